From an optimization exercise on the open Yosys and OpenROAD flow, aimed at small area; shortcuts taken in it are not production practice.
At most, simulation tests tie the RTL to the original design; equivalence was not proved.
The runs stand in the order in which they began. Some may have run side by side, so a run need not build on the results above it, and the first need not be the original design.
The series may have gaps, and a smaller design here may also do less where the tests do not look.
For runs 1, 4, 10 and 11, only the layout was checked, not whether the RTL still works.

[run.sh]
#!/bin/bash
# synth_recipe.tcl (not shown) runs the flow's synth.tcl, then flattens the netlist and writes it again
# the make line also repeats each setting of config.mk as NAME=value (left out here)
make -C /OpenROAD-flow-scripts/flow DESIGN_CONFIG=/design/flow/config.mk WORK_HOME=/design/flow/orfs CLKGATE_MAP_FILE= SYNTH_SCRIPT=/design/flow/synth_recipe.tcl finish
[config.mk]
export PLATFORM = sky130hd
export DESIGN_NAME = ioTest
export DESIGN_NICKNAME = ioTest
export VERILOG_FILES = /design/flow/design.v
export SDC_FILE = /design/flow/constraint.sdc
export NUM_CORES = 4
export LEC_CHECK = 0
export CAP_MARGIN = 20
export CORE_MARGIN = 2
export CORE_UTILIZATION = 40
export SLEW_MARGIN = 20
[constraint.sdc]
create_clock -name core_clock -period 10.0 [get_ports {M_CLOCK}]
set_input_delay 2.0000 -clock core_clock [delete_from_list [all_inputs] [get_ports {M_CLOCK}]]
set_output_delay 2.0000 -clock core_clock [all_outputs]
set_load 0.01 [all_outputs]
[design.v]
module ioTest (input  M_CLOCK,	   
		   input  rst,	   
		   input  [3:0] IO_PB,	   
		   input  [7:0] IO_DSW,	   
	    	output reg [3:0] F_LED,	   
	   	output reg [7:0] IO_LED,	   
		   output reg [3:0] IO_SSEGD,  
		   output reg [7:0] IO_SSEG,   
		   output IO_SSEG_COL);	   
	parameter s0 = 3'b000, s1 = 3'b001, s2 = 3'b010, s3 = 3'b011, s4 = 3'b100, s5 = 3'b101;	
	reg [7:0] sevSeg3, sevSeg4;	
	reg [2:0] state, refreshState;
	reg [3:0] scrollCountGreet, scrollCountLose;
	reg [7:0] sCount, level_state, firstBlock, secondBlock, thirdBlock, fourthBlock, dig1, dig2;
	reg [31:0] sCounter, bCounter, counter, timerCounter, delay_time, gCounter;
	integer i[0:15];
	integer seq_val;
	reg [7:0] x_out;
	wire linear_feedback;
	assign IO_SSEG_COL = 1;		 
	assign linear_feedback = !(!(x_out[7] ^ x_out[5]) ^ x_out[1]);
	always @(posedge M_CLOCK) begin
	  if(rst) begin
		state = s0; refreshState = s0;
		scrollCountGreet = 0; scrollCountLose = 0;
		sCount = 0; level_state = 1;
		sCounter = 0; bCounter = 1; counter = 0; timerCounter = 8000; delay_time = 0; gCounter = 1;
		x_out = 8'b11101001;
		F_LED = 4'b0000; IO_LED = 8'b00000000; IO_SSEGD = 4'b1111; IO_SSEG = 8'b11111111;
	  end else begin
		bCounter = bCounter + 1;
		sCounter = sCounter + 1;
		gCounter = gCounter + 1;
		if(sCounter >= 32 && state != s0 && state != s3 && state != s5) begin
			sCounter = 1;		
			case(refreshState)
				s0: begin IO_SSEGD = 4'b1110; IO_SSEG = 8'b01000111; refreshState = s1; end		 
				s1: begin IO_SSEGD = 4'b1101; IO_SSEG = 8'b10111111; refreshState = s2; end		 
				s2: begin IO_SSEGD = 4'b1011; IO_SSEG = dig1; refreshState = s3; end					 
				s3: begin IO_SSEGD = 4'b0111; IO_SSEG = dig2; refreshState = s0; end					 
			endcase
		end
		case(state)
			s0: begin
					IO_LED = 8'b00000000;
					if(sCounter >= 32) begin
						sCounter = 1;
						if(gCounter >= 5000) begin
							gCounter = 1;
							scrollCountGreet = scrollCountGreet + 1;
							if(scrollCountGreet >= 14) scrollCountGreet = 0;
						end
						case(refreshState)
							s0: begin IO_SSEGD = 4'b1110; IO_SSEG = fourthBlock; refreshState = s1; end					 
							s1: begin IO_SSEGD = 4'b1101; IO_SSEG = thirdBlock; refreshState = s2; end						 
							s2: begin IO_SSEGD = 4'b1011; IO_SSEG = secondBlock; refreshState = s3; end					 
							s3: begin IO_SSEGD = 4'b0111; IO_SSEG = firstBlock; refreshState = s0; end						 
						endcase					
					end		
					if(~IO_DSW[7]) begin state = s1; level_state = 1; scrollCountGreet = 0; end
			end  
			s1: begin 
					counter = counter + 32'b1;
					if(counter >= timerCounter && sCount <= level_state) begin
						x_out = {x_out[6], x_out[5], x_out[4], x_out[3], x_out[2], x_out[1], x_out[0], linear_feedback};
						if(level_state == 1) begin i[sCount] = {x_out[7],x_out[6]}; seq_val = {x_out[7],x_out[6]}; end
						else if(sCount == level_state) begin i[sCount] = {x_out[7],x_out[6]}; seq_val = {x_out[7],x_out[6]}; end
						else seq_val = i[sCount];
						case(seq_val)
							0: begin IO_LED = 8'b10000000; end
							1: begin IO_LED = 8'b01000000; end 
							2: begin IO_LED = 8'b00100000; end
							3: begin IO_LED = 8'b00010000; end
							default: IO_LED = 8'b00000000;			
						endcase
						sCount = sCount + 1'b1;
						counter = 32'b1;
					end
					if(counter >= (timerCounter / 2)) begin
						IO_LED = 8'b00000000;
						if(sCount >= (1 + level_state)) begin
							counter = 32'b1;
							sCount = 0;
							state = s2;
						end
					end
			end  
			s2: begin
					case({~IO_PB[0], ~IO_PB[1], ~IO_PB[2], ~IO_PB[3]})
						1: begin 
							IO_LED = 8'b00010000;
							state = s4;
							if(i[sCount] == 3) begin sCount = sCount + 1'b1; end
							else state = s3;
						end
						2: begin
							IO_LED = 8'b00100000;
							state = s4;
							if(i[sCount] == 2) begin sCount = sCount + 1'b1; end
							else state = s3;
						end
						4: begin
							IO_LED = 8'b01000000;
							state = s4;
							if(i[sCount] == 1) begin sCount = sCount + 1'b1; end
							else state = s3;
						end
						8: begin
							IO_LED = 8'b10000000;
							state = s4;
							if(i[sCount] == 0) begin sCount = sCount + 1'b1; end
							else state = s3;									
						end
						default: begin IO_LED = 8'b00000000; end
					endcase
					if(sCount >= (1 + level_state)) begin
						counter = 32'b1;
						timerCounter = timerCounter - 700;
						state = s4;
					end				
			end  
			s3: begin
					F_LED = 4'b1111;
					counter = counter + 1'b1;
					if(bCounter <= 1000) IO_SSEGD = 4'b1111;
					else if(bCounter >= 1001 && bCounter <= 2000) begin
						if(sCounter >= 32) begin
							sCounter = 1;
							case(refreshState)
								s0: begin IO_SSEGD = 4'b1110; IO_SSEG = 8'b01000111; refreshState = s1; end		 
								s1: begin IO_SSEGD = 4'b1101; IO_SSEG = 8'b10111111; refreshState = s2; end		 
								s2: begin IO_SSEGD = 4'b1011; IO_SSEG = dig1; refreshState = s3; end					 
								s3: begin IO_SSEGD = 4'b0111; IO_SSEG = dig2; refreshState = s0; end					 
							endcase
						end
					end
					else if(bCounter >= 2001) bCounter = 1;
					if(counter >= 16000) state = s5;
			end  
			s4: begin
					delay_time = delay_time + 1;
					if(delay_time >= 2000) IO_LED = 8'b00000000;
					if(delay_time >= 4000) begin
						if(sCount >= (1 + level_state)) begin level_state = level_state + 1; sCount = 0; state = s1; end
						else state = s2;
						delay_time = 0;
					end			
			end  
			s5: begin
					if(sCounter >= 32) begin
						sCounter = 1;
						if(gCounter >= 5000) begin
							gCounter = 1;
							scrollCountLose = scrollCountLose + 1;
							if(scrollCountLose >= 13) begin
								scrollCountLose = 0;
								timerCounter = 8000;
								counter = 32'b1;
								F_LED = 4'b0000;
								state = s0;
								level_state = 1;
								sCount = 0;
							end
						end
						case(refreshState)
							s0: begin IO_SSEGD = 4'b1110; IO_SSEG = fourthBlock; refreshState = s1; end					 
							s1: begin IO_SSEGD = 4'b1101; IO_SSEG = thirdBlock; refreshState = s2; end						 
							s2: begin IO_SSEGD = 4'b1011; IO_SSEG = secondBlock; refreshState = s3; end					 
							s3: begin IO_SSEGD = 4'b0111; IO_SSEG = firstBlock; refreshState = s0; end						 
						endcase
					end					
			end  
		endcase  
	  end
	end  
	always @* begin
		sevSeg3 = level_state / 10;
		sevSeg4 = level_state % 10;
		case(sevSeg3)
			0: dig1 = 8'b11000000;
			1: dig1 = 8'b11111001;
			2: dig1 = 8'b10100100;
			3: dig1 = 8'b10110000;
			4: dig1 = 8'b10011001;
			5: dig1 = 8'b10010010;
			6: dig1 = 8'b10000010;
			7: dig1 = 8'b11111000;
			8: dig1 = 8'b10000000;
			9: dig1 = 8'b10011000;
			default: dig1 = 8'b11000000;
		endcase
		case(sevSeg4)
			0: dig2 = 8'b11000000;
			1: dig2 = 8'b11111001;
			2: dig2 = 8'b10100100;
			3: dig2 = 8'b10110000;
			4: dig2 = 8'b10011001;
			5: dig2 = 8'b10010010;
			6: dig2 = 8'b10000010;
			7: dig2 = 8'b11111000;
			8: dig2 = 8'b10000000;
			9: dig2 = 8'b10011000;
			default: dig2 = 8'b11000000;
		endcase
	end  
	always @* begin
		case(state)
			s0: begin
				case(scrollCountGreet)
					0: begin
						fourthBlock = 8'b11111111;			 
						thirdBlock = 8'b11111111;			 
						secondBlock = 8'b11111111;			 
						firstBlock = 8'b11111111;			 
					end
					1: begin
						fourthBlock = 8'b11111111;			 
						thirdBlock = 8'b11111111;			 
						secondBlock = 8'b11111111;			 
						firstBlock = 8'b10010000;			 
					end
					2: begin
						fourthBlock = 8'b11111111;			 
						thirdBlock = 8'b11111111;			 
						secondBlock = 8'b10010000;			 
						firstBlock = 8'b10101111;			 
					end
					3: begin
						fourthBlock = 8'b11111111;			 
						thirdBlock = 8'b10010000;			 
						secondBlock = 8'b10101111;			 
						firstBlock = 8'b10000110;			 
					end					
					4: begin
						fourthBlock = 8'b10010000;			 
						thirdBlock = 8'b10101111;			 
						secondBlock = 8'b10000110;			 
						firstBlock = 8'b10000110;			 
					end
					5: begin
						fourthBlock = 8'b10101111;			 
						thirdBlock = 8'b10000110;			 
						secondBlock = 8'b10000110;			 
						firstBlock = 8'b10000111;			 
					end
					6: begin
						fourthBlock = 8'b10000110;			 
						thirdBlock = 8'b10000110;			 
						secondBlock = 8'b10000111;			 
						firstBlock = 8'b11101111;			 
					end
					7: begin
						fourthBlock = 8'b10000110;			 
						thirdBlock = 8'b10000111;			 
						secondBlock = 8'b11101111;			 
						firstBlock = 8'b10101011;			 
					end
					8: begin
						fourthBlock = 8'b10000111;			 
						thirdBlock = 8'b11101111;			 
						secondBlock = 8'b10101011;			 
						firstBlock = 8'b10010000;			 
					end
					9: begin
						fourthBlock = 8'b11101111;			 
						thirdBlock = 8'b10101011;			 
						secondBlock = 8'b10010000;			 
						firstBlock = 8'b10010010;			 
					end
					10: begin
						fourthBlock = 8'b10101011;			 
						thirdBlock = 8'b10010000;			 
						secondBlock = 8'b10010010;			 
						firstBlock = 8'b11111111;			 
					end
					11: begin
						fourthBlock = 8'b10010000;			 
						thirdBlock = 8'b10010010;			 
						secondBlock = 8'b11111111;			 
						firstBlock = 8'b11111111;			 
					end
					12: begin
						fourthBlock = 8'b10010010;			 
						thirdBlock = 8'b11111111;			 
						secondBlock = 8'b11111111;			 
						firstBlock = 8'b11111111;			 
					end
					13: begin
						fourthBlock = 8'b11111111;			 
						thirdBlock = 8'b11111111;			 
						secondBlock = 8'b11111111;			 
						firstBlock = 8'b11111111;			 
					end
					default: begin
						fourthBlock = 8'b11111111;			 
						thirdBlock = 8'b11111111;			 
						secondBlock = 8'b11111111;			 
						firstBlock = 8'b11111111;			 
					end
				endcase  
			end  
			s5: begin
				case(scrollCountLose)
					0: begin
						fourthBlock = 8'b11111111;			 
						thirdBlock = 8'b11111111;			 
						secondBlock = 8'b11111111;			 
						firstBlock = 8'b11111111;			 
					end
					1: begin
						fourthBlock = 8'b11111111;			 
						thirdBlock = 8'b11111111;			 
						secondBlock = 8'b11111111;			 
						firstBlock = 8'b10010001;			 
					end
					2: begin
						fourthBlock = 8'b11111111;			 
						thirdBlock = 8'b11111111;			 
						secondBlock = 8'b10010001;			 
						firstBlock = 8'b11000000;			 
					end
					3: begin
						fourthBlock = 8'b11111111;			 
						thirdBlock = 8'b10010001;			 
						secondBlock = 8'b11000000;			 
						firstBlock = 8'b11000001;			 
					end
					4: begin
						fourthBlock = 8'b10010001;			 
						thirdBlock = 8'b11000000;			 
						secondBlock = 8'b11000001;			 
						firstBlock = 8'b11111111;			 
					end
					5: begin
						fourthBlock = 8'b11000000;			 
						thirdBlock = 8'b11000001;			 
						secondBlock = 8'b11111111;			 
						firstBlock = 8'b11000111;			 
					end
					6: begin
						fourthBlock = 8'b11000001;			 
						thirdBlock = 8'b11111111;			 
						secondBlock = 8'b11000111;			 
						firstBlock = 8'b11000000;			 
					end
					7: begin
						fourthBlock = 8'b11111111;			 
						thirdBlock = 8'b11000111;			 
						secondBlock = 8'b11000000;			 
						firstBlock = 8'b10010010;			 
					end
					8: begin
						fourthBlock = 8'b11000111;			 
						thirdBlock = 8'b11000000;			 
						secondBlock = 8'b10010010;			 
						firstBlock = 8'b10000110;			 
					end
					9: begin
						fourthBlock = 8'b11000000;			 
						thirdBlock = 8'b10010010;			 
						secondBlock = 8'b10000110;			 
						firstBlock = 8'b11111111;			 
					end
					10: begin
						fourthBlock = 8'b10010010;			 
						thirdBlock = 8'b10000110;			 
						secondBlock = 8'b11111111;			 
						firstBlock = 8'b11111111;			 
					end
					11: begin
						fourthBlock = 8'b10000110;			 
						thirdBlock = 8'b11111111;			 
						secondBlock = 8'b11111111;			 
						firstBlock = 8'b11111111;			 
					end
					12: begin
						fourthBlock = 8'b11111111;			 
						thirdBlock = 8'b11111111;			 
						secondBlock = 8'b11111111;			 
						firstBlock = 8'b11111111;			 
					end
					default: begin
						fourthBlock = 8'b11111111;			 
						thirdBlock = 8'b11111111;			 
						secondBlock = 8'b11111111;			 
						firstBlock = 8'b11111111;			 
					end				
				endcase	 
			end  
			default: begin
				fourthBlock = 8'b11111111;
				thirdBlock = 8'b11111111;
				secondBlock = 8'b11111111;
				firstBlock = 8'b11111111;
			end
		endcase  
	end  
endmodule
==> impl_results.md, run 1 <==
- Iteration-0 DRC count of the detailed router: 1,469
- Resized cells post-CTS: 0
- CTS Buffer Depth: 3
- Clock Skew: 0.0164 ns
- Total detailed-routing wirelength: 58,100 um
- Worst Hold Endpoint: gCounter[0]$_SDFF_PP1_
- Post-placement setup slack: 1.91 ns
- Hold Crit Start: gCounter[0]$_SDFF_PP1_
- Number of antenna violations at the first check in global routing: 0
- Number of failing setup endpoints in the final timing report: 0
- Area of the multi-input gates: 0.0147 mm2
- Maximum number of pins on one net before global-route repair: 70
- Share of post-route cells with drive strength above 1: 0.0611
- Placeable Area: 0.0561 mm2
- Die Area: 0.0583 mm2
- Post-detailed-route wirelength per cell: 16.5 um
- Relative slew slack: 0.253
- Share of Yosys cell area claimed by the top area cell type: 0.260
- Final estimated routing congestion in global placement: 0.895
- Final hold violations: 0
- Post-DP HPWL: 42,100 um
- Critical path class: reg2reg
- Upper clock frequency limit: 0.127 GHz
- Gr ovfl total: 0
- Die Width: 241 um
- Met1 layer usage reported by global route: 0.267
- Crit-path max cell delay: 0.88 ns
- Post-layout min period: 7.90 ns
- Reg-to-reg endpoint: counter[16]$_SDFFE_PP0P_
- Max Cap Violations: 0
- Sequential fraction of the synthesis area: 0.303
- Library cell with the largest summed area after synthesis: dfxtp_1
- Setup Fix Bufs, Post-CTS: 0
- Routing usage on met2: 0.331
- Hold Crit Depth: 1
- Overall track demand over capacity in global routing: 0.197
- Min-Delay Path Class: reg2reg
- Result of the run: complete, no violations
- Setup repair after global routing missed its margin: false
- Proportion of register bits with asynchronous set or reset after synthesis: 0
- Number of enable-type register cells in the synthesized netlist: 32
- Most instantiated library cell after synthesis: nor2_1
- Number of warnings printed during yosys synthesis: 2
- Cts hold-fix bufs: 0
- First-pass GRT wire length: 95,500 um
- Depth of the most critical reg-to-reg path: 32
- Storage element area: 0.00683 mm2
- FF-to-FF Start: counter[2]$_SDFFE_PP0P_
- Number of remaining DRC errors: 0
- H-Tree Level Count: 2
- Average footprint of a synthesized cell: 8.06 um2
- Maximum fanout along the worst path: 31
- Clock edge transition at the registers on the reported setup and hold paths: 0.06 ns
- Ys flop type: dfxtp_1
- Cell area after synthesis: 0.0225 mm2
- Average via count per standard cell: 5.72
- Worst slew pin tran: 1.12 ns
- Met3 usage: 0.0245
- DR vias: 20,100
- Filler cell count in the final layout: 5,552
- Antenna cell count: 0
- Cell family with most CP delay: compound AO/OA/AOI/OAI gates
- Total number of nets in the final design: 2,894
- Number of sinks on the clock net: 325
- Data required time at the worst endpoint: 10.47 ns
- Nature of the critical path endpoint: flop
- Max Slew Vio Count: 0
- DR pass1 iterations: 8
- Flop and latch count out of synthesis: 325
- Buffers plus inverters on the worst setup path: 3
- CP Data Arrival Time: 8.37 ns
- Slowest CP cell: nor4_1
- Crit-path most repeated cell: a21o_1
- Root buffer cell: clkbuf_16
- Total CTS buffers: 40
- Register-to-register setup slack: 2.10 ns
- Count of different cell masters after synthesis: 112
- Die Ht: 241 um
- Cell types with the largest area share after synthesis: dfxtp_1 26%, ha_1 8.1%, nor2_1 5.7%
- Syn Inst Count: 2,798
- CTS tree: yes
- Antenna Nets Post-Route: 0
- Worst skew pair latency: 0.57 ns
- Number of global-route vias before repair: 18,700
- Initial core utilization: 0.402
- Number of top-level pins: 39
- # rows: 87
- Busiest layer in global routing: met2
- Final WS setup: 2.10 ns
- Commonest cells in the netlist: 345 x nor2_1, 293 x dfxtp_1, 232 x nand2_1
- Setup TNS: 0 ns
- Type of element launching the critical path: flop
- Share of the cycle needed by the critical path after routing: 0.790
- Port bufs: 26
- Area growth syn-to-layout: 9.84%
## how the worst max path moves through the flow
stage	from	to	slack, ns	depth (start not counted)
3_5_place_dp	counter[2]$_SDFFE_PP0P_	sCount[0]$_SDFFE_PP0P_	1.91	30
6_report	counter[2]$_SDFFE_PP0P_	counter[16]$_SDFFE_PP0P_	2.10	32
3_3_place_gp	counter[2]$_SDFFE_PP0P_	sCount[0]$_SDFFE_PP0P_	2.01	30
5_1_grt	counter[2]$_SDFFE_PP0P_	counter[16]$_SDFFE_PP0P_	1.50	28
2_1_floorplan	counter[6]$_SDFFE_PP0P_	counter[8]$_SDFFE_PP0P_	2.77	36
4_1_cts	counter[2]$_SDFFE_PP0P_	sCount[0]$_SDFFE_PP0P_	1.85	30
## metal layers
| metal | wire length, um | vias up |
|---|---|---|
| met2 | 27100 | 509 |
| met1 | 27100 | 9540 |
| met3 | 2760 | 75 |
| met4 | 1080 | 0 |
| li1 | - | 10000 |
| met5 | 0 | - |
## cells by family after synthesis
family / synth area share
buffers and inverters: 0.0495
AND/OR/NAND/NOR: 0.267
adder cells (fa/ha/maj): 0.0810
XOR/XNOR: 0.0738
flip-flops: 0.303
other: 0.000333
AO/OA/AOI/OAI: 0.196
multiplexers: 0.0294
## cell usage in the layout, fill, tap and decap left out, types with 41 or more instances in the layout
cell type    n
inv_1      104
clkbuf_16   41
nor3_1      79
nand2b_1    46
a21o_1      55
nor2_1     345
nand3_1    121
xor2_1      70
a21oi_1    142
nor2b_1     41
dfxtp_1    293
xnor2_1    120
o21ai_0     98
ha_1       146
and3_1      70
nand2_1    232
mux2i_1     47
nand4_1     56
## per-stage QoR
step	std cells	utilization	hold WS, ns	area [um2]
2_1_floorplan	2801	-	0.422	22600
3_3_place_gp	3448	0.415	0.441	23300
3_5_place_dp	3448	0.415	0.454	23300
4_1_cts	3520	0.442	0.467	24800
5_1_grt	3520	0.442	0.495	24800
6_report	3520	0.442	0.468	24800
## layout make-up
| cell class | count | area share |
|---|---|---|
| clock buffer | 52 | 0.0459 |
| clock inverter | 20 | 0.0141 |
| inverter | 108 | 0.0164 |
| multi-input combinational | 2209 | 0.592 |
| sequential | 325 | 0.276 |
| tap | 756 | 0.0382 |
| timing repair buffer | 50 | 0.0177 |
Power of run 1 is not shown: the default activity estimate is doubtful for this run.
==> inputs of run 2 (changes only) <==
==> design.v (replaced) <==
module ioTest (input  M_CLOCK,         
               input  rst,             
               input  [3:0] IO_PB,     
               input  [7:0] IO_DSW,    
               output [3:0] F_LED,     
               output [7:0] IO_LED,    
               output [3:0] IO_SSEGD,  
               output reg [7:0] IO_SSEG,   
               output IO_SSEG_COL);    
  localparam S0 = 3'd0, S1 = 3'd1, S2 = 3'd2, S3 = 3'd3, S4 = 3'd4, S5 = 3'd5;
  function [13:0] inc14(input [13:0] a);
    integer n; reg c;
    begin c = 1'b1;
      for (n = 0; n < 14; n = n + 1) begin inc14[n] = a[n] ^ c; c = c & a[n]; end
    end
  endfunction
  function [5:0] inc6(input [5:0] a);
    integer n; reg c;
    begin c = 1'b1;
      for (n = 0; n < 6; n = n + 1) begin inc6[n] = a[n] ^ c; c = c & a[n]; end
    end
  endfunction
  function [3:0] inc4(input [3:0] a);
    integer n; reg c;
    begin c = 1'b1;
      for (n = 0; n < 4; n = n + 1) begin inc4[n] = a[n] ^ c; c = c & a[n]; end
    end
  endfunction
  function [2:0] inc3(input [2:0] a);
    integer n; reg c;
    begin c = 1'b1;
      for (n = 0; n < 3; n = n + 1) begin inc3[n] = a[n] ^ c; c = c & a[n]; end
    end
  endfunction
  function ge14(input [13:0] a, input [13:0] b);
    integer n; reg g, e;
    begin g = 1'b0; e = 1'b1;
      for (n = 13; n >= 0; n = n - 1) begin
        g = g | (e & a[n] & ~b[n]); e = e & ~(a[n] ^ b[n]);
      end
      ge14 = g | e;
    end
  endfunction
  reg  [2:0]  state;
  reg  [1:0]  rs;         
  reg  [3:0]  sc;         
  reg  [3:0]  scnt;       
  reg  [3:0]  lvl;        
  reg  [7:0]  x;          
  reg  [25:0] q;          
  reg  [5:0]  sc32;       
  reg  [13:0] r;          
  reg         z;          
  reg         fled;
  reg         lon;        
  reg  [1:0]  lval;       
  reg         blank;      
  assign IO_SSEG_COL = 1'b1;
  assign F_LED = {4{fled}};
  assign IO_LED = {lon & (lval == 2'd0), lon & (lval == 2'd1),
                   lon & (lval == 2'd2), lon & (lval == 2'd3), 4'b0000};
  assign IO_SSEGD = blank ? 4'b1111 :
                    (rs == 2'd1) ? 4'b1110 :
                    (rs == 2'd2) ? 4'b1101 :
                    (rs == 2'd3) ? 4'b1011 : 4'b0111;
  function [7:0] txt(input lose, input [4:0] j);
    begin
      txt = 8'b11111111;
      if ({lose, j} == 6'b0_00100) txt = 8'b10010000;
      if ({lose, j} == 6'b0_00101) txt = 8'b10101111;
      if ({lose, j} == 6'b0_00110) txt = 8'b10000110;
      if ({lose, j} == 6'b0_00111) txt = 8'b10000110;
      if ({lose, j} == 6'b0_01000) txt = 8'b10000111;
      if ({lose, j} == 6'b0_01001) txt = 8'b11101111;
      if ({lose, j} == 6'b0_01010) txt = 8'b10101011;
      if ({lose, j} == 6'b0_01011) txt = 8'b10010000;
      if ({lose, j} == 6'b0_01100) txt = 8'b10010010;
      if ({lose, j} == 6'b1_00100) txt = 8'b10010001;
      if ({lose, j} == 6'b1_00101) txt = 8'b11000000;
      if ({lose, j} == 6'b1_00110) txt = 8'b11000001;
      if ({lose, j} == 6'b1_01000) txt = 8'b11000111;
      if ({lose, j} == 6'b1_01001) txt = 8'b11000000;
      if ({lose, j} == 6'b1_01010) txt = 8'b10010010;
      if ({lose, j} == 6'b1_01011) txt = 8'b10000110;
    end
  endfunction
  function [12:0] halfm1(input [3:0] l);
    begin
      halfm1 = 13'b0;
      if (l == 4'd1) halfm1 = 13'd3999;
      if (l == 4'd2) halfm1 = 13'd3649;
      if (l == 4'd3) halfm1 = 13'd3299;
      if (l == 4'd4) halfm1 = 13'd2949;
      if (l == 4'd5) halfm1 = 13'd2599;
      if (l == 4'd6) halfm1 = 13'd2249;
      if (l == 4'd7) halfm1 = 13'd1899;
      if (l == 4'd8) halfm1 = 13'd1549;
      if (l == 4'd9) halfm1 = 13'd1199;
      if (l == 4'd10) halfm1 = 13'd849;
      if (l == 4'd11) halfm1 = 13'd499;
      if (l == 4'd12) halfm1 = 13'd149;
    end
  endfunction
  function [15:0] lev(input [3:0] l);
    begin
      lev = 16'b0;
      if (l == 4'd1) lev = {8'b11000000, 8'b11111001};
      if (l == 4'd2) lev = {8'b11000000, 8'b10100100};
      if (l == 4'd3) lev = {8'b11000000, 8'b10110000};
      if (l == 4'd4) lev = {8'b11000000, 8'b10011001};
      if (l == 4'd5) lev = {8'b11000000, 8'b10010010};
      if (l == 4'd6) lev = {8'b11000000, 8'b10000010};
      if (l == 4'd7) lev = {8'b11000000, 8'b11111000};
      if (l == 4'd8) lev = {8'b11000000, 8'b10000000};
      if (l == 4'd9) lev = {8'b11000000, 8'b10011000};
      if (l == 4'd10) lev = {8'b11111001, 8'b11000000};
      if (l == 4'd11) lev = {8'b11111001, 8'b11111001};
      if (l == 4'd12) lev = {8'b11111001, 8'b10100100};
      if (l == 4'd13) lev = {8'b11111001, 8'b10110000};
    end
  endfunction
  wire [4:0]  tj;
  wire        tc0 = sc[0] & rs[0];
  wire        tc1 = (sc[1] & rs[1]) | ((sc[1] ^ rs[1]) & tc0);
  assign tj = {sc[3] & sc[2] & tc1, sc[3] ^ (sc[2] & tc1), sc[2] ^ tc1, sc[1] ^ rs[1] ^ tc0, sc[0] ^ rs[0]};
  wire        tick   = sc32[5];
  wire [7:0]  tchar  = txt(state == S5, tj);
  wire [15:0] ldig   = lev(lvl);
  wire [7:0]  lchar  = (rs == 2'd0) ? 8'b01000111 :
                       (rs == 2'd1) ? 8'b10111111 :
                       (rs == 2'd2) ? ldig[15:8] : ldig[7:0];
  wire        done   = ~ge14({10'b0, lvl}, {10'b0, scnt});               
  wire        match  = (r[12:0] == halfm1(lvl)) && (lvl != 4'd13);
  wire [7:0]  xn     = {x[6:0], x[7] ^ x[5] ^ x[1]};
  wire [3:0]  pb     = {~IO_PB[0], ~IO_PB[1], ~IO_PB[2], ~IO_PB[3]};
  wire        single = (pb == 4'd1) || (pb == 4'd2) || (pb == 4'd4) || (pb == 4'd8);
  wire [1:0]  pv     = {~IO_PB[2] | ~IO_PB[3], ~IO_PB[1] | ~IO_PB[3]};
  wire        u0     = (r[10:0] == 11'd0);
  wire        ushow  = ge14({3'b0, r[10:0]}, 14'd1000);
  reg rot;            
  reg [1:0] rin;      
  always @(posedge M_CLOCK) begin
    if (rst) begin
      state <= S0; rs <= 2'd0; sc <= 4'd0; scnt <= 4'd0; lvl <= 4'd1;
      x <= 8'b11101001; sc32 <= 6'd1; r <= 14'd1; z <= 1'b1;
      fled <= 1'b0; lon <= 1'b0; blank <= 1'b1; IO_SSEG <= 8'hFF;
    end else begin
      rot = 1'b0;
      rin = q[1:0];
      sc32 <= tick ? sc32 : inc6(sc32);
      case (state)
        S0: begin
          lon <= 1'b0;
          r <= inc14(r);
          if (tick) begin
            sc32 <= 6'd2;
            if (ge14(r, 14'd4999)) begin
              r <= 14'd1;
              sc <= (sc == 4'd13) ? 4'd0 : inc4(sc);
            end
            IO_SSEG <= tchar; blank <= 1'b0; rs <= {rs[1]^rs[0], ~rs[0]};
          end
          if (~IO_DSW[7]) begin
            state <= S1; sc <= 4'd0; r <= {13'd0, ~z};
          end
        end
        S1: begin
          z <= 1'b0;
          r <= inc14(r);
          if (tick) begin
            sc32 <= 6'd2; IO_SSEG <= lchar; blank <= 1'b0; rs <= {rs[1]^rs[0], ~rs[0]};
          end
          if (match & r[13]) begin
            x <= xn;
            rot = 1'b1;
            if (lvl == 4'd1 || scnt == lvl) rin = xn[7:6];
            lon <= 1'b1; lval <= rin;
            scnt <= inc4(scnt);
            r <= 14'd1;
          end else begin
            if (done && scnt != 4'd13) begin rot = 1'b1; scnt <= inc4(scnt); end
            if (match) begin
              lon <= 1'b0;
              r <= 14'h2000;
              if (done) begin scnt <= 4'd0; state <= S2; end
            end
          end
        end
        S2: begin
          r <= 14'd0;
          if (tick) begin
            sc32 <= 6'd2; IO_SSEG <= lchar; blank <= 1'b0; rs <= {rs[1]^rs[0], ~rs[0]};
          end
          lon <= single; lval <= pv;
          if (single) begin
            if (q[1:0] == pv) begin
              rot = 1'b1; scnt <= inc4(scnt); state <= S4;
            end else state <= S3;
          end
        end
        S3: begin
          fled <= 1'b1;
          if (r[10:0] == 11'd1999) r <= {inc3(r[13:11]), 11'd0};
          else r <= inc14(r);
          if (!u0 && !ushow) blank <= 1'b1;
          if (ushow && tick) begin
            sc32 <= 6'd2; IO_SSEG <= lchar; blank <= 1'b0; rs <= {rs[1]^rs[0], ~rs[0]};
          end
          if (r == {3'd7, 11'd1998}) state <= S5;
        end
        S4: begin
          r <= inc14(r);
          if (tick) begin
            sc32 <= 6'd2; IO_SSEG <= lchar; blank <= 1'b0; rs <= {rs[1]^rs[0], ~rs[0]};
          end
          if (done && scnt != 4'd13) begin rot = 1'b1; scnt <= inc4(scnt); end
          if (ge14(r, 14'd1999)) lon <= 1'b0;
          if (r == 14'd3999) begin
            r <= 14'd1;
            if (done) begin lvl <= inc4(lvl); scnt <= 4'd0; state <= S1; end
            else state <= S2;
          end
        end
        S5: begin
          r <= inc14(r);
          if (tick) begin
            sc32 <= 6'd2;
            if (ge14(r, 14'd4999)) begin
              r <= 14'd1;
              sc <= inc4(sc);
              if (sc == 4'd12) begin
                sc <= 4'd0; fled <= 1'b0; state <= S0; lvl <= 4'd1; scnt <= 4'd0;
              end
            end
            IO_SSEG <= tchar; blank <= 1'b0; rs <= {rs[1]^rs[0], ~rs[0]};
          end
        end
        default: ;
      endcase
      if (rot) begin
        q <= {rin, q[25:2]};
      end
    end
  end
endmodule
==> impl_results.md, run 2 <==
- Max Slew Vio Count: 0 (unchanged)
- Flop and latch count out of synthesis: 85 (-74%)
- Average via count per standard cell: 6.15 (+7.5%)
- Final WS setup: 5.33 ns (+3.23 ns)
- Post-placement setup slack: 5.34 ns (+3.43 ns)
- Port bufs: 26 (unchanged)
- Number of failing setup endpoints in the final timing report: 0 (unchanged)
- Setup repair after global routing missed its margin: false
- Worst slew pin tran: 1.04 ns (-0.0781 ns)
- Result of the run: complete, no violations
- Maximum number of pins on one net before global-route repair: 33 (-53%)
- Sequential fraction of the synthesis area: 0.322 (+0.0189)
- First-pass GRT wire length: 28,000 um (-71%)
- Slowest CP cell: ha_1
- Die Area: 0.0164 mm2 (-72%)
- Placeable Area: 0.0151 mm2 (-73%)
- Gr ovfl total: 0 (unchanged)
- DR pass1 iterations: 5 (-3)
- Max Cap Violations: 0 (unchanged)
- Count of different cell masters after synthesis: 85 (-24%)
- H-Tree Level Count: 3 (+1)
- Filler cell count in the final layout: 1,443 (-74%)
- Overall track demand over capacity in global routing: 0.213 (+0.0160)
- Final core utilization: 0.443 (+0.00140)
- Relative slew slack: 0.306 (+0.0530)
- Initial core utilization: 0.407 (+0.00462)
- Cts hold-fix bufs: 0 (unchanged)
- DR vias: 5,687 (-72%)
- CP Data Arrival Time: 4.69 ns (-3.68 ns)
- Ys flop type: dfxtp_1
- Area growth syn-to-layout: 8.93%
- Post-DP HPWL: 12,000 um (-71%)
- Root buffer cell: clkbuf_16
- Total placed instance area: 0.00642 mm2 (-72%)
- Antenna cell count: 0 (unchanged)
- Crit-path most repeated cell: and3_1
- Proportion of register bits with asynchronous set or reset after synthesis: 0 (unchanged)
- Share of post-route cells with drive strength above 1: 0.0516 (-0.00958)
- Final estimated routing congestion in global placement: 0.895 (about the same)
- Number of remaining DRC errors: 0 (unchanged)
- Iteration-0 DRC count of the detailed router: 489 (-67%)
- Cell types with the largest area share after synthesis: dfxtp_1 19%, edfxtp_1 14%, ha_1 8.9%
- Number of warnings printed during yosys synthesis: 1 (-1)
- Setup Fix Bufs, Post-CTS: 0 (unchanged)
- Share of the cycle needed by the critical path after routing: 0.467 (-0.323)
- Storage element area: 0.00198 mm2 (-71%)
- Worst-path cell chain: ha_1 > inv_1 > and3_1 > or4_1 > a22oi_1 > and3_1 > nand4_2 > o2bb2ai_1 > a21oi_2 > buf_4
- Worst skew pair latency: 0.35 ns (-0.22 ns)
- Total number of nets in the final design: 791 (-73%)
- CTS tree: yes
- Top flop regs: q: 26 flops, r: 14 flops
- Crit-path max cell delay: 0.82 ns (-0.06 ns)
- Resized cells post-CTS: 0 (unchanged)
- Leading cell types in the layout, fill and taps excluded: 73 x nand2_1, 73 x nor2_1, 57 x dfxtp_1
- Cell area after synthesis: 0.00616 mm2 (-73%)
- Number of antenna violations at the first check in global routing: 0 (unchanged)
- Share of Yosys cell area claimed by the top area cell type: 0.185 (-0.0749)
- Average footprint of a synthesized cell: 8.32 um2 (+3.2%)
- Flip-flop count of the largest register after layout: 26
- Clock edge transition at the registers on the reported setup and hold paths: 0.07 ns (about the same)
- Final hold violations: 0 (unchanged)
- Post-layout min period: 4.67 ns (-3.23 ns)
- Die Ht: 128 um (-47%)
- Setup TNS: 0 ns (unchanged)
- Top reg by flops: q
- Die Width: 128 um (-47%)
- Number of top-level pins: 39 (unchanged)
- Clock Skew: 0.0105 ns (-0.00590 ns)
- Number of enable-type register cells in the synthesized netlist: 28 (-13%)
- Antenna Nets Post-Route: 0 (unchanged)
- Total non-filler cell area in the finished layout: 0.00671 mm2 (-73%)
- Post-detailed-route wirelength per cell: 18.3 um (+11%)
- Syn Inst Count: 741 (-74%)
- CTS Buffer Depth: 2 (-1)
- Min-Delay Path Class: reg2reg
- Maximum fanout along the worst path: 28 (-9.7%)
- Number of sinks on the clock net: 85 (-74%)
- Upper clock frequency limit: 0.214 GHz (+69%)
- Type of element launching the critical path: flop
- # rows: 45 (-48%)
- Total CTS buffers: 9 (-78%)
- Commonest cells in the netlist: 73 x nand2_1, 73 x nor2_1, 57 x dfxtp_1
- Area of the multi-input gates: 0.00381 mm2 (-74%)
- Total detailed-routing wirelength: 16,900 um (-71%)
- Number of global-route vias before repair: 5,614 (-70%)
- Nature of the critical path endpoint: flop
- Data required time at the worst endpoint: 10.02 ns (-0.45 ns)
- Library cell with the largest summed area after synthesis: dfxtp_1
- Critical path class: reg2reg
run 2: metrics by stage:
step	hold WS, ns	cells
2_1_floorplan	0.400	744
3_3_place_gp	0.404	909
3_5_place_dp	0.406	909
4_1_cts	0.435	925
5_1_grt	0.436	925
6_report	0.428	925
run 2: final cells by class:
class,instances,area share
clock buffers,9,0.0336
clock inverters,7,0.0101
multi-input cells,578,0.568
inverters,30,0.0168
well taps,188,0.0350
repair buffers,28,0.0410
flip-flops and latches,85,0.295
run 2: metal layers:
layer	wire length, um	GRT usage
met3	879	0.0447
met2	7990	0.346
met4	569	0.106
met1	7500	0.269
met5	0	0
run 2: cell families after synthesis:
group,share of synthesized area
AOI/OAI and AO/OA,0.240
xor gates and xnor gates,0.0227
adders and majority gates,0.0942
buffers and inverters,0.0617
DFF,0.322
muxes,0.0282
other,0.00122
and+or+nand+nor,0.230
run 2: critical path: cells and delay by family (launching register included):
kind	cells	cell delay, ns
AO/OA/AOI/OAI	3	0.65
flip-flops	1	0.48
adder cells (fa/ha/maj)	1	0.82
AND/OR/NAND/NOR	4	1.77
buffers and inverters	2	0.61
run 2: path summary, 6_finish.rpt:
path / startpoint / end / slack (ns) / depth (start not counted)
max reg2reg: lvl[1]$_SDFFE_PP0P_ / q[9]$_DFFE_PP_ / 5.33 / 10
max: lvl[1]$_SDFFE_PP0P_ / q[9]$_DFFE_PP_ / 5.33 / 10
min reg2reg: q[8]$_DFFE_PP_ / q[6]$_DFFE_PP_ / 0.43 / 0
min: q[8]$_DFFE_PP_ / q[6]$_DFFE_PP_ / 0.43 / 0
Power of run 2 is not shown: the default activity estimate is doubtful for this run.
==> inputs of run 3 (changes only) <==
--- a/config.mk
+++ b/config.mk
@@ -9,3 +9,4 @@
 export CORE_MARGIN = 2
 export CORE_UTILIZATION = 40
+export CTS_BUF_LIST = sky130_fd_sc_hd__clkbuf_8
 export SLEW_MARGIN = 20
==> impl_results.md, run 3 <==
- Result of the run: complete, no violations
- Antenna Nets Post-Route: 0 (unchanged)
- Min-Delay Path Class: reg2reg
- Final estimated routing congestion in global placement: 0.895 (unchanged)
- Hold Crit Depth: 0 (unchanged)
- Flip-flop count of the largest register after layout: 26 (unchanged)
- Initial core utilization: 0.407 (unchanged)
- Die Ht: 128 um (unchanged)
- Data required time at the worst endpoint: 10.07 ns (+0.05 ns)
- Max Slew Vio Count: 0 (unchanged)
- Total CTS buffers: 9 (unchanged)
- Number of warnings printed during yosys synthesis: 1 (unchanged)
- Ys flop type: dfxtp_1
- Number of enable-type register cells in the synthesized netlist: 28 (unchanged)
- # rows: 45 (unchanged)
- Overall track demand over capacity in global routing: 0.214 (+0.00106)
- Clock Skew: 0.0137 ns (+0.00315 ns)
- Worst skew pair latency: 0.39 ns (+0.04 ns)
- H-Tree Level Count: 3 (unchanged)
- First-pass GRT wire length: 28,100 um (+0.37%)
- Upper clock frequency limit: 0.213 GHz (-0.52%)
- Number of global-route vias before repair: 5,627 (+0.23%)
- Proportion of register bits with asynchronous set or reset after synthesis: 0 (unchanged)
- Gr ovfl total: 0 (unchanged)
- Share of post-route cells with drive strength above 1: 0.0516 (unchanged)
- Post-DP HPWL: 12,000 um (unchanged)
- CTS Buffer Depth: 2 (unchanged)
- Maximum number of pins on one net before global-route repair: 33 (unchanged)
- Critical path class: reg2reg
- Maximum fanout along the worst path: 28 (unchanged)
- Top flop regs: q: 26 flops, r: 14 flops
- Clock edge transition at the registers on the reported setup and hold paths: 0.10 ns (+0.03 ns)
- Count of different cell masters after synthesis: 85 (unchanged)
- Setup Fix Bufs, Post-CTS: 0 (unchanged)
- Cell types with the largest area share after synthesis: dfxtp_1 19%, edfxtp_1 14%, ha_1 8.9%
- Die Width: 128 um (unchanged)
- Number of top-level pins: 39 (unchanged)
- Smallest hold slack: 0.432 ns (+0.00390 ns)
- Port bufs: 26 (unchanged)
- Post-layout min period: 4.69 ns (+0.0244 ns)
- Top reg by flops: q
- Worst Hold Endpoint: q[12]$_DFFE_PP_
- Number of sinks on the clock net: 85 (unchanged)
- Library cell with the largest summed area after synthesis: dfxtp_1
- Final hold violations: 0 (unchanged)
- Number of antenna violations at the first check in global routing: 0 (unchanged)
- DR pass1 iterations: 5 (unchanged)
- Average footprint of a synthesized cell: 8.32 um2 (unchanged)
- Number of remaining DRC errors: 0 (unchanged)
- Hold Crit Start: q[14]$_DFFE_PP_
- Leading cell types in the layout, fill and taps excluded: 73 x nand2_1, 73 x nor2_1, 57 x dfxtp_1
- Sequential fraction of the synthesis area: 0.322 (unchanged)
- FF-to-FF Start: lvl[1]$_SDFFE_PP0P_
- CP Data Arrival Time: 4.76 ns (+0.07 ns)
- Resized cells post-CTS: 0 (unchanged)
- Cell area after synthesis: 0.00616 mm2 (unchanged)
- CTS tree: yes
- Depth of the most critical reg-to-reg path: 10 (unchanged)
- Total number of nets in the final design: 791 (unchanged)
- Area growth syn-to-layout: 7.29%
- Antenna cell count: 0 (unchanged)
- Relative slew slack: 0.301 (-0.00556)
- Syn Inst Count: 741 (unchanged)
- Placeable Area: 0.0151 mm2 (unchanged)
- Setup repair after global routing missed its margin: false
- Type of element launching the critical path: flop
- Die Area: 0.0164 mm2 (unchanged)
- Nature of the critical path endpoint: flop
- Max Cap Violations: 0 (unchanged)
- Setup TNS: 0 ns (unchanged)
- Register-to-register setup slack: 5.31 ns (-0.02 ns)
- Flop and latch count out of synthesis: 85 (unchanged)
- Total detailed-routing wirelength: 17,000 um (+0.51%)
- Share of Yosys cell area claimed by the top area cell type: 0.185 (unchanged)
- Iteration-0 DRC count of the detailed router: 473 (-3.3%)
- DR vias: 5,731 (+0.77%)
- Worst slew pin tran: 1.05 ns (+0.00834 ns)
- Average via count per standard cell: 6.20 (+0.77%)
- Root buffer cell: clkbuf_8
- Share of the cycle needed by the critical path after routing: 0.469 (+0.00243)
- Reg-to-reg endpoint: q[13]$_DFFE_PP_
- Cts hold-fix bufs: 0 (unchanged)
- Commonest cells in the netlist: 73 x nand2_1, 73 x nor2_1, 57 x dfxtp_1
- Post-detailed-route wirelength per cell: 18.4 um (+0.51%)
- Number of failing setup endpoints in the final timing report: 0 (unchanged)
[run 3: cell counts after synthesis]
No cell type changed its count.
[run 3: cell type report]
cell class	instances	area [um2]
clock inverters	7	67.6
repair buffers	28	275
clock buffers	9	124
well taps	188	235
fillers	1460	8530
flip-flops and latches	85	1980
multi-input cells	578	3810
inverters	30	113
[run 3: how the worst max path moves through the flow]
stage	slack (ns)	depth (start not counted)	from	to
global placement	5.44	10	lvl[1]$_SDFFE_PP0P_	q[25]$_DFFE_PP_
global route	4.90	10	lvl[1]$_SDFFE_PP0P_	q[3]$_DFFE_PP_
floorplan	5.72	6	IO_PB[2]	q[0]$_DFFE_PP_
CTS	5.35	10	lvl[1]$_SDFFE_PP0P_	q[19]$_DFFE_PP_
finish	5.31	10	lvl[1]$_SDFFE_PP0P_	q[13]$_DFFE_PP_
detailed placement	5.34	10	lvl[1]$_SDFFE_PP0P_	q[19]$_DFFE_PP_
[run 3: cells by family (layout without fill, tap and decap cells)]
group,Yosys count,in the layout,share of synthesized area
compound gates,214,214,0.240
xor+xnor,16,16,0.0227
fa+ha+maj,46,46,0.0942
buf+inv,81,74,0.0617
flops,85,85,0.322
mux,17,17,0.0282
other cells,2,5,0.00122
simple gates,280,280,0.230
[run 3: metrics by stage]
step	cell area [um2]	utilization	instances	worst slack, ns
6_report	6610	0.437	925	5.31
2_1_floorplan	6170	-	744	5.72
4_1_cts	6610	0.437	925	5.35
3_3_place_gp	6420	0.424	909	5.44
3_5_place_dp	6420	0.424	909	5.34
5_1_grt	6610	0.437	925	4.90
[run 3: critical path: stages, from the launching register on]
cell and delay, ns:
dfxtp_1 0.48, ha_1 0.82, inv_1 0.30, and3_1 0.25, or4_1 0.47, a22oi_1 0.21, and3_1 0.56, nand4_2 0.50
o2bb2ai_1 0.30, a21oi_2 0.15, buf_4 0.31
[run 3: per-layer routing]
| metal | global-route usage | vias to the layer above | wire length [um] |
|---|---|---|---|
| met1 | 0.269 | 2726 | 7450 |
| met2 | 0.347 | 239 | 7950 |
| li1 | - | 2726 | - |
| met5 | 0 | - | 0 |
| met4 | 0.101 | 0 | 573 |
| met3 | 0.0518 | 40 | 1070 |
Power of run 3 is not shown: the default activity estimate is doubtful for this run.
==> inputs of run 4 (changes only) <==
--- a/design.v
+++ b/design.v
@@ -47,6 +47,5 @@
   reg  [3:0]  scnt;       
   reg  [3:0]  lvl;        
-  reg  [7:0]  x;          
-  reg  [25:0] q;          
+  reg  [3:0]  g;          
   reg  [5:0]  sc32;       
   reg  [13:0] r;          
@@ -85,4 +84,42 @@
     end
   endfunction
+  function [3:0] pos(input [3:0] k);
+    begin
+      pos = 4'd0;
+      if (k == 4'd0) pos = 4'd1;
+      if (k == 4'd1) pos = 4'd2;
+      if (k == 4'd2) pos = 4'd5;
+      if (k == 4'd3) pos = 4'd9;
+      if (k == 4'd4) pos = 4'd2;
+      if (k == 4'd5) pos = 4'd8;
+      if (k == 4'd6) pos = 4'd3;
+      if (k == 4'd7) pos = 4'd11;
+      if (k == 4'd8) pos = 4'd8;
+      if (k == 4'd9) pos = 4'd6;
+      if (k == 4'd10) pos = 4'd5;
+      if (k == 4'd11) pos = 4'd5;
+      if (k == 4'd12) pos = 4'd6;
+    end
+  endfunction
+  function [1:0] val(input [3:0] p);
+    begin
+      val = 2'd0;
+      if (p == 4'd0) val = 2'd3;
+      if (p == 4'd1) val = 2'd3;
+      if (p == 4'd2) val = 2'd2;
+      if (p == 4'd3) val = 2'd1;
+      if (p == 4'd4) val = 2'd2;
+      if (p == 4'd6) val = 2'd1;
+      if (p == 4'd7) val = 2'd2;
+      if (p == 4'd11) val = 2'd1;
+    end
+  endfunction
+  function [3:0] add12(input [3:0] a, input [3:0] b);
+    reg [4:0] t;
+    begin
+      t = {1'b0, a} + {1'b0, b};
+      add12 = (t >= 5'd12) ? t[3:0] - 4'd12 : t[3:0];
+    end
+  endfunction
   function [12:0] halfm1(input [3:0] l);
     begin
@@ -132,20 +169,19 @@
   wire        done   = ~ge14({10'b0, lvl}, {10'b0, scnt});               
   wire        match  = (r[12:0] == halfm1(lvl)) && (lvl != 4'd13);
-  wire [7:0]  xn     = {x[6:0], x[7] ^ x[5] ^ x[1]};
   wire [3:0]  pb     = {~IO_PB[0], ~IO_PB[1], ~IO_PB[2], ~IO_PB[3]};
   wire        single = (pb == 4'd1) || (pb == 4'd2) || (pb == 4'd4) || (pb == 4'd8);
   wire [1:0]  pv     = {~IO_PB[2] | ~IO_PB[3], ~IO_PB[1] | ~IO_PB[3]};
-  wire        u0     = (r[10:0] == 11'd0);
-  wire        ushow  = ge14({3'b0, r[10:0]}, 14'd1000);
-  reg rot;            
-  reg [1:0] rin;      
+  wire        u1     = (r[10:0] == 11'd1);
+  wire        ushow  = ge14({3'b0, r[10:0]}, 14'd1001);
+  wire        step   = (state == S1) & match & r[13];
+  wire [3:0]  kk     = (state == S5) ? lvl : scnt;
+  wire [3:0]  gk     = add12(g, pos(kk));
+  wire [1:0]  sv     = val(gk);
   always @(posedge M_CLOCK) begin
     if (rst) begin
       state <= S0; rs <= 2'd0; sc <= 4'd0; scnt <= 4'd0; lvl <= 4'd1;
-      x <= 8'b11101001; sc32 <= 6'd1; r <= 14'd1; z <= 1'b1;
+      g <= 4'd0; sc32 <= 6'd1; r <= 14'd1; z <= 1'b1;
       fled <= 1'b0; lon <= 1'b0; blank <= 1'b1; IO_SSEG <= 8'hFF;
     end else begin
-      rot = 1'b0;
-      rin = q[1:0];
       sc32 <= tick ? sc32 : inc6(sc32);
       case (state)
@@ -171,22 +207,16 @@
             sc32 <= 6'd2; IO_SSEG <= lchar; blank <= 1'b0; rs <= {rs[1]^rs[0], ~rs[0]};
           end
-          if (match & r[13]) begin
-            x <= xn;
-            rot = 1'b1;
-            if (lvl == 4'd1 || scnt == lvl) rin = xn[7:6];
-            lon <= 1'b1; lval <= rin;
+          if (step) begin
+            lon <= 1'b1; lval <= sv;
             scnt <= inc4(scnt);
             r <= 14'd1;
-          end else begin
-            if (done && scnt != 4'd13) begin rot = 1'b1; scnt <= inc4(scnt); end
-            if (match) begin
-              lon <= 1'b0;
-              r <= 14'h2000;
-              if (done) begin scnt <= 4'd0; state <= S2; end
-            end
+          end else if (match) begin
+            lon <= 1'b0;
+            r <= 14'h2000;
+            if (done) begin scnt <= 4'd0; state <= S2; end
           end
         end
         S2: begin
-          r <= 14'd0;
+          r <= 14'd1;
           if (tick) begin
             sc32 <= 6'd2; IO_SSEG <= lchar; blank <= 1'b0; rs <= {rs[1]^rs[0], ~rs[0]};
@@ -194,6 +224,6 @@
           lon <= single; lval <= pv;
           if (single) begin
-            if (q[1:0] == pv) begin
-              rot = 1'b1; scnt <= inc4(scnt); state <= S4;
+            if (sv == pv) begin
+              scnt <= inc4(scnt); state <= S4;
             end else state <= S3;
           end
@@ -201,11 +231,11 @@
         S3: begin
           fled <= 1'b1;
-          if (r[10:0] == 11'd1999) r <= {inc3(r[13:11]), 11'd0};
+          if (r[10:0] == 11'd2000) r <= {inc3(r[13:11]), 11'd1};
           else r <= inc14(r);
-          if (!u0 && !ushow) blank <= 1'b1;
+          if (!u1 && !ushow) blank <= 1'b1;
           if (ushow && tick) begin
             sc32 <= 6'd2; IO_SSEG <= lchar; blank <= 1'b0; rs <= {rs[1]^rs[0], ~rs[0]};
           end
-          if (r == {3'd7, 11'd1998}) state <= S5;
+          if (r == {3'd7, 11'd1999}) state <= S5;
         end
         S4: begin
@@ -214,7 +244,6 @@
             sc32 <= 6'd2; IO_SSEG <= lchar; blank <= 1'b0; rs <= {rs[1]^rs[0], ~rs[0]};
           end
-          if (done && scnt != 4'd13) begin rot = 1'b1; scnt <= inc4(scnt); end
-          if (ge14(r, 14'd1999)) lon <= 1'b0;
-          if (r == 14'd3999) begin
+          if (ge14(r, 14'd2000)) lon <= 1'b0;
+          if (r == 14'd4000) begin
             r <= 14'd1;
             if (done) begin lvl <= inc4(lvl); scnt <= 4'd0; state <= S1; end
@@ -231,4 +260,5 @@
               if (sc == 4'd12) begin
                 sc <= 4'd0; fled <= 1'b0; state <= S0; lvl <= 4'd1; scnt <= 4'd0;
+                g <= gk;   
               end
             end
@@ -238,7 +268,4 @@
         default: ;
       endcase
-      if (rot) begin
-        q <= {rin, q[25:2]};
-      end
     end
   end
==> impl_results.md, run 4 <==
- Sequential fraction of the synthesis area: 0.214 (-0.107)
- Die Ht: 118 um (-7.6%)
- Top flop regs: r: 14 flops, IO_SSEG: 8 flops, sc32: 6 flops
- DR vias: 4,955 (-14%)
- Nature of the critical path endpoint: flop
- Setup repair after global routing missed its margin: false
- Most instantiated library cell after synthesis: nor2_1
- Total number of nets in the final design: 736 (-7.0%)
- Root buffer cell: clkbuf_8
- Worst skew pair latency: 0.33 ns (-0.06 ns)
- Routing usage on met2: 0.313 (-0.0334)
- Maximum fanout along the worst path: 23 (-18%)
- Relative slew slack: 0.335 (+0.0346)
- First-pass GRT wire length: 22,500 um (-20%)
- Total detailed-routing wirelength: 13,500 um (-21%)
- Post-DP HPWL: 9820 um (-18%)
- Clock Skew: 0.00961 ns (-0.00407 ns)
- Most common cell after layout, fill and taps aside: nor2_1
- Cell types with the largest area share after synthesis: dfxtp_1 20%, ha_1 11%, a21oi_1 6.4%
- Number of sinks on the clock net: 55 (-35%)
- Share of the cycle needed by the critical path after routing: 0.653 (+0.184)
- Post-detailed-route wirelength per cell: 15.9 um (-14%)
- Die Area: 0.0140 mm2 (-15%)
- Leading cell types in the layout, fill and taps excluded: 68 x nor2_1, 67 x a21oi_1, 60 x nand2_1
- Max Cap Violations: 0 (unchanged)
- Count of different cell masters after synthesis: 81 (-4.7%)
- Top reg by flops: r
- Slowest CP cell: dfxtp_1
- Number of enable-type register cells in the synthesized netlist: 2 (-93%)
- Setup Fix Bufs, Post-CTS: 0 (unchanged)
- CTS tree: yes
- Crit-path most repeated cell: ha_1
- Share of post-route cells with drive strength above 1: 0.0547 (+0.00317)
- Worst-path cell chain: clkinv_1 > nor2_2 > mux2i_1 > o21ai_0 > ha_1 > fa_1 > xnor2_1 > inv_1 > ha_1 > nor3b_1 > or2_1 > o41ai_4 > and3_1 > a211oi_1 > o22ai_1 > a22o_2 > a21oi_2 > a311oi_2
- Cts hold-fix bufs: 0 (unchanged)
- Commonest cells in the netlist: 69 x nor2_1, 67 x a21oi_1, 60 x nand2_1
- Maximum number of pins on one net before global-route repair: 51 (+55%)
- CP Data Arrival Time: 6.77 ns (+2.01 ns)
- DR pass1 iterations: 4 (-1)
- Result of the run: complete, no violations
- Number of antenna violations at the first check in global routing: 0 (unchanged)
- Crit-path max cell delay: 0.84 ns (+0.02 ns)
- Type of element launching the critical path: flop
- CTS Buffer Depth: 2 (unchanged)
- Number of failing setup endpoints in the final timing report: 0 (unchanged)
- Flop and latch count out of synthesis: 55 (-35%)
- Setup TNS: 0 ns (unchanged)
- Upper clock frequency limit: 0.153 GHz (-28%)
- Gr ovfl total: 0 (unchanged)
- Post-layout min period: 6.53 ns (+1.84 ns)
- # rows: 41 (-8.9%)
- Cell family with most CP delay: compound AO/OA/AOI/OAI gates
- Flip-flop count of the largest register after layout: 14 (-46%)
- Average footprint of a synthesized cell: 7.56 um2 (-9.1%)
- Share of Yosys cell area claimed by the top area cell type: 0.203 (+0.0175)
- Average via count per standard cell: 5.84 (-5.7%)
- Number of warnings printed during yosys synthesis: 1 (unchanged)
- Ys flop type: dfxtp_1
- Met3 usage: 0.0261 (-0.0257)
- Met1 layer usage reported by global route: 0.263 (-0.00532)
- Buffers plus inverters on the worst setup path: 2 (unchanged)
- Worst slew pin tran: 0.997 ns (-0.0504 ns)
- Critical path class: reg2reg
- Die Width: 118 um (-7.6%)
- Number of global-route vias before repair: 4,580 (-19%)
- Clock edge transition at the registers on the reported setup and hold paths: 0.11 ns (about the same)
- Proportion of register bits with asynchronous set or reset after synthesis: 0 (unchanged)
- Initial core utilization: 0.411 (+0.00453)
- Busiest layer in global routing: met2
- Syn Inst Count: 692 (-6.6%)
- Placeable Area: 0.0127 mm2 (-16%)
- Total CTS buffers: 5 (-4)
- Library cell with the largest summed area after synthesis: dfxtp_1
- H-Tree Level Count: 2 (-1)
- Cell area after synthesis: 0.00523 mm2 (-15%)
- Number of top-level pins: 39 (unchanged)
- Antenna cell count: 0 (unchanged)
- Port bufs: 26 (unchanged)
- Final estimated routing congestion in global placement: 0.827 (-7.6%)
- Min-Delay Path Class: reg2reg
- Antenna Nets Post-Route: 0 (unchanged)
- Area growth syn-to-layout: 5.69%
- Iteration-0 DRC count of the detailed router: 354 (-25%)
- Max Slew Vio Count: 0 (unchanged)
- Number of remaining DRC errors: 0 (unchanged)
- Data required time at the worst endpoint: 10.24 ns (+0.17 ns)
- Overall track demand over capacity in global routing: 0.192 (-0.0222)
- Final hold violations: 0 (unchanged)
- Resized cells post-CTS: 0 (unchanged)
-- run 4: path summary, 6_finish.rpt --
kind                            from                      end  slack (ns)  depth (start not counted)
min          IO_SSEG[2]$_SDFFE_PP1P_  IO_SSEG[2]$_SDFFE_PP1P_        0.47                          1
max reg2reg    state[0]$_SDFFE_PP0P_     scnt[3]$_SDFFE_PP0P_        3.47                         18
max            state[0]$_SDFFE_PP0P_     scnt[3]$_SDFFE_PP0P_        3.47                         18
min reg2reg  IO_SSEG[2]$_SDFFE_PP1P_  IO_SSEG[2]$_SDFFE_PP1P_        0.47                          1
-- run 4: through the flow --
stage	utilization	cell area (um2)	worst slack [ns]	std cells	hold slack (ns)
after global placement	0.428	5450	3.37	840	0.442
after detailed placement	0.428	5450	3.28	840	0.446
final	0.435	5530	3.47	848	0.468
after floorplan	-	5250	4.91	695	0.423
after CTS	0.435	5530	3.20	848	0.473
after global routing	0.435	5530	2.90	848	0.500
-- run 4: cell families (layout without fill, tap and decap cells) --
| kind of cell | count (synthesis) | count (layout) | synth area share |
|---|---|---|---|
| simple gates | 259 | 259 | 0.256 |
| compound gates | 213 | 213 | 0.275 |
| buf+inv | 80 | 61 | 0.0724 |
| flops | 55 | 55 | 0.214 |
| fa+ha+maj | 49 | 49 | 0.119 |
| mux | 18 | 18 | 0.0349 |
| xor+xnor | 16 | 16 | 0.0268 |
| other cells | 2 | 5 | 0.00143 |
-- run 4: area by class of cell --
class,instances,area [um2]
clock buffer,5,68.8
multi-input combinational,560,3750
sequential,55,1120
inverter,25,93.8
timing repair buffer,28,270
tap,172,215
fill,1340,7190
clock inverter,3,15.0
-- run 4: per-layer routing --
metal  wire length [um]  part of all wire
met4                184             0.014
met1               6490              0.48
met2               6310              0.47
met5                  0                 0
met3                492             0.037
Power of run 4 is not shown: the default activity estimate is doubtful for this run.
==> inputs of run 5 (changes only) <==
--- a/design.v
+++ b/design.v
@@ -21,4 +21,10 @@
     end
   endfunction
+  function [7:0] inc8c(input [7:0] a, input ci);
+    integer n; reg c;
+    begin c = ci;
+      for (n = 0; n < 8; n = n + 1) begin inc8c[n] = a[n] ^ c; c = c & a[n]; end
+    end
+  endfunction
   function [3:0] inc4(input [3:0] a);
     integer n; reg c;
@@ -49,5 +55,5 @@
   reg  [3:0]  g;          
   reg  [5:0]  sc32;       
-  reg  [13:0] r;          
+  reg  [13:0] r;
   reg         z;          
   reg         fled;
@@ -122,19 +128,19 @@
     end
   endfunction
-  function [12:0] halfm1(input [3:0] l);
-    begin
-      halfm1 = 13'b0;
-      if (l == 4'd1) halfm1 = 13'd3999;
-      if (l == 4'd2) halfm1 = 13'd3649;
-      if (l == 4'd3) halfm1 = 13'd3299;
-      if (l == 4'd4) halfm1 = 13'd2949;
-      if (l == 4'd5) halfm1 = 13'd2599;
-      if (l == 4'd6) halfm1 = 13'd2249;
-      if (l == 4'd7) halfm1 = 13'd1899;
-      if (l == 4'd8) halfm1 = 13'd1549;
-      if (l == 4'd9) halfm1 = 13'd1199;
-      if (l == 4'd10) halfm1 = 13'd849;
-      if (l == 4'd11) halfm1 = 13'd499;
-      if (l == 4'd12) halfm1 = 13'd149;
+  function [6:0] halfq(input [3:0] l);
+    begin
+      halfq = 7'd0;
+      if (l == 4'd1) halfq = 7'd79;
+      if (l == 4'd2) halfq = 7'd72;
+      if (l == 4'd3) halfq = 7'd65;
+      if (l == 4'd4) halfq = 7'd58;
+      if (l == 4'd5) halfq = 7'd51;
+      if (l == 4'd6) halfq = 7'd44;
+      if (l == 4'd7) halfq = 7'd37;
+      if (l == 4'd8) halfq = 7'd30;
+      if (l == 4'd9) halfq = 7'd23;
+      if (l == 4'd10) halfq = 7'd16;
+      if (l == 4'd11) halfq = 7'd9;
+      if (l == 4'd12) halfq = 7'd2;
     end
   endfunction
@@ -168,10 +174,16 @@
                        (rs == 2'd2) ? ldig[15:8] : ldig[7:0];
   wire        done   = ~ge14({10'b0, lvl}, {10'b0, scnt});               
-  wire        match  = (r[12:0] == halfm1(lvl)) && (lvl != 4'd13);
+  wire [7:0]  rq     = r[13:6];
+  wire [5:0]  rp     = r[5:0];
+  wire        pw     = (rp == 6'd49);
+  wire [13:0] rinc   = {inc8c(rq, pw), pw ? 6'd0 : inc6(rp)};
+  wire        match  = pw && (rq[6:0] == halfq(lvl)) && (lvl != 4'd13);
+  wire        q100   = rq[7] | (rq[6] & rq[5] & (rq[4] | rq[3] | rq[2]));    
+  wire        q40    = rq[6] | (rq[5] & (rq[4] | rq[3]));                    
+  wire        q20    = rq[5] | (rq[4] & (rq[3] | rq[2]));                    
+  wire        q39    = (rq == 8'd39);
   wire [3:0]  pb     = {~IO_PB[0], ~IO_PB[1], ~IO_PB[2], ~IO_PB[3]};
   wire        single = (pb == 4'd1) || (pb == 4'd2) || (pb == 4'd4) || (pb == 4'd8);
   wire [1:0]  pv     = {~IO_PB[2] | ~IO_PB[3], ~IO_PB[1] | ~IO_PB[3]};
-  wire        u1     = (r[10:0] == 11'd1);
-  wire        ushow  = ge14({3'b0, r[10:0]}, 14'd1001);
   wire        step   = (state == S1) & match & r[13];
   wire [3:0]  kk     = (state == S5) ? lvl : scnt;
@@ -181,5 +193,5 @@
     if (rst) begin
       state <= S0; rs <= 2'd0; sc <= 4'd0; scnt <= 4'd0; lvl <= 4'd1;
-      g <= 4'd0; sc32 <= 6'd1; r <= 14'd1; z <= 1'b1;
+      g <= 4'd0; sc32 <= 6'd1; r <= 14'd2; z <= 1'b1;
       fled <= 1'b0; lon <= 1'b0; blank <= 1'b1; IO_SSEG <= 8'hFF;
     end else begin
@@ -188,9 +200,9 @@
         S0: begin
           lon <= 1'b0;
-          r <= inc14(r);
+          r <= rinc;
           if (tick) begin
             sc32 <= 6'd2;
-            if (ge14(r, 14'd4999)) begin
-              r <= 14'd1;
+            if (q100) begin
+              r <= 14'd2;
               sc <= (sc == 4'd13) ? 4'd0 : inc4(sc);
             end
@@ -203,5 +215,5 @@
         S1: begin
           z <= 1'b0;
-          r <= inc14(r);
+          r <= rinc;
           if (tick) begin
             sc32 <= 6'd2; IO_SSEG <= lchar; blank <= 1'b0; rs <= {rs[1]^rs[0], ~rs[0]};
@@ -218,5 +230,5 @@
         end
         S2: begin
-          r <= 14'd1;
+          r <= {13'd0, sv == pv};
           if (tick) begin
             sc32 <= 6'd2; IO_SSEG <= lchar; blank <= 1'b0; rs <= {rs[1]^rs[0], ~rs[0]};
@@ -226,24 +238,26 @@
             if (sv == pv) begin
               scnt <= inc4(scnt); state <= S4;
-            end else state <= S3;
+            end else begin
+              scnt <= 4'd0; state <= S3;
+            end
           end
         end
         S3: begin
           fled <= 1'b1;
-          if (r[10:0] == 11'd2000) r <= {inc3(r[13:11]), 11'd1};
-          else r <= inc14(r);
-          if (!u1 && !ushow) blank <= 1'b1;
-          if (ushow && tick) begin
-            sc32 <= 6'd2; IO_SSEG <= lchar; blank <= 1'b0; rs <= {rs[1]^rs[0], ~rs[0]};
-          end
-          if (r == {3'd7, 11'd1999}) state <= S5;
+          r <= rinc;
+          if (q39 & pw) begin r <= 14'd0; scnt <= inc4(scnt); end
+          if (!q20 && r != 14'd0) blank <= 1'b1;
+          if (q20 && tick) begin
+            sc32 <= 6'd2; IO_SSEG <= lchar; blank <= 1'b0; rs <= {rs[1]^rs[0], ~rs[0]};
+          end
+          if (scnt == 4'd7 && q39 && rp == 6'd48) begin state <= S5; r <= {8'd128, 6'd0}; end
         end
         S4: begin
-          r <= inc14(r);
-          if (tick) begin
-            sc32 <= 6'd2; IO_SSEG <= lchar; blank <= 1'b0; rs <= {rs[1]^rs[0], ~rs[0]};
-          end
-          if (ge14(r, 14'd2000)) lon <= 1'b0;
-          if (r == 14'd4000) begin
+          r <= rinc;
+          if (tick) begin
+            sc32 <= 6'd2; IO_SSEG <= lchar; blank <= 1'b0; rs <= {rs[1]^rs[0], ~rs[0]};
+          end
+          if (q40) lon <= 1'b0;
+          if (rq == 8'd80 && rp == 6'd0) begin
             r <= 14'd1;
             if (done) begin lvl <= inc4(lvl); scnt <= 4'd0; state <= S1; end
@@ -252,9 +266,9 @@
         end
         S5: begin
-          r <= inc14(r);
+          r <= rinc;
           if (tick) begin
             sc32 <= 6'd2;
-            if (ge14(r, 14'd4999)) begin
-              r <= 14'd1;
+            if (q100) begin
+              r <= 14'd2;
               sc <= inc4(sc);
               if (sc == 4'd12) begin
==> impl_results.md, run 5 <==
- Clock edge transition at the registers on the reported setup and hold paths: 0.10 ns (about the same)
- Overall track demand over capacity in global routing: 0.208 (+0.0162)
- Critical path class: reg2reg
- Worst-path cell chain: clkinv_1 > nor2_1 > nand2_1 > nor2_1 > a21oi_1 > a21boi_0 > o22ai_1 > ha_1 > fa_1 > xnor2_2 > inv_1 > ha_1 > nor3b_1 > a211oi_1 > o21ai_0 > and3_1 > a311oi_1 > nand3_1 > a2111oi_0 > o41ai_1
- Share of the cycle needed by the critical path after routing: 0.663 (+0.00983)
- Nature of the critical path endpoint: flop
- Initial core utilization: 0.412 (about the same)
- DR pass1 iterations: 5 (+1)
- Storage element area: 0.00112 mm2 (unchanged)
- Relative slew slack: 0.393 (+0.0577)
- Ys flop type: dfxtp_1
- Total number of nets in the final design: 763 (+3.7%)
- Clock Skew: 0.00729 ns (-0.00232 ns)
- Max Cap Violations: 0 (unchanged)
- Sequential fraction of the synthesis area: 0.215 (+0.000668)
- Most common cell after layout, fill and taps aside: nor2_1
- Cell area after synthesis: 0.00522 mm2 (-0.31%)
- Leading cell types in the layout, fill and taps excluded: 95 x nor2_1, 70 x nand2_1, 53 x dfxtp_1
- Flip-flop count of the largest register after layout: 14 (unchanged)
- Post-DP HPWL: 10,600 um (+7.5%)
- Number of enable-type register cells in the synthesized netlist: 2 (unchanged)
- Maximum fanout along the worst path: 16 (-30%)
- Register-to-register setup slack: 3.37 ns (-0.10 ns)
- DR vias: 5,338 (+7.7%)
- Iteration-0 DRC count of the detailed router: 301 (-15%)
- Hold Crit Start: z$_SDFFE_PP1P_
- Antenna cell count: 0 (unchanged)
- FF-to-FF Start: state[2]$_SDFFE_PP0P_
- Crit-path max cell delay: 0.74 ns (-0.10 ns)
- Total non-filler cell area in the finished layout: 0.00562 mm2 (+1.7%)
- Die Width: 118 um (-0.15%)
- Number of top-level pins: 39 (unchanged)
- Final hold violations: 0 (unchanged)
- Worst skew pair latency: 0.33 ns (about the same)
- H-Tree Level Count: 2 (unchanged)
- Final estimated routing congestion in global placement: 0.910 (+10%)
- Setup TNS: 0 ns (unchanged)
- Placeable Area: 0.0127 mm2 (-0.40%)
- Max Slew Vio Count: 0 (unchanged)
- Average via count per standard cell: 6.09 (+4.2%)
- Top flop regs: r: 14 flops, IO_SSEG: 8 flops, sc32: 6 flops
- Count of different cell masters after synthesis: 74 (-8.6%)
- Result of the run: complete, no violations
- Cell types with the largest area share after synthesis: dfxtp_1 20%, ha_1 10%, nor2_1 6.8%
- Total detailed-routing wirelength: 14,500 um (+7.4%)
- Root buffer cell: clkbuf_8
- Post-layout min period: 6.63 ns (+0.0983 ns)
- Library cell with the largest summed area after synthesis: dfxtp_1
- Number of warnings printed during yosys synthesis: 1 (unchanged)
- Resized cells post-CTS: 0 (unchanged)
- Area of the multi-input gates: 0.00379 mm2 (+1.1%)
- First-pass GRT wire length: 24,500 um (+8.7%)
- Number of antenna violations at the first check in global routing: 0 (unchanged)
- Setup Fix Bufs, Post-CTS: 0 (unchanged)
- Maximum number of pins on one net before global-route repair: 42 (-18%)
- Number of sinks on the clock net: 55 (unchanged)
- Min-Delay Path Class: reg2reg
- Number of remaining DRC errors: 0 (unchanged)
- Data required time at the worst endpoint: 10.21 ns (-0.03 ns)
- Most instantiated library cell after synthesis: nor2_1
- Filler cell count in the final layout: 1,334 (-0.45%)
- Total CTS buffers: 5 (unchanged)
- Commonest cells in the netlist: 95 x nor2_1, 70 x nand2_1, 53 x dfxtp_1
- Depth of the most critical reg-to-reg path: 20 (+2)
- Flop and latch count out of synthesis: 55 (unchanged)
- Hold Crit Depth: 2 (+1)
- Slowest CP cell: dfxtp_1
- Setup repair after global routing missed its margin: false
- Share of post-route cells with drive strength above 1: 0.0411 (-0.0136)
- Number of global-route vias before repair: 4,994 (+9.0%)
- Area growth syn-to-layout: 7.79%
- Number of failing setup endpoints in the final timing report: 0 (unchanged)
- CP Data Arrival Time: 6.84 ns (+0.07 ns)
- Reg-to-reg endpoint: scnt[2]$_SDFFE_PP0P_
- Worst slew pin tran: 0.910 ns (-0.0878 ns)
- # rows: 41 (unchanged)
- Share of Yosys cell area claimed by the top area cell type: 0.203 (+0.000632)
- Top reg by flops: r
- Upper clock frequency limit: 0.151 GHz (-1.5%)
- CTS tree: yes
- Gr ovfl total: 0 (unchanged)
- Total placed instance area: 0.00552 mm2 (+1.4%)
- Proportion of register bits with asynchronous set or reset after synthesis: 0 (unchanged)
- CTS Buffer Depth: 2 (unchanged)
- Syn Inst Count: 711 (+2.7%)
- Die Area: 0.0140 mm2 (-0.30%)
- Worst Hold Endpoint: z$_SDFFE_PP1P_
- Type of element launching the critical path: flop
- Post-detailed-route wirelength per cell: 16.5 um (+3.8%)
- Cts hold-fix bufs: 0 (unchanged)
- Average footprint of a synthesized cell: 7.34 um2 (-3.0%)
- Die Ht: 118 um (-0.15%)
- Antenna Nets Post-Route: 0 (unchanged)
- Port bufs: 26 (unchanged)
[run 5: cell count changes in the layout (fill, tap and decap cells not counted), sizes merged, moves of 4 or more]
cell    before  now
a211oi       9   15
a21oi       70   49
a22oi        4   14
and2         6    2
and3        11    5
mux2i       16   10
nand2       60   70
nand2b      19   14
nand3       30   22
nor2        69   95
nor2b       13    5
nor4         6   10
o211ai       5   11
[run 5: per-layer routing]
metal / GRT usage / part of all wire / routed length (um)
met2: 0.355 / 0.48 / 6890
met1: 0.276 / 0.46 / 6640
met4: 0.0595 / 0.014 / 206
met5: 0 / 0 / 0
met3: 0.0236 / 0.051 / 731
[run 5: worst max-delay path by stage]
stage / start / cells after the start / slack (ns) / end
floorplan: state[0]$_SDFFE_PP0P_ / 20 / 4.88 / scnt[2]$_SDFFE_PP0P_
global placement: state[2]$_SDFFE_PP0P_ / 20 / 3.67 / scnt[2]$_SDFFE_PP0P_
detailed placement: state[2]$_SDFFE_PP0P_ / 20 / 3.55 / scnt[2]$_SDFFE_PP0P_
CTS: state[2]$_SDFFE_PP0P_ / 20 / 3.50 / scnt[2]$_SDFFE_PP0P_
global route: state[2]$_SDFFE_PP0P_ / 20 / 2.81 / scnt[2]$_SDFFE_PP0P_
finish: state[2]$_SDFFE_PP0P_ / 20 / 3.37 / scnt[2]$_SDFFE_PP0P_
[run 5: cells by family (layout without fill, tap and decap cells)]
| family | count (synthesis) | after routing | synth area share |
|---|---|---|---|
| AO/OA/AOI/OAI | 224 | 224 | 0.294 |
| XOR/XNOR | 14 | 14 | 0.0249 |
| adder cells (fa/ha/maj) | 47 | 47 | 0.115 |
| buffers and inverters | 75 | 66 | 0.0611 |
| flip-flops | 55 | 55 | 0.215 |
| multiplexers | 10 | 10 | 0.0192 |
| other | 2 | 5 | 0.00144 |
| AND/OR/NAND/NOR | 284 | 284 | 0.270 |
[run 5: critical path: cells and delay by family, from the launching register on]
kind / cells / cell delay [ns]
adder cells (fa/ha/maj): 3 / 0.93
AND/OR/NAND/NOR: 6 / 1.69
XOR/XNOR: 1 / 0.42
flip-flops: 1 / 0.74
buffers and inverters: 2 / 0.64
AO/OA/AOI/OAI: 8 / 2.06
[run 5: layout make-up]
| class | count | area share |
|---|---|---|
| Clock buffer | 7 | 0.0171 |
| Timing Repair Buffer | 31 | 0.0529 |
| Clock inverter | 1 | 0.000667 |
| Inverter | 27 | 0.0180 |
| Multi-Input combinational cell | 584 | 0.674 |
| Tap cell | 172 | 0.0383 |
| Sequential cell | 55 | 0.199 |
[run 5: metrics by stage]
step	utilization	cells	worst slack, ns	hold slack [ns]
floorplan	-	714	4.88	0.423
global placement	0.436	869	3.67	0.438
detailed placement	0.436	869	3.55	0.445
CTS	0.444	877	3.50	0.462
global route	0.444	877	2.81	0.488
finish	0.444	877	3.37	0.462
Power of run 5 is not shown: the default activity estimate is doubtful for this run.
==> inputs of run 6 (changes only) <==
==> flow/run.sh (new file) <==
#!/bin/bash
# Own flow: the standard synthesis, then the logic between its flip-flops re-mapped
# for area (flip-flops untouched), then the standard layout from floorplan to finish.
# Each tool's output goes to a log file of its own in the work folder.
set -euo pipefail
W=$PWD
PLAT=${FLOW_PLATFORM:-sky130hd}
YOSYS=$FLOW_HOME/../tools/install/yosys/bin/yosys
[[ -x $YOSYS ]] || YOSYS=yosys
LIB=$FLOW_HOME/platforms/$PLAT/lib/sky130_fd_sc_hd__tt_025C_1v80.lib
RES=$W/orfs/results/$PLAT/ioTest/base
LOGS=$W/orfs/logs/$PLAT/ioTest/base

bash standard.sh synth > $W/synth_std.log 2>&1
cp $RES/1_2_yosys.v $W/std_1_2_yosys.v

# the cells the standard synthesis may not use
DONTUSE=$(grep -o -- '-dont_use [A-Za-z0-9_]*' $LOGS/1_2_yosys.log | sort -u | tr '\n' ' ')
sed -e "s#{LIB}#$LIB#g" -e "s#{STD}#$W/std_1_2_yosys.v#g" -e "s#{ABC}#$W/flow/area.abc#g" \
    -e "s#{DONTUSE}#$DONTUSE#g" -e "s#{OUT}#$W/resyn_1_2_yosys.v#g" flow/resyn.ys > $W/resyn.ys
sed -e "s#{LIB}#$LIB#g" -e "s#{STD}#$W/std_1_2_yosys.v#g" -e "s#{NEW}#$W/resyn_1_2_yosys.v#g" \
    flow/equiv.ys > $W/equiv.ys
if $YOSYS -s $W/resyn.ys > $W/resyn.log 2>&1 && \
   $YOSYS -s $W/equiv.ys > $W/equiv.log 2>&1; then
  cp $W/resyn_1_2_yosys.v $RES/1_2_yosys.v
  touch $RES/1_2_yosys.v
  echo "re-mapped netlist in use" > $W/resyn_status.txt
else
  echo "re-mapping failed or not proven equivalent: standard netlist kept" > $W/resyn_status.txt
fi

bash standard.sh > $W/layout.log 2>&1
==> flow/area.abc (new file) <==
strash
&get -n
&deepsyn -T 30
&put
dch -f
amap
topo
==> flow/equiv.ys (new file) <==
read_liberty -ignore_miss_func {LIB}
read_verilog {STD}
rename ioTest gold
read_verilog {NEW}
rename ioTest gate
flatten gold gate
opt_clean
equiv_make gold gate equiv
hierarchy -top equiv
equiv_simple -undef
equiv_induct -undef
equiv_status -assert
==> flow/resyn.ys (new file) <==
# Re-map the combinational logic of the standard synthesis's netlist for area.
# The flip-flops (and tie cells) stay as they are, with their names and cell types.
read_liberty -ignore_miss_func {LIB}
blackbox sky130_fd_sc_hd__*df* sky130_fd_sc_hd__*dl* sky130_fd_sc_hd__conb_1
read_verilog {STD}
hierarchy -top ioTest
flatten
opt_clean
techmap
opt -fast
abc -script {ABC} -liberty {LIB} {DONTUSE}
opt_clean -purge
hilomap -singleton -hicell sky130_fd_sc_hd__conb_1 HI -locell sky130_fd_sc_hd__conb_1 LO
splitnets
opt_clean -purge
insbuf -buf sky130_fd_sc_hd__buf_1 A X
read_liberty -lib -overwrite {LIB}
tee -o {OUT}.stat stat -liberty {LIB}
write_verilog -noattr -nohex -nodec {OUT}
==> standard.sh (new file) <==
#!/bin/bash
# synth_recipe.tcl (not shown) runs the flow's synth.tcl, then flattens the netlist and writes it again
# the make line also repeats each setting of config.mk as NAME=value (left out here)
make -C /OpenROAD-flow-scripts/flow DESIGN_CONFIG=/design/flow/config.mk WORK_HOME=/design/flow/orfs CLKGATE_MAP_FILE= SYNTH_SCRIPT=/design/flow/synth_recipe.tcl "${@:-finish}"
removed: run.sh
==> impl_results.md, run 6 <==
- Reg-to-reg endpoint: state[0]$_SDFFE_PP0P_
- Filler-free cell count of the finished design: 645 (-26%)
- Final estimated routing congestion in global placement: 0.963 (+5.9%)
- Final hold violations: 0 (unchanged)
- CP Data Arrival Time: 5.81 ns (-1.03 ns)
- Depth of the most critical reg-to-reg path: 22 (+10%)
- DR pass1 iterations: 5 (unchanged)
- Final WS setup: 4.42 ns (+1.05 ns)
- Result of the run: complete, no violations
- Number of failing setup endpoints in the final timing report: 0 (unchanged)
- Max Cap Violations: 0 (unchanged)
- Placeable Area: 0.00822 mm2 (-35%)
- Number of sinks on the clock net: 55 (unchanged)
- Die Width: 96.0 um (-19%)
- Total detailed-routing wirelength: 9520 um (-34%)
- Share of post-route cells with drive strength above 1: 0.0167 (-0.0245)
- Data required time at the worst endpoint: 10.23 ns (+0.02 ns)
- Type of element launching the critical path: flop
- # rows: 33 (-20%)
- Initial core utilization: 0.412 (about the same)
- Nature of the critical path endpoint: flop
- Post-DP HPWL: 7380 um (-30%)
- Post-placement setup slack: 4.50 ns (+0.947 ns)
- Average via count per standard cell: 5.75 (-5.6%)
- Number of remaining DRC errors: 0 (unchanged)
- First-pass GRT wire length: 15,500 um (-37%)
- Number of global-route vias before repair: 3,340 (-33%)
- Area growth syn-to-layout: 12.9%
- Share of the cycle needed by the critical path after routing: 0.558 (-0.105)
- Flip-flop count of the largest register after layout: 14 (unchanged)
- Iteration-0 DRC count of the detailed router: 187 (-38%)
- Clock edge transition at the registers on the reported setup and hold paths: 0.10 ns (about the same)
- Cts hold-fix bufs: 0 (unchanged)
- Total non-filler cell area in the finished layout: 0.00382 mm2 (-32%)
- Critical path class: reg2reg
- Upper clock frequency limit: 0.179 GHz (+19%)
- Overall track demand over capacity in global routing: 0.214 (+0.00552)
- Register-to-register setup slack: 4.42 ns (+1.05 ns)
- H-Tree Level Count: 2 (unchanged)
- Total placed instance area: 0.00373 mm2 (-32%)
- Capture point of the critical path: state[0]$_SDFFE_PP0P_
- Antenna cell count: 0 (unchanged)
- Setup TNS: 0 ns (unchanged)
- Average footprint of a synthesized cell: 6.53 um2 (-11%)
- Die Area: 0.00921 mm2 (-34%)
- Relative slew slack: 0.588 (+0.195)
- Cell area after synthesis: 0.00338 mm2 (-35%)
- Root buffer cell: clkbuf_8
- FF-to-FF Start: state[0]$_SDFFE_PP0P_
- CTS tree: yes
- Port bufs: 26 (unchanged)
- Worst slew pin tran: 0.616 ns (-0.294 ns)
- Top reg by flops: r
- Min-Delay Path Class: reg2reg
- Gr ovfl total: 0 (unchanged)
- DR vias: 3,706 (-31%)
- CTS Buffer Depth: 2 (unchanged)
- Total number of nets in the final design: 553 (-28%)
- Worst skew pair latency: 0.32 ns (about the same)
- Setup Fix Bufs, Post-CTS: 0 (unchanged)
- Post-detailed-route wirelength per cell: 14.8 um (-11%)
- Setup repair after global routing missed its margin: false
- Most common cell after layout, fill and taps aside: nor2_1
- Dpl cells: 637 (-27%)
- Number of antenna violations at the first check in global routing: 0 (unchanged)
- Crit. Startpoint: state[0]$_SDFFE_PP0P_
- Max Slew Vio Count: 0 (unchanged)
- Top flop regs: r: 14 flops, IO_SSEG: 8 flops, sc32: 6 flops
- Leading cell types in the layout, fill and taps excluded: 104 x nor2_1, 78 x clkinv_1, 53 x dfxtp_1
- Resized cells post-CTS: 0 (unchanged)
- Maximum number of pins on one net before global-route repair: 18 (-57%)
- Clock Skew: 0.00862 ns (+0.00132 ns)
- Maximum fanout along the worst path: 9 (-7)
- Total CTS buffers: 5 (unchanged)
- Number of warnings printed during yosys synthesis: 1 (unchanged)
- Antenna Nets Post-Route: 0 (unchanged)
- Syn Inst Count: 518 (-27%)
- Number of top-level pins: 39 (unchanged)
- Die Ht: 96.0 um (-19%)
- Post-layout min period: 5.58 ns (-1.05 ns)
run 6: worst min path at each step:
stage | from | endpoint | slack [ns] | depth (start not counted)
global route | g[1]$_SDFFE_PP0P_ | g[1]$_SDFFE_PP0P_ | 0.50 | 2
finish | g[1]$_SDFFE_PP0P_ | g[1]$_SDFFE_PP0P_ | 0.48 | 2
CTS | g[1]$_SDFFE_PP0P_ | g[1]$_SDFFE_PP0P_ | 0.48 | 2
floorplan | IO_SSEG[4]$_SDFFE_PP1P_ | IO_SSEG[4]$_SDFFE_PP1P_ | 0.43 | 2
detailed placement | z$_SDFFE_PP1P_ | z$_SDFFE_PP1P_ | 0.47 | 2
global placement | r[3]$_SDFFE_PP0N_ | r[3]$_SDFFE_PP0N_ | 0.45 | 2
run 6: per-layer routing:
| metal | track usage | share of wire |
|---|---|---|
| met3 | 0.0329 | 0.061 |
| met5 | 0 | 0 |
| met2 | 0.358 | 0.47 |
| met4 | 0.0726 | 0.019 |
| met1 | 0.280 | 0.45 |
run 6: cell type report:
| cell class | count | area, um2 |
|---|---|---|
| timing repair buffer | 27 | 268 |
| inverter | 78 | 293 |
| tap | 105 | 131 |
| clock inverter | 3 | 18.8 |
| multi-input combinational | 372 | 1920 |
| clock buffer | 5 | 68.8 |
| fill | 892 | 4400 |
| sequential | 55 | 1120 |
run 6: worst max-delay path, stage by stage (launching register included):
cell	delay, ns
dfxtp_1	0.55
clkinv_1	0.38
nor3_1	0.36
clkinv_1	0.18
o22ai_1	0.26
clkinv_1	0.14
nor2_1	0.20
nor2_1	0.09
nor2_1	0.09
a21oi_1	0.06
o21ai_0	0.31
nor2_1	0.13
clkinv_1	0.08
nand2_1	0.08
o21ai_0	0.48
nor2_1	0.10
a211oi_1	0.32
clkinv_1	0.16
a221oi_1	0.40
clkinv_1	0.17
a211oi_1	0.54
nor2_1	0.11
a311oi_1	0.29
run 6: metrics by stage:
stage	util	hold WS, ns
global route	0.465	0.498
detailed placement	0.454	0.465
finish	0.465	0.476
global placement	0.454	0.447
CTS	0.465	0.480
floorplan	-	0.430
Power of run 6 is not shown: the default activity estimate is doubtful for this run.
==> inputs of run 7 (changes only) <==
--- a/flow/run.sh
+++ b/flow/run.sh
@@ -30,3 +30,3 @@
 fi
 
-bash standard.sh > $W/layout.log 2>&1
+bash standard.sh "BUFFER_PORTS_ARGS=-buffer_cell sky130_fd_sc_hd__buf_1" finish > $W/layout.log 2>&1
==> impl_results.md, run 7 <==
- DR vias: 3,706 (unchanged)
- Number of warnings printed during yosys synthesis: 1 (unchanged)
- CP Data Arrival Time: 5.76 ns (-0.05 ns)
- Register-to-register setup slack: 4.49 ns (+0.07 ns)
- Antenna Nets Post-Route: 0 (unchanged)
- Post-DP HPWL: 7200 um (-2.5%)
- Final estimated routing congestion in global placement: 0.967 (+0.36%)
- Data required time at the worst endpoint: 10.24 ns (about the same)
- Number of sinks on the clock net: 55 (unchanged)
- Port bufs: 26 (unchanged)
- Total CTS buffers: 5 (unchanged)
- Resized cells post-CTS: 0 (unchanged)
- Crit-path most repeated cell: clkinv_1
- Most common cell after layout, fill and taps aside: nor2_1
- Filler-free cell count of the finished design: 645 (unchanged)
- First-pass GRT wire length: 14,900 um (-3.5%)
- Clock Skew: 0.00986 ns (+0.00124 ns)
- Buffers plus inverters on the worst setup path: 6 (unchanged)
- Maximum fanout along the worst path: 9 (unchanged)
- Nature of the critical path endpoint: flop
- Number of remaining DRC errors: 0 (unchanged)
- Crit-path max cell delay: 0.62 ns (+0.07 ns)
- Setup TNS: 0 ns (unchanged)
- Type of element launching the critical path: flop
- Min-Delay Path Class: reg2reg
- Worst-path cell chain: clkinv_1 > nor3_1 > clkinv_1 > o22ai_1 > clkinv_1 > nor2_1 > nor2_1 > nor2_1 > a21oi_1 > o21ai_0 > nor2_1 > clkinv_1 > nand2_1 > o21ai_0 > nor2_1 > a211oi_1 > clkinv_1 > a221oi_1 > clkinv_1 > a211oi_1 > o22ai_1 > o22ai_1
- Met3 usage: 0.0384 (+0.00548)
- Cell family with most CP delay: compound AO/OA/AOI/OAI gates
- Slowest CP cell: a211oi_1
- Total number of nets in the final design: 553 (unchanged)
- Cts hold-fix bufs: 0 (unchanged)
- Area growth syn-to-layout: 8.28%
- CTS tree: yes
- Average footprint of a synthesized cell: 6.53 um2 (unchanged)
- Flip-flop count of the largest register after layout: 14 (unchanged)
- Root buffer cell: clkbuf_8
- Max Slew Vio Count: 0 (unchanged)
- Met1 layer usage reported by global route: 0.270 (-0.00987)
- Upper clock frequency limit: 0.181 GHz (+1.2%)
- Leading cell types in the layout, fill and taps excluded: 104 x nor2_1, 78 x clkinv_1, 53 x dfxtp_1
- Maximum number of pins on one net before global-route repair: 19 (+1)
- Number of antenna violations at the first check in global routing: 0 (unchanged)
- Post-detailed-route wirelength per cell: 14.3 um (-3.0%)
- Share of post-route cells with drive strength above 1: 0.0167 (unchanged)
- # rows: 33 (unchanged)
- Critical path class: reg2reg
- Gr ovfl total: 0 (unchanged)
- Clock edge transition at the registers on the reported setup and hold paths: 0.10 ns (about the same)
- Number of failing setup endpoints in the final timing report: 0 (unchanged)
- Placeable Area: 0.00822 mm2 (unchanged)
- Final hold violations: 0 (unchanged)
- Worst skew pair latency: 0.32 ns (about the same)
- Setup Fix Bufs, Post-CTS: 0 (unchanged)
- H-Tree Level Count: 2 (unchanged)
- Antenna cell count: 0 (unchanged)
- Die Width: 96.0 um (unchanged)
- Busiest layer in global routing: met2
- Setup repair after global routing missed its margin: false
- Share of the cycle needed by the critical path after routing: 0.551 (-0.00671)
- Number of global-route vias before repair: 3,241 (-3.0%)
- Cell area after synthesis: 0.00338 mm2 (unchanged)
- Worst slew pin tran: 0.747 ns (+0.132 ns)
- CTS Buffer Depth: 2 (unchanged)
- Total detailed-routing wirelength: 9230 um (-3.0%)
- Die Area: 0.00921 mm2 (unchanged)
- Routing usage on met2: 0.333 (-0.0251)
- Top reg by flops: r
- DR pass1 iterations: 5 (unchanged)
- Post-layout min period: 5.51 ns (-0.0671 ns)
- Iteration-0 DRC count of the detailed router: 273 (+46%)
- Overall track demand over capacity in global routing: 0.206 (-0.00718)
- Top flop regs: r: 14 flops, IO_SSEG: 8 flops, sc32: 6 flops
- Die Ht: 96.0 um (unchanged)
- Final core utilization: 0.446 (-0.0192)
- Max Cap Violations: 0 (unchanged)
- Filler cell count in the final layout: 872 (-2.2%)
- Result of the run: complete, no violations
- Relative slew slack: 0.502 (-0.0864)
- Number of top-level pins: 39 (unchanged)
- Syn Inst Count: 518 (unchanged)
- Initial core utilization: 0.412 (unchanged)
- Average via count per standard cell: 5.75 (unchanged)
- Dpl cells: 637 (unchanged)
-- run 7: area by class of cell --
type	instances	area, um2	share of cell area
Timing Repair Buffer	27	105	0.0287
Tap cell	105	131	0.0359
Sequential cell	55	1120	0.306
Multi-Input combinational cell	372	1920	0.524
Clock inverter	3	23.8	0.00649
Clock buffer	5	68.8	0.0188
Inverter	78	293	0.0799
-- run 7: path summary, 6_finish.rpt --
| path | startpoint | endpoint | depth (start not counted) |
|---|---|---|---|
| hold / removal | r[3]$_SDFFE_PP0N_ | r[3]$_SDFFE_PP0N_ | 2 |
| setup reg to reg | state[0]$_SDFFE_PP0P_ | scnt[3]$_SDFFE_PP0P_ | 22 |
| hold reg to reg | r[3]$_SDFFE_PP0N_ | r[3]$_SDFFE_PP0N_ | 2 |
| setup / recovery | state[0]$_SDFFE_PP0P_ | scnt[3]$_SDFFE_PP0P_ | 22 |
-- run 7: layer usage --
| metal | up-vias | share of wire |
|---|---|---|
| li1 | 1868 | - |
| met1 | 1671 | 0.46 |
| met2 | 141 | 0.45 |
| met3 | 26 | 0.065 |
| met4 | 0 | 0.027 |
| met5 | - | 0 |
-- run 7: tightest hold or removal path, cell delays in order, from the launching register on --
cell,delay (ns)
dfxtp_1,0.34
nand2_1,0.04
o21ai_0,0.06
-- run 7: metrics by stage --
step | cell area [um2] | setup slack (ns) | hold WS, ns
floorplan | 3390 | 5.03 | 0.430
finish | 3660 | 4.49 | 0.470
global placement | 3570 | 4.76 | 0.447
CTS | 3660 | 4.55 | 0.475
detailed placement | 3570 | 4.61 | 0.451
global route | 3660 | 3.76 | 0.513
Power of run 7 is not shown: the default activity estimate is doubtful for this run.
==> inputs of run 8 (changes only) <==
--- a/design.v
+++ b/design.v
@@ -6,5 +6,5 @@
                output [7:0] IO_LED,    
                output [3:0] IO_SSEGD,  
-               output reg [7:0] IO_SSEG,   
+               output [7:0] IO_SSEG,   
                output IO_SSEG_COL);    
   localparam S0 = 3'd0, S1 = 3'd1, S2 = 3'd2, S3 = 3'd3, S4 = 3'd4, S5 = 3'd5;
@@ -54,12 +54,13 @@
   reg  [3:0]  lvl;        
   reg  [3:0]  g;          
-  reg  [5:0]  sc32;       
+  reg  [4:0]  sc5;
   reg  [13:0] r;
-  reg         z;          
   reg         fled;
   reg         lon;        
   reg  [1:0]  lval;       
   reg         blank;      
+  reg  [4:0]  sym;        
   assign IO_SSEG_COL = 1'b1;
+  assign IO_SSEG = segs(sym);
   assign F_LED = {4{fled}};
   assign IO_LED = {lon & (lval == 2'd0), lon & (lval == 2'd1),
@@ -69,23 +70,49 @@
                     (rs == 2'd2) ? 4'b1101 :
                     (rs == 2'd3) ? 4'b1011 : 4'b0111;
-  function [7:0] txt(input lose, input [4:0] j);
-    begin
-      txt = 8'b11111111;
-      if ({lose, j} == 6'b0_00100) txt = 8'b10010000;
-      if ({lose, j} == 6'b0_00101) txt = 8'b10101111;
-      if ({lose, j} == 6'b0_00110) txt = 8'b10000110;
-      if ({lose, j} == 6'b0_00111) txt = 8'b10000110;
-      if ({lose, j} == 6'b0_01000) txt = 8'b10000111;
-      if ({lose, j} == 6'b0_01001) txt = 8'b11101111;
-      if ({lose, j} == 6'b0_01010) txt = 8'b10101011;
-      if ({lose, j} == 6'b0_01011) txt = 8'b10010000;
-      if ({lose, j} == 6'b0_01100) txt = 8'b10010010;
-      if ({lose, j} == 6'b1_00100) txt = 8'b10010001;
-      if ({lose, j} == 6'b1_00101) txt = 8'b11000000;
-      if ({lose, j} == 6'b1_00110) txt = 8'b11000001;
-      if ({lose, j} == 6'b1_01000) txt = 8'b11000111;
-      if ({lose, j} == 6'b1_01001) txt = 8'b11000000;
-      if ({lose, j} == 6'b1_01010) txt = 8'b10010010;
-      if ({lose, j} == 6'b1_01011) txt = 8'b10000110;
+  function [7:0] segs(input [4:0] c);
+    begin
+      segs = 8'b11111111;
+      if (c == 5'd1) segs = 8'b10010000;
+      if (c == 5'd2) segs = 8'b10101111;
+      if (c == 5'd3) segs = 8'b10000110;
+      if (c == 5'd4) segs = 8'b10000111;
+      if (c == 5'd5) segs = 8'b11101111;
+      if (c == 5'd6) segs = 8'b10101011;
+      if (c == 5'd7) segs = 8'b10010010;
+      if (c == 5'd8) segs = 8'b10010001;
+      if (c == 5'd9) segs = 8'b11000000;
+      if (c == 5'd10) segs = 8'b11000001;
+      if (c == 5'd11) segs = 8'b11000111;
+      if (c == 5'd12) segs = 8'b01000111;
+      if (c == 5'd13) segs = 8'b10111111;
+      if (c == 5'd14) segs = 8'b11111001;
+      if (c == 5'd15) segs = 8'b10100100;
+      if (c == 5'd16) segs = 8'b10110000;
+      if (c == 5'd17) segs = 8'b10011001;
+      if (c == 5'd18) segs = 8'b10000010;
+      if (c == 5'd19) segs = 8'b11111000;
+      if (c == 5'd20) segs = 8'b10000000;
+      if (c == 5'd21) segs = 8'b10011000;
+    end
+  endfunction
+  function [4:0] txt(input lose, input [4:0] j);
+    begin
+      txt = 5'd0;
+      if ({lose, j} == 6'b0_00100) txt = 5'd1;
+      if ({lose, j} == 6'b0_00101) txt = 5'd2;
+      if ({lose, j} == 6'b0_00110) txt = 5'd3;
+      if ({lose, j} == 6'b0_00111) txt = 5'd3;
+      if ({lose, j} == 6'b0_01000) txt = 5'd4;
+      if ({lose, j} == 6'b0_01001) txt = 5'd5;
+      if ({lose, j} == 6'b0_01010) txt = 5'd6;
+      if ({lose, j} == 6'b0_01011) txt = 5'd1;
+      if ({lose, j} == 6'b0_01100) txt = 5'd7;
+      if ({lose, j} == 6'b1_00100) txt = 5'd8;
+      if ({lose, j} == 6'b1_00101) txt = 5'd9;
+      if ({lose, j} == 6'b1_00110) txt = 5'd10;
+      if ({lose, j} == 6'b1_01000) txt = 5'd11;
+      if ({lose, j} == 6'b1_01001) txt = 5'd9;
+      if ({lose, j} == 6'b1_01010) txt = 5'd7;
+      if ({lose, j} == 6'b1_01011) txt = 5'd3;
     end
   endfunction
@@ -145,20 +172,20 @@
     end
   endfunction
-  function [15:0] lev(input [3:0] l);
-    begin
-      lev = 16'b0;
-      if (l == 4'd1) lev = {8'b11000000, 8'b11111001};
-      if (l == 4'd2) lev = {8'b11000000, 8'b10100100};
-      if (l == 4'd3) lev = {8'b11000000, 8'b10110000};
-      if (l == 4'd4) lev = {8'b11000000, 8'b10011001};
-      if (l == 4'd5) lev = {8'b11000000, 8'b10010010};
-      if (l == 4'd6) lev = {8'b11000000, 8'b10000010};
-      if (l == 4'd7) lev = {8'b11000000, 8'b11111000};
-      if (l == 4'd8) lev = {8'b11000000, 8'b10000000};
-      if (l == 4'd9) lev = {8'b11000000, 8'b10011000};
-      if (l == 4'd10) lev = {8'b11111001, 8'b11000000};
-      if (l == 4'd11) lev = {8'b11111001, 8'b11111001};
-      if (l == 4'd12) lev = {8'b11111001, 8'b10100100};
-      if (l == 4'd13) lev = {8'b11111001, 8'b10110000};
+  function [9:0] lev(input [3:0] l);
+    begin
+      lev = 10'd0;
+      if (l == 4'd1) lev = {5'd9, 5'd14};
+      if (l == 4'd2) lev = {5'd9, 5'd15};
+      if (l == 4'd3) lev = {5'd9, 5'd16};
+      if (l == 4'd4) lev = {5'd9, 5'd17};
+      if (l == 4'd5) lev = {5'd9, 5'd7};
+      if (l == 4'd6) lev = {5'd9, 5'd18};
+      if (l == 4'd7) lev = {5'd9, 5'd19};
+      if (l == 4'd8) lev = {5'd9, 5'd20};
+      if (l == 4'd9) lev = {5'd9, 5'd21};
+      if (l == 4'd10) lev = {5'd14, 5'd9};
+      if (l == 4'd11) lev = {5'd14, 5'd14};
+      if (l == 4'd12) lev = {5'd14, 5'd15};
+      if (l == 4'd13) lev = {5'd14, 5'd16};
     end
   endfunction
@@ -167,10 +194,10 @@
   wire        tc1 = (sc[1] & rs[1]) | ((sc[1] ^ rs[1]) & tc0);
   assign tj = {sc[3] & sc[2] & tc1, sc[3] ^ (sc[2] & tc1), sc[2] ^ tc1, sc[1] ^ rs[1] ^ tc0, sc[0] ^ rs[0]};
-  wire        tick   = sc32[5];
-  wire [7:0]  tchar  = txt(state == S5, tj);
-  wire [15:0] ldig   = lev(lvl);
-  wire [7:0]  lchar  = (rs == 2'd0) ? 8'b01000111 :
-                       (rs == 2'd1) ? 8'b10111111 :
-                       (rs == 2'd2) ? ldig[15:8] : ldig[7:0];
+  wire        tick   = (sc5 == 5'b10000);
+  wire [4:0]  tchar  = txt(state == S5, tj);
+  wire [9:0]  ldig   = lev(lvl);
+  wire [4:0]  lchar  = (rs == 2'd0) ? 5'd12 :
+                       (rs == 2'd1) ? 5'd13 :
+                       (rs == 2'd2) ? ldig[9:5] : ldig[4:0];
   wire        done   = ~ge14({10'b0, lvl}, {10'b0, scnt});               
   wire [7:0]  rq     = r[13:6];
@@ -192,9 +219,9 @@
   always @(posedge M_CLOCK) begin
     if (rst) begin
-      state <= S0; rs <= 2'd0; sc <= 4'd0; scnt <= 4'd0; lvl <= 4'd1;
-      g <= 4'd0; sc32 <= 6'd1; r <= 14'd2; z <= 1'b1;
-      fled <= 1'b0; lon <= 1'b0; blank <= 1'b1; IO_SSEG <= 8'hFF;
+      state <= S0; rs <= 2'd0; sc <= 4'd0; scnt <= 4'd0; lvl <= 4'd0;
+      g <= 4'd0; sc5 <= 5'd0; r <= 14'd2;
+      fled <= 1'b0; lon <= 1'b0; blank <= 1'b1; sym <= 5'd0;
     end else begin
-      sc32 <= tick ? sc32 : inc6(sc32);
+      sc5 <= {sc5[3:0], sc5[4] ^ sc5[2] ^ (sc5 == 5'd0)};
       case (state)
         S0: begin
@@ -202,20 +229,18 @@
           r <= rinc;
           if (tick) begin
-            sc32 <= 6'd2;
             if (q100) begin
               r <= 14'd2;
               sc <= (sc == 4'd13) ? 4'd0 : inc4(sc);
             end
-            IO_SSEG <= tchar; blank <= 1'b0; rs <= {rs[1]^rs[0], ~rs[0]};
+            sym <= tchar; blank <= 1'b0; rs <= {rs[1]^rs[0], ~rs[0]};
           end
           if (~IO_DSW[7]) begin
-            state <= S1; sc <= 4'd0; r <= {13'd0, ~z};
+            state <= S1; sc <= 4'd0; lvl <= 4'd1; r <= {13'd0, lvl[0]};
           end
         end
         S1: begin
-          z <= 1'b0;
-          r <= rinc;
-          if (tick) begin
-            sc32 <= 6'd2; IO_SSEG <= lchar; blank <= 1'b0; rs <= {rs[1]^rs[0], ~rs[0]};
+          r <= rinc;
+          if (tick) begin
+            sym <= lchar; blank <= 1'b0; rs <= {rs[1]^rs[0], ~rs[0]};
           end
           if (step) begin
@@ -232,5 +257,5 @@
           r <= {13'd0, sv == pv};
           if (tick) begin
-            sc32 <= 6'd2; IO_SSEG <= lchar; blank <= 1'b0; rs <= {rs[1]^rs[0], ~rs[0]};
+            sym <= lchar; blank <= 1'b0; rs <= {rs[1]^rs[0], ~rs[0]};
           end
           lon <= single; lval <= pv;
@@ -248,6 +273,7 @@
           if (q39 & pw) begin r <= 14'd0; scnt <= inc4(scnt); end
           if (!q20 && r != 14'd0) blank <= 1'b1;
-          if (q20 && tick) begin
-            sc32 <= 6'd2; IO_SSEG <= lchar; blank <= 1'b0; rs <= {rs[1]^rs[0], ~rs[0]};
+          if (rq == 8'd20 && rp == 6'd0) sc5 <= 5'd1;
+          if (q20 && (tick || (rq == 8'd20 && rp == 6'd0))) begin
+            sym <= lchar; blank <= 1'b0; rs <= {rs[1]^rs[0], ~rs[0]};
           end
           if (scnt == 4'd7 && q39 && rp == 6'd48) begin state <= S5; r <= {8'd128, 6'd0}; end
@@ -256,5 +282,5 @@
           r <= rinc;
           if (tick) begin
-            sc32 <= 6'd2; IO_SSEG <= lchar; blank <= 1'b0; rs <= {rs[1]^rs[0], ~rs[0]};
+            sym <= lchar; blank <= 1'b0; rs <= {rs[1]^rs[0], ~rs[0]};
           end
           if (q40) lon <= 1'b0;
@@ -268,5 +294,4 @@
           r <= rinc;
           if (tick) begin
-            sc32 <= 6'd2;
             if (q100) begin
               r <= 14'd2;
@@ -277,5 +302,5 @@
               end
             end
-            IO_SSEG <= tchar; blank <= 1'b0; rs <= {rs[1]^rs[0], ~rs[0]};
+            sym <= tchar; blank <= 1'b0; rs <= {rs[1]^rs[0], ~rs[0]};
           end
         end
==> flow/run.sh (replaced) <==
#!/bin/bash
# Own flow: the standard synthesis; then the logic between its flip-flops is
# re-mapped for area with ABC (flip-flops untouched, four ABC seeds tried, the
# smallest result that yosys proves equivalent to the standard netlist is kept);
# then the standard layout from floorplan to finish, with buf_1 as the port buffer.
# Each tool's output goes to a log file of its own in the work folder.
set -euo pipefail
W=$PWD
PLAT=${FLOW_PLATFORM:-sky130hd}
YOSYS=$FLOW_HOME/../tools/install/yosys/bin/yosys
[[ -x $YOSYS ]] || YOSYS=yosys
LIB=$FLOW_HOME/platforms/$PLAT/lib/sky130_fd_sc_hd__tt_025C_1v80.lib
RES=$W/orfs/results/$PLAT/ioTest/base
LOGS=$W/orfs/logs/$PLAT/ioTest/base

bash standard.sh synth > $W/synth_std.log 2>&1
cp $RES/1_2_yosys.v $W/std_1_2_yosys.v

# the cells the standard synthesis may not use
DONTUSE=$(grep -o -- '-dont_use [A-Za-z0-9_]*' $LOGS/1_2_yosys.log | sort -u | tr '\n' ' ')
for S in 0 1 2 3; do
  sed -e "s#{SEED}#$S#" flow/area.abc > $W/area_$S.abc
  sed -e "s#{LIB}#$LIB#g" -e "s#{STD}#$W/std_1_2_yosys.v#g" -e "s#{ABC}#$W/area_$S.abc#g" \
      -e "s#{DONTUSE}#$DONTUSE#g" -e "s#{OUT}#$W/resyn_$S.v#g" flow/resyn.ys > $W/resyn_$S.ys
  ( $YOSYS -s $W/resyn_$S.ys > $W/resyn_$S.log 2>&1 || true ) &
done
wait
# candidates, smallest area first
: > $W/resyn_status.txt
for S in 0 1 2 3; do
  if [[ -f $W/resyn_$S.v.stat ]]; then
    echo "$(grep 'Chip area' $W/resyn_$S.v.stat | awk '{print $NF}') $S" >> $W/resyn_areas.txt
  fi
done
USED=""
if [[ -f $W/resyn_areas.txt ]]; then
  for S in $(sort -g $W/resyn_areas.txt | awk '{print $2}'); do
    sed -e "s#{LIB}#$LIB#g" -e "s#{STD}#$W/std_1_2_yosys.v#g" -e "s#{NEW}#$W/resyn_$S.v#g" \
        flow/equiv.ys > $W/equiv_$S.ys
    if $YOSYS -s $W/equiv_$S.ys > $W/equiv_$S.log 2>&1; then USED=$S; break; fi
  done
fi
if [[ -n $USED ]]; then
  cp $W/resyn_$USED.v $RES/1_2_yosys.v
  touch $RES/1_2_yosys.v
  echo "re-mapped netlist (seed $USED) in use" >> $W/resyn_status.txt
else
  echo "no re-mapped netlist proven equivalent: standard netlist kept" >> $W/resyn_status.txt
fi

bash standard.sh "BUFFER_PORTS_ARGS=-buffer_cell sky130_fd_sc_hd__buf_1" finish > $W/layout.log 2>&1
==> flow/area.abc (replaced) <==
strash
&get -n
&deepsyn -T 30 -S {SEED}
&put
dch -f
amap
topo
==> impl_results.md, run 8 <==
- Root buffer cell: clkbuf_8
- Initial core utilization: 0.409 (-0.00274)
- Met1 layer usage reported by global route: 0.274 (+0.00440)
- Nature of the critical path endpoint: flop
- Buffers plus inverters on the worst setup path: 5 (-1)
- Busiest layer in global routing: met2
- Number of remaining DRC errors: 0 (unchanged)
- Post-layout min period: 5.95 ns (+0.438 ns)
- Number of global-route vias before repair: 3,283 (+1.3%)
- Leading cell types in the layout, fill and taps excluded: 96 x nor2_1, 71 x clkinv_1, 55 x nand2_1
- Port bufs: 26 (unchanged)
- CTS tree: yes
- Setup repair after global routing missed its margin: false
- Total detailed-routing wirelength: 9170 um (-0.73%)
- Share of post-route cells with drive strength above 1: 0.0112 (-0.00549)
- Cell family with most CP delay: compound AO/OA/AOI/OAI gates
- Top flop regs: r: 14 flops, sc5: 5 flops, sym: 5 flops
- Share of the cycle needed by the critical path after routing: 0.595 (+0.0438)
- Antenna cell count: 0 (unchanged)
- Iteration-0 DRC count of the detailed router: 202 (-26%)
- Average footprint of a synthesized cell: 6.55 um2 (+0.27%)
- Total CTS buffers: 5 (unchanged)
- Min-Delay Path Class: reg2reg
- Die Area: 0.00906 mm2 (-1.6%)
- Area growth syn-to-layout: 8.84%
- Result of the run: complete, no violations
- Data required time at the worst endpoint: 10.25 ns (about the same)
- Placeable Area: 0.00813 mm2 (-1.0%)
- CTS Buffer Depth: 2 (unchanged)
- Max Slew Vio Count: 0 (unchanged)
- Type of element launching the critical path: flop
- Worst slew pin tran: 0.805 ns (+0.0576 ns)
- Maximum number of pins on one net before global-route repair: 18 (-1)
- Antenna Nets Post-Route: 0 (unchanged)
- Average via count per standard cell: 5.82 (+1.4%)
- Final hold violations: 0 (unchanged)
- # rows: 33 (unchanged)
- Maximum fanout along the worst path: 8 (-1)
- Overall track demand over capacity in global routing: 0.209 (+0.00275)
- DR pass1 iterations: 5 (unchanged)
- Most common cell after layout, fill and taps aside: nor2_1
- CP Data Arrival Time: 6.20 ns (+0.44 ns)
- Crit-path most repeated cell: nor2_1
- H-Tree Level Count: 2 (unchanged)
- Number of sinks on the clock net: 50 (-9.1%)
- Number of failing setup endpoints in the final timing report: 0 (unchanged)
- Number of antenna violations at the first check in global routing: 0 (unchanged)
- Die Width: 95.2 um (-0.80%)
- Met3 usage: 0.0356 (-0.00280)
- Post-DP HPWL: 7030 um (-2.3%)
- Worst skew pair latency: 0.31 ns (about the same)
- Setup Fix Bufs, Post-CTS: 0 (unchanged)
- Cell area after synthesis: 0.00333 mm2 (-1.7%)
- First-pass GRT wire length: 15,200 um (+1.6%)
- Critical path class: reg2reg
- Top reg by flops: r
- Final estimated routing congestion in global placement: 0.898 (-7.1%)
- Gr ovfl total: 0 (unchanged)
- Syn Inst Count: 508 (-1.9%)
- Number of warnings printed during yosys synthesis: 1 (unchanged)
- Clock Skew: 0.00662 ns (-0.00324 ns)
- Filler cell count in the final layout: 846 (-3.0%)
- Die Ht: 95.2 um (-0.80%)
- Filler-free cell count of the finished design: 642 (-0.47%)
- Number of top-level pins: 39 (unchanged)
- Relative slew slack: 0.457 (-0.0452)
- Total number of nets in the final design: 551 (-0.36%)
- Resized cells post-CTS: 0 (unchanged)
- Slowest CP cell: dfxtp_1
- Max Cap Violations: 0 (unchanged)
- Setup TNS: 0 ns (unchanged)
- Crit-path max cell delay: 0.51 ns (-0.11 ns)
- Post-detailed-route wirelength per cell: 14.3 um (-0.26%)
- Dpl cells: 635 (-0.31%)
- Clock edge transition at the registers on the reported setup and hold paths: 0.09 ns (about the same)
- DR vias: 3,739 (+0.89%)
- Upper clock frequency limit: 0.168 GHz (-7.4%)
- Routing usage on met2: 0.354 (+0.0217)
- Flip-flop count of the largest register after layout: 14 (unchanged)
- Cts hold-fix bufs: 0 (unchanged)
run 8: final cells by class:
cell class / count / area (um2) / area share
multi-input combinational: 382 / 2020 / 0.558
timing repair buffer: 27 / 105 / 0.0290
sequential: 50 / 1020 / 0.282
tap: 105 / 131 / 0.0363
clock buffer: 5 / 68.8 / 0.0190
clock inverter: 2 / 7.51 / 0.00207
inverter: 71 / 267 / 0.0736
run 8: final timing paths:
| path | from | endpoint | slack (ns) | cells past startpoint |
|---|---|---|---|---|
| max | state[1]$_SDFFE_PP0P_ | lvl[3]$_SDFFE_PP0P_ | 4.05 | 30 |
| min | sc5[3]$_SDFF_PP0_ | sc5[4]$_SDFF_PP0_ | 0.47 | 1 |
| max reg2reg | state[1]$_SDFFE_PP0P_ | lvl[3]$_SDFFE_PP0P_ | 4.05 | 30 |
| min reg2reg | sc5[3]$_SDFF_PP0_ | sc5[4]$_SDFF_PP0_ | 0.47 | 1 |
run 8: metal layers:
| layer | wire length [um] | vias to the layer above |
|---|---|---|
| met2 | 4270 | 118 |
| met3 | 549 | 13 |
| li1 | - | 1885 |
| met5 | 0 | - |
| met1 | 4220 | 1723 |
| met4 | 132 | 0 |
run 8: stage by stage:
step	utilization	hold WS [ns]	worst slack, ns	cell area (um2)
6_report	0.445	0.471	4.05	3620
5_1_grt	0.445	0.492	3.26	3620
4_1_cts	0.445	0.473	4.10	3620
3_5_place_dp	0.436	0.459	4.14	3540
3_3_place_gp	0.436	0.455	4.26	3540
2_1_floorplan	-	0.433	5.34	3340
Power of run 8 is not shown: the default activity estimate is doubtful for this run.
==> inputs of run 9 (changes only) <==
==> flow/area.abc (replaced) <==
strash
&get -n
&deepsyn -T 90 -S {SEED}
&put
dch -f
amap
topo
==> impl_results.md, run 9 <==
- Result of the run: complete, no violations
- Number of warnings printed during yosys synthesis: 1 (unchanged)
- Top reg by flops: r
- Hold Crit Start: sc5[2]$_SDFF_PP0_
- Number of failing setup endpoints in the final timing report: 0 (unchanged)
- Max Cap Violations: 0 (unchanged)
- Crit-path max cell delay: 0.47 ns (-0.04 ns)
- Total number of nets in the final design: 553 (+0.36%)
- Most common cell after layout, fill and taps aside: nor2_1
- Cell family with most CP delay: compound AO/OA/AOI/OAI gates
- Final hold violations: 0 (unchanged)
- Top flop regs: r: 14 flops, sc5: 5 flops, sym: 5 flops
- Max Slew Vio Count: 0 (unchanged)
- Antenna cell count: 0 (unchanged)
- Area growth syn-to-layout: 8.94% (about the same)
- Flip-flop count of the largest register after layout: 14 (unchanged)
- CTS Buffer Depth: 2 (unchanged)
- Slowest CP cell: dfxtp_1
- Worst skew pair latency: 0.31 ns (about the same)
- Die Area: 0.00897 mm2 (-1.0%)
- Overall track demand over capacity in global routing: 0.205 (-0.00429)
- Number of global-route vias before repair: 3,303 (+0.61%)
- Number of top-level pins: 39 (unchanged)
- Gr ovfl total: 0 (unchanged)
- Post-detailed-route wirelength per cell: 13.9 um (-2.4%)
- Number of antenna violations at the first check in global routing: 0 (unchanged)
- Syn Inst Count: 510 (+0.39%)
- Number of sinks on the clock net: 50 (unchanged)
- Hold Crit Depth: 2 (+1)
- Final estimated routing congestion in global placement: 0.916 (+2.0%)
- Clock Skew: 0.00684 ns (+0.000219 ns)
- Antenna Nets Post-Route: 0 (unchanged)
- Setup TNS: 0 ns (unchanged)
- Min-Delay Path Class: reg2reg
- Setup repair after global routing missed its margin: false
- CTS tree: yes
- Post-DP HPWL: 7010 um (-0.32%)
- FF-to-FF Start: state[2]$_SDFFE_PP0P_
- Crit-path most repeated cell: nor2_1
- Post-layout min period: 5.56 ns (-0.393 ns)
- Nature of the critical path endpoint: flop
- Cell area after synthesis: 0.00329 mm2 (-1.1%)
- Worst slew pin tran: 0.865 ns (+0.0596 ns)
- DR vias: 3,654 (-2.3%)
- Setup Fix Bufs, Post-CTS: 0 (unchanged)
- Critical path class: reg2reg
- Share of post-route cells with drive strength above 1: 0.0111 (-0.0000415)
- Placeable Area: 0.00809 mm2 (-0.51%)
- Worst Hold Endpoint: sc5[3]$_SDFF_PP0_
- Depth of the most critical reg-to-reg path: 28 (-6.7%)
- Port bufs: 26 (unchanged)
- Die Width: 94.7 um (-0.53%)
- Register-to-register setup slack: 4.44 ns (+0.39 ns)
- Number of remaining DRC errors: 0 (unchanged)
- Iteration-0 DRC count of the detailed router: 165 (-18%)
- Die Ht: 94.7 um (-0.53%)
- Initial core utilization: 0.407 (-0.00240)
- Average via count per standard cell: 5.67 (-2.6%)
- # rows: 33 (unchanged)
- CP Data Arrival Time: 5.78 ns (-0.42 ns)
- Total detailed-routing wirelength: 8980 um (-2.1%)
- H-Tree Level Count: 2 (unchanged)
- Data required time at the worst endpoint: 10.22 ns (-0.03 ns)
- Resized cells post-CTS: 0 (unchanged)
- Maximum number of pins on one net before global-route repair: 18 (unchanged)
- Reg-to-reg endpoint: lvl[2]$_SDFFE_PP0P_
- Relative slew slack: 0.409 (-0.0478)
- Cts hold-fix bufs: 0 (unchanged)
- Share of the cycle needed by the critical path after routing: 0.556 (-0.0393)
- Type of element launching the critical path: flop
- Buffers plus inverters on the worst setup path: 4 (-1)
- Upper clock frequency limit: 0.180 GHz (+7.1%)
- Clock edge transition at the registers on the reported setup and hold paths: 0.09 ns (about the same)
- Leading cell types in the layout, fill and taps excluded: 112 x nor2_1, 79 x clkinv_1, 48 x dfxtp_1
- Root buffer cell: clkbuf_8
- DR pass1 iterations: 4 (-1)
- Total CTS buffers: 5 (unchanged)
- Maximum fanout along the worst path: 9 (+1)
- Average footprint of a synthesized cell: 6.45 um2 (-1.5%)
- First-pass GRT wire length: 14,800 um (-2.3%)
[run 9: metrics by stage]
step	util	cells	cell area (um2)	hold WS, ns	setup slack (ns)
after floorplan	-	513	3300	0.431	5.57
after global placement	0.434	637	3510	0.458	4.71
after detailed placement	0.434	637	3510	0.451	4.59
after CTS	0.443	644	3580	0.472	4.53
after global routing	0.443	644	3580	0.483	3.72
final	0.443	644	3580	0.470	4.44
[run 9: how the worst max path moves through the flow]
stage                                from                  end  depth (start not counted)
finish              state[2]$_SDFFE_PP0P_  lvl[2]$_SDFFE_PP0P_                         28
global route        state[2]$_SDFFE_PP0P_  lvl[2]$_SDFFE_PP0P_                         28
CTS                 state[1]$_SDFFE_PP0P_  lvl[2]$_SDFFE_PP0P_                         28
detailed placement  state[1]$_SDFFE_PP0P_  lvl[2]$_SDFFE_PP0P_                         28
global placement    state[2]$_SDFFE_PP0P_  lvl[3]$_SDFFE_PP0P_                         29
floorplan           state[1]$_SDFFE_PP0P_  lvl[3]$_SDFFE_PP0P_                         29
[run 9: layout make-up]
type / count / area [um2]
Inverter: 79 / 297
Clock buffer: 5 / 68.8
Fill cell: 906 / 4510
Clock inverter: 2 / 7.51
Timing Repair Buffer: 27 / 105
Multi-Input combinational cell: 376 / 1950
Tap cell: 105 / 131
Sequential cell: 50 / 1020
[run 9: per-layer routing]
metal,vias to the layer above,GRT usage,part of all wire,wire length (um)
li1,1872,-,-,-
met1,1665,0.255,0.46,4140
met2,108,0.362,0.47,4250
met3,9,0.0327,0.051,460
met4,0,0.0604,0.014,127
met5,-,0,0,0
[run 9: worst reg2reg max path: cells and delay by family, from the launching register on]
| family | cells | cell delay [ns] |
|---|---|---|
| AOI/OAI and AO/OA | 14 | 3.03 |
| buffers and inverters | 4 | 0.79 |
| DFF | 1 | 0.47 |
| and+or+nand+nor | 10 | 1.16 |
Power of run 9 is not shown: the default activity estimate is doubtful for this run.
==> inputs of run 10 (changes only) <==
--- a/design.v
+++ b/design.v
@@ -61,6 +61,7 @@
   reg         blank;      
   reg  [4:0]  sym;        
+  reg         lm;         
   assign IO_SSEG_COL = 1'b1;
-  assign IO_SSEG = segs(sym);
+  assign IO_SSEG = lm ? lseg(sym[3:0]) : tseg(sym[4], sym[3:0]);
   assign F_LED = {4{fled}};
   assign IO_LED = {lon & (lval == 2'd0), lon & (lval == 2'd1),
@@ -70,49 +71,40 @@
                     (rs == 2'd2) ? 4'b1101 :
                     (rs == 2'd3) ? 4'b1011 : 4'b0111;
-  function [7:0] segs(input [4:0] c);
-    begin
-      segs = 8'b11111111;
-      if (c == 5'd1) segs = 8'b10010000;
-      if (c == 5'd2) segs = 8'b10101111;
-      if (c == 5'd3) segs = 8'b10000110;
-      if (c == 5'd4) segs = 8'b10000111;
-      if (c == 5'd5) segs = 8'b11101111;
-      if (c == 5'd6) segs = 8'b10101011;
-      if (c == 5'd7) segs = 8'b10010010;
-      if (c == 5'd8) segs = 8'b10010001;
-      if (c == 5'd9) segs = 8'b11000000;
-      if (c == 5'd10) segs = 8'b11000001;
-      if (c == 5'd11) segs = 8'b11000111;
-      if (c == 5'd12) segs = 8'b01000111;
-      if (c == 5'd13) segs = 8'b10111111;
-      if (c == 5'd14) segs = 8'b11111001;
-      if (c == 5'd15) segs = 8'b10100100;
-      if (c == 5'd16) segs = 8'b10110000;
-      if (c == 5'd17) segs = 8'b10011001;
-      if (c == 5'd18) segs = 8'b10000010;
-      if (c == 5'd19) segs = 8'b11111000;
-      if (c == 5'd20) segs = 8'b10000000;
-      if (c == 5'd21) segs = 8'b10011000;
-    end
-  endfunction
-  function [4:0] txt(input lose, input [4:0] j);
-    begin
-      txt = 5'd0;
-      if ({lose, j} == 6'b0_00100) txt = 5'd1;
-      if ({lose, j} == 6'b0_00101) txt = 5'd2;
-      if ({lose, j} == 6'b0_00110) txt = 5'd3;
-      if ({lose, j} == 6'b0_00111) txt = 5'd3;
-      if ({lose, j} == 6'b0_01000) txt = 5'd4;
-      if ({lose, j} == 6'b0_01001) txt = 5'd5;
-      if ({lose, j} == 6'b0_01010) txt = 5'd6;
-      if ({lose, j} == 6'b0_01011) txt = 5'd1;
-      if ({lose, j} == 6'b0_01100) txt = 5'd7;
-      if ({lose, j} == 6'b1_00100) txt = 5'd8;
-      if ({lose, j} == 6'b1_00101) txt = 5'd9;
-      if ({lose, j} == 6'b1_00110) txt = 5'd10;
-      if ({lose, j} == 6'b1_01000) txt = 5'd11;
-      if ({lose, j} == 6'b1_01001) txt = 5'd9;
-      if ({lose, j} == 6'b1_01010) txt = 5'd7;
-      if ({lose, j} == 6'b1_01011) txt = 5'd3;
+  function [7:0] tseg(input lose, input [3:0] j);
+    begin
+      tseg = 8'b11111111;
+      if ({lose, j} == 5'b0_0100) tseg = 8'b10010000;
+      if ({lose, j} == 5'b0_0101) tseg = 8'b10101111;
+      if ({lose, j} == 5'b0_0110) tseg = 8'b10000110;
+      if ({lose, j} == 5'b0_0111) tseg = 8'b10000110;
+      if ({lose, j} == 5'b0_1000) tseg = 8'b10000111;
+      if ({lose, j} == 5'b0_1001) tseg = 8'b11101111;
+      if ({lose, j} == 5'b0_1010) tseg = 8'b10101011;
+      if ({lose, j} == 5'b0_1011) tseg = 8'b10010000;
+      if ({lose, j} == 5'b0_1100) tseg = 8'b10010010;
+      if ({lose, j} == 5'b1_0100) tseg = 8'b10010001;
+      if ({lose, j} == 5'b1_0101) tseg = 8'b11000000;
+      if ({lose, j} == 5'b1_0110) tseg = 8'b11000001;
+      if ({lose, j} == 5'b1_1000) tseg = 8'b11000111;
+      if ({lose, j} == 5'b1_1001) tseg = 8'b11000000;
+      if ({lose, j} == 5'b1_1010) tseg = 8'b10010010;
+      if ({lose, j} == 5'b1_1011) tseg = 8'b10000110;
+    end
+  endfunction
+  function [7:0] lseg(input [3:0] d);
+    begin
+      lseg = 8'b11111111;
+      if (d == 4'd0) lseg = 8'b11000000;
+      if (d == 4'd1) lseg = 8'b11111001;
+      if (d == 4'd2) lseg = 8'b10100100;
+      if (d == 4'd3) lseg = 8'b10110000;
+      if (d == 4'd4) lseg = 8'b10011001;
+      if (d == 4'd5) lseg = 8'b10010010;
+      if (d == 4'd6) lseg = 8'b10000010;
+      if (d == 4'd7) lseg = 8'b11111000;
+      if (d == 4'd8) lseg = 8'b10000000;
+      if (d == 4'd9) lseg = 8'b10011000;
+      if (d == 4'd10) lseg = 8'b01000111;
+      if (d == 4'd11) lseg = 8'b10111111;
     end
   endfunction
@@ -172,22 +164,4 @@
     end
   endfunction
-  function [9:0] lev(input [3:0] l);
-    begin
-      lev = 10'd0;
-      if (l == 4'd1) lev = {5'd9, 5'd14};
-      if (l == 4'd2) lev = {5'd9, 5'd15};
-      if (l == 4'd3) lev = {5'd9, 5'd16};
-      if (l == 4'd4) lev = {5'd9, 5'd17};
-      if (l == 4'd5) lev = {5'd9, 5'd7};
-      if (l == 4'd6) lev = {5'd9, 5'd18};
-      if (l == 4'd7) lev = {5'd9, 5'd19};
-      if (l == 4'd8) lev = {5'd9, 5'd20};
-      if (l == 4'd9) lev = {5'd9, 5'd21};
-      if (l == 4'd10) lev = {5'd14, 5'd9};
-      if (l == 4'd11) lev = {5'd14, 5'd14};
-      if (l == 4'd12) lev = {5'd14, 5'd15};
-      if (l == 4'd13) lev = {5'd14, 5'd16};
-    end
-  endfunction
   wire [4:0]  tj;
   wire        tc0 = sc[0] & rs[0];
@@ -195,9 +169,8 @@
   assign tj = {sc[3] & sc[2] & tc1, sc[3] ^ (sc[2] & tc1), sc[2] ^ tc1, sc[1] ^ rs[1] ^ tc0, sc[0] ^ rs[0]};
   wire        tick   = (sc5 == 5'b10000);
-  wire [4:0]  tchar  = txt(state == S5, tj);
-  wire [9:0]  ldig   = lev(lvl);
-  wire [4:0]  lchar  = (rs == 2'd0) ? 5'd12 :
-                       (rs == 2'd1) ? 5'd13 :
-                       (rs == 2'd2) ? ldig[9:5] : ldig[4:0];
+  wire [4:0]  tchar  = {state == S5, tj[3:0]};
+  wire        tens   = lvl[3] & (lvl[2] | lvl[1]);    
+  wire [3:0]  ones   = tens ? {1'b0, lvl[2:0] - 3'd2} : lvl;
+  wire [4:0]  lchar  = (rs == 2'd0) ? 5'd10 : (rs == 2'd1) ? 5'd11 : (rs == 2'd2) ? {4'd0, tens} : {1'b0, ones};
   wire        done   = ~ge14({10'b0, lvl}, {10'b0, scnt});               
   wire [7:0]  rq     = r[13:6];
@@ -221,5 +194,5 @@
       state <= S0; rs <= 2'd0; sc <= 4'd0; scnt <= 4'd0; lvl <= 4'd0;
       g <= 4'd0; sc5 <= 5'd0; r <= 14'd2;
-      fled <= 1'b0; lon <= 1'b0; blank <= 1'b1; sym <= 5'd0;
+      fled <= 1'b0; lon <= 1'b0; blank <= 1'b1; sym <= 5'd0; lm <= 1'b0;
     end else begin
       sc5 <= {sc5[3:0], sc5[4] ^ sc5[2] ^ (sc5 == 5'd0)};
@@ -233,5 +206,5 @@
               sc <= (sc == 4'd13) ? 4'd0 : inc4(sc);
             end
-            sym <= tchar; blank <= 1'b0; rs <= {rs[1]^rs[0], ~rs[0]};
+            sym <= tchar; lm <= 1'b0; blank <= 1'b0; rs <= {rs[1]^rs[0], ~rs[0]};
           end
           if (~IO_DSW[7]) begin
@@ -242,5 +215,5 @@
           r <= rinc;
           if (tick) begin
-            sym <= lchar; blank <= 1'b0; rs <= {rs[1]^rs[0], ~rs[0]};
+            sym <= lchar; lm <= 1'b1; blank <= 1'b0; rs <= {rs[1]^rs[0], ~rs[0]};
           end
           if (step) begin
@@ -257,5 +230,5 @@
           r <= {13'd0, sv == pv};
           if (tick) begin
-            sym <= lchar; blank <= 1'b0; rs <= {rs[1]^rs[0], ~rs[0]};
+            sym <= lchar; lm <= 1'b1; blank <= 1'b0; rs <= {rs[1]^rs[0], ~rs[0]};
           end
           lon <= single; lval <= pv;
@@ -275,5 +248,5 @@
           if (rq == 8'd20 && rp == 6'd0) sc5 <= 5'd1;
           if (q20 && (tick || (rq == 8'd20 && rp == 6'd0))) begin
-            sym <= lchar; blank <= 1'b0; rs <= {rs[1]^rs[0], ~rs[0]};
+            sym <= lchar; lm <= 1'b1; blank <= 1'b0; rs <= {rs[1]^rs[0], ~rs[0]};
           end
           if (scnt == 4'd7 && q39 && rp == 6'd48) begin state <= S5; r <= {8'd128, 6'd0}; end
@@ -282,5 +255,5 @@
           r <= rinc;
           if (tick) begin
-            sym <= lchar; blank <= 1'b0; rs <= {rs[1]^rs[0], ~rs[0]};
+            sym <= lchar; lm <= 1'b1; blank <= 1'b0; rs <= {rs[1]^rs[0], ~rs[0]};
           end
           if (q40) lon <= 1'b0;
@@ -302,5 +275,5 @@
               end
             end
-            sym <= tchar; blank <= 1'b0; rs <= {rs[1]^rs[0], ~rs[0]};
+            sym <= tchar; lm <= 1'b0; blank <= 1'b0; rs <= {rs[1]^rs[0], ~rs[0]};
           end
         end
==> flow/area.abc (replaced) <==
strash
&get -n
&deepsyn -T 20 -S {SEED}
&put
dch -f
amap
topo
--- a/config.mk
+++ b/config.mk
@@ -9,4 +9,6 @@
 export CORE_MARGIN = 2
 export CORE_UTILIZATION = 40
-export CTS_BUF_LIST = sky130_fd_sc_hd__clkbuf_8
+export CTS_BUF_LIST = sky130_fd_sc_hd__clkbuf_16
+export CTS_CLUSTER_DIAMETER = 200
+export CTS_CLUSTER_SIZE = 60
 export SLEW_MARGIN = 20
==> impl_results.md, run 10 <==
- Number of remaining DRC errors: 0 (unchanged)
- Antenna cell count: 0 (unchanged)
- Setup Fix Bufs, Post-CTS: 0 (unchanged)
- Type of element launching the critical path: flop
- Setup TNS: 0 ns (unchanged)
- Max Cap Violations: 0 (unchanged)
- Top reg by flops: r
- Final hold violations: 0 (unchanged)
- Most common cell after layout, fill and taps aside: nor2_1
- Placeable Area: 0.00809 mm2 (unchanged)
- Upper clock frequency limit: 0.168 GHz (-6.8%)
- Filler-free cell count of the finished design: 638 (-0.93%)
- Worst skew pair latency: 0.29 ns (-0.02 ns)
- First-pass GRT wire length: 14,700 um (-0.70%)
- Number of failing setup endpoints in the final timing report: 0 (unchanged)
- CTS tree: yes
- Leading cell types in the layout, fill and taps excluded: 117 x nor2_1, 75 x clkinv_1, 49 x dfxtp_1
- Port bufs: 26 (unchanged)
- Min-Delay Path Class: reg2reg
- Post-DP HPWL: 6970 um (-0.52%)
- Crit-path max cell delay: 0.46 ns (about the same)
- Iteration-0 DRC count of the detailed router: 205 (+24%)
- Share of post-route cells with drive strength above 1: 0.0150 (+0.00388)
- Hold Crit Start: sc5[2]$_SDFF_PP0_
- Crit. Startpoint: state[2]$_SDFFE_PP0P_
- Result of the run: complete, no violations
- Dpl cells: 631 (-0.94%)
- Clock edge transition at the registers on the reported setup and hold paths: 0.07 ns (-0.02 ns)
- H-Tree Level Count: 2 (unchanged)
- CTS Buffer Depth: 2 (unchanged)
- Max Slew Vio Count: 0 (unchanged)
- Syn Inst Count: 503 (-1.4%)
- Overall track demand over capacity in global routing: 0.205 (about the same)
- # rows: 33 (unchanged)
- Die Area: 0.00897 mm2 (about the same)
- CP Data Arrival Time: 6.16 ns (+0.38 ns)
- Data required time at the worst endpoint: 10.19 ns (-0.03 ns)
- Post-detailed-route wirelength per cell: 14.0 um (+0.74%)
- Cts hold-fix bufs: 0 (unchanged)
- Initial core utilization: 0.406 (about the same)
- Number of sinks on the clock net: 51 (+2.0%)
- Filler cell count in the final layout: 847 (-6.5%)
- Area growth syn-to-layout: 10.9%
- Die Width: 94.7 um (about the same)
- Setup repair after global routing missed its margin: false
- Number of antenna violations at the first check in global routing: 0 (unchanged)
- Resized cells post-CTS: 0 (unchanged)
- Total CTS buffers: 5 (unchanged)
- Critical path class: reg2reg
- Number of global-route vias before repair: 3,202 (-3.1%)
- Cell area after synthesis: 0.00329 mm2 (about the same)
- Relative slew slack: 0.565 (+0.156)
- Slowest CP cell: dfxtp_1
- Final estimated routing congestion in global placement: 0.898 (-2.0%)
- Flip-flop count of the largest register after layout: 14 (unchanged)
- Crit-path most repeated cell: nor2_1
- Clock Skew: 0.00621 ns (-0.000635 ns)
- Maximum fanout along the worst path: 8 (-1)
- Number of warnings printed during yosys synthesis: 1 (unchanged)
- Die Ht: 94.7 um (about the same)
- Top flop regs: r: 14 flops, sc5: 5 flops, sym: 5 flops
- Antenna Nets Post-Route: 0 (unchanged)
- FF-to-FF Start: state[2]$_SDFFE_PP0P_
- DR pass1 iterations: 7 (+3)
- Post-layout min period: 5.96 ns (+0.404 ns)
- Share of the cycle needed by the critical path after routing: 0.596 (+0.0404)
- DR vias: 3,666 (+0.33%)
- Average via count per standard cell: 5.75 (+1.3%)
- Worst slew pin tran: 0.645 ns (-0.220 ns)
- Average footprint of a synthesized cell: 6.54 um2 (+1.4%)
- Gr ovfl total: 0 (unchanged)
- Number of top-level pins: 39 (unchanged)
- Total number of nets in the final design: 547 (-1.1%)
- Root buffer cell: clkbuf_16
- Maximum number of pins on one net before global-route repair: 16 (-2)
- Total detailed-routing wirelength: 8960 um (-0.20%)
- Nature of the critical path endpoint: flop
## run 10: metrics by stage
step	worst slack (ns)	hold WS (ns)	utilization	instance area [um2]
floorplan	4.97	0.431	-	3300
CTS	4.08	0.469	0.451	3650
global placement	4.27	0.454	0.434	3510
global route	3.28	0.507	0.451	3650
detailed placement	4.12	0.459	0.434	3510
finish	4.04	0.465	0.451	3650
## run 10: cell type report
cell class	instances	area, um2	area share
multi-input cells	373	1950	0.535
inverters	74	278	0.0761
flip-flops and latches	51	1040	0.285
clock inverters	2	8.76	0.00240
repair buffers	28	113	0.0309
well taps	105	131	0.0360
clock buffers	5	125	0.0343
## run 10: routing by layer
layer | track usage | up-vias | share of wire
met5 | 0 | - | 0
met4 | 0.0531 | 0 | 0.014
met3 | 0.0295 | 10 | 0.038
met2 | 0.337 | 86 | 0.47
met1 | 0.281 | 1701 | 0.48
li1 | - | 1869 | -
## run 10: path summary, 6_finish.rpt
| kind | end | depth (start not counted) | slack, ns |
|---|---|---|---|
| max | scnt[3]$_SDFFE_PP0P_ | 28 | 4.04 |
| min | sc5[3]$_SDFF_PP0_ | 2 | 0.47 |
| max reg2reg | scnt[3]$_SDFFE_PP0P_ | 28 | 4.04 |
| min reg2reg | sc5[3]$_SDFF_PP0_ | 2 | 0.47 |
## run 10: worst max-delay path: cells and delay by family (launching register included)
| kind | cells | cell delay, ns |
|---|---|---|
| AOI/OAI and AO/OA | 10 | 2.64 |
| and+or+nand+nor | 13 | 1.87 |
| buffers and inverters | 5 | 0.89 |
| DFF | 1 | 0.46 |
Power of run 10 is not shown: the default activity estimate is doubtful for this run.
==> inputs of run 11 (changes only) <==
--- a/config.mk
+++ b/config.mk
@@ -9,6 +9,6 @@
 export CORE_MARGIN = 2
 export CORE_UTILIZATION = 40
-export CTS_BUF_LIST = sky130_fd_sc_hd__clkbuf_16
+export CTS_BUF_LIST = sky130_fd_sc_hd__clkbuf_8
 export CTS_CLUSTER_DIAMETER = 200
-export CTS_CLUSTER_SIZE = 60
+export CTS_CLUSTER_SIZE = 30
 export SLEW_MARGIN = 20
==> impl_results.md, run 11 <==
- Resized cells post-CTS: 0 (unchanged)
- H-Tree Level Count: 2 (unchanged)
- Levels on crit path: 28 (unchanged)
- Leading cell types in the layout, fill and taps excluded: 117 x nor2_1, 74 x clkinv_1, 49 x dfxtp_1
- Critical path class: reg2reg
- # rows: 33 (unchanged)
- Root buffer cell: clkbuf_8
- Capture point of the critical path: scnt[3]$_SDFFE_PP0P_
- Post-detailed-route wirelength per cell: 14.0 um (-0.20%)
- Post-layout min period: 6.00 ns (+0.0416 ns)
- Share of the cycle needed by the critical path after routing: 0.600 (+0.00416)
- Register-to-register setup slack: 4.00 ns (-0.04 ns)
- CTS Buffer Depth: 2 (unchanged)
- Die Ht: 94.7 um (unchanged)
- Final hold violations: 0 (unchanged)
- Post-DP HPWL: 6970 um (unchanged)
- Number of remaining DRC errors: 0 (unchanged)
- Clock edge transition at the registers on the reported setup and hold paths: 0.09 ns (+0.02 ns)
- Number of failing setup endpoints in the final timing report: 0 (unchanged)
- Data required time at the worst endpoint: 10.21 ns (+0.02 ns)
- Most common cell after layout, fill and taps aside: nor2_1
- CP Data Arrival Time: 6.21 ns (+0.05 ns)
- Average via count per standard cell: 5.73 (-0.33%)
- Antenna cell count: 0 (unchanged)
- Placeable Area: 0.00809 mm2 (unchanged)
- Maximum fanout along the worst path: 8 (unchanged)
- Antenna Nets Post-Route: 0 (unchanged)
- Flip-flop count of the largest register after layout: 14 (unchanged)
- Nature of the critical path endpoint: flop
- DR vias: 3,654 (-0.33%)
- Min-Delay Path Class: reg2reg
- Result of the run: complete, no violations
- Relative slew slack: 0.567 (+0.00207)
- Max Cap Violations: 0 (unchanged)
- Gr ovfl total: 0 (unchanged)
- Top flop regs: r: 14 flops, sc5: 5 flops, sym: 5 flops
- Cell family with most CP delay: compound AO/OA/AOI/OAI gates
- Clock Skew: 0.00552 ns (-0.000689 ns)
- Total detailed-routing wirelength: 8940 um (-0.20%)
- Number of sinks on the clock net: 51 (unchanged)
- Share of post-route cells with drive strength above 1: 0.0169 (+0.00188)
- Maximum number of pins on one net before global-route repair: 16 (unchanged)
- Setup Fix Bufs, Post-CTS: 0 (unchanged)
- Cell area after synthesis: 0.00329 mm2 (unchanged)
- DR pass1 iterations: 5 (-2)
- Syn Inst Count: 503 (unchanged)
- Iteration-0 DRC count of the detailed router: 199 (-2.9%)
- Overall track demand over capacity in global routing: 0.205 (about the same)
- Die Area: 0.00897 mm2 (unchanged)
- Number of antenna violations at the first check in global routing: 0 (unchanged)
- Total CTS buffers: 5 (unchanged)
- Setup repair after global routing missed its margin: false
- FF-to-FF Start: state[2]$_SDFFE_PP0P_
- CTS tree: yes
- Crit-path most repeated cell: nor2_1
- Top reg by flops: r
- Crit. Startpoint: state[2]$_SDFFE_PP0P_
- Setup TNS: 0 ns (unchanged)
- Number of warnings printed during yosys synthesis: 1 (unchanged)
- Upper clock frequency limit: 0.167 GHz (-0.69%)
- Final estimated routing congestion in global placement: 0.898 (unchanged)
- Type of element launching the critical path: flop
- Port bufs: 26 (unchanged)
- Reg-to-reg endpoint: scnt[3]$_SDFFE_PP0P_
- Buffers plus inverters on the worst setup path: 5 (unchanged)
- Cts hold-fix bufs: 0 (unchanged)
- Number of global-route vias before repair: 3,214 (+0.37%)
- Slowest CP cell: dfxtp_1
- Total number of nets in the final design: 547 (unchanged)
- First-pass GRT wire length: 14,700 um (+0.29%)
- Average footprint of a synthesized cell: 6.54 um2 (unchanged)
- Max Slew Vio Count: 0 (unchanged)
- Crit-path max cell delay: 0.47 ns (about the same)
- Worst slew pin tran: 0.642 ns (-0.00306 ns)
- Area growth syn-to-layout: 9.51%
- Die Width: 94.7 um (unchanged)
- Worst skew pair latency: 0.30 ns (about the same)
- Initial core utilization: 0.406 (unchanged)
- Depth of the most critical reg-to-reg path: 28 (unchanged)
- Number of top-level pins: 39 (unchanged)
## run 11: layer usage
layer | up-vias | GRT usage | routed length, um
met5 | - | 0 | 0
met4 | 0 | 0.0471 | 100
met3 | 7 | 0.0343 | 392
met2 | 91 | 0.338 | 4160
met1 | 1682 | 0.280 | 4280
li1 | 1874 | - | -
## run 11: worst min path at each step
| stage | start | to | slack (ns) | cells past startpoint |
|---|---|---|---|---|
| after detailed placement | sc5[2]$_SDFF_PP0_ | sc5[3]$_SDFF_PP0_ | 0.46 | 2 |
| after CTS | sc5[2]$_SDFF_PP0_ | sc5[3]$_SDFF_PP0_ | 0.47 | 2 |
| final | sc5[2]$_SDFF_PP0_ | sc5[3]$_SDFF_PP0_ | 0.47 | 2 |
| after floorplan | sc5[2]$_SDFF_PP0_ | sc5[3]$_SDFF_PP0_ | 0.43 | 2 |
| after global routing | sc5[3]$_SDFF_PP0_ | sc5[4]$_SDFF_PP0_ | 0.51 | 1 |
| after global placement | sc5[2]$_SDFF_PP0_ | sc5[3]$_SDFF_PP0_ | 0.45 | 2 |
## run 11: through the flow
step	util	std cells	setup WS [ns]	area (um2)	hold WS, ns
after global routing	0.445	638	3.28	3600	0.515
after detailed placement	0.434	631	4.12	3510	0.459
after global placement	0.434	631	4.27	3510	0.454
after CTS	0.445	638	4.06	3600	0.473
final	0.445	638	4.00	3600	0.470
after floorplan	-	506	4.97	3300	0.431
## run 11: layout make-up
type | count | area [um2]
Fill cell | 863 | 4490
Multi-Input combinational cell | 373 | 1950
Sequential cell | 51 | 1040
Inverter | 74 | 278
Tap cell | 105 | 131
Timing Repair Buffer | 28 | 113
Clock buffer | 6 | 82.6
Clock inverter | 1 | 5.00
## run 11: worst min-delay path, stage by stage, from the launching register on
cell and delay, ns:
dfxtp_1 0.32, clkinv_1 0.06, nor3_1 0.05
Power of run 11 is not shown: the default activity estimate is doubtful for this run.
==> inputs of run 12 (changes only) <==
--- a/design.v
+++ b/design.v
@@ -9,10 +9,4 @@
                output IO_SSEG_COL);    
   localparam S0 = 3'd0, S1 = 3'd1, S2 = 3'd2, S3 = 3'd3, S4 = 3'd4, S5 = 3'd5;
-  function [13:0] inc14(input [13:0] a);
-    integer n; reg c;
-    begin c = 1'b1;
-      for (n = 0; n < 14; n = n + 1) begin inc14[n] = a[n] ^ c; c = c & a[n]; end
-    end
-  endfunction
   function [5:0] inc6(input [5:0] a);
     integer n; reg c;
@@ -33,17 +27,11 @@
     end
   endfunction
-  function [2:0] inc3(input [2:0] a);
-    integer n; reg c;
-    begin c = 1'b1;
-      for (n = 0; n < 3; n = n + 1) begin inc3[n] = a[n] ^ c; c = c & a[n]; end
-    end
-  endfunction
-  function ge14(input [13:0] a, input [13:0] b);
+  function gt4(input [3:0] a, input [3:0] b);
     integer n; reg g, e;
     begin g = 1'b0; e = 1'b1;
-      for (n = 13; n >= 0; n = n - 1) begin
+      for (n = 3; n >= 0; n = n - 1) begin
         g = g | (e & a[n] & ~b[n]); e = e & ~(a[n] ^ b[n]);
       end
-      ge14 = g | e;
+      gt4 = g;
     end
   endfunction
@@ -173,5 +161,5 @@
   wire [3:0]  ones   = tens ? {1'b0, lvl[2:0] - 3'd2} : lvl;
   wire [4:0]  lchar  = (rs == 2'd0) ? 5'd10 : (rs == 2'd1) ? 5'd11 : (rs == 2'd2) ? {4'd0, tens} : {1'b0, ones};
-  wire        done   = ~ge14({10'b0, lvl}, {10'b0, scnt});               
+  wire        done   = gt4(scnt, lvl);               
   wire [7:0]  rq     = r[13:6];
   wire [5:0]  rp     = r[5:0];
--- a/flow/run.sh
+++ b/flow/run.sh
@@ -1,5 +1,5 @@
 #!/bin/bash
 # Own flow: the standard synthesis; then the logic between its flip-flops is
-# re-mapped for area with ABC (flip-flops untouched, four ABC seeds tried, the
+# re-mapped for area with ABC (flip-flops untouched, eight ABC seeds tried, the
 # smallest result that yosys proves equivalent to the standard netlist is kept);
 # then the standard layout from floorplan to finish, with buf_1 as the port buffer.
@@ -19,14 +19,19 @@
 # the cells the standard synthesis may not use
 DONTUSE=$(grep -o -- '-dont_use [A-Za-z0-9_]*' $LOGS/1_2_yosys.log | sort -u | tr '\n' ' ')
-for S in 0 1 2 3; do
+SEEDS="0 1 2 3 4 5 6 7"
+for S in $SEEDS; do
   sed -e "s#{SEED}#$S#" flow/area.abc > $W/area_$S.abc
   sed -e "s#{LIB}#$LIB#g" -e "s#{STD}#$W/std_1_2_yosys.v#g" -e "s#{ABC}#$W/area_$S.abc#g" \
       -e "s#{DONTUSE}#$DONTUSE#g" -e "s#{OUT}#$W/resyn_$S.v#g" flow/resyn.ys > $W/resyn_$S.ys
+done
+# four at a time
+for S in $SEEDS; do
   ( $YOSYS -s $W/resyn_$S.ys > $W/resyn_$S.log 2>&1 || true ) &
+  if (( S % 4 == 3 )); then wait; fi
 done
 wait
 # candidates, smallest area first
 : > $W/resyn_status.txt
-for S in 0 1 2 3; do
+for S in $SEEDS; do
   if [[ -f $W/resyn_$S.v.stat ]]; then
     echo "$(grep 'Chip area' $W/resyn_$S.v.stat | awk '{print $NF}') $S" >> $W/resyn_areas.txt
==> flow/area.abc (replaced) <==
strash
&get -n
&deepsyn -T 60 -S {SEED}
&put
dch -f
amap -F 4 -A 8
topo
--- a/config.mk
+++ b/config.mk
@@ -10,5 +10,3 @@
 export CORE_UTILIZATION = 40
 export CTS_BUF_LIST = sky130_fd_sc_hd__clkbuf_8
-export CTS_CLUSTER_DIAMETER = 200
-export CTS_CLUSTER_SIZE = 30
 export SLEW_MARGIN = 20
==> impl_results.md, run 12 <==
- Share of post-route cells with drive strength above 1: 0.0178 (+0.000901)
- Number of sinks on the clock net: 51 (unchanged)
- Critical path class: reg2reg
- Area growth syn-to-layout: 9.93%
- Port bufs: 26 (unchanged)
- Relative slew slack: 0.373 (-0.194)
- Cts hold-fix bufs: 0 (unchanged)
- Maximum fanout along the worst path: 11 (+3)
- Initial core utilization: 0.413 (+0.00626)
- Die Ht: 93.3 um (-1.5%)
- Clock Skew: 0.00805 ns (+0.00253 ns)
- Routing usage on met2: 0.344 (+0.00546)
- Placeable Area: 0.00773 mm2 (-4.5%)
- CTS Buffer Depth: 2 (unchanged)
- Average footprint of a synthesized cell: 6.70 um2 (+2.5%)
- Top reg by flops: r
- Overall track demand over capacity in global routing: 0.215 (+0.00977)
- Gr ovfl total: 0 (unchanged)
- Setup repair after global routing missed its margin: false
- Maximum number of pins on one net before global-route repair: 17 (+1)
- Post-layout min period: 6.49 ns (+0.485 ns)
- Die Area: 0.00870 mm2 (-2.9%)
- Share of the cycle needed by the critical path after routing: 0.649 (+0.0485)
- CP Data Arrival Time: 6.71 ns (+0.50 ns)
- H-Tree Level Count: 2 (unchanged)
- Antenna cell count: 0 (unchanged)
- Max Slew Vio Count: 0 (unchanged)
- Filler cell count in the final layout: 814 (-5.7%)
- Leading cell types in the layout, fill and taps excluded: 90 x nor2_1, 73 x clkinv_1, 49 x dfxtp_1
- Syn Inst Count: 476 (-5.4%)
- Flip-flop count of the largest register after layout: 14 (unchanged)
- Number of top-level pins: 39 (unchanged)
- Met3 usage: 0.0266 (-0.00773)
- Busiest layer in global routing: met2
- Result of the run: complete, no violations
- Total number of nets in the final design: 519 (-5.1%)
- Setup Fix Bufs, Post-CTS: 0 (unchanged)
- Depth of the most critical reg-to-reg path: 19 (-32%)
- CTS tree: yes
- Final estimated routing congestion in global placement: 0.988 (+10%)
- Worst slew pin tran: 0.931 ns (+0.290 ns)
- Number of global-route vias before repair: 3,215 (+0.031%)
- Number of warnings printed during yosys synthesis: 1 (unchanged)
- First-pass GRT wire length: 15,100 um (+2.2%)
- Final hold violations: 0 (unchanged)
- Type of element launching the critical path: flop
- # rows: 32 (-3.0%)
- Cell area after synthesis: 0.00319 mm2 (-3.0%)
- Upper clock frequency limit: 0.154 GHz (-7.5%)
- Max Cap Violations: 0 (unchanged)
- Met1 layer usage reported by global route: 0.300 (+0.0197)
- Average via count per standard cell: 5.81 (+1.5%)
- Post-DP HPWL: 6950 um (-0.21%)
- Iteration-0 DRC count of the detailed router: 194 (-2.5%)
- Min-Delay Path Class: reg2reg
- Number of failing setup endpoints in the final timing report: 0 (unchanged)
- Die Width: 93.3 um (-1.5%)
- Total CTS buffers: 5 (unchanged)
- Storage element area: 0.00104 mm2 (unchanged)
- Worst skew pair latency: 0.31 ns (about the same)
- DR pass1 iterations: 5 (unchanged)
- DR vias: 3,533 (-3.3%)
- Clock edge transition at the registers on the reported setup and hold paths: 0.10 ns (about the same)
- Setup TNS: 0 ns (unchanged)
- Top flop regs: r: 14 flops, sc5: 5 flops, sym: 5 flops
- Hold Crit Depth: 2 (unchanged)
- Total detailed-routing wirelength: 9000 um (+0.68%)
- Area of the multi-input gates: 0.00186 mm2 (-4.9%)
- Number of remaining DRC errors: 0 (unchanged)
- Nature of the critical path endpoint: flop
- Data required time at the worst endpoint: 10.22 ns (about the same)
- Root buffer cell: clkbuf_8
- Antenna Nets Post-Route: 0 (unchanged)
- Most common cell after layout, fill and taps aside: nor2_1
- Resized cells post-CTS: 0 (unchanged)
- Number of antenna violations at the first check in global routing: 0 (unchanged)
- Post-detailed-route wirelength per cell: 14.8 um (+5.7%)
## run 12: changes by cell type in the layout (fill, tap and decap cells not counted), sizes merged, moves of 3 or more
| cell | previous run | this run |
|---|---|---|
| and3 | 7 | 1 |
| o21ai | 27 | 34 |
| nand2 | 43 | 30 |
| nor2 | 117 | 90 |
| nor2b | 0 | 6 |
| or3 | 3 | 10 |
| a21oi | 28 | 33 |
| nor3 | 27 | 18 |
| nand3 | 12 | 15 |
| o211ai | 2 | 6 |
| o32ai | 11 | 4 |
| o22ai | 20 | 23 |
## run 12: final cells by class
cell class                 count  share of cell area
multi-input combinational    347               0.529
sequential                    51               0.297
clock buffer                   7              0.0275
tap                          102              0.0364
inverter                      73              0.0782
clock inverter                 1             0.00178
timing repair buffer          27              0.0300
## run 12: worst max-delay path, cell delays in order (launching register included)
cell,delay (ns)
dfxtp_1,0.57
clkinv_1,0.20
nor3_1,0.68
clkinv_1,0.41
o22ai_1,0.32
o22ai_1,0.15
o21ai_0,0.31
clkinv_1,0.14
nor2_1,0.15
clkinv_1,0.08
a221oi_1,0.32
nor2_1,0.12
o311ai_0,0.63
clkinv_1,0.21
o21ai_0,0.22
o21ai_0,0.20
a2111oi_0,0.73
nor2_1,0.12
or4_1,0.52
a221oi_1,0.31
## run 12: path summary, 6_finish.rpt
path	end	slack [ns]	from
max	scnt[3]$_SDFFE_PP0P_	3.51	state[0]$_SDFFE_PP0P_
min	sc5[3]$_SDFF_PP0_	0.47	sc5[2]$_SDFF_PP0_
max reg2reg	scnt[3]$_SDFFE_PP0P_	3.51	state[0]$_SDFFE_PP0P_
min reg2reg	sc5[3]$_SDFF_PP0_	0.47	sc5[2]$_SDFF_PP0_
## run 12: metal layers
layer,vias to the layer above,part of all wire
li1,1775,-
met3,18,0.057
met4,0,0.022
met2,123,0.45
met5,-,0
met1,1617,0.47
## run 12: stage by stage
stage	util	hold WS, ns	area [um2]	cells	worst slack (ns)
finish	0.454	0.467	3510	608	3.51
global route	0.454	0.492	3510	608	2.93
CTS	0.454	0.467	3510	608	3.63
detailed placement	0.440	0.454	3400	600	3.67
global placement	0.440	0.448	3400	600	3.83
floorplan	-	0.427	3200	479	4.94
Power of run 12 is not shown: the default activity estimate is doubtful for this run.
==> inputs of run 13 (changes only) <==
--- a/design.v
+++ b/design.v
@@ -166,7 +166,6 @@
   wire        pw     = (rp == 6'd49);
   wire [13:0] rinc   = {inc8c(rq, pw), pw ? 6'd0 : inc6(rp)};
-  wire        match  = pw && (rq[6:0] == halfq(lvl)) && (lvl != 4'd13);
+  wire        match  = pw && (rq[6:0] == ((state == S4) ? 7'd39 : halfq(lvl))) && ((state == S4) || (lvl != 4'd13));
   wire        q100   = rq[7] | (rq[6] & rq[5] & (rq[4] | rq[3] | rq[2]));    
-  wire        q40    = rq[6] | (rq[5] & (rq[4] | rq[3]));                    
   wire        q20    = rq[5] | (rq[4] & (rq[3] | rq[2]));                    
   wire        q39    = (rq == 8'd39);
@@ -216,5 +215,5 @@
         end
         S2: begin
-          r <= {13'd0, sv == pv};
+          r <= 14'd0;
           if (tick) begin
             sym <= lchar; lm <= 1'b1; blank <= 1'b0; rs <= {rs[1]^rs[0], ~rs[0]};
@@ -245,6 +244,6 @@
             sym <= lchar; lm <= 1'b1; blank <= 1'b0; rs <= {rs[1]^rs[0], ~rs[0]};
           end
-          if (q40) lon <= 1'b0;
-          if (rq == 8'd80 && rp == 6'd0) begin
+          if (match & ~r[13]) begin lon <= 1'b0; r <= 14'h2000; end
+          if (match & r[13]) begin
             r <= 14'd1;
             if (done) begin lvl <= inc4(lvl); scnt <= 4'd0; state <= S1; end
--- a/flow/run.sh
+++ b/flow/run.sh
@@ -1,5 +1,5 @@
 #!/bin/bash
 # Own flow: the standard synthesis; then the logic between its flip-flops is
-# re-mapped for area with ABC (flip-flops untouched, eight ABC seeds tried, the
+# re-mapped for area with ABC (flip-flops untouched, sixteen ABC seeds tried, the
 # smallest result that yosys proves equivalent to the standard netlist is kept);
 # then the standard layout from floorplan to finish, with buf_1 as the port buffer.
@@ -19,5 +19,5 @@
 # the cells the standard synthesis may not use
 DONTUSE=$(grep -o -- '-dont_use [A-Za-z0-9_]*' $LOGS/1_2_yosys.log | sort -u | tr '\n' ' ')
-SEEDS="0 1 2 3 4 5 6 7"
+SEEDS="0 1 2 3 4 5 6 7 8 9 10 11 12 13 14 15"
 for S in $SEEDS; do
   sed -e "s#{SEED}#$S#" flow/area.abc > $W/area_$S.abc
==> impl_results.md, run 13 <==
- Relative slew slack: 0.393 (+0.0208)
- Average footprint of a synthesized cell: 6.63 um2 (-1.1%)
- Nature of the critical path endpoint: flop
- Total CTS buffers: 5 (unchanged)
- Max Slew Vio Count: 0 (unchanged)
- Antenna Nets Post-Route: 0 (unchanged)
- Antenna cell count: 0 (unchanged)
- Storage element area: 0.00104 mm2 (unchanged)
- DR pass1 iterations: 5 (unchanged)
- Clock Skew: 0.0111 ns (+0.00309 ns)
- Final hold violations: 0 (unchanged)
- Resized cells post-CTS: 0 (unchanged)
- Most common cell after layout, fill and taps aside: nor2_1
- Crit-path most repeated cell: clkinv_1
- Max Cap Violations: 0 (unchanged)
- Met3 routed WL: 374 um (-27%)
- Number of remaining DRC errors: 0 (unchanged)
- Leading cell types in the layout, fill and taps excluded: 83 x nor2_1, 76 x clkinv_1, 52 x o21ai_0
- CTS Buffer Depth: 2 (unchanged)
- Maximum number of pins on one net before global-route repair: 18 (+1)
- Share of post-route cells with drive strength above 1: 0.0157 (-0.00213)
- Placeable Area: 0.00773 mm2 (unchanged)
- Setup Fix Bufs, Post-CTS: 0 (unchanged)
- Share of the cycle needed by the critical path after routing: 0.612 (-0.0372)
- Data required time at the worst endpoint: 10.19 ns (-0.03 ns)
- Post-detailed-route wirelength per cell: 13.8 um (-6.6%)
- Number of failing setup endpoints in the final timing report: 0 (unchanged)
- Number of antenna violations at the first check in global routing: 0 (unchanged)
- Worst slew pin tran: 0.900 ns (-0.0309 ns)
- Upper clock frequency limit: 0.163 GHz (+6.1%)
- Total number of nets in the final design: 524 (+0.96%)
- Overall track demand over capacity in global routing: 0.204 (-0.0105)
- Top reg by flops: r
- Worst skew pair latency: 0.31 ns (about the same)
- Setup repair after global routing missed its margin: false
- Detail Route met2 WL: 3950 um (-3.1%)
- Number of top-level pins: 39 (unchanged)
- Slowest CP cell: a2111oi_0
- # rows: 32 (unchanged)
- Uppermost signal routing layer after detailed routing: met4
- Post-DP HPWL: 6580 um (-5.4%)
- Iteration-0 DRC count of the detailed router: 208 (+7.2%)
- Min-Delay Path Class: reg2reg
- CP Data Arrival Time: 6.31 ns (-0.40 ns)
- Initial core utilization: 0.413 (about the same)
- CTS tree: yes
- Die Ht: 93.3 um (about the same)
- Number of warnings printed during yosys synthesis: 1 (unchanged)
- Maximum fanout along the worst path: 10 (-1)
- Post-route met1 wirelength: 4000 um (-5.1%)
- Total detailed-routing wirelength: 8480 um (-5.8%)
- H-Tree Level Count: 2 (unchanged)
- Final estimated routing congestion in global placement: 0.900 (-8.9%)
- Critical path class: reg2reg
- Area growth syn-to-layout: 9.38%
- Cts hold-fix bufs: 0 (unchanged)
- Number of sinks on the clock net: 51 (unchanged)
- Buffers plus inverters on the worst setup path: 5 (unchanged)
- Filler cell count in the final layout: 806 (-0.98%)
- Average via count per standard cell: 5.68 (-2.2%)
- Flip-flop count of the largest register after layout: 14 (unchanged)
- Result of the run: complete, no violations
- Root buffer cell: clkbuf_8
- Setup TNS: 0 ns (unchanged)
- Die Width: 93.3 um (about the same)
- Type of element launching the critical path: flop
- First-pass GRT wire length: 14,600 um (-2.9%)
- Port bufs: 26 (unchanged)
- Number of global-route vias before repair: 3,223 (+0.25%)
- Cell area after synthesis: 0.00319 mm2 (about the same)
- Post-layout min period: 6.12 ns (-0.372 ns)
- Top flop regs: r: 14 flops, sc5: 5 flops, sym: 5 flops
- Die Area: 0.00870 mm2 (about the same)
- Syn Inst Count: 481 (+1.1%)
- DR vias: 3,483 (-1.4%)
- Clock edge transition at the registers on the reported setup and hold paths: 0.10 ns (about the same)
- Crit-path max cell delay: 0.61 ns (-0.12 ns)
- Area of the multi-input gates: 0.00184 mm2 (-0.67%)
- Gr ovfl total: 0 (unchanged)
- Cell family with most CP delay: compound AO/OA/AOI/OAI gates
## run 13: cell count changes in the layout (fill, tap and decap cells not counted), moves of 4 or more
cell,delta
nand2_1,+11
nand3_1,-6
o221ai_1,-4
nor2_1,-7
or3_1,-7
nor3_1,+6
o21ai_0,+18
o22ai_1,-4
a21oi_1,-14
a31oi_1,+10
## run 13: path summary, 6_finish.rpt
kind	end	cells after the start	slack, ns	startpoint
setup / recovery	scnt[1]$_SDFFE_PP0P_	25	3.88	state[2]$_SDFFE_PP0P_
hold / removal	sc5[1]$_SDFF_PP0_	1	0.47	sc5[0]$_SDFF_PP0_
setup reg to reg	scnt[1]$_SDFFE_PP0P_	25	3.88	state[2]$_SDFFE_PP0P_
hold reg to reg	sc5[1]$_SDFF_PP0_	1	0.47	sc5[0]$_SDFF_PP0_
## run 13: cell type report
class / count / share of cell area
multi-input cells: 349 / 0.529
flip-flops and latches: 51 / 0.299
inverters: 76 / 0.0818
well taps: 102 / 0.0366
repair buffers: 27 / 0.0301
clock buffers: 5 / 0.0197
clock inverters: 3 / 0.00466
## run 13: worst reg2reg max path: stages (launching register included)
cell	delay [ns]
dfxtp_1	0.54
clkinv_1	0.25
nor3_1	0.51
clkinv_1	0.30
o22ai_1	0.31
clkinv_1	0.19
o21ai_0	0.18
o21ai_0	0.16
nor2_1	0.15
o22ai_1	0.10
o21ai_0	0.13
nand2_1	0.11
o21a_1	0.12
or2_0	0.23
nor2_1	0.16
clkinv_1	0.08
a31oi_1	0.33
nor2b_1	0.22
nand2_1	0.08
o211ai_1	0.15
nor2_1	0.07
a2111oi_0	0.61
clkinv_1	0.19
a22oi_1	0.32
nor2_1	0.15
a2111oi_0	0.36
## run 13: routing by layer
layer  vias to the layer above  global-route usage
met4                         0              0.0564
met5                         -                   0
met2                        92               0.343
met3                        17              0.0298
li1                       1785                   -
met1                      1589               0.274
## run 13: stage by stage
step           hold slack, ns  setup slack [ns]  utilization  std cells  cell area [um2]
2_1_floorplan           0.427              5.13            -        484             3200
3_3_place_gp            0.450              4.20        0.440        605             3400
3_5_place_dp            0.455              3.99        0.440        605             3400
4_1_cts                 0.471              3.94        0.451        613             3490
5_1_grt                 0.491              3.10        0.451        613             3490
6_report                0.469              3.88        0.451        613             3490
Power of run 13 is not shown: the default activity estimate is doubtful for this run.
==> inputs of run 14 (changes only) <==
--- a/flow/run.sh
+++ b/flow/run.sh
@@ -1,5 +1,5 @@
 #!/bin/bash
 # Own flow: the standard synthesis; then the logic between its flip-flops is
-# re-mapped for area with ABC (flip-flops untouched, sixteen ABC seeds tried, the
+# re-mapped for area with ABC (flip-flops untouched, eight ABC seeds tried, the
 # smallest result that yosys proves equivalent to the standard netlist is kept);
 # then the standard layout from floorplan to finish, with buf_1 as the port buffer.
@@ -19,5 +19,5 @@
 # the cells the standard synthesis may not use
 DONTUSE=$(grep -o -- '-dont_use [A-Za-z0-9_]*' $LOGS/1_2_yosys.log | sort -u | tr '\n' ' ')
-SEEDS="0 1 2 3 4 5 6 7 8 9 10 11 12 13 14 15"
+SEEDS="0 1 2 3 4 5 6 7"
 for S in $SEEDS; do
   sed -e "s#{SEED}#$S#" flow/area.abc > $W/area_$S.abc
==> flow/area.abc (replaced) <==
strash
&get -n
&deepsyn -T 300 -S {SEED}
&put
dch -f
amap -F 4 -A 8
topo
==> impl_results.md, run 14 <==
- Number of remaining DRC errors: 0 (unchanged)
- Total detailed-routing wirelength: 8320 um (-1.8%)
- Share of post-route cells with drive strength above 1: 0.0136 (-0.00204)
- Final estimated routing congestion in global placement: 0.952 (+5.8%)
- Max Cap Violations: 0 (unchanged)
- Most common cell after layout, fill and taps aside: nor2_1
- Filler cell count in the final layout: 835 (+3.6%)
- Die Width: 92.8 um (-0.55%)
- Area growth syn-to-layout: 9.96%
- Number of warnings printed during yosys synthesis: 1 (unchanged)
- Result of the run: complete, no violations
- Number of antenna violations at the first check in global routing: 0 (unchanged)
- Number of sinks on the clock net: 51 (unchanged)
- Top flop regs: r: 14 flops, sc5: 5 flops, sym: 5 flops
- CTS tree: yes
- Total CTS buffers: 5 (unchanged)
- Clock Skew: 0.00700 ns (-0.00414 ns)
- Hold Crit Depth: 2 (+1)
- Leading cell types in the layout, fill and taps excluded: 108 x nor2_1, 69 x clkinv_1, 50 x o21ai_0
- Register-to-register setup slack: 4.26 ns (+0.38 ns)
- Worst skew pair latency: 0.30 ns (about the same)
- Antenna Nets Post-Route: 0 (unchanged)
- CP Data Arrival Time: 5.98 ns (-0.33 ns)
- # rows: 32 (unchanged)
- CTS Buffer Depth: 2 (unchanged)
- Maximum number of pins on one net before global-route repair: 16 (-2)
- Final WS setup: 4.26 ns (+0.381 ns)
- Iteration-0 DRC count of the detailed router: 267 (+28%)
- Depth of the most critical reg-to-reg path: 30 (+20%)
- Overall track demand over capacity in global routing: 0.202 (-0.00234)
- Top reg by flops: r
- Die Area: 0.00861 mm2 (-1.1%)
- Total number of nets in the final design: 527 (+0.57%)
- Average footprint of a synthesized cell: 6.50 um2 (-2.0%)
- Placeable Area: 0.00769 mm2 (-0.52%)
- Root buffer cell: clkbuf_8
- First-pass GRT wire length: 14,200 um (-2.8%)
- Average via count per standard cell: 5.59 (-1.6%)
- Maximum fanout along the worst path: 7 (-3)
- Data required time at the worst endpoint: 10.24 ns (+0.05 ns)
- Crit-path max cell delay: 0.50 ns (-0.11 ns)
- Number of failing setup endpoints in the final timing report: 0 (unchanged)
- Share of the cycle needed by the critical path after routing: 0.574 (-0.0381)
- Cell area after synthesis: 0.00315 mm2 (-1.1%)
- Filler-free cell count of the finished design: 616 (+0.49%)
- Critical path class: reg2reg
- Storage element area: 0.00104 mm2 (unchanged)
- Clock edge transition at the registers on the reported setup and hold paths: 0.09 ns (about the same)
- Resized cells post-CTS: 0 (unchanged)
- Crit-path most repeated cell: nor2_1
- Syn Inst Count: 485 (+0.83%)
- Initial core utilization: 0.410 (-0.00257)
- Post-layout min period: 5.74 ns (-0.381 ns)
- Total non-filler cell area in the finished layout: 0.00347 mm2 (-0.61%)
- Setup TNS: 0 ns (unchanged)
- Post-placement setup slack: 4.39 ns (+0.402 ns)
- Number of top-level pins: 39 (unchanged)
- Slowest CP cell: dfxtp_1
- Post-DP HPWL: 6500 um (-1.2%)
- Final hold violations: 0 (unchanged)
- Relative slew slack: 0.469 (+0.0753)
- Die Ht: 92.8 um (-0.55%)
- Min-Delay Path Class: reg2reg
- Port bufs: 26 (unchanged)
- Setup Fix Bufs, Post-CTS: 0 (unchanged)
- Total placed instance area: 0.00336 mm2 (-1.3%)
- Upper clock frequency limit: 0.174 GHz (+6.6%)
- H-Tree Level Count: 2 (unchanged)
- Area of the multi-input gates: 0.00184 mm2 (-0.34%)
- DR pass1 iterations: 5 (unchanged)
- Nature of the critical path endpoint: flop
- Type of element launching the critical path: flop
- Number of global-route vias before repair: 3,101 (-3.8%)
- Worst slew pin tran: 0.777 ns (-0.123 ns)
- DR vias: 3,443 (-1.1%)
- Dpl cells: 608 (+0.50%)
- Post-detailed-route wirelength per cell: 13.5 um (-2.3%)
- Flip-flop count of the largest register after layout: 14 (unchanged)
- Antenna cell count: 0 (unchanged)
- Gr ovfl total: 0 (unchanged)
- Max Slew Vio Count: 0 (unchanged)
- Cts hold-fix bufs: 0 (unchanged)
- Setup repair after global routing missed its margin: false
==> run 14: metrics by stage <==
stage | hold slack [ns] | util
floorplan | 0.427 | -
global placement | 0.448 | 0.437
detailed placement | 0.447 | 0.437
CTS | 0.458 | 0.451
global route | 0.478 | 0.451
finish | 0.464 | 0.451
==> run 14: worst paths after layout <==
check                          endpoint                  start
hold / removal        sc5[3]$_SDFF_PP0_      sc5[2]$_SDFF_PP0_
setup reg to reg  state[0]$_SDFFE_PP0P_  state[0]$_SDFFE_PP0P_
setup / recovery  state[0]$_SDFFE_PP0P_  state[0]$_SDFFE_PP0P_
hold reg to reg       sc5[3]$_SDFF_PP0_      sc5[2]$_SDFF_PP0_
==> run 14: layout make-up <==
type,count,area share
multi-input combinational,361,0.530
sequential,51,0.300
inverter,68,0.0736
tap,102,0.0368
timing repair buffer,26,0.0282
clock buffer,5,0.0199
clock inverter,3,0.0112
==> run 14: critical path, delay by kind of cell, from the launching register on <==
family                 cells  cell delay (ns)
flip-flops                 1             0.50
AND/OR/NAND/NOR           13             2.21
buffers and inverters      6             0.99
AO/OA/AOI/OAI             11             1.96
==> run 14: metal layers <==
| metal | global-route usage | wire length, um | share of wire | vias to the layer above |
|---|---|---|---|---|
| met4 | 0.0576 | 116 | 0.014 | 0 |
| met2 | 0.319 | 3710 | 0.45 | 109 |
| met5 | 0 | 0 | 0 | - |
| li1 | - | - | - | 1769 |
| met1 | 0.287 | 4110 | 0.49 | 1552 |
| met3 | 0.0277 | 383 | 0.046 | 13 |
Power of run 14 is not shown: the default activity estimate is doubtful for this run.
==> inputs of run 15 (changes only) <==
==> flow/area.abc (replaced) <==
strash
&get -n
&deepsyn -T 600 -S {SEED}
&put
dch -f
amap -F 4 -A 8
topo
==> impl_results.md, run 15 <==
- Setup Fix Bufs, Post-CTS: 0 (unchanged)
- Setup TNS: 0 ns (unchanged)
- DR vias: 3,325 (-3.4%)
- Gr ovfl total: 0 (unchanged)
- Die Area: 0.00858 mm2 (-0.34%)
- Number of warnings printed during yosys synthesis: 1 (unchanged)
- Number of antenna violations at the first check in global routing: 0 (unchanged)
- Hold Crit Start: sc5[2]$_SDFF_PP0_
- Average via count per standard cell: 5.50 (-1.7%)
- Port bufs: 26 (unchanged)
- Relative slew slack: 0.269 (-0.199)
- First-pass GRT wire length: 13,400 um (-6.0%)
- Die Width: 92.6 um (-0.17%)
- Type of element launching the critical path: flop
- Upper clock frequency limit: 0.170 GHz (-2.7%)
- Final estimated routing congestion in global placement: 0.927 (-2.6%)
- FF-to-FF Start: state[0]$_SDFFE_PP0P_
- Post-layout min period: 5.89 ns (+0.157 ns)
- Resized cells post-CTS: 0 (unchanged)
- Cts hold-fix bufs: 0 (unchanged)
- DR pass1 iterations: 5 (unchanged)
- Number of sinks on the clock net: 51 (unchanged)
- Min-Delay Path Class: reg2reg
- CTS Buffer Depth: 2 (unchanged)
- Placeable Area: 0.00765 mm2 (-0.52%)
- Area growth syn-to-layout: 10.6%
- Nature of the critical path endpoint: flop
- Number of failing setup endpoints in the final timing report: 0 (unchanged)
- Worst slew pin tran: 1.08 ns (+0.308 ns)
- Average footprint of a synthesized cell: 6.65 um2 (+2.4%)
- Initial core utilization: 0.411 (+0.000674)
- Result of the run: complete, no violations
- Antenna cell count: 0 (unchanged)
- Overall track demand over capacity in global routing: 0.190 (-0.0121)
- Share of post-route cells with drive strength above 1: 0.0199 (+0.00626)
- Number of top-level pins: 39 (unchanged)
- Data required time at the worst endpoint: 10.23 ns (about the same)
- Worst skew pair latency: 0.31 ns (about the same)
- Max Cap Violations: 0 (unchanged)
- Clock edge transition at the registers on the reported setup and hold paths: 0.10 ns (about the same)
- Setup repair after global routing missed its margin: false
- CTS tree: yes
- Die Ht: 92.6 um (-0.17%)
- Most common cell after layout, fill and taps aside: nor2_1
- Top flop regs: r: 14 flops, sc5: 5 flops, sym: 5 flops
- H-Tree Level Count: 2 (unchanged)
- Total CTS buffers: 5 (unchanged)
- Root buffer cell: clkbuf_8
- Post-detailed-route wirelength per cell: 13.2 um (-2.1%)
- Syn Inst Count: 472 (-2.7%)
- # rows: 32 (unchanged)
- Number of global-route vias before repair: 2,817 (-9.2%)
- Antenna Nets Post-Route: 0 (unchanged)
- CP Data Arrival Time: 6.13 ns (+0.15 ns)
- Flip-flop count of the largest register after layout: 14 (unchanged)
- Crit. Startpoint: state[0]$_SDFFE_PP0P_
- Maximum number of pins on one net before global-route repair: 17 (+1)
- Share of the cycle needed by the critical path after routing: 0.589 (+0.0157)
- Critical path class: reg2reg
- Clock Skew: 0.00946 ns (+0.00245 ns)
- Maximum fanout along the worst path: 7 (unchanged)
- Cell area after synthesis: 0.00314 mm2 (-0.36%)
- Iteration-0 DRC count of the detailed router: 182 (-32%)
- Number of remaining DRC errors: 0 (unchanged)
- Top reg by flops: r
- Total number of nets in the final design: 516 (-2.1%)
- Total detailed-routing wirelength: 8000 um (-3.9%)
- Leading cell types in the layout, fill and taps excluded: 88 x nor2_1, 76 x clkinv_1, 49 x dfxtp_1
- Final hold violations: 0 (unchanged)
- Post-DP HPWL: 6230 um (-4.1%)
- Max Slew Vio Count: 0 (unchanged)
==> run 15: changes by cell type in the layout (fill, tap and decap cells not counted), sizes merged, moves of 5 or more <==
cell,before,now
nor2,108,88
clkinv,70,78
o221ai,0,8
a21oi,30,25
nand2,37,32
==> run 15: layout make-up <==
| class | count | area (um2) |
|---|---|---|
| fill | 785 | 4170 |
| clock inverter | 3 | 43.8 |
| sequential | 51 | 1040 |
| tap | 102 | 128 |
| inverter | 76 | 285 |
| timing repair buffer | 28 | 113 |
| clock buffer | 5 | 68.8 |
| multi-input combinational | 340 | 1800 |
==> run 15: critical path: stages, from the launching register on <==
cell	delay, ns
dfxtp_1	0.52
clkinv_1	0.32
nor3_1	0.61
clkinv_1	0.30
o22ai_1	0.26
clkinv_1	0.13
nor2b_1	0.18
o21ai_0	0.14
o22ai_1	0.19
clkinv_1	0.14
o21ai_0	0.30
nor2_1	0.12
a21oi_1	0.17
nor2_1	0.10
nor2_1	0.17
clkinv_1	0.12
nor2_1	0.15
o22ai_1	0.10
a21oi_1	0.25
or2_0	0.19
a21oi_1	0.05
nor3_1	0.39
o221ai_1	0.20
o311a_1	0.16
nor3_1	0.16
nor2_1	0.15
a211oi_1	0.24
==> run 15: layer usage <==
layer	global-route usage	share of wire	vias up
li1	-	-	1732
met1	0.276	0.50	1506
met2	0.293	0.45	76
met3	0.0285	0.041	11
met4	0.0498	0.014	0
met5	0	0	-
==> run 15: path summary, 6_finish.rpt <==
| path | endpoint | slack [ns] | cells after the start |
|---|---|---|---|
| worst min-delay path | sc5[3]$_SDFF_PP0_ | 0.46 | 2 |
| worst min register to register | sc5[3]$_SDFF_PP0_ | 0.46 | 2 |
| worst max register to register | scnt[2]$_SDFFE_PP0P_ | 4.11 | 26 |
| worst max-delay path | scnt[2]$_SDFFE_PP0P_ | 4.11 | 26 |
==> run 15: stage by stage <==
| step | utilization | instances | worst slack (ns) | cell area [um2] | hold slack [ns] |
|---|---|---|---|---|---|
| after floorplan | - | 475 | 5.20 | 3150 | 0.427 |
| after global placement | 0.440 | 597 | 4.42 | 3360 | 0.449 |
| after detailed placement | 0.440 | 597 | 4.24 | 3360 | 0.451 |
| after CTS | 0.454 | 605 | 4.19 | 3470 | 0.469 |
| after global routing | 0.454 | 605 | 3.42 | 3470 | 0.481 |
| final | 0.454 | 605 | 4.11 | 3470 | 0.459 |
Power of run 15 is not shown: the default activity estimate is doubtful for this run.

static timing again, ports no longer ideal:
How much do the figures lean on ideal ports? The routed layouts below were timed once more, with nothing changed but the port constraints. Step 1 assumes that a clkbuf_16 drives the clock port and a buf_2 every other input. Step 2, shift: input delay + t, output delay - t, t = (earliest + latest rising clock arrival at the registers) / 2. This alone moves slack from input paths to output paths. Three values: no drivers, after step 1, after step 2; two values: the first two.
run | t, ns | setup WS [ns] | clock arrival spread, ns | worst register clock-pin slew, ns | worst slew at a driven data input, ns
run 1 | 0.615 | 2.102 / 2.102 / 2.102 | 0.016 / 0.017 | 0.06 / 0.06 | 0.05
run 2 | 0.386 | 5.334 / 5.334 / 5.334 | 0.010 / 0.011 | 0.07 / 0.07 | 0.04
run 3 | 0.419 | 5.310 / 5.310 / 5.310 | 0.014 / 0.014 | 0.10 / 0.10 | 0.04
run 4 | 0.364 | 3.471 / 3.471 / 3.471 | 0.011 / 0.010 | 0.11 / 0.11 | 0.03
run 5 | 0.357 | 3.373 / 3.373 / 3.373 | 0.007 / 0.008 | 0.10 / 0.10 | 0.03
run 6 | 0.350 | 4.419 / 4.419 / 4.419 | 0.008 / 0.009 | 0.11 / 0.11 | 0.03
run 7 | 0.346 | 4.486 / 4.486 / 4.486 | 0.010 / 0.010 | 0.11 / 0.11 | 0.03
run 8 | 0.343 | 4.048 / 4.048 / 4.048 | 0.006 / 0.007 | 0.09 / 0.09 | 0.03
run 9 | 0.334 | 4.441 / 4.441 / 4.441 | 0.007 / 0.006 | 0.09 / 0.09 | 0.04
run 10 | 0.326 | 4.037 / 4.037 / 4.037 | 0.006 / 0.006 | 0.07 / 0.07 | 0.03
run 11 | 0.335 | 3.995 / 3.995 / 3.995 | 0.005 / 0.006 | 0.09 / 0.09 | 0.03
run 12 | 0.338 | 3.510 / 3.510 / 3.510 | 0.008 / 0.009 | 0.10 / 0.10 | 0.03
run 13 | 0.335 | 3.883 / 3.883 / 3.883 | 0.011 / 0.011 | 0.10 / 0.10 | 0.03
run 14 | 0.330 | 4.264 / 4.264 / 4.264 | 0.007 / 0.007 | 0.09 / 0.09 | 0.03
run 15 | 0.338 | 4.107 / 4.107 / 4.107 | 0.010 / 0.010 | 0.10 / 0.10 | 0.03
After both steps every run listed still meets setup and hold.
